Source: an optimization exercise on an open RTL-to-GDS flow (aim: small area). Production flows keep margins and buffers that such runs may drop.
RTL that was checked went through simulation tests only; none was proved equivalent to the original.
Order is by start time. A run may have started before the one above it ended, and the first run may already hold edits.
Not every run is shown, and edits may drop behaviour that the tests do not exercise.
The RTL of runs 12 and 13 was laid out without a check of its function.
The clock port is modelled as an ideal driver; clocking choices that lean on that would not hold on a real chip.
No activity file was given, so power comes from the tool's default toggle rates.

[flow/run.sh]
#!/bin/bash
# synth_recipe.tcl (not shown) runs the flow's synth.tcl, then flattens the netlist and writes it again
# the make line also repeats each setting of config.mk as NAME=value (left out here)
make -C /OpenROAD-flow-scripts/flow DESIGN_CONFIG=/design/flow/config.mk WORK_HOME=/design/flow/orfs CLKGATE_MAP_FILE= SYNTH_SCRIPT=/design/flow/synth_recipe.tcl finish
[flow/config.mk]
export PLATFORM = sky130hd
export DESIGN_NAME = top
export DESIGN_NICKNAME = top
export VERILOG_FILES = /design/flow/design.v
export SDC_FILE = /design/flow/constraint.sdc
export NUM_CORES = 4
export LEC_CHECK = 0
export CAP_MARGIN = 20
export CORE_MARGIN = 2
export CORE_UTILIZATION = 40
export SLEW_MARGIN = 20
[flow/constraint.sdc]
create_clock -name core_clock -period 5.0 [get_ports {clk}]
set_input_delay 1.0000 -clock core_clock [delete_from_list [all_inputs] [get_ports {clk}]]
set_output_delay 1.0000 -clock core_clock [all_outputs]
set_load 0.01 [all_outputs]
[flow/design.v]
module apb_master (clk,rst,addr_in,wr_in,ready,sel,
        data_in,sel_port,en,wr_out,addr_out,data_out);
  input clk;
  input rst;
  input [11:0] addr_in;
  input wr_in;  
  input ready;
  input sel;
  input [31:0] data_in;
  output reg [2:0] sel_port;
  output reg en;
  output reg wr_out;
  output reg [11:0] addr_out;
  output reg [31:0] data_out;
  reg [1:0] state;
  localparam [1:0]  IDLE    = 2'b00,
                    SETUP   = 2'b01,
                    ACCESS  = 2'b10,
                    WAIT    = 2'b11;
  always @(posedge clk or negedge rst)
    begin
      if (rst == 0) 
        begin 
          state    <= IDLE;
          addr_out <= 12'b0;
          data_out <= 32'b0;
          sel_port <= 3'b0;
          en       <= 0;
          wr_out   <= 0;   
        end
    else
      begin
        case (state)
          IDLE: begin
            addr_out   <= 12'b0;
            data_out   <= 32'b0;
            sel_port   <= 3'b0;
            en         <= 0;
            wr_out     <= 0;
            if (sel == 1) begin
              state  <= SETUP;
              end
              else begin
                state <= IDLE;
              end
            end
            SETUP: begin           
              sel_port   <= {addr_in[10],addr_in[9],addr_in[8]};
              en         <= 1;
              if (sel == 1) begin
                 state  <= ACCESS;
                end
                  else begin
                  state <= SETUP;
                end
              end
            ACCESS: begin
              if (ready == 1)
                begin
                  wr_out <= wr_in;
                  addr_out <= addr_in;
                  data_out <= data_in;
                  state <= WAIT;
                end
                  else begin
                  state <= ACCESS;
                end
              end
            WAIT: begin
                 en <= 0;
                if (sel == 1)
                  begin
                    if (ready == 0)
                      begin
                      state <= SETUP;
                      addr_out   <= 12'b0;
                      data_out   <= 32'b0;
                      sel_port   <= 3'b0;
                      wr_out     <= 0;
                     end
                   else
                     begin
                     state <= WAIT;
                    end
                  end
                else 
                  begin                     
                    state <= IDLE;
                  end
                end
              default: begin
                state <= IDLE;
              end
            endcase
          end
        end
endmodule
module apb_slave (clk,rst,wr_in,en,sel_port,addr_in,data_in,ready,
  wr_out1,addr_out1,data_out1,wr_out2,addr_out2,data_out2,
  wr_out3,addr_out3,data_out3,wr_out4,addr_out4,data_out4,
  wr_out5,addr_out5,data_out5,wr_out6,addr_out6,data_out6,
  psel1,psel2,psel3,psel4,psel5,psel6);
  input clk;
  input rst;
  input wr_in;  
  input en;
  input [2:0] sel_port;
  input [11:0] addr_in;
  input [31:0] data_in;
  output reg ready;
  output reg wr_out1,wr_out2,wr_out3,wr_out4,wr_out5,wr_out6;
  output reg [11:0] addr_out1,addr_out2,addr_out3,addr_out4,addr_out5,addr_out6;
  output reg [31:0] data_out1,data_out2,data_out3,data_out4,data_out5,data_out6;
  output reg psel1,psel2,psel3,psel4,psel5,psel6 ;
  reg [2:0] port,state;
  localparam [2:0] INIT = 3'b000,
                   PORT1 = 3'b010,
                   PORT2 = 3'b011,
                   PORT3 = 3'b100,
                   PORT4 = 3'b101,
                   PORT5 = 3'b110,
                   PORT6 = 3'b111;
  localparam [2:0]  IDLE    = 3'b000,
                    SETUP   = 3'b001,
                    ACCESS  = 3'b010,
                    WAIT    = 3'b101;
  always @(posedge clk or negedge rst)
    begin
      if (rst == 0) 
        begin 
          state    <= IDLE;
          ready    <= 0;
          port     <= INIT;
        end
    else
      begin
        case (state)
          IDLE : begin      
            ready    <= 0;
            port <= INIT;
            if (en == 1)
              begin
                state <= SETUP;
              end
            else
              begin
                state <= IDLE;
              end
            end
            SETUP: begin
              ready <= 1;
              state <= ACCESS;
              end
             ACCESS: begin
               case (sel_port)
                PORT1: begin
                  wr_out1 <=  wr_in;
                  wr_out2 <= 0;
                  wr_out3 <= 0;
                  wr_out4 <= 0;
                  wr_out5 <= 0;
                  wr_out6 <= 0;
                  addr_out1 <= addr_in;
                  addr_out2 <= 12'b0;
                  addr_out3 <= 12'b0;
                  addr_out4 <= 12'b0;
                  addr_out5 <= 12'b0;
                  addr_out6 <= 12'b0;
                  data_out1 <= data_in;
                  data_out2 <= 32'b0;
                  data_out3 <= 32'b0;
                  data_out4 <= 32'b0;
                  data_out5 <= 32'b0;
                  data_out6 <= 32'b0;
                  psel1 <= 1;
                  psel2 <= 0;
                  psel3 <= 0;
                  psel4 <= 0; 
                  psel5 <= 0; 
                  psel6 <= 0;
                 end
                PORT2: begin
                     wr_out1 <= 0;
                     wr_out2 <= wr_in;
                     wr_out3 <= 0;
                     wr_out4 <= 0;
                     wr_out5 <= 0;
                     wr_out6 <= 0;
                    addr_out1 <= 12'b0;
                    addr_out2 <= addr_in;
                    addr_out3 <= 12'b0;
                    addr_out4 <= 12'b0;
                    addr_out5 <= 12'b0;
                    addr_out6 <= 12'b0;
                    data_out1 <= 32'b0;
                    data_out2 <= data_in;
                    data_out3 <= 32'b0;
                    data_out4 <= 32'b0; 
                    data_out5 <= 32'b0;
                    data_out6 <= 32'b0; 
                    psel1 <= 0;
                    psel2 <= 1;
                    psel3 <= 0;
                    psel4 <= 0; 
                    psel5 <= 0; 
                    psel6 <= 0;
                  end   
                PORT3: begin
                    wr_out1 <= 0;
                    wr_out2 <= 0;
                    wr_out3 <= wr_in;
                    wr_out4 <= 0;
                    wr_out5 <= 0;
                    wr_out6 <= 0;
                    addr_out1 <= 12'b0;
                    addr_out2 <= 12'b0;
                    addr_out3 <= addr_in;
                    addr_out4 <= 12'b0;
                    addr_out5 <= 12'b0;
                    addr_out6 <= 12'b0;
                    data_out1 <= 32'b0;
                    data_out2 <= 32'b0;
                    data_out3 <= data_in;
                    data_out4 <= 32'b0;
                    data_out5 <= 32'b0;
                    data_out6 <= 32'b0;
                    psel1 <= 0;
                    psel2 <= 0;
                    psel3 <= 1;
                    psel4 <= 0; 
                    psel5 <= 0; 
                    psel6 <= 0;
                  end
                PORT4: begin
                    wr_out1 <= 0;
                    wr_out2 <= 0;
                    wr_out3 <= 0;
                    wr_out4 <= wr_in;
                    wr_out5 <= 0;
                    wr_out6 <= 0;
                    addr_out1 <= 12'b0;
                    addr_out2 <= 12'b0;
                    addr_out3 <= 12'b0;
                    addr_out4 <= addr_in;
                    addr_out5 <= 12'b0;
                    addr_out6 <= 12'b0;
                    data_out1 <= 32'b0;
                    data_out2 <= 32'b0;
                    data_out3 <= 32'b0;
                    data_out4 <= data_in;
                    data_out5 <= 32'b0;
                    data_out6 <= 32'b0;
                    psel1 <= 0;
                    psel2 <= 0;
                    psel3 <= 0;
                    psel4 <= 1; 
                    psel5 <= 0; 
                    psel6 <= 0;
                  end
                PORT5: begin
                    wr_out1 <= 0;
                    wr_out2 <= 0;
                    wr_out3 <= 0;
                    wr_out4 <= 0;
                    wr_out5 <= wr_in;
                    wr_out6 <= 0;
                    addr_out1 <= 12'b0;
                    addr_out2 <= 12'b0;
                    addr_out3 <= 12'b0;
                    addr_out4 <= 12'b0;
                    addr_out5 <= addr_in;
                    addr_out6 <= 12'b0;
                    data_out1 <= 32'b0;
                    data_out2 <= 32'b0;
                    data_out3 <= 32'b0;
                    data_out4 <= 32'b0;
                    data_out5 <= data_in;
                    data_out6 <= 32'b0;
                    psel1 <= 0;
                    psel2 <= 0;
                    psel3 <= 0;
                    psel4 <= 0; 
                    psel5 <= 1; 
                    psel6 <= 0;
                  end
                PORT6: begin
                    wr_out1 <= 0;
                    wr_out2 <= 0;
                    wr_out3 <= 0;
                    wr_out4 <= 0;
                    wr_out5 <= 0;
                    wr_out6 <= wr_in;
                    addr_out1 <= 12'b0;
                    addr_out2 <= 12'b0;
                    addr_out3 <= 12'b0;
                    addr_out4 <= 12'b0;
                    addr_out5 <= 12'b0;
                    addr_out6 <= addr_in;
                    data_out1 <= 32'b0;
                    data_out2 <= 32'b0;
                    data_out3 <= 32'b0;
                    data_out4 <= 32'b0;
                    data_out5 <= 32'b0;
                    data_out6 <= data_in;
                    psel1 <= 0;
                    psel2 <= 0;
                    psel3 <= 0;
                    psel4 <= 0; 
                    psel5 <= 0; 
                    psel6 <= 1;
                  end
                default:begin
                    wr_out1 <= 0;
                    wr_out2 <= 0;
                    wr_out3 <= 0;
                    wr_out4 <= 0;
                    wr_out5 <= 0;
                    wr_out6 <= 0;
                    addr_out1 <= 12'b0;
                    addr_out2 <= 12'b0;
                    addr_out3 <= 12'b0;
                    addr_out4 <= 12'b0;
                    addr_out5 <= 12'b0;
                    addr_out6 <= 12'b0;
                    data_out1 <= 32'b0;
                    data_out2 <= 32'b0;
                    data_out3 <= 32'b0;
                    data_out4 <= 32'b0;
                    data_out5 <= 32'b0;
                    data_out6 <= 32'b0;
                    psel1 <= 0;
                    psel2 <= 0;
                    psel3 <= 0;
                    psel4 <= 0; 
                    psel5 <= 0; 
                    psel6 <= 0;
                  end 
              endcase
               state <= WAIT;
             end
             WAIT: begin
               ready <= 0;
               if (en == 0)
                 begin
                   state <= IDLE;
                 end
               else
                 begin
                   state <= WAIT;
                 end
               end
             endcase
           end
         end
endmodule   
module top (clk,rst,addr_in,wr_in,sel,data_in,
  wr_out1,addr_out1,data_out1,wr_out2,addr_out2,data_out2,
  wr_out3,addr_out3,data_out3,wr_out4,addr_out4,data_out4,
  wr_out5,addr_out5,data_out5,wr_out6,addr_out6,data_out6,
  psel1,psel2,psel3,psel4,psel5,psel6);
  input clk;
  input rst;
  input [11:0] addr_in;
  input wr_in;  
  input sel;
  input [31:0] data_in;
  output wr_out1,wr_out2,wr_out3,wr_out4,wr_out5,wr_out6;
  output [11:0] addr_out1,addr_out2,addr_out3,addr_out4,addr_out5,addr_out6;
  output [31:0] data_out1,data_out2,data_out3,data_out4,data_out5,data_out6;
  output psel1,psel2,psel3,psel4,psel5,psel6 ;
  wire [2:0] sel_port;
  wire en,wr_out,ready;
  wire [11:0] addr_out;
  wire [31:0] data_out;
 apb_master apb_m (clk,rst,addr_in,wr_in,ready,sel,
        data_in,sel_port,en,wr_out,addr_out,data_out);
 apb_slave apb_s (clk,rst,wr_in,en,sel_port,addr_in,data_in,ready,
        wr_out1,addr_out1,data_out1,wr_out2,addr_out2,data_out2,
        wr_out3,addr_out3,data_out3,wr_out4,addr_out4,data_out4,
        wr_out5,addr_out5,data_out5,wr_out6,addr_out6,data_out6,
        psel1,psel2,psel3,psel4,psel5,psel6);
endmodule
==> results_dict.tcl, run 1 <==
set metrics [dict create \
    status "timing/DRC/antenna clean" \
    antennaDiodeCount 0 \
    arrival_ns 3.02 \
    switching_share_pct 26.2 \
    routabilityCongestion 0.755 \
    reg2reg_slack_ns 2.73 \
    timing.rr.end "apb_s.data_out4[14]" \
    place_worst_setup_slack_ns 1.54 \
    timing.reg2reg.worst_path_depth 4 \
    required_ns 5.17 \
    yosys_warnings 2 \
    p_per_area_nw_per_um2 419 \
    drt_first_iter_violations 481 \
    finalHoldViolations 0 \
    cts_inserted_buffers 30 \
    post-route-drc-count 0 \
    power.share.sequential_pct 48.7 \
    setup_fix_buffers_added_after_clock_tree_synthesis 0 \
    fill_cells 2135 \
    max_clk_rate_mhz 352 \
    fraction_of_the_yosys_area_taken_by_sequential_cells_pct 79.0 \
    min_delay_startpoint "apb_m.en" \
    die_x_um 168 \
    wire_per_inst_um 19.2 \
    grt_start_max_net_pins 103 \
    mappedNetlistArea_um2 10800 \
    post_synthesis_instance_total 625 \
    ys_seq_elements 286 \
    mostFrequentLayoutCell "sky130_fd_sc_hd__clkdlybuf4s50_1" \
    global_route.overflow_total 0 \
    wire_length_of_the_first_global_routing_pass_um 38900 \
    setup_tns_ns 0 \
    dr_total_vias 6133 \
    synth_cell_type_count 28 \
    slew_violations 0 \
    fin_ws_ns 2.16 \
    cp-end-kind "flop" \
    finalSetupViolCount 0 \
    core.rowCount 60 \
    post_route_cells_drive_above_1_share_pct 7.40 \
    fin_crit_ns 2.84 \
    timing_worst_slew_pin_value_ns 1.07 \
    skew_ns 0.0142 \
    reg2reg_from "apb_m.sel_port[0]" \
    die_area_um2 28300 \
    post_cts_resize_count 0 \
    place_hpwl_um 16600 \
    clkTransAtPathRegs_ns 0.06 \
    io_pins 324 \
    most_used_cells_in_the_layout_excluding_fill_and_tap_cells "323 x sky130_fd_sc_hd__clkdlybuf4s50_1, 276 x sky130_fd_sc_hd__edfxtp_1, 252 x sky130_fd_sc_hd__and2_1, 31 x sky130_fd_sc_hd__clkbuf_16, 18 x sky130_fd_sc_hd__and2_2" \
    switching_pwr_mw 1.67 \
    slew_headroom_pct 28.7 \
    setup.worst_path.start_class "input port" \
    clockRootBuffer "sky130_fd_sc_hd__clkbuf_16" \
    clkPwrFrac_pct 30.9 \
    critical_path.max_fanout 102 \
    grt.total_usage_pct 18.0 \
    clkSinkCount 286 \
    comb_power_share_pct 20.4 \
    vias_per_cell 4.62 \
    floorplan.initialDensity_pct 40.4 \
    buffers_added_on_ports 323 \
    core_region_area_um2 26700 \
    final_util_pct 57.1 \
    design.final.nets 1020 \
    vdd_ir_drop_max_mv 0.325 \
    postCtsHoldBufs 0 \
    final.period_utilization_pct 56.9 \
    power.static_leakage_nw 5.45 \
    die_height_um 168 \
    synth_edf_count 276 \
    timing_worst_setup_path_type "input port to flop" \
    h-tree-depth 1 \
    clock_latency_ns 0.54 \
    power_report.internal_total_mw 4.72 \
    drtPass1Iterations 4 \
    antenna_violating_nets_post_route 0 \
    synth.net_count 678 \
    synth.avg_cell_area_um2 17.3 \
    worstHoldPathCells 1 \
    ctsLongestPathBuffers 3 \
    ys_dominant_reg_cell "sky130_fd_sc_hd__edfxtp_1" \
    area_delta_synth_final_pct 41.4 \
    cts_tree "yes" \
    timing.hold.worst_endpoint "apb_s.state[2]" \
    maxCapViolCount 0 \
    grt_pass1_vias 6354 \
    worst_hold_path_type "flop to flop" \
    grt_antenna_before_repair 0 \
    rsz0062_at_grt "false" \
    totalWireLength_um 25500 \
    synth-async-reset-ratio_pct 3.50 \
]
## cell type report
type / count / area [µm²] / share of cell area [%]
inverter: 6 / 25.0 / 0.164
multi-input combinational: 309 / 2050 / 13.4
sequential: 286 / 8540 / 55.9
timing repair buffer: 334 / 3370 / 22.1
tap: 341 / 427 / 2.79
clock inverter: 10 / 43.8 / 0.287
clock buffer: 42 / 817 / 5.35
## routing by layer
metal,part of all wire (%),GRT usage [%],vias to the layer above
met5,0,0,-
met4,3.8,6.37,0
met3,10,7.52,51
met2,46,28.3,248
met1,40,22.4,2956
li1,-,-,2878
## cells in the mapped netlist (2+ instances only)
master	count	share of area (%)
sky130_fd_sc_hd__o21ai_0	3	0.14
sky130_fd_sc_hd__nor2_1	2	0.070
sky130_fd_sc_hd__nor2b_1	2	0.12
sky130_fd_sc_hd__and2_2	18	1.3
sky130_fd_sc_hd__a21oi_1	3	0.14
sky130_fd_sc_hd__and2_1	252	15
sky130_fd_sc_hd__clkbuf_2	6	0.28
sky130_fd_sc_hd__ha_1	5	0.58
sky130_fd_sc_hd__buf_2	3	0.14
sky130_fd_sc_hd__mux2i_1	3	0.28
sky130_fd_sc_hd__buf_6	12	1.3
sky130_fd_sc_hd__clkbuf_1	3	0.10
sky130_fd_sc_hd__nand2_1	5	0.17
sky130_fd_sc_hd__inv_2	2	0.070
sky130_fd_sc_hd__edfxtp_1	276	77
sky130_fd_sc_hd__nand2b_1	2	0.12
sky130_fd_sc_hd__inv_1	3	0.10
sky130_fd_sc_hd__nor3_4	6	0.90
sky130_fd_sc_hd__dfrtp_1	10	2.3
## critical path, stage by stage
cell and delay (ns):
sky130_fd_sc_hd__clkdlybuf4s50_1 0.76, sky130_fd_sc_hd__and3b_4 0.69, sky130_fd_sc_hd__buf_12 0.49
## registers in the layout (all words and copies together), names as in the netlist, 32 cells and up
signal and cells:
apb_s.data_out3 32, apb_s.data_out5 32, apb_s.data_out4 32, apb_s.data_out2 32
apb_s.data_out1 32, apb_s.data_out6 32
## worst max-delay path by stage
stage	from	end	slack, ns	depth (start not counted)
6_report	rst	apb_s.data_out5[30]	2.16	3
5_1_grt	rst	apb_s.data_out3[20]	1.96	3
4_1_cts	rst	apb_s.data_out3[15]	2.11	3
3_5_place_dp	rst	apb_s.data_out3[15]	1.54	3
3_3_place_gp	rst	apb_s.data_out3[15]	1.59	3
2_1_floorplan	rst	apb_s.addr_out1[0]	0.18	1
## through the flow
stage               hold slack (ns)  power, mW  cells  area (µm²)
floorplan                     0.477       3.84    625       10800
global placement              0.522       4.45   1274       14400
detailed placement            0.537       4.49   1275       14400
CTS                           0.550       6.47   1327       15300
global route                  0.597       6.68   1328       15300
finish                        0.548       6.39   1328       15300
## power by group through the flow
stage	clock, mW	sequential [mW]	combinational (mW)
after floorplan	0	3.30	0.542
after global placement	0	3.16	1.30
after detailed placement	0	3.16	1.33
after CTS	2.02	3.12	1.33
after global routing	2.12	3.14	1.42
final	1.98	3.11	1.30
## cell families after synthesis
family                   share of synthesized area (%)
multiplexers                                     0.382
adder cells (fa/ha/maj)                          0.579
AND/OR/NAND/NOR                                   17.4
buffers and inverters                             2.00
AO/OA/AOI/OAI                                    0.579
flip-flops                                        79.0
==> run 2, diff against run 1 <==
==> flow/design.v (replaced) <==
module apb_master (clk, rst, sel, addr_in, latch, acc, sel_port);
  input clk;
  input rst;
  input sel;
  input [11:0] addr_in;
  output latch;
  output acc;
  output reg [2:0] sel_port;
  localparam [3:0] IDLE  = 4'd0,   
                   S0    = 4'd1,   
                   S1    = 4'd2,   
                   S2    = 4'd3,   
                   S3    = 4'd4,   
                   S4    = 4'd5,   
                   A0    = 4'd6,   
                   A1    = 4'd7,   
                   A2    = 4'd8,   
                   W     = 4'd9,   
                   DEAD  = 4'd10;  
  reg [3:0] state;
  always @(posedge clk or negedge rst)
    if (!rst)
      state <= IDLE;
    else
      case (state)
        IDLE:    state <= sel ? S0 : IDLE;
        S0:      state <= sel ? A0 : S1;
        S1:      state <= sel ? A1 : S2;
        S2:      state <= sel ? A2 : S3;
        S3:      state <= sel ? W  : S4;
        S4:      state <= sel ? DEAD : S4;
        A0:      state <= A1;
        A1:      state <= A2;
        A2:      state <= W;
        W:       state <= IDLE;
        default: state <= DEAD;
      endcase
  assign latch = (state == S0) | (state == S1) | (state == S2) |
                 (state == S3) | (state == S4);
  assign acc   = (state == S3) | (state == A2);
  always @(posedge clk)
    if (latch)
      sel_port <= addr_in[10:8];
endmodule
module apb_slave (clk, acc, sel_port, wr_in, addr_in, data_in,
  wr_out1,addr_out1,data_out1,wr_out2,addr_out2,data_out2,
  wr_out3,addr_out3,data_out3,wr_out4,addr_out4,data_out4,
  wr_out5,addr_out5,data_out5,wr_out6,addr_out6,data_out6,
  psel1,psel2,psel3,psel4,psel5,psel6);
  input clk;
  input acc;
  input [2:0] sel_port;
  input wr_in;
  input [11:0] addr_in;
  input [31:0] data_in;
  output wr_out1,wr_out2,wr_out3,wr_out4,wr_out5,wr_out6;
  output [11:0] addr_out1,addr_out2,addr_out3,addr_out4,addr_out5,addr_out6;
  output [31:0] data_out1,data_out2,data_out3,data_out4,data_out5,data_out6;
  output psel1,psel2,psel3,psel4,psel5,psel6;
  reg [2:0]  port;
  reg [44:0] xfer;    
  always @(posedge clk)
    if (acc) begin
      port <= sel_port;
      xfer <= {wr_in, addr_in, data_in};
    end
  assign psel1 = (port == 3'b010);
  assign psel2 = (port == 3'b011);
  assign psel3 = (port == 3'b100);
  assign psel4 = (port == 3'b101);
  assign psel5 = (port == 3'b110);
  assign psel6 = (port == 3'b111);
  assign {wr_out1, addr_out1, data_out1} = xfer & {45{psel1}};
  assign {wr_out2, addr_out2, data_out2} = xfer & {45{psel2}};
  assign {wr_out3, addr_out3, data_out3} = xfer & {45{psel3}};
  assign {wr_out4, addr_out4, data_out4} = xfer & {45{psel4}};
  assign {wr_out5, addr_out5, data_out5} = xfer & {45{psel5}};
  assign {wr_out6, addr_out6, data_out6} = xfer & {45{psel6}};
endmodule
module top (clk,rst,addr_in,wr_in,sel,data_in,
  wr_out1,addr_out1,data_out1,wr_out2,addr_out2,data_out2,
  wr_out3,addr_out3,data_out3,wr_out4,addr_out4,data_out4,
  wr_out5,addr_out5,data_out5,wr_out6,addr_out6,data_out6,
  psel1,psel2,psel3,psel4,psel5,psel6);
  input clk;
  input rst;
  input [11:0] addr_in;
  input wr_in;  
  input sel;
  input [31:0] data_in;
  output wr_out1,wr_out2,wr_out3,wr_out4,wr_out5,wr_out6;
  output [11:0] addr_out1,addr_out2,addr_out3,addr_out4,addr_out5,addr_out6;
  output [31:0] data_out1,data_out2,data_out3,data_out4,data_out5,data_out6;
  output psel1,psel2,psel3,psel4,psel5,psel6 ;
  wire latch, acc;
  wire [2:0] sel_port;
  apb_master apb_m (.clk(clk), .rst(rst), .sel(sel), .addr_in(addr_in),
                    .latch(latch), .acc(acc), .sel_port(sel_port));
  apb_slave apb_s (clk, acc, sel_port, wr_in, addr_in, data_in,
        wr_out1,addr_out1,data_out1,wr_out2,addr_out2,data_out2,
        wr_out3,addr_out3,data_out3,wr_out4,addr_out4,data_out4,
        wr_out5,addr_out5,data_out5,wr_out6,addr_out6,data_out6,
        psel1,psel2,psel3,psel4,psel5,psel6);
endmodule
==> results_dict.tcl, run 2 <==
set metrics [dict create \
    status "timing/DRC/antenna clean" \
    antennaDiodeCount 0 \
    drt_first_iter_violations 199 \
    max_clk_rate_mhz 265 \
    wire_length_of_the_first_global_routing_pass_um 23500 \
    cp-end-kind "output pin" \
    post-synth-top-area-fraction_pct 43.7 \
    grt.total_usage_pct 31.7 \
    reg2reg_from "apb_m.state[1]" \
    die_height_um 97.6 \
    cts_tree "yes" \
    power.share.sequential_pct 29.3 \
    post_route_cells_drive_above_1_share_pct 2.83 \
    wire_per_inst_um 19.0 \
    timing_worst_slew_pin_value_ns 0.733 \
    die_x_um 97.6 \
    h-tree-depth 2 \
    mappedNetlistArea_um2 3500 \
    switching_share_pct 43.4 \
    antenna_violating_nets_post_route 0 \
    grt_start_max_net_pins 35 \
    min_delay_startpoint "apb_m.sel_port[1]" \
    grt_antenna_before_repair 0 \
    fill_cells 628 \
    place_hpwl_um 12500 \
    yosys.area.top_type "sky130_fd_sc_hd__edfxtp_1" \
    largest_reg_flops 45 \
    yosys_warnings 2 \
    clkPwrFrac_pct 8.6 \
    floorplan.initialDensity_pct 40.8 \
    final_util_pct 78.9 \
    multiInputGateArea_um2 1660 \
    core.rowCount 34 \
    design.final.nets 789 \
    mostFrequentLayoutCell "sky130_fd_sc_hd__clkdlybuf4s50_1" \
    setup.worst_path.start_class "flop" \
    post_synthesis_instance_total 442 \
    clockRootBuffer "sky130_fd_sc_hd__clkbuf_8" \
    routing_usage_on_met3_pct 6.91 \
    top_usage_layer "met2" \
    clkTransAtPathRegs_ns 0.11 \
    synth.cells.most_frequent "184 x sky130_fd_sc_hd__nor2_1, 90 x sky130_fd_sc_hd__and2_1, 51 x sky130_fd_sc_hd__edfxtp_1" \
    fin_crit_ns 3.77 \
    met2_usage_pct 57.9 \
    synth-async-reset-ratio_pct 7.27 \
    grt_pass1_vias 3987 \
    vdd_ir_drop_max_mv 0.259 \
    final.period_utilization_pct 75.4 \
    fraction_of_the_yosys_area_taken_by_sequential_cells_pct 46.6 \
    totalWireLength_um 16100 \
    p_per_area_nw_per_um2 418 \
    die_area_um2 9530 \
    synth.most_common_cell "sky130_fd_sc_hd__nor2_1" \
    post_cts_resize_count 0 \
    synth_cell_type_count 30 \
    most_used_cells_in_the_layout_excluding_fill_and_tap_cells "323 x sky130_fd_sc_hd__clkdlybuf4s50_1, 184 x sky130_fd_sc_hd__nor2_1, 90 x sky130_fd_sc_hd__and2_1, 51 x sky130_fd_sc_hd__edfxtp_1, 46 x sky130_fd_sc_hd__nand2_1" \
    timing_worst_setup_path_type "flop to output pin" \
    drtPass1Iterations 5 \
    power.static_leakage_nw 2.44 \
    report.power.total_mw 2.83 \
    slew_headroom_pct 51.0 \
    ctsLongestPathBuffers 2 \
    registers.top_by_ff_count "apb_s.xfer" \
    rsz0062_at_grt "false" \
    core_region_area_um2 8590 \
    dr_total_vias 4208 \
    maxCapViolCount 0 \
    slew_violations 0 \
    post-route-drc-count 0 \
    switching_pwr_mw 1.23 \
    global_route.overflow_total 0 \
    power_report.internal_total_mw 1.60 \
    skew_ns 0.0172 \
    setup_tns_ns 0 \
    area_delta_synth_final_pct 93.4 \
    vias_per_cell 4.95 \
    synth.avg_cell_area_um2 7.93 \
    comb_power_share_pct 62.1 \
    finalHoldViolations 0 \
    clock_latency_ns 0.31 \
    synth_edf_count 51 \
    regArea_um2 1630 \
    crit_path_start "apb_s.port[2]" \
    setup_fix_buffers_added_after_clock_tree_synthesis 0 \
    postCtsHoldBufs 0 \
    worst_hold_path_type "flop to flop" \
    grt_use_met1_pct 37.8 \
    routabilityCongestion 1.01 \
    io_pins 324 \
    clkSinkCount 55 \
    cts_inserted_buffers 5 \
    synthTopCellsByArea "sky130_fd_sc_hd__edfxtp_1 44%, sky130_fd_sc_hd__nor2_1 20%, sky130_fd_sc_hd__and2_1 16%, sky130_fd_sc_hd__nand2_1 5.1%, sky130_fd_sc_hd__dfrtp_1 2.9%" \
    synth.net_count 490 \
    critical_path.max_fanout 34 \
    buffers_added_on_ports 323 \
    ys_dominant_reg_cell "sky130_fd_sc_hd__edfxtp_1" \
    arrival_ns 2.77 \
    reg_top3 "apb_s.xfer (45), apb_m.state (4)" \
    hold-worst-slack_ns 0.414 \
    finalSetupViolCount 0 \
    required_ns 4.00 \
    ys_seq_elements 55 \
]
## run 2: metrics by stage
step	cells	area, µm²	setup slack [ns]
3_5_place_dp	842	6690	1.46
4_1_cts	850	6770	1.11
5_1_grt	850	6780	1.08
6_report	850	6780	1.23
2_1_floorplan	442	3500	0.561
3_3_place_gp	842	6690	1.58
## run 2: routing by layer
| metal | wire length (µm) | part of all wire, % |
|---|---|---|
| met5 | 0 | 0 |
| met4 | 390 | 2.4 |
| met3 | 1240 | 7.7 |
| met2 | 8430 | 52 |
| met1 | 6050 | 38 |
## run 2: path summary, 6_finish.rpt
| kind | to | slack, ns | cells past startpoint |
|---|---|---|---|
| worst max-delay path | data_out4[6] | 1.23 | 4 |
| worst min-delay path | apb_s.port[1] | 0.41 | 0 |
| max in group asynchronous | apb_m.state[0] | 3.90 | 1 |
| worst max register to register | apb_m.sel_port[1] | 3.49 | 2 |
| min in group asynchronous | apb_m.state[3] | 0.90 | 1 |
| worst min register to register | apb_s.port[1] | 0.41 | 0 |
## run 2: final cells by class
cell class / count / area share, %
Clock inverter: 3 / 0.222
Inverter: 2 / 0.111
Sequential cell: 55 / 24.1
Tap cell: 108 / 1.99
Multi-Input combinational cell: 350 / 24.4
Clock buffer: 5 / 1.02
Timing Repair Buffer: 327 / 48.1
## run 2: critical path: stages (launching register included)
cell and delay (ns):
sky130_fd_sc_hd__edfxtp_1 0.78, sky130_fd_sc_hd__inv_2 0.22, sky130_fd_sc_hd__nor2_4 0.64, sky130_fd_sc_hd__and2_1 0.25
sky130_fd_sc_hd__clkdlybuf4s50_1 0.56
## run 2: power by group through the flow
stage	clock (mW)	combinational, mW	sequential, mW
6_report	0.243	1.76	0.830
2_1_floorplan	0	0.889	0.782
3_5_place_dp	0	1.75	0.838
3_3_place_gp	0	1.72	0.824
4_1_cts	0.244	1.76	0.828
5_1_grt	0.262	1.86	0.854
## run 2: cell families after synthesis
family	count (synthesis)	synth area share (%)
simple gates	337	44.4
flops	55	46.6
buf+inv	37	6.46
compound gates	11	2.11
xor+xnor	2	0.500
==> run 3, diff against run 2 <==
==> flow/flow/run.sh (new file) <==
#!/bin/bash
set -o pipefail
export BUFFER_PORTS_ARGS="-buffer_cell sky130_fd_sc_hd__buf_1"
export CTS_ARGS="-sink_clustering_enable -repair_clock_nets -dont_use_dummy_load -buf_list {sky130_fd_sc_hd__clkbuf_4 sky130_fd_sc_hd__clkbuf_8} -sink_clustering_size 30"
bash standard.sh > standard.log 2>&1
==> flow/standard.sh (new file) <==
#!/bin/bash
# synth_recipe.tcl (not shown) runs the flow's synth.tcl, then flattens the netlist and writes it again
# the make line also repeats each setting of config.mk as NAME=value (left out here)
make -C /OpenROAD-flow-scripts/flow DESIGN_CONFIG=/design/flow/config.mk WORK_HOME=/design/flow/orfs CLKGATE_MAP_FILE= SYNTH_SCRIPT=/design/flow/synth_recipe.tcl "${@:-finish}"
--- a/flow/config.mk
+++ b/flow/config.mk
@@ -6,6 +6,7 @@
 export NUM_CORES = 4
 export LEC_CHECK = 0
-export CAP_MARGIN = 20
+export ABC_AREA = 1
+export CAP_MARGIN = 0
 export CORE_MARGIN = 2
 export CORE_UTILIZATION = 40
-export SLEW_MARGIN = 20
+export SLEW_MARGIN = 0
removed: flow/run.sh
==> results_dict.tcl, run 3 <==
set metrics [dict create \
    status "timing/DRC/antenna clean" \
    die_area_um2 9190 \
    worstPathCellList "nand3_2, nor2_1, buf_1" \
    fraction_of_the_yosys_area_taken_by_sequential_cells_pct 48.3 \
    totalWireLength_um 13100 \
    synth.avg_cell_area_um2 7.39 \
    die_x_um 95.9 \
    fill_cells 865 \
    critical-path-top-delay-family "simple AND/OR/NAND/NOR gates" \
    synth.net_count 505 \
    core_region_area_um2 8220 \
    clkSinkCount 55 \
    setup_fix_buffers_added_after_clock_tree_synthesis 0 \
    final_util_pct 55.8 \
    finalHoldViolations 0 \
    place_hpwl_um 9500 \
    synth_cell_type_count 17 \
    core.rowCount 33 \
    cp-end-kind "output pin" \
    design.final.nets 808 \
    cts_inserted_buffers 5 \
    grt_start_max_net_pins 50 \
    critical_path.max_fanout 46 \
    synth.cells.most_frequent "265 x sky130_fd_sc_hd__nor2_1, 59 x sky130_fd_sc_hd__inv_1, 51 x sky130_fd_sc_hd__edfxtp_1" \
    yosys_warnings 2 \
    routabilityCongestion 0.799 \
    synthTopCellsByArea "sky130_fd_sc_hd__edfxtp_1 45%, sky130_fd_sc_hd__nor2_1 29%, sky130_fd_sc_hd__inv_1 6.6%, sky130_fd_sc_hd__buf_6 3.3%, sky130_fd_sc_hd__dfrtp_1 3.0%" \
    arrival_ns 2.40 \
    clkTransAtPathRegs_ns 0.08 \
    dr_total_vias 4049 \
    io_pins 324 \
    final.period_utilization_pct 68.1 \
    worstSetupPathDepth 3 \
    h-tree-depth 2 \
    timing_worst_setup_path_type "flop to output pin" \
    wire_length_of_the_first_global_routing_pass_um 17200 \
    slowest_stage_cell_crit_path "sky130_fd_sc_hd__nand3_2" \
    postCtsHoldBufs 0 \
    cts_tree "yes" \
    grt.total_usage_pct 25.4 \
    ys_seq_elements 55 \
    antennaDiodeCount 0 \
    vias_per_cell 4.69 \
    floorplan.initialDensity_pct 41.1 \
    grt_antenna_before_repair 0 \
    required_ns 4.00 \
    largest_reg_flops 45 \
    mappedNetlistArea_um2 3380 \
    ctsLongestPathBuffers 2 \
    finalSetupViolCount 0 \
    registers.top_by_ff_count "apb_s.xfer" \
    clockRootBuffer "sky130_fd_sc_hd__clkbuf_8" \
    hold-worst-slack_ns 0.424 \
    post_synthesis_instance_total 457 \
    post-route-drc-count 0 \
    mostFrequentLayoutCell "sky130_fd_sc_hd__buf_1" \
    ys_dominant_reg_cell "sky130_fd_sc_hd__edfxtp_1" \
    drt_first_iter_violations 255 \
    timing_worst_slew_pin_value_ns 1.14 \
    cp_num_buf_inv 1 \
    post_route_cells_drive_above_1_share_pct 4.22 \
    max_clk_rate_mhz 294 \
    rsz0062_at_grt "false" \
    area_delta_synth_final_pct 35.8 \
    yosys.area.top_type "sky130_fd_sc_hd__edfxtp_1" \
    antenna_violating_nets_post_route 0 \
    worst_path_largest_cell_delay_ns 0.86 \
    grt_pass1_vias 3098 \
    clock_latency_ns 0.31 \
    post_cts_resize_count 0 \
    slew_violations 0 \
    setup_tns_ns 0 \
    most_used_cells_in_the_layout_excluding_fill_and_tap_cells "323 x sky130_fd_sc_hd__buf_1, 265 x sky130_fd_sc_hd__nor2_1, 59 x sky130_fd_sc_hd__inv_1, 51 x sky130_fd_sc_hd__edfxtp_1, 14 x sky130_fd_sc_hd__nand2_1" \
    setup.worst_path.start_class "flop" \
    synth.most_common_cell "sky130_fd_sc_hd__nor2_1" \
    synth-async-reset-ratio_pct 7.27 \
    synth_edf_count 51 \
    slew_headroom_pct 23.5 \
    wire_per_inst_um 15.2 \
    fin_crit_ns 3.40 \
    worst_hold_path_type "flop to flop" \
    post-synth-top-area-fraction_pct 45.4 \
    die_height_um 95.9 \
    maxCapViolCount 0 \
    reg_top3 "apb_s.xfer (45), apb_m.state (4)" \
    global_route.overflow_total 0 \
    buffers_added_on_ports 323 \
    worstHoldPathCells 0 \
    skew_ns 0.0182 \
    timing.reg2reg.worst_path_depth 3 \
    drtPass1Iterations 4 \
]
-- run 3: kinds of logic after synthesis --
kind of cell           Yosys count  share of synthesized area (%)
AND/OR/NAND/NOR                309                           37.9
AO/OA/AOI/OAI                    3                          0.445
buffers and inverters           90                           13.3
flip-flops                      55                           48.3
-- run 3: area by class of cell --
| cell class | count | area (µm²) | area share (%) |
|---|---|---|---|
| Clock buffer | 5 | 68.8 | 1.50 |
| Timing Repair Buffer | 323 | 1210 | 26.5 |
| Multi-Input combinational cell | 312 | 1300 | 28.3 |
| Tap cell | 105 | 131 | 2.87 |
| Inverter | 63 | 241 | 5.27 |
| Sequential cell | 55 | 1630 | 35.6 |
-- run 3: routing by layer --
| layer | up-vias | track usage [%] | wire, µm |
|---|---|---|---|
| met5 | - | 0 | 0 |
| li1 | 1957 | - | - |
| met4 | 0 | 5.83 | 76 |
| met1 | 1858 | 33.5 | 5310 |
| met2 | 228 | 43.9 | 6620 |
| met3 | 6 | 4.23 | 1090 |
-- run 3: worst reg2reg max path, delay by kind of cell, from the launching register on --
kind / cells / cell delay, ns
DFF: 1 / 0.45
and+or+nand+nor: 3 / 1.25
-- run 3: final timing paths --
path                                       end  slack (ns)         startpoint
worst min register to register   apb_s.port[1]        0.42  apb_m.sel_port[1]
worst min-delay path             apb_s.port[1]        0.42  apb_m.sel_port[1]
min in group asynchronous       apb_m.state[0]        0.53                rst
worst max register to register  apb_s.xfer[28]        2.89     apb_m.state[1]
max in group asynchronous       apb_m.state[2]        4.23                rst
worst max-delay path             data_out6[10]        1.60      apb_s.port[0]
-- run 3: metrics by stage --
step	instance area (µm²)	setup WS, ns	instances
after global routing	4580	1.43	863
after floorplan	3380	2.81	457
after detailed placement	4510	1.94	858
final	4580	1.60	863
after global placement	4510	1.93	858
after CTS	4580	1.60	863
Power of run 3 is not shown: the default activity estimate is doubtful for this run.
==> run 4, diff against run 3 <==
--- a/flow/design.v
+++ b/flow/design.v
@@ -7,36 +7,18 @@
   output acc;
   output reg [2:0] sel_port;
-  localparam [3:0] IDLE  = 4'd0,   
-                   S0    = 4'd1,   
-                   S1    = 4'd2,   
-                   S2    = 4'd3,   
-                   S3    = 4'd4,   
-                   S4    = 4'd5,   
-                   A0    = 4'd6,   
-                   A1    = 4'd7,   
-                   A2    = 4'd8,   
-                   W     = 4'd9,   
-                   DEAD  = 4'd10;  
-  reg [3:0] state;
+  reg [2:0] t;
+  reg m;
+  wire hold = (~t[2] & ~t[0] & ~sel) | (t[2] & ~t[1] & ~m);
   always @(posedge clk or negedge rst)
-    if (!rst)
-      state <= IDLE;
-    else
-      case (state)
-        IDLE:    state <= sel ? S0 : IDLE;
-        S0:      state <= sel ? A0 : S1;
-        S1:      state <= sel ? A1 : S2;
-        S2:      state <= sel ? A2 : S3;
-        S3:      state <= sel ? W  : S4;
-        S4:      state <= sel ? DEAD : S4;
-        A0:      state <= A1;
-        A1:      state <= A2;
-        A2:      state <= W;
-        W:       state <= IDLE;
-        default: state <= DEAD;
-      endcase
-  assign latch = (state == S0) | (state == S1) | (state == S2) |
-                 (state == S3) | (state == S4);
-  assign acc   = (state == S3) | (state == A2);
+    if (!rst) begin
+      t <= 3'b000;
+      m <= 1'b0;
+    end else begin
+      if (!hold)
+        t <= {t[1], t[0], ~t[2]};
+      m <= (t[1] | t[0]) & (m | sel);
+    end
+  assign latch = ~m;
+  assign acc   = t[1] & ~t[0];
   always @(posedge clk)
     if (latch)
==> results_dict.tcl, run 4 <==
set metrics [dict create \
    most_used_cells_in_the_layout_excluding_fill_and_tap_cells "323 x sky130_fd_sc_hd__buf_1, 272 x sky130_fd_sc_hd__nor2_1, 58 x sky130_fd_sc_hd__inv_1, 51 x sky130_fd_sc_hd__edfxtp_1, 7 x sky130_fd_sc_hd__nand2_1" \
    comb_power_share_pct 53.3 \
    slew_violations 0 \
    rsz0062_at_grt "false" \
    top_usage_layer "met2" \
    skew_ns 0.0115 \
    floorplan.initialDensity_pct 41.1 \
    ys_seq_elements 55 \
    die_x_um 92.9 \
    global_route.overflow_total 0 \
    wire_per_inst_um 14.5 \
    timing_worst_slew_pin_value_ns 1.03 \
    finalSetupViolCount 0 \
    maxCapViolCount 0 \
    synth_mux_area_share_pct 0 \
    worst_hold_path_type "flop to flop" \
    synthTopCellsByArea "sky130_fd_sc_hd__edfxtp_1 48%, sky130_fd_sc_hd__nor2_1 32%, sky130_fd_sc_hd__inv_1 6.9%, sky130_fd_sc_hd__dfrtp_1 3.2%, sky130_fd_sc_hd__buf_2 2.5%" \
    h-tree-depth 2 \
    vdd_ir_drop_max_mv 0.237 \
    vias_per_cell 4.63 \
    antenna_violating_nets_post_route 0 \
    synth.avg_cell_area_um2 7.36 \
    met2_usage_pct 44.0 \
    switching_pwr_mw 1.01 \
    synth_top_family_by_area "simple AND/OR/NAND/NOR gates" \
    post_synthesis_instance_total 430 \
    cts_inserted_buffers 5 \
    power.static_leakage_nw 1.92 \
    p_per_area_nw_per_um2 464 \
    synth-async-reset-ratio_pct 7.27 \
    drtPass1Iterations 5 \
    yosys.area.top_type "sky130_fd_sc_hd__edfxtp_1" \
    area_delta_synth_final_pct 39.5 \
    mappedNetlistArea_um2 3160 \
    simple_gate_portion_of_the_synthesized_area_pct 35.6 \
    setup_fix_buffers_added_after_clock_tree_synthesis 0 \
    core_region_area_um2 7690 \
    ctsLongestPathBuffers 2 \
    die_height_um 92.9 \
    clock_latency_ns 0.30 \
    synth.cells.most_frequent "273 x sky130_fd_sc_hd__nor2_1, 58 x sky130_fd_sc_hd__inv_1, 51 x sky130_fd_sc_hd__edfxtp_1" \
    io_pins 324 \
    synth.most_common_cell "sky130_fd_sc_hd__nor2_1" \
    antennaDiodeCount 0 \
    power_report.internal_total_mw 1.04 \
    grt_use_met1_pct 35.2 \
    fraction_of_the_yosys_area_taken_by_sequential_cells_pct 51.6 \
    die_area_um2 8640 \
    status "timing/DRC/antenna clean" \
    setup_tns_ns 0 \
    final_util_pct 57.4 \
    grt.total_usage_pct 26.3 \
    synth_cell_type_count 13 \
    ys_dominant_reg_cell "sky130_fd_sc_hd__edfxtp_1" \
    slew_headroom_pct 31.4 \
    setup.worst_path.start_class "flop" \
    wire_length_of_the_first_global_routing_pass_um 17400 \
    mostFrequentLayoutCell "sky130_fd_sc_hd__buf_1" \
    buffers_added_on_ports 323 \
    critical_path.max_fanout 46 \
    grt_start_max_net_pins 47 \
    post-route-drc-count 0 \
    clkSinkCount 55 \
    clkPwrFrac_pct 10.7 \
    power.share.sequential_pct 36.1 \
    finalHoldViolations 0 \
    cts_tree "yes" \
    required_ns 4.00 \
    postCtsHoldBufs 0 \
    max_clk_rate_mhz 299 \
    switching_share_pct 49.4 \
    synth_edf_count 51 \
    drt_first_iter_violations 215 \
    routing_usage_on_met3_pct 5.78 \
    yosys.area_share.adder_pct 0 \
    yosys_warnings 2 \
    core.rowCount 32 \
    grt_pass1_vias 3228 \
    place_hpwl_um 8850 \
    synth.net_count 478 \
    registers.top_by_ff_count "apb_s.xfer" \
    grt_antenna_before_repair 0 \
    design.final.nets 783 \
    dr_total_vias 3862 \
    timing_worst_setup_path_type "flop to output pin" \
    fin_crit_ns 3.35 \
    cp-end-kind "output pin" \
    largest_reg_flops 45 \
    clkTransAtPathRegs_ns 0.09 \
    routabilityCongestion 0.802 \
    final.period_utilization_pct 67.0 \
    synth_compound_gate_area_share_pct 0.396 \
    clockRootBuffer "sky130_fd_sc_hd__clkbuf_8" \
    post-synth-top-area-fraction_pct 48.4 \
    arrival_ns 2.35 \
    post_cts_resize_count 0 \
    report.power.total_mw 2.05 \
    totalWireLength_um 12100 \
    synthXorXnorAreaFrac_pct 0 \
    post_route_cells_drive_above_1_share_pct 1.77 \
]
-- run 4: cell types whose count changed in the layout (fill, tap and decap cells not counted), moves of 3 or more --
cell,change
sky130_fd_sc_hd__nor2_1,+7
sky130_fd_sc_hd__nor2_4,-3
sky130_fd_sc_hd__nor2_2,-12
sky130_fd_sc_hd__o21ai_0,-3
sky130_fd_sc_hd__nand2_1,-7
sky130_fd_sc_hd__nand3_1,-4
-- run 4: final timing paths --
kind	startpoint	cells past startpoint	slack, ns	to
max reg2reg	apb_m.t[0]	2	3.23	apb_s.xfer[42]
min reg2reg	apb_m.sel_port[2]	0	0.42	apb_s.port[2]
max	apb_s.port[2]	4	1.65	data_out2[3]
max in group asynchronous	rst	1	4.27	apb_m.t[2]
min	apb_m.sel_port[2]	0	0.42	apb_s.port[2]
min in group asynchronous	rst	1	0.52	apb_m.m
-- run 4: worst max-delay path, stage by stage, from the launching register on --
cell                       delay [ns]
sky130_fd_sc_hd__edfxtp_1        0.50
sky130_fd_sc_hd__inv_1           0.15
sky130_fd_sc_hd__nand3_2         0.78
sky130_fd_sc_hd__nor2_1          0.39
sky130_fd_sc_hd__buf_1           0.21
-- run 4: logic make-up after synthesis --
kind of cell	Yosys count
compound gates	2
buf+inv	84
flops	55
simple gates	289
-- run 4: power groups by stage --
stage,sequential (mW),combinational (mW),clock (mW)
detailed placement,0.749,1.09,0
floorplan,0.737,0.722,0
global placement,0.743,1.08,0
global route,0.757,1.21,0.245
CTS,0.740,1.09,0.226
finish,0.739,1.09,0.219
-- run 4: stage by stage --
step                std cells  hold WS, ns  setup slack (ns)  area [µm²]
floorplan                 430        0.400              2.11        3160
global placement          830        0.407              2.11        4340
detailed placement        830        0.405              2.05        4340
CTS                       835        0.428              1.70        4410
global route              835        0.427              1.46        4410
finish                    835        0.420              1.65        4410
-- run 4: area by class of cell --
type                       instances  area [µm²]
clock buffer                       5        68.8
fill                             793        3270
inverter                          58         218
multi-input combinational        291        1150
sequential                        55        1630
tap                              102         128
timing repair buffer             324        1220
-- run 4: layer usage --
metal | vias up | part of all wire (%)
met5 | - | 0
met1 | 1751 | 41
li1 | 1875 | -
met4 | 0 | 1.0
met2 | 221 | 49
met3 | 15 | 9.1
==> run 5, diff against run 4 <==
--- a/flow/design.v
+++ b/flow/design.v
@@ -9,5 +9,6 @@
   reg [2:0] t;
   reg m;
-  wire hold = (~t[2] & ~t[0] & ~sel) | (t[2] & ~t[1] & ~m);
+  wire idle_hold = ~t[2] & ~t[1] & ~t[0] & ~sel;
+  wire stuck     = t[2] & t[1] & ~t[0] & ~m & ~sel;    
   always @(posedge clk or negedge rst)
     if (!rst) begin
@@ -15,10 +16,10 @@
       m <= 1'b0;
     end else begin
-      if (!hold)
-        t <= {t[1], t[0], ~t[2]};
+      if (!idle_hold)
+        t <= {t[1] & ~stuck, t[0] | stuck, ~t[2]};
       m <= (t[1] | t[0]) & (m | sel);
     end
   assign latch = ~m;
-  assign acc   = t[1] & ~t[0];
+  assign acc   = t[2] & t[1] & ~t[0];
   always @(posedge clk)
     if (latch)
==> flow/flow/run.sh (replaced) <==
#!/bin/bash
# The standard layout (standard.sh: unchanged synthesis and ORFS steps),
# with these changes, made through ORFS's own variables and step hooks:
#  - port buffers are the smallest buffer cell (buf_1), not the cell
#    buffer_ports picks by default;
#  - before repair_design, combinational cells are set to their smallest
#    drive strength (downsize.tcl), and repair_design sizes up what it needs;
#  - the clock tree is built by clocktree.tcl (two clock buffers fed by the
#    clock port); TritonCTS is then pointed at the clock port's net, which
#    only feeds those buffers, so it adds nothing. The rest of the CTS step
#    (legalisation, timing repair) runs as usual.
set -o pipefail
here=$(cd "$(dirname "$0")" && pwd)
export BUFFER_PORTS_ARGS="-buffer_cell sky130_fd_sc_hd__buf_1"
export PRE_RESIZE_TCL=$here/downsize.tcl
export PRE_CTS_TCL=$here/clocktree.tcl
export CLK_LEAF_CELL=sky130_fd_sc_hd__clkbuf_16
export CLK_NLEAF=2
export CTS_ARGS="-dont_use_dummy_load -clk_nets clk"
bash standard.sh > standard.log 2>&1
==> flow/flow/clocktree.tcl (new file) <==
set block [ord::get_db_block]
set db [ord::get_db]
set clknet [$block findNet clk]
set leafcell $::env(CLK_LEAF_CELL)
set nleaf $::env(CLK_NLEAF)
set sinks {}
foreach it [$clknet getITerms] {
  set bb [[$it getInst] getBBox]
  lappend sinks [list $it [expr {([$bb xMin]+[$bb xMax])/2.0}] [expr {([$bb yMin]+[$bb yMax])/2.0}]]
}
set n [llength $sinks]
set sorted [lsort -real -index 1 $sinks]
set cx {}; set cy {}
for {set k 0} {$k < $nleaf} {incr k} {
  set s [lindex $sorted [expr {int(($k + 0.5) * $n / $nleaf)}]]
  lappend cx [lindex $s 1]; lappend cy [lindex $s 2]
}
for {set iter 0} {$iter < 50} {incr iter} {
  set assign {}
  foreach s $sinks {
    set best 0; set bd 1e30
    for {set k 0} {$k < $nleaf} {incr k} {
      set d [expr {abs([lindex $s 1]-[lindex $cx $k]) + abs([lindex $s 2]-[lindex $cy $k])}]
      if {$d < $bd} {set bd $d; set best $k}
    }
    lappend assign $best
  }
  set nx {}; set ny {}
  for {set k 0} {$k < $nleaf} {incr k} {
    set sx 0; set sy 0; set c 0
    foreach s $sinks a $assign {
      if {$a == $k} { set sx [expr {$sx+[lindex $s 1]}]; set sy [expr {$sy+[lindex $s 2]}]; incr c }
    }
    if {$c > 0} { lappend nx [expr {$sx/$c}]; lappend ny [expr {$sy/$c}] } else { lappend nx [lindex $cx $k]; lappend ny [lindex $cy $k] }
  }
  set cx $nx; set cy $ny
}
for {set k 0} {$k < $nleaf} {incr k} {
  set leaf [odb::dbInst_create $block [$db findMaster $leafcell] clkbuf_leaf_$k]
  set net [odb::dbNet_create $block clknet_leaf_$k]
  $net setSigType CLOCK
  [$leaf findITerm A] connect $clknet
  [$leaf findITerm X] connect $net
  set c 0
  foreach s $sinks a $assign {
    if {$a == $k} { set it [lindex $s 0]; $it disconnect; $it connect $net; incr c }
  }
  $leaf setLocation [expr {int([lindex $cx $k])}] [expr {int([lindex $cy $k])}]
  $leaf setPlacementStatus PLACED
  puts "clock tree: leaf $k, $leafcell, $c registers"
}
set_propagated_clock [all_clocks]
==> flow/flow/downsize.tcl (new file) <==
# Before repair_design: give every combinational cell its smallest drive
# strength (same function and pins), so that only the nets that need it
# are sized up or buffered again by repair_design.
set n 0
set saved 0.0
foreach inst [get_cells *] {
  set lc [get_lib_cells -of_objects $inst]
  set name [get_name $lc]
  if {![regexp {^(sky130_fd_sc_hd__[a-z0-9]+)_([0-9]+)$} $name -> base drive]} { continue }
  if {[regexp {df|edf|sdf|dl|tap|fill|decap|conb|clkbuf|clkinv} $base]} { continue }
  set best $name
  set barea [get_property $lc area]
  foreach d {0 1 2} {
    set cand [get_lib_cells -quiet */${base}_$d]
    if {$cand eq "" || [get_property $cand dont_use]} { continue }
    set a [get_property $cand area]
    if {$a < $barea} { set best [get_name $cand]; set barea $a }
  }
  if {$best ne $name} {
    set saved [expr {$saved + [get_property $lc area] - $barea}]
    replace_cell $inst [get_lib_cells */$best]
    incr n
  }
}
puts "downsize: $n cells to a smaller drive, [format %.1f $saved] um2"
==> results_dict.tcl, run 5 <==
set metrics [dict create \
    synth.most_common_cell "sky130_fd_sc_hd__nor2_1" \
    mappedNetlistArea_um2 3140 \
    ys_dominant_reg_cell "sky130_fd_sc_hd__edfxtp_1" \
    yosys.area.top_type "sky130_fd_sc_hd__edfxtp_1" \
    status "stopped before the end" \
    synth.net_count 473 \
    synth_top_family_by_area "simple AND/OR/NAND/NOR gates" \
    yosys.area_share.adder_pct 0 \
    routabilityCongestion 0.825 \
    synth_cell_type_count 11 \
    ys_seq_elements 55 \
    io_pins 324 \
    post_synthesis_instance_total 425 \
    synth_edf_count 51 \
    synthTopCellsByArea "sky130_fd_sc_hd__edfxtp_1 49%, sky130_fd_sc_hd__nor2_1 33%, sky130_fd_sc_hd__inv_1 6.9%, sky130_fd_sc_hd__dfrtp_1 3.2%, sky130_fd_sc_hd__buf_2 2.5%" \
    post-synth-top-area-fraction_pct 48.8 \
    yosys_warnings 2 \
    synthXorXnorAreaFrac_pct 0 \
    synth.avg_cell_area_um2 7.39 \
    synth.cells.most_frequent "275 x sky130_fd_sc_hd__nor2_1, 58 x sky130_fd_sc_hd__inv_1, 51 x sky130_fd_sc_hd__edfxtp_1" \
    synth-async-reset-ratio_pct 7.27 \
    die_height_um 92.6 \
    failed_stage "placement repair" \
    fraction_of_the_yosys_area_taken_by_sequential_cells_pct 52.0 \
    simple_gate_portion_of_the_synthesized_area_pct 35.0 \
    floorplan.initialDensity_pct 41.1 \
    synth_mux_area_share_pct 0 \
    core.rowCount 32 \
    tool.error "[ERROR STA-2204] get_property NULL is not an object." \
    synth_compound_gate_area_share_pct 0.558 \
    die_x_um 92.6 \
    buffers_added_on_ports 323 \
]
-- run 5: cell families after synthesis --
logic type / after synthesis
compound gates: 3
buf+inv: 84
flops: 55
simple gates: 283
-- run 5: power by group through the flow --
stage	combinational [mW]	clock, mW	sequential, mW
floorplan	0.000237	0	0.512
global placement	0.0139	0	0.512
-- run 5: worst max path at each step --
stage	endpoint	slack, ns
floorplan	apb_s.port[0]	2.11
global placement	data_out1[4]	2.18
==> run 6, diff against run 5 <==
--- a/flow/flow/downsize.tcl
+++ b/flow/flow/downsize.tcl
@@ -4,9 +4,9 @@
 set n 0
 set saved 0.0
-foreach inst [get_cells *] {
-  set lc [get_lib_cells -of_objects $inst]
-  set name [get_name $lc]
+foreach dbinst [[ord::get_db_block] getInsts] {
+  set name [[$dbinst getMaster] getName]
   if {![regexp {^(sky130_fd_sc_hd__[a-z0-9]+)_([0-9]+)$} $name -> base drive]} { continue }
   if {[regexp {df|edf|sdf|dl|tap|fill|decap|conb|clkbuf|clkinv} $base]} { continue }
+  set lc [get_lib_cells */$name]
   set best $name
   set barea [get_property $lc area]
@@ -18,6 +18,7 @@
   }
   if {$best ne $name} {
+    puts "downsize: [$dbinst getName] $name -> $best"
     set saved [expr {$saved + [get_property $lc area] - $barea}]
-    replace_cell $inst [get_lib_cells */$best]
+    replace_cell [get_cells [$dbinst getName]] [get_lib_cells */$best]
     incr n
   }
==> results_dict.tcl, run 6 <==
set metrics [dict create \
    die_area_um2 8580 \
    synth.avg_cell_area_um2 7.39 \
    max_clk_rate_mhz 297 \
    dr_total_vias 3824 \
    yosys_warnings 2 \
    post_cts_resize_count 0 \
    wire_length_of_the_first_global_routing_pass_um 17800 \
    synth_edf_count 51 \
    global_route.overflow_total 0 \
    mostFrequentLayoutCell "sky130_fd_sc_hd__buf_1" \
    area_delta_synth_final_pct 43.9 \
    die_x_um 92.6 \
    finalHoldViolations 0 \
    registers.top_by_ff_count "apb_s.xfer" \
    slew_headroom_pct 13.9 \
    postCtsHoldBufs 0 \
    largest_reg_flops 45 \
    drt_first_iter_violations 196 \
    cts_inserted_buffers 3 \
    skew_ns 0.0126 \
    die_height_um 92.6 \
    timing_worst_setup_path_type "flop to output pin" \
    ys_dominant_reg_cell "sky130_fd_sc_hd__edfxtp_1" \
    most_used_cells_in_the_layout_excluding_fill_and_tap_cells "323 x sky130_fd_sc_hd__buf_1, 275 x sky130_fd_sc_hd__nor2_1, 58 x sky130_fd_sc_hd__inv_1, 51 x sky130_fd_sc_hd__edfxtp_1, 6 x sky130_fd_sc_hd__nand3_2" \
    synthTopCellsByArea "sky130_fd_sc_hd__edfxtp_1 49%, sky130_fd_sc_hd__nor2_1 33%, sky130_fd_sc_hd__inv_1 6.9%, sky130_fd_sc_hd__dfrtp_1 3.2%, sky130_fd_sc_hd__buf_2 2.5%" \
    reg2reg_from "apb_m.t[1]" \
    cts_tree "yes" \
    place_worst_setup_slack_ns 2.10 \
    critical_path.max_fanout 46 \
    ys_seq_elements 55 \
    fill_cells 752 \
    finalSetupViolCount 0 \
    clock_latency_ns 0.40 \
    worstPathCellList "inv_1, nand3_2, nor2_1, buf_1" \
    arrival_ns 2.37 \
    post_synthesis_instance_total 425 \
    worst_hold_path_type "input port to async pin" \
    mappedNetlistArea_um2 3140 \
    totalWireLength_um 12400 \
    slew_violations 0 \
    synth_cell_type_count 11 \
    synth.cells.most_frequent "275 x sky130_fd_sc_hd__nor2_1, 58 x sky130_fd_sc_hd__inv_1, 51 x sky130_fd_sc_hd__edfxtp_1" \
    routabilityCongestion 0.825 \
    grt.total_usage_pct 26.9 \
    setup.worst_path.start_class "flop" \
    setup_fix_buffers_added_after_clock_tree_synthesis 0 \
    vias_per_cell 4.58 \
    place_hpwl_um 9570 \
    crit_path_start "apb_s.port[1]" \
    fin_crit_ns 3.37 \
    post-route-drc-count 0 \
    grt_pass1_vias 3245 \
    synth.most_common_cell "sky130_fd_sc_hd__nor2_1" \
    grt_antenna_before_repair 0 \
    fin_ws_ns 1.63 \
    maxCapViolCount 0 \
    final.period_utilization_pct 67.4 \
    timing.rr.end "apb_s.xfer[42]" \
    core.rowCount 32 \
    reg2reg_slack_ns 2.43 \
    post_route_cells_drive_above_1_share_pct 2.32 \
    core_region_area_um2 7650 \
    timing_worst_slew_pin_value_ns 1.29 \
    antennaDiodeCount 0 \
    synth-async-reset-ratio_pct 7.27 \
    wire_per_inst_um 14.8 \
    io_pins 324 \
    fraction_of_the_yosys_area_taken_by_sequential_cells_pct 52.0 \
    buffers_added_on_ports 323 \
    clkTransAtPathRegs_ns 0.11 \
    timing.critical_path.to "data_out3[22]" \
    status "timing/DRC/antenna clean" \
    post-synth-top-area-fraction_pct 48.8 \
    worst_path_largest_cell_delay_ns 0.75 \
    grt_start_max_net_pins 47 \
    floorplan.initialDensity_pct 41.1 \
    slowest_stage_cell_crit_path "sky130_fd_sc_hd__nand3_2" \
    timing.reg2reg.worst_path_depth 3 \
    setup_tns_ns 0 \
    drtPass1Iterations 5 \
    required_ns 4.00 \
    synth.net_count 473 \
    yosys.area.top_type "sky130_fd_sc_hd__edfxtp_1" \
    antenna_violating_nets_post_route 0 \
    rsz0062_at_grt "false" \
    design.final.nets 783 \
    cp-end-kind "output pin" \
]
==> run 6: cell counts after synthesis <==
Identical to the previous run, type by type.
==> run 6: final cells by class, clock buffers not listed <==
class	instances	area (µm²)	share of cell area (%)
buffer	2	50.0	1.11
inverter	58	218	4.82
multi-input combinational	286	1120	24.7
sequential	55	1630	36.1
tap	102	128	2.82
timing repair buffer	329	1330	29.5
==> run 6: worst min path at each step <==
| stage | slack (ns) | startpoint | endpoint | cells past startpoint |
|---|---|---|---|---|
| floorplan | 0.40 | apb_m.sel_port[0] | apb_s.port[0] | 0 |
| global placement | 0.40 | apb_m.sel_port[1] | apb_s.port[1] | 0 |
| detailed placement | 0.41 | apb_m.sel_port[0] | apb_s.port[0] | 0 |
| CTS | 0.41 | rst | apb_m.m | 1 |
| global route | 0.42 | rst | apb_m.m | 1 |
| finish | 0.41 | rst | apb_m.m | 1 |
==> run 6: metal layers <==
layer | vias up | wire length (µm) | part of all wire, % | GRT usage [%]
met1 | 1735 | 4730 | 38 | 32.6
met5 | - | 0 | 0 | 0
met4 | 0 | 199 | 1.6 | 7.21
met3 | 10 | 887 | 7.2 | 3.25
met2 | 208 | 6580 | 53 | 50.0
li1 | 1871 | - | - | -
==> run 6: through the flow <==
step / instance area [µm²] / instances / utilization [%] / hold WS [ns]
floorplan: 3140 / 425 / - / 0.400
global placement: 4320 / 825 / 56.5 / 0.403
detailed placement: 4430 / 830 / 57.9 / 0.407
CTS: 4520 / 835 / 59.1 / 0.415
global route: 4520 / 835 / 59.1 / 0.420
finish: 4520 / 835 / 59.1 / 0.415
==> run 6: cell families after synthesis <==
logic type      count (synthesis)  share of synthesized area [%]
simple gates                  283                           35.0
buf+inv                        84                           12.5
flops                          55                           52.0
compound gates                  3                          0.558
==> run 6: critical path: cells and delay by family, from the launching register on <==
family        cells  cell delay, ns
flops             1            0.51
buf+inv           2            0.33
simple gates      2            1.10
Power of run 6 is not shown: the default activity estimate is doubtful for this run.
==> run 7, diff against run 6 <==
==> flow/flow/run.sh (replaced) <==
#!/bin/bash
# The standard layout (standard.sh: unchanged synthesis and ORFS steps),
# with these changes, made through ORFS's own variables and step hooks:
#  - port buffers are the smallest buffer cell (buf_1), not the cell
#    buffer_ports picks by default;
#  - the clock tree is built by clocktree.tcl (a small root buffer on the
#    clock port feeding two leaf clock buffers); TritonCTS is then pointed at the clock port's net, which
#    only feeds those buffers, so it adds nothing. The rest of the CTS step
#    (legalisation, timing repair) runs as usual.
set -o pipefail
here=$(cd "$(dirname "$0")" && pwd)
export BUFFER_PORTS_ARGS="-buffer_cell sky130_fd_sc_hd__buf_1"
export PRE_CTS_TCL=$here/clocktree.tcl
export CLK_LEAF_CELL=sky130_fd_sc_hd__clkbuf_16
export CLK_NLEAF=2
export CLK_ROOT_CELL=sky130_fd_sc_hd__clkbuf_1
export CTS_ARGS="-dont_use_dummy_load -clk_nets clk"
bash standard.sh > standard.log 2>&1
--- a/flow/flow/clocktree.tcl
+++ b/flow/flow/clocktree.tcl
@@ -1,2 +1,6 @@
+# Clock tree by hand, in place of TritonCTS's: the clock port drives one
+# small root buffer, which drives NLEAF leaf clock buffers; the registers
+# are split among the leaves by position (k-means on their locations), each
+# leaf placed at its cluster's centre and the root at the leaves' centre.
 set block [ord::get_db_block]
 set db [ord::get_db]
@@ -36,9 +40,15 @@
   set cx $nx; set cy $ny
 }
+set root [odb::dbInst_create $block [$db findMaster $::env(CLK_ROOT_CELL)] clkbuf_root]
+set rootnet [odb::dbNet_create $block clknet_root]
+$rootnet setSigType CLOCK
+[$root findITerm A] connect $clknet
+[$root findITerm X] connect $rootnet
+set rx 0; set ry 0
 for {set k 0} {$k < $nleaf} {incr k} {
   set leaf [odb::dbInst_create $block [$db findMaster $leafcell] clkbuf_leaf_$k]
   set net [odb::dbNet_create $block clknet_leaf_$k]
   $net setSigType CLOCK
-  [$leaf findITerm A] connect $clknet
+  [$leaf findITerm A] connect $rootnet
   [$leaf findITerm X] connect $net
   set c 0
@@ -48,5 +58,8 @@
   $leaf setLocation [expr {int([lindex $cx $k])}] [expr {int([lindex $cy $k])}]
   $leaf setPlacementStatus PLACED
+  set rx [expr {$rx + [lindex $cx $k]}]; set ry [expr {$ry + [lindex $cy $k]}]
   puts "clock tree: leaf $k, $leafcell, $c registers"
 }
+$root setLocation [expr {int($rx/$nleaf)}] [expr {int($ry/$nleaf)}]
+$root setPlacementStatus PLACED
 set_propagated_clock [all_clocks]
removed: flow/flow/downsize.tcl
==> results_dict.tcl, run 7 <==
set metrics [dict create \
    status "timing/DRC/antenna clean" \
    skew_ns 0.0115 \
    finalHoldViolations 0 \
    antenna_violating_nets_post_route 0 \
    floorplan.initialDensity_pct 41.1 \
    post-synth-top-area-fraction_pct 48.8 \
    finalSetupViolCount 0 \
    vias_per_cell 4.58 \
    die_x_um 92.6 \
    worstPathCellList "inv_1, nand3_2, nor2_1, buf_1" \
    setup_tns_ns 0 \
    cp-end-kind "output pin" \
    mostFrequentLayoutCell "sky130_fd_sc_hd__buf_1" \
    largest_reg_flops 45 \
    setup_fix_buffers_added_after_clock_tree_synthesis 0 \
    critical-path-top-delay-family "simple AND/OR/NAND/NOR gates" \
    grt_pass1_vias 3130 \
    clkTransAtPathRegs_ns 0.11 \
    die_area_um2 8580 \
    synth_edf_count 51 \
    post_cts_resize_count 0 \
    rsz0062_at_grt "false" \
    hold-worst-slack_ns 0.367 \
    wire_length_of_the_first_global_routing_pass_um 17400 \
    fin_crit_ns 3.46 \
    post_synthesis_instance_total 425 \
    critical_path.max_fanout 46 \
    wire_per_inst_um 14.8 \
    post-route-drc-count 0 \
    postCtsHoldBufs 0 \
    totalWireLength_um 12300 \
    max_clk_rate_mhz 289 \
    io_pins 324 \
    drtPass1Iterations 6 \
    synth_cell_type_count 11 \
    ys_seq_elements 55 \
    fraction_of_the_yosys_area_taken_by_sequential_cells_pct 52.0 \
    arrival_ns 2.46 \
    clock_latency_ns 0.46 \
    synth-async-reset-ratio_pct 7.27 \
    worst_hold_path_type "input port to async pin" \
    core_region_area_um2 7650 \
    final.period_utilization_pct 69.2 \
    timing_worst_setup_path_type "flop to output pin" \
    grt_start_max_net_pins 47 \
    registers.top_by_ff_count "apb_s.xfer" \
    most_used_cells_in_the_layout_excluding_fill_and_tap_cells "323 x sky130_fd_sc_hd__buf_1, 274 x sky130_fd_sc_hd__nor2_1, 58 x sky130_fd_sc_hd__inv_1, 51 x sky130_fd_sc_hd__edfxtp_1, 6 x sky130_fd_sc_hd__nand3_2" \
    slew_headroom_pct 31.1 \
    routabilityCongestion 0.825 \
    timing_worst_slew_pin_value_ns 1.03 \
    place_hpwl_um 9040 \
    grt_antenna_before_repair 0 \
    global_route.overflow_total 0 \
    worst_path_largest_cell_delay_ns 0.80 \
    yosys_warnings 2 \
    core.rowCount 32 \
    ys_dominant_reg_cell "sky130_fd_sc_hd__edfxtp_1" \
    grt.total_usage_pct 25.8 \
    drt_first_iter_violations 271 \
    buffers_added_on_ports 323 \
    dr_total_vias 3791 \
    die_height_um 92.6 \
    slowest_stage_cell_crit_path "sky130_fd_sc_hd__nand3_2" \
    cp_num_buf_inv 2 \
    required_ns 4.00 \
    slew_violations 0 \
    synthTopCellsByArea "sky130_fd_sc_hd__edfxtp_1 49%, sky130_fd_sc_hd__nor2_1 33%, sky130_fd_sc_hd__inv_1 6.9%, sky130_fd_sc_hd__dfrtp_1 3.2%, sky130_fd_sc_hd__buf_2 2.5%" \
    synth.most_common_cell "sky130_fd_sc_hd__nor2_1" \
    yosys.area.top_type "sky130_fd_sc_hd__edfxtp_1" \
    post_route_cells_drive_above_1_share_pct 1.38 \
    synth.net_count 473 \
    maxCapViolCount 0 \
    antennaDiodeCount 0 \
    setup.worst_path.start_class "flop" \
    synth.cells.most_frequent "275 x sky130_fd_sc_hd__nor2_1, 58 x sky130_fd_sc_hd__inv_1, 51 x sky130_fd_sc_hd__edfxtp_1" \
    area_delta_synth_final_pct 39.3 \
    mappedNetlistArea_um2 3140 \
    design.final.nets 776 \
    synth.avg_cell_area_um2 7.39 \
]
## run 7: cell counts after synthesis
No cell type changed its count.
## run 7: area by class of cell
cell class	count	area (µm²)
fill	758	3270
inverter	58	218
buffer	3	53.8
tap	102	128
timing repair buffer	324	1220
multi-input combinational	286	1120
sequential	55	1630
## run 7: routing by layer
metal | share of wire, % | track usage [%] | up-vias
met1 | 39 | 32.1 | 1702
met3 | 6.7 | 2.36 | 12
met2 | 52 | 49.0 | 220
li1 | - | - | 1857
met5 | 0 | 0 | -
met4 | 1.9 | 4.48 | 0
## run 7: per-stage QoR
step,setup WS [ns],area (µm²),cells,utilization [%]
after global routing,1.27,4380,828,57.2
after global placement,2.18,4320,825,56.5
after detailed placement,2.07,4320,825,56.5
after CTS,1.55,4380,828,57.2
after floorplan,2.11,3140,425,-
final,1.54,4380,828,57.2
## run 7: worst paths after layout
kind,from,end,slack (ns),depth (start not counted)
setup / recovery,apb_s.port[0],data_out5[29],1.54,4
hold / removal,rst,apb_m.m,0.37,1
setup reg to reg,apb_m.t[1],apb_s.xfer[41],3.29,3
hold reg to reg,apb_m.sel_port[1],apb_s.port[1],0.43,0
max in group asynchronous,rst,apb_m.t[0],4.42,1
min in group core_clock,apb_m.sel_port[1],apb_s.port[1],0.43,0
## run 7: logic make-up after synthesis
family	share of synthesized area, %
and+or+nand+nor	35.0
AOI/OAI and AO/OA	0.558
DFF	52.0
buffers and inverters	12.5
Power of run 7 is not shown: the default activity estimate is doubtful for this run.
==> run 8, diff against run 7 <==
--- a/flow/flow/run.sh
+++ b/flow/flow/run.sh
@@ -5,5 +5,5 @@
 #    buffer_ports picks by default;
 #  - the clock tree is built by clocktree.tcl (a small root buffer on the
-#    clock port feeding two leaf clock buffers); TritonCTS is then pointed at the clock port's net, which
+#    clock port feeding three leaf buffers); TritonCTS is then pointed at the clock port's net, which
 #    only feeds those buffers, so it adds nothing. The rest of the CTS step
 #    (legalisation, timing repair) runs as usual.
@@ -12,6 +12,6 @@
 export BUFFER_PORTS_ARGS="-buffer_cell sky130_fd_sc_hd__buf_1"
 export PRE_CTS_TCL=$here/clocktree.tcl
-export CLK_LEAF_CELL=sky130_fd_sc_hd__clkbuf_16
-export CLK_NLEAF=2
+export CLK_LEAF_CELL=sky130_fd_sc_hd__buf_8
+export CLK_NLEAF=3
 export CLK_ROOT_CELL=sky130_fd_sc_hd__clkbuf_1
 export CTS_ARGS="-dont_use_dummy_load -clk_nets clk"
==> results_dict.tcl, run 8 <==
set metrics [dict create \
    status "timing/DRC/antenna clean" \
    required_ns 4.00 \
    floorplan.initialDensity_pct 41.1 \
    post-synth-top-area-fraction_pct 48.8 \
    fin_crit_ns 3.54 \
    reg2reg_slack_ns 3.30 \
    area_delta_synth_final_pct 39.2 \
    synth.avg_cell_area_um2 7.39 \
    rsz0062_at_grt "false" \
    skew_ns 0.00916 \
    grt_pass1_vias 3137 \
    buffers_added_on_ports 323 \
    maxCapViolCount 0 \
    clkTransAtPathRegs_ns 0.10 \
    grt_antenna_before_repair 0 \
    antenna_violating_nets_post_route 0 \
    timing_worst_slew_pin_value_ns 1.03 \
    wire_per_inst_um 14.8 \
    totalWireLength_um 12300 \
    synth_edf_count 51 \
    ys_dominant_reg_cell "sky130_fd_sc_hd__edfxtp_1" \
    largest_reg_flops 45 \
    yosys.area.top_type "sky130_fd_sc_hd__edfxtp_1" \
    timing.rr.end "apb_s.xfer[16]" \
    setup_fix_buffers_added_after_clock_tree_synthesis 0 \
    antennaDiodeCount 0 \
    die_area_um2 8580 \
    post-route-drc-count 0 \
    fraction_of_the_yosys_area_taken_by_sequential_cells_pct 52.0 \
    post_synthesis_instance_total 425 \
    synth.net_count 473 \
    grt_start_max_net_pins 47 \
    timing_worst_setup_path_type "flop to output pin" \
    global_route.overflow_total 0 \
    arrival_ns 2.54 \
    slew_violations 0 \
    post_cts_resize_count 0 \
    cp-end-kind "output pin" \
    postCtsHoldBufs 0 \
    synth.most_common_cell "sky130_fd_sc_hd__nor2_1" \
    finalSetupViolCount 0 \
    mostFrequentLayoutCell "sky130_fd_sc_hd__buf_1" \
    synth.cells.most_frequent "275 x sky130_fd_sc_hd__nor2_1, 58 x sky130_fd_sc_hd__inv_1, 51 x sky130_fd_sc_hd__edfxtp_1" \
    synthTopCellsByArea "sky130_fd_sc_hd__edfxtp_1 49%, sky130_fd_sc_hd__nor2_1 33%, sky130_fd_sc_hd__inv_1 6.9%, sky130_fd_sc_hd__dfrtp_1 3.2%, sky130_fd_sc_hd__buf_2 2.5%" \
    setup.worst_path.start_class "flop" \
    drt_first_iter_violations 298 \
    registers.top_by_ff_count "apb_s.xfer" \
    reg2reg_from "apb_m.t[1]" \
    place_hpwl_um 9040 \
    worst_hold_path_type "input port to async pin" \
    regArea_um2 1630 \
    clock_latency_ns 0.53 \
    synth_cell_type_count 11 \
    most_used_cells_in_the_layout_excluding_fill_and_tap_cells "323 x sky130_fd_sc_hd__buf_1, 274 x sky130_fd_sc_hd__nor2_1, 58 x sky130_fd_sc_hd__inv_1, 51 x sky130_fd_sc_hd__edfxtp_1, 6 x sky130_fd_sc_hd__nand3_2" \
    design.final.nets 777 \
    post_route_cells_drive_above_1_share_pct 1.51 \
    synth-async-reset-ratio_pct 7.27 \
    core_region_area_um2 7650 \
    dr_total_vias 3785 \
    setup_tns_ns 0 \
    hold-worst-slack_ns 0.293 \
    io_pins 324 \
    mappedNetlistArea_um2 3140 \
    core.rowCount 32 \
    vias_per_cell 4.57 \
    drtPass1Iterations 6 \
    ys_seq_elements 55 \
    wire_length_of_the_first_global_routing_pass_um 17500 \
    fill_cells 761 \
    finalHoldViolations 0 \
    die_height_um 92.6 \
    critical_path.max_fanout 46 \
    multiInputGateArea_um2 1120 \
    timing.reg2reg.worst_path_depth 3 \
    die_x_um 92.6 \
    timing.critical_path.to "data_out1[4]" \
    slew_headroom_pct 31.5 \
    grt.total_usage_pct 26.0 \
    crit_path_start "apb_s.port[2]" \
    yosys_warnings 2 \
    final.period_utilization_pct 70.8 \
    max_clk_rate_mhz 282 \
    routabilityCongestion 0.825 \
]
-- run 8: routing by layer --
layer  routed length [µm]  GRT usage (%)  share of wire, %
met2                 6420           49.3                52
met1                 4690           32.1                38
met3                  850           2.60               6.9
met5                    0              0                 0
met4                  303           4.85               2.5
-- run 8: worst min path at each step --
stage / start / end / depth (start not counted)
final: rst / apb_m.m / 1
after detailed placement: apb_m.sel_port[1] / apb_s.port[1] / 0
after CTS: rst / apb_m.m / 1
after global routing: rst / apb_m.m / 1
after global placement: apb_m.sel_port[1] / apb_s.port[1] / 0
after floorplan: apb_m.sel_port[0] / apb_s.port[0] / 0
-- run 8: cell type report --
type,count,area share [%]
plain buffers,4,1.12
multi-input cells,286,25.7
well taps,102,2.92
repair buffers,324,27.9
inverters,58,4.98
flip-flops and latches,55,37.3
-- run 8: kinds of logic (layout without fill, tap and decap cells) --
group	Yosys count	after routing	synth area share, %
buffers and inverters	84	386	12.5
AO/OA/AOI/OAI	3	3	0.558
flip-flops	55	55	52.0
AND/OR/NAND/NOR	283	283	35.0
-- run 8: through the flow --
stage                     cells  setup WS [ns]  area (µm²)  util [%]
after global routing        829           1.20        4370      57.1
after global placement      825           2.18        4320      56.5
after CTS                   829           1.47        4370      57.1
after detailed placement    825           2.07        4320      56.5
after floorplan             425           2.11        3140         -
final                       829           1.46        4370      57.1
-- run 8: worst max-delay path, cell delays in order (launching register included) --
cell and delay, ns:
sky130_fd_sc_hd__edfxtp_1 0.50, sky130_fd_sc_hd__inv_1 0.14, sky130_fd_sc_hd__nand3_2 0.75, sky130_fd_sc_hd__nor2_1 0.37, sky130_fd_sc_hd__buf_1 0.21
Power of run 8 is not shown: the default activity estimate is doubtful for this run.
==> run 9, diff against run 8 <==
==> flow/flow/run.sh (replaced) <==
#!/bin/bash
# The standard layout (standard.sh: unchanged synthesis and ORFS steps),
# with these changes, made through ORFS's own variables and step hooks:
#  - port buffers are the smallest buffer cell (buf_1), not the cell
#    buffer_ports picks by default;
#  - the clock tree is built by clocktree.tcl (the clock port feeds one clock
#    buffer, which feeds every register); TritonCTS is then pointed at the
#    clock port's net, which only feeds that buffer, so it adds nothing. The rest of the CTS step
#    (legalisation, timing repair) runs as usual.
set -o pipefail
here=$(cd "$(dirname "$0")" && pwd)
export BUFFER_PORTS_ARGS="-buffer_cell sky130_fd_sc_hd__buf_1"
export PRE_CTS_TCL=$here/clocktree.tcl
export CLK_LEAF_CELL=sky130_fd_sc_hd__clkbuf_16
export CLK_NLEAF=1
export CLK_ROOT_CELL=
export CTS_ARGS="-dont_use_dummy_load -clk_nets clk"
bash standard.sh > standard.log 2>&1
--- a/flow/flow/clocktree.tcl
+++ b/flow/flow/clocktree.tcl
@@ -1,6 +1,7 @@
 # Clock tree by hand, in place of TritonCTS's: the clock port drives one
-# small root buffer, which drives NLEAF leaf clock buffers; the registers
-# are split among the leaves by position (k-means on their locations), each
-# leaf placed at its cluster's centre and the root at the leaves' centre.
+# small root buffer (or, when CLK_ROOT_CELL is empty, the leaves directly),
+# which drives NLEAF leaf clock buffers; the registers are split among the
+# leaves by position (k-means on their locations), each leaf placed at its
+# cluster's centre and the root at the leaves' centre.
 set block [ord::get_db_block]
 set db [ord::get_db]
@@ -40,9 +41,13 @@
   set cx $nx; set cy $ny
 }
-set root [odb::dbInst_create $block [$db findMaster $::env(CLK_ROOT_CELL)] clkbuf_root]
-set rootnet [odb::dbNet_create $block clknet_root]
-$rootnet setSigType CLOCK
-[$root findITerm A] connect $clknet
-[$root findITerm X] connect $rootnet
+if {$::env(CLK_ROOT_CELL) ne ""} {
+  set root [odb::dbInst_create $block [$db findMaster $::env(CLK_ROOT_CELL)] clkbuf_root]
+  set rootnet [odb::dbNet_create $block clknet_root]
+  $rootnet setSigType CLOCK
+  [$root findITerm A] connect $clknet
+  [$root findITerm X] connect $rootnet
+} else {
+  set rootnet $clknet
+}
 set rx 0; set ry 0
 for {set k 0} {$k < $nleaf} {incr k} {
@@ -61,5 +66,7 @@
   puts "clock tree: leaf $k, $leafcell, $c registers"
 }
-$root setLocation [expr {int($rx/$nleaf)}] [expr {int($ry/$nleaf)}]
-$root setPlacementStatus PLACED
+if {$::env(CLK_ROOT_CELL) ne ""} {
+  $root setLocation [expr {int($rx/$nleaf)}] [expr {int($ry/$nleaf)}]
+  $root setPlacementStatus PLACED
+}
 set_propagated_clock [all_clocks]
--- a/flow/config.mk
+++ b/flow/config.mk
@@ -9,4 +9,4 @@
 export CAP_MARGIN = 0
 export CORE_MARGIN = 2
-export CORE_UTILIZATION = 40
+export CORE_UTILIZATION = 70
 export SLEW_MARGIN = 0
==> results_dict.tcl, run 9 <==
set metrics [dict create \
    status "stopped before the end" \
    failed_stage "I/O pin placement" \
    tool.error "[ERROR PPL-0024] Number of IO pins (324) exceeds maximum number of available positions (246). Increase the die perimeter from 283.92um to 440.64um." \
    synth_mux_area_share_pct 0 \
    synthXorXnorAreaFrac_pct 0 \
    core.rowCount 24 \
    synth.cells.most_frequent "275 x sky130_fd_sc_hd__nor2_1, 58 x sky130_fd_sc_hd__inv_1, 51 x sky130_fd_sc_hd__edfxtp_1" \
    synth_edf_count 51 \
    die_x_um 71.0 \
    synth.avg_cell_area_um2 7.39 \
    ys_seq_elements 55 \
    post_synthesis_instance_total 425 \
    synth-async-reset-ratio_pct 7.27 \
    simple_gate_portion_of_the_synthesized_area_pct 35.0 \
    yosys_warnings 2 \
    synth.net_count 473 \
    synth_compound_gate_area_share_pct 0.558 \
    mappedNetlistArea_um2 3140 \
    yosys.area.top_type "sky130_fd_sc_hd__edfxtp_1" \
    synth.most_common_cell "sky130_fd_sc_hd__nor2_1" \
    fraction_of_the_yosys_area_taken_by_sequential_cells_pct 52.0 \
    synth_top_family_by_area "simple AND/OR/NAND/NOR gates" \
    synthTopCellsByArea "sky130_fd_sc_hd__edfxtp_1 49%, sky130_fd_sc_hd__nor2_1 33%, sky130_fd_sc_hd__inv_1 6.9%, sky130_fd_sc_hd__dfrtp_1 3.2%, sky130_fd_sc_hd__buf_2 2.5%" \
    ys_dominant_reg_cell "sky130_fd_sc_hd__edfxtp_1" \
    synth_cell_type_count 11 \
    die_height_um 71.0 \
    yosys.area_share.adder_pct 0 \
    floorplan.initialDensity_pct 72.6 \
    post-synth-top-area-fraction_pct 48.8 \
]
-- run 9: cell counts after synthesis --
No cell type changed its count.
-- run 9: kinds of logic after synthesis --
family / Yosys count
simple gates: 283
buf+inv: 84
compound gates: 3
flops: 55
==> run 10, diff against run 9 <==
==> flow/flow/run.sh (replaced) <==
#!/bin/bash
# The standard layout (standard.sh: unchanged synthesis and ORFS steps),
# with these changes, made through ORFS's own variables and step hooks:
#  - port buffers are the smallest buffer cell (buf_1), not the cell
#    buffer_ports picks by default;
#  - the clock tree is built by clocktree.tcl (a small root buffer on the
#    clock port feeding two leaf buffers); TritonCTS is then pointed at the clock port's net, which
#    only feeds those buffers, so it adds nothing. The rest of the CTS step
#    (legalisation, timing repair) runs as usual.
set -o pipefail
here=$(cd "$(dirname "$0")" && pwd)
export BUFFER_PORTS_ARGS="-buffer_cell sky130_fd_sc_hd__buf_1"
export PRE_CTS_TCL=$here/clocktree.tcl
export CLK_LEAF_CELL=sky130_fd_sc_hd__buf_12
export CLK_NLEAF=2
export CLK_ROOT_CELL=sky130_fd_sc_hd__clkbuf_1
export CTS_ARGS="-dont_use_dummy_load -clk_nets clk"
bash standard.sh > standard.log 2>&1
--- a/flow/flow/clocktree.tcl
+++ b/flow/flow/clocktree.tcl
@@ -1,7 +1,6 @@
 # Clock tree by hand, in place of TritonCTS's: the clock port drives one
-# small root buffer (or, when CLK_ROOT_CELL is empty, the leaves directly),
-# which drives NLEAF leaf clock buffers; the registers are split among the
-# leaves by position (k-means on their locations), each leaf placed at its
-# cluster's centre and the root at the leaves' centre.
+# small root buffer, which drives NLEAF leaf clock buffers; the registers
+# are split among the leaves by position (k-means on their locations), each
+# leaf placed at its cluster's centre and the root at the leaves' centre.
 set block [ord::get_db_block]
 set db [ord::get_db]
@@ -41,13 +40,9 @@
   set cx $nx; set cy $ny
 }
-if {$::env(CLK_ROOT_CELL) ne ""} {
-  set root [odb::dbInst_create $block [$db findMaster $::env(CLK_ROOT_CELL)] clkbuf_root]
-  set rootnet [odb::dbNet_create $block clknet_root]
-  $rootnet setSigType CLOCK
-  [$root findITerm A] connect $clknet
-  [$root findITerm X] connect $rootnet
-} else {
-  set rootnet $clknet
-}
+set root [odb::dbInst_create $block [$db findMaster $::env(CLK_ROOT_CELL)] clkbuf_root]
+set rootnet [odb::dbNet_create $block clknet_root]
+$rootnet setSigType CLOCK
+[$root findITerm A] connect $clknet
+[$root findITerm X] connect $rootnet
 set rx 0; set ry 0
 for {set k 0} {$k < $nleaf} {incr k} {
@@ -66,7 +61,5 @@
   puts "clock tree: leaf $k, $leafcell, $c registers"
 }
-if {$::env(CLK_ROOT_CELL) ne ""} {
-  $root setLocation [expr {int($rx/$nleaf)}] [expr {int($ry/$nleaf)}]
-  $root setPlacementStatus PLACED
-}
+$root setLocation [expr {int($rx/$nleaf)}] [expr {int($ry/$nleaf)}]
+$root setPlacementStatus PLACED
 set_propagated_clock [all_clocks]
--- a/flow/config.mk
+++ b/flow/config.mk
@@ -9,4 +9,4 @@
 export CAP_MARGIN = 0
 export CORE_MARGIN = 2
-export CORE_UTILIZATION = 70
+export CORE_UTILIZATION = 40
 export SLEW_MARGIN = 0
==> results_dict.tcl, run 10 <==
set metrics [dict create \
    final_util_pct 57.1 \
    die_x_um 92.6 \
    die_height_um 92.6 \
    critical_path.max_fanout 46 \
    die_area_um2 8580 \
    vias_per_cell 4.58 \
    post_synthesis_instance_total 425 \
    cp_num_buf_inv 2 \
    cp-end-kind "output pin" \
    slew_headroom_pct 32.3 \
    timing_worst_setup_path_type "flop to output pin" \
    post_route_cells_drive_above_1_share_pct 1.38 \
    fin_crit_ns 3.44 \
    synthTopCellsByArea "sky130_fd_sc_hd__edfxtp_1 49%, sky130_fd_sc_hd__nor2_1 33%, sky130_fd_sc_hd__inv_1 6.9%, sky130_fd_sc_hd__dfrtp_1 3.2%, sky130_fd_sc_hd__buf_2 2.5%" \
    floorplan.initialDensity_pct 41.1 \
    skew_ns 0.00943 \
    largest_reg_flops 45 \
    synth_edf_count 51 \
    grt_start_max_net_pins 47 \
    mappedNetlistArea_um2 3140 \
    post-route-drc-count 0 \
    required_ns 4.00 \
    post-synth-top-area-fraction_pct 48.8 \
    design.final.nets 776 \
    antenna_violating_nets_post_route 0 \
    grt_antenna_before_repair 0 \
    wire_length_of_the_first_global_routing_pass_um 17400 \
    most_used_cells_in_the_layout_excluding_fill_and_tap_cells "323 x sky130_fd_sc_hd__buf_1, 274 x sky130_fd_sc_hd__nor2_1, 58 x sky130_fd_sc_hd__inv_1, 51 x sky130_fd_sc_hd__edfxtp_1, 6 x sky130_fd_sc_hd__nand3_2" \
    synth-async-reset-ratio_pct 7.27 \
    timing_worst_slew_pin_value_ns 1.02 \
    synth.net_count 473 \
    drtPass1Iterations 5 \
    status "timing/DRC/antenna clean" \
    io_pins 324 \
    arrival_ns 2.44 \
    drt_first_iter_violations 296 \
    routabilityCongestion 0.825 \
    synth.most_common_cell "sky130_fd_sc_hd__nor2_1" \
    synth.avg_cell_area_um2 7.39 \
    clock_latency_ns 0.44 \
    worst_hold_path_type "input port to async pin" \
    mostFrequentLayoutCell "sky130_fd_sc_hd__buf_1" \
    fraction_of_the_yosys_area_taken_by_sequential_cells_pct 52.0 \
    antennaDiodeCount 0 \
    postCtsHoldBufs 0 \
    setup_fix_buffers_added_after_clock_tree_synthesis 0 \
    ys_dominant_reg_cell "sky130_fd_sc_hd__edfxtp_1" \
    setup.worst_path.start_class "flop" \
    synth.cells.most_frequent "275 x sky130_fd_sc_hd__nor2_1, 58 x sky130_fd_sc_hd__inv_1, 51 x sky130_fd_sc_hd__edfxtp_1" \
    slowest_stage_cell_crit_path "sky130_fd_sc_hd__nand3_2" \
    post_cts_resize_count 0 \
    place_hpwl_um 9040 \
    rsz0062_at_grt "false" \
    grt_pass1_vias 3129 \
    slew_violations 0 \
    stdcell_area_um2 4370 \
    final.period_utilization_pct 68.8 \
    buffers_added_on_ports 323 \
    wire_per_inst_um 14.8 \
    synth_cell_type_count 11 \
    dr_total_vias 3790 \
    yosys_warnings 2 \
    critical-path-top-delay-family "simple AND/OR/NAND/NOR gates" \
    finalHoldViolations 0 \
    totalWireLength_um 12300 \
    ys_seq_elements 55 \
    grt.total_usage_pct 25.8 \
    registers.top_by_ff_count "apb_s.xfer" \
    worstPathCellList "inv_1, nand3_2, nor2_1, buf_1" \
    setup_tns_ns 0 \
    maxCapViolCount 0 \
    clkTransAtPathRegs_ns 0.11 \
    worst_path_largest_cell_delay_ns 0.75 \
    yosys.area.top_type "sky130_fd_sc_hd__edfxtp_1" \
    place_area_um2 4320 \
    global_route.overflow_total 0 \
    finalSetupViolCount 0 \
    area_delta_synth_final_pct 39.0 \
    max_clk_rate_mhz 291 \
    core_region_area_um2 7650 \
    core.rowCount 32 \
]
## run 10: per-stage QoR
stage          instances  worst slack (ns)  hold slack, ns
2_1_floorplan        425              2.11           0.400
3_3_place_gp         825              2.18           0.403
3_5_place_dp         825              2.07           0.405
4_1_cts              828              1.58           0.361
5_1_grt              828              1.28           0.350
6_report             828              1.56           0.382
## run 10: cells by family after synthesis
family	synth area share, %
buffers and inverters	12.5
AO/OA/AOI/OAI	0.558
AND/OR/NAND/NOR	35.0
flip-flops	52.0
## run 10: final timing paths
check	startpoint	to	slack [ns]	cells past startpoint
hold / removal	rst	apb_m.m	0.38	1
max in group asynchronous	rst	apb_m.t[0]	4.40	1
min in group core_clock	apb_m.sel_port[1]	apb_s.port[1]	0.43	0
hold reg to reg	apb_m.sel_port[1]	apb_s.port[1]	0.43	0
setup reg to reg	apb_m.t[1]	apb_s.xfer[37]	3.31	3
setup / recovery	apb_s.port[2]	data_out1[4]	1.56	4
## run 10: final cells by class
class	instances	area, µm²
Inverter	58	218
Fill cell	759	3280
Multi-Input combinational cell	286	1120
Tap cell	102	128
Sequential cell	55	1630
Timing Repair Buffer	324	1220
Buffer	3	43.8
## run 10: layer usage
layer  wire, µm  up-vias  track usage [%]
met5          0        -                0
met4        231        0             4.35
met3        766       12             2.44
met2       6420      210             49.2
met1       4850     1711             32.0
li1           -     1857                -
Power of run 10 is not shown: the default activity estimate is doubtful for this run.
==> run 11, diff against run 10 <==
--- a/flow/design.v
+++ b/flow/design.v
@@ -54,10 +54,18 @@
   assign psel5 = (port == 3'b110);
   assign psel6 = (port == 3'b111);
-  assign {wr_out1, addr_out1, data_out1} = xfer & {45{psel1}};
-  assign {wr_out2, addr_out2, data_out2} = xfer & {45{psel2}};
-  assign {wr_out3, addr_out3, data_out3} = xfer & {45{psel3}};
-  assign {wr_out4, addr_out4, data_out4} = xfer & {45{psel4}};
-  assign {wr_out5, addr_out5, data_out5} = xfer & {45{psel5}};
-  assign {wr_out6, addr_out6, data_out6} = xfer & {45{psel6}};
+  wire [44:0] xfer_n = ~xfer;
+  apb_gate g1 (xfer_n, psel1, {wr_out1, addr_out1, data_out1});
+  apb_gate g2 (xfer_n, psel2, {wr_out2, addr_out2, data_out2});
+  apb_gate g3 (xfer_n, psel3, {wr_out3, addr_out3, data_out3});
+  apb_gate g4 (xfer_n, psel4, {wr_out4, addr_out4, data_out4});
+  apb_gate g5 (xfer_n, psel5, {wr_out5, addr_out5, data_out5});
+  apb_gate g6 (xfer_n, psel6, {wr_out6, addr_out6, data_out6});
+endmodule
+module apb_gate (xfer_n, psel, out);
+  input [44:0] xfer_n;
+  input psel;
+  output [44:0] out;
+  wire psel_n = ~psel;
+  assign out = ~(xfer_n | {45{psel_n}});
 endmodule
 module top (clk,rst,addr_in,wr_in,sel,data_in,
--- a/flow/config.mk
+++ b/flow/config.mk
@@ -11,2 +11,3 @@
 export CORE_UTILIZATION = 40
 export SLEW_MARGIN = 0
+export SYNTH_HIERARCHICAL = 1
==> results_dict.tcl, run 11 <==
set metrics [dict create \
    antennaDiodeCount 0 \
    drtPass1Iterations 5 \
    die_area_um2 8770 \
    finalHoldViolations 0 \
    cp_num_buf_inv 3 \
    synthTopCellsByArea "sky130_fd_sc_hd__edfxtp_1 48%, sky130_fd_sc_hd__nor2_1 33%, sky130_fd_sc_hd__buf_6 8.4%, sky130_fd_sc_hd__inv_1 6.1%, sky130_fd_sc_hd__dfrtp_1 3.1%" \
    slew_headroom_pct 42.5 \
    ys_dominant_reg_cell "sky130_fd_sc_hd__edfxtp_1" \
    synth_compound_gate_area_share_pct 0.662 \
    finalSetupViolCount 0 \
    synth_cell_type_count 9 \
    arrival_ns 2.13 \
    vias_per_cell 4.64 \
    max_clk_rate_mhz 319 \
    die_height_um 93.6 \
    maxCapViolCount 0 \
    topRoutingLayerUsed "met4" \
    post-route-drc-count 0 \
    timing_worst_slew_pin_value_ns 0.862 \
    simple_gate_portion_of_the_synthesized_area_pct 33.4 \
    yosys.area.top_type "sky130_fd_sc_hd__edfxtp_1" \
    timing_worst_setup_path_type "flop to output pin" \
    critical_path.max_fanout 45 \
    final.period_utilization_pct 62.6 \
    grt_start_max_net_pins 46 \
    totalWireLength_um 11900 \
    setup_fix_buffers_added_after_clock_tree_synthesis 0 \
    post_route_cells_drive_above_1_share_pct 1.51 \
    critical-path-top-cell-by-count "sky130_fd_sc_hd__nor2_1" \
    mappedNetlistArea_um2 3210 \
    antenna_violating_nets_post_route 0 \
    fraction_of_the_yosys_area_taken_by_sequential_cells_pct 50.8 \
    slowest_stage_cell_crit_path "sky130_fd_sc_hd__inv_2" \
    registers.top_by_ff_count "apb_s.xfer" \
    post-synth-top-area-fraction_pct 47.6 \
    post_synthesis_instance_total 426 \
    drt_first_iter_violations 283 \
    slew_violations 0 \
    floorplan.initialDensity_pct 41.4 \
    required_ns 4.00 \
    setup.worst_path.start_class "flop" \
    post_cts_resize_count 0 \
    met3_wirelength_um 1130 \
    worstPathCellList "inv_1, nor2_1, inv_2, nor2_1, buf_1" \
    rsz0062_at_grt "false" \
    die_x_um 93.6 \
    core.rowCount 32 \
    worst_hold_path_type "input port to async pin" \
    yosys.area_share.adder_pct 0 \
    global_route.overflow_total 0 \
    dr_total_vias 3857 \
    grt.total_usage_pct 24.2 \
    most_used_cells_in_the_layout_excluding_fill_and_tap_cells "323 x sky130_fd_sc_hd__buf_1, 280 x sky130_fd_sc_hd__nor2_1, 52 x sky130_fd_sc_hd__inv_1, 51 x sky130_fd_sc_hd__edfxtp_1, 6 x sky130_fd_sc_hd__inv_2" \
    yosys_warnings 8 \
    skew_ns 0.00593 \
    grt_pass1_vias 3190 \
    synth-async-reset-ratio_pct 7.27 \
    fin_crit_ns 3.13 \
    io_pins 324 \
    synth.most_common_cell "sky130_fd_sc_hd__nor2_1" \
    buffers_added_on_ports 323 \
    synth_edf_count 51 \
    route.layer.met1.wl_um 4560 \
    status "timing/DRC/antenna clean" \
    setup_tns_ns 0 \
    synth_mux_area_share_pct 0 \
    routabilityCongestion 0.846 \
    synth_top_family_by_area "simple AND/OR/NAND/NOR gates" \
    worstSetupPathDepth 5 \
    synthXorXnorAreaFrac_pct 0 \
    synth.cells.most_frequent "281 x sky130_fd_sc_hd__nor2_1, 52 x sky130_fd_sc_hd__inv_1, 51 x sky130_fd_sc_hd__edfxtp_1" \
    clock_latency_ns 0.46 \
    synth.avg_cell_area_um2 7.55 \
    synth.net_count 474 \
    wire_length_of_the_first_global_routing_pass_um 16900 \
    postCtsHoldBufs 0 \
    cp-end-kind "output pin" \
    ys_seq_elements 55 \
    design.final.nets 779 \
    timing.reg2reg.worst_path_depth 3 \
    core_region_area_um2 7770 \
    grt_antenna_before_repair 0 \
    largest_reg_flops 45 \
    place_hpwl_um 8660 \
    mostFrequentLayoutCell "sky130_fd_sc_hd__buf_1" \
    wire_per_inst_um 14.4 \
    critical-path-top-delay-family "buffers and inverters" \
    worst_path_largest_cell_delay_ns 0.63 \
    area_delta_synth_final_pct 35.1 \
    wl_met2_um 6040 \
    clkTransAtPathRegs_ns 0.11 \
]
run 11: metrics by stage:
stage | instances | setup slack (ns) | util, % | hold WS, ns | cell area (µm²)
floorplan | 426 | 2.10 | - | 0.400 | 3210
global placement | 828 | 2.44 | 55.3 | 0.402 | 4300
detailed placement | 828 | 2.40 | 55.3 | 0.405 | 4300
CTS | 831 | 1.87 | 55.9 | 0.325 | 4340
global route | 831 | 1.72 | 55.9 | 0.312 | 4340
finish | 831 | 1.87 | 55.9 | 0.349 | 4340
run 11: worst register-to-register path, stage by stage, from the launching register on:
cell and delay (ns):
sky130_fd_sc_hd__dfrtp_1 0.40, sky130_fd_sc_hd__nand2_1 0.12, sky130_fd_sc_hd__nor2_4 0.31, sky130_fd_sc_hd__buf_4 0.50
run 11: final cells by class:
cell class	count	area, µm²
flip-flops and latches	55	1630
well taps	102	128
inverters	58	218
fillers	807	3420
repair buffers	324	1220
plain buffers	3	43.8
multi-input cells	289	1100
run 11: Yosys stat by module, one instance, submodules excluded, excerpt:
module,cells,times used,area [µm²]
apb_gate,50,6,218
apb_master,21,1,253
apb_slave,105,1,1660
run 11: path summary, 6_finish.rpt:
path | start | endpoint | slack, ns
worst max-delay path | apb_s.port[2] | data_out6[9] | 1.87
worst min-delay path | rst | apb_m.m | 0.35
worst max register to register | apb_m.t[2] | apb_s.xfer[26] | 3.31
worst min register to register | apb_m.sel_port[2] | apb_s.port[2] | 0.43
max in group asynchronous | rst | apb_m.t[0] | 4.46
min in group core_clock | apb_m.sel_port[2] | apb_s.port[2] | 0.43
run 11: logic make-up after synthesis:
group | after synthesis
and+or+nand+nor | 286
DFF | 55
buffers and inverters | 82
AOI/OAI and AO/OA | 3
run 11: layer usage:
metal | GRT usage [%] | up-vias
met1 | 31.0 | 1769
li1 | - | 1857
met3 | 4.03 | 20
met2 | 43.6 | 211
met5 | 0 | -
met4 | 4.35 | 0
Power of run 11 is not shown: the default activity estimate is doubtful for this run.
==> run 12, diff against run 11 <==
--- a/flow/design.v
+++ b/flow/design.v
@@ -1,3 +1,3 @@
-module apb_master (clk, rst, sel, addr_in, latch, acc, sel_port);
+module apb_master (clk, rst, sel, addr_in, latch, acc_n, sel_port);
   input clk;
   input rst;
@@ -5,5 +5,5 @@
   input [11:0] addr_in;
   output latch;
-  output acc;
+  output acc_n;
   output reg [2:0] sel_port;
   reg [2:0] t;
@@ -21,10 +21,10 @@
     end
   assign latch = ~m;
-  assign acc   = t[2] & t[1] & ~t[0];
+  assign acc_n = ~(t[2] & t[1] & ~t[0]);
   always @(posedge clk)
     if (latch)
       sel_port <= addr_in[10:8];
 endmodule
-module apb_slave (clk, acc, sel_port, wr_in, addr_in, data_in,
+module apb_slave (clk, acc_n, sel_port, wr_in, addr_in, data_in,
   wr_out1,addr_out1,data_out1,wr_out2,addr_out2,data_out2,
   wr_out3,addr_out3,data_out3,wr_out4,addr_out4,data_out4,
@@ -32,5 +32,5 @@
   psel1,psel2,psel3,psel4,psel5,psel6);
   input clk;
-  input acc;
+  input acc_n;    
   input [2:0] sel_port;
   input wr_in;
@@ -43,4 +43,5 @@
   reg [2:0]  port;
   reg [44:0] xfer;    
+  wire acc = ~acc_n;
   always @(posedge clk)
     if (acc) begin
@@ -84,9 +85,9 @@
   output [31:0] data_out1,data_out2,data_out3,data_out4,data_out5,data_out6;
   output psel1,psel2,psel3,psel4,psel5,psel6 ;
-  wire latch, acc;
+  wire latch, acc_n;
   wire [2:0] sel_port;
   apb_master apb_m (.clk(clk), .rst(rst), .sel(sel), .addr_in(addr_in),
-                    .latch(latch), .acc(acc), .sel_port(sel_port));
-  apb_slave apb_s (clk, acc, sel_port, wr_in, addr_in, data_in,
+                    .latch(latch), .acc_n(acc_n), .sel_port(sel_port));
+  apb_slave apb_s (clk, acc_n, sel_port, wr_in, addr_in, data_in,
         wr_out1,addr_out1,data_out1,wr_out2,addr_out2,data_out2,
         wr_out3,addr_out3,data_out3,wr_out4,addr_out4,data_out4,
==> results_dict.tcl, run 12 <==
set metrics [dict create \
    status "timing/DRC/antenna clean" \
    grt_antenna_before_repair 0 \
    die_height_um 93.7 \
    yosys.area.top_type "sky130_fd_sc_hd__edfxtp_1" \
    post_synthesis_instance_total 427 \
    antenna_violating_nets_post_route 0 \
    dr_total_vias 3853 \
    synthTopCellsByArea "sky130_fd_sc_hd__edfxtp_1 48%, sky130_fd_sc_hd__nor2_1 33%, sky130_fd_sc_hd__buf_6 8.4%, sky130_fd_sc_hd__inv_1 6.2%, sky130_fd_sc_hd__dfrtp_1 3.1%" \
    setup_fix_buffers_added_after_clock_tree_synthesis 0 \
    synth.net_count 475 \
    grt_pass1_vias 3191 \
    most_used_cells_in_the_layout_excluding_fill_and_tap_cells "323 x sky130_fd_sc_hd__buf_1, 280 x sky130_fd_sc_hd__nor2_1, 52 x sky130_fd_sc_hd__inv_1, 51 x sky130_fd_sc_hd__edfxtp_1, 7 x sky130_fd_sc_hd__inv_2" \
    place_hpwl_um 8310 \
    final_util_pct 55.8 \
    fill_cells 797 \
    timing_worst_setup_path_type "flop to output pin" \
    grt.total_usage_pct 22.7 \
    max_clk_rate_mhz 324 \
    clkTransAtPathRegs_ns 0.11 \
    postCtsHoldBufs 0 \
    skew_ns 0.00963 \
    antennaDiodeCount 0 \
    die_area_um2 8780 \
    finalHoldViolations 0 \
    io_pins 324 \
    synth_edf_count 51 \
    core.rowCount 32 \
    largest_reg_flops 45 \
    floorplan.initialDensity_pct 41.4 \
    finalSetupViolCount 0 \
    area_delta_synth_final_pct 34.6 \
    buffers_added_on_ports 323 \
    synth.most_common_cell "sky130_fd_sc_hd__nor2_1" \
    arrival_ns 2.09 \
    maxCapViolCount 0 \
    wire_per_inst_um 13.8 \
    synth.avg_cell_area_um2 7.54 \
    worst_hold_path_type "input port to async pin" \
    mappedNetlistArea_um2 3220 \
    design.final.nets 779 \
    setup.worst_path.start_class "flop" \
    routabilityCongestion 0.896 \
    yosys_warnings 8 \
    post_cts_resize_count 0 \
    rsz0062_at_grt "false" \
    drtPass1Iterations 5 \
    mostFrequentLayoutCell "sky130_fd_sc_hd__buf_1" \
    wire_length_of_the_first_global_routing_pass_um 16100 \
    clock_latency_ns 0.47 \
    place_inst 828 \
    ys_seq_elements 55 \
    slew_violations 0 \
    synth-async-reset-ratio_pct 7.27 \
    critical_path.max_fanout 45 \
    post_route_cells_drive_above_1_share_pct 1.37 \
    post-synth-top-area-fraction_pct 47.6 \
    registers.top_by_ff_count "apb_s.xfer" \
    post-route-drc-count 0 \
    die_x_um 93.7 \
    final.period_utilization_pct 61.8 \
    fin_crit_ns 3.09 \
    final_cell_count_no_fill 831 \
    drt_first_iter_violations 285 \
    synth.cells.most_frequent "280 x sky130_fd_sc_hd__nor2_1, 53 x sky130_fd_sc_hd__inv_1, 51 x sky130_fd_sc_hd__edfxtp_1" \
    required_ns 4.00 \
    hold-worst-slack_ns 0.328 \
    global_route.overflow_total 0 \
    slew_headroom_pct 33.4 \
    cp-end-kind "output pin" \
    fraction_of_the_yosys_area_taken_by_sequential_cells_pct 50.7 \
    ys_dominant_reg_cell "sky130_fd_sc_hd__edfxtp_1" \
    totalWireLength_um 11500 \
    setup_tns_ns 0 \
    synth_cell_type_count 9 \
    core_region_area_um2 7770 \
    timing_worst_slew_pin_value_ns 0.999 \
    grt_start_max_net_pins 49 \
    vias_per_cell 4.64 \
]
[run 12: changes by cell type after synthesis, sizes merged]
| cell | before | now |
|---|---|---|
| inv | 58 | 59 |
| nand2 | 5 | 6 |
| nor2 | 281 | 280 |
[run 12: area by class of cell]
class                           count  area (µm²)  area share [%]
Sequential cell                    55        1630            37.7
Timing Repair Buffer              323        1210            28.0
Multi-Input combinational cell    289        1090            25.3
Inverter                           59         221            5.11
Tap cell                          102         128            2.95
Buffer                              3        43.8            1.01
[run 12: path summary, 6_finish.rpt]
check                      slack (ns)              start  cells after the start              to
min in group core_clock          0.44  apb_m.sel_port[2]                      0   apb_s.port[2]
max reg2reg                      3.25         apb_m.t[2]                      4  apb_s.xfer[35]
min                              0.33                rst                      1      apb_m.t[0]
max in group asynchronous        4.48                rst                      1         apb_m.m
max                              1.91      apb_s.port[2]                      5   data_out3[20]
min reg2reg                      0.44  apb_m.sel_port[2]                      0   apb_s.port[2]
[run 12: critical path, cell delays in order (launching register included)]
cell and delay, ns:
sky130_fd_sc_hd__edfxtp_1 0.46, sky130_fd_sc_hd__nand2_1 0.14, sky130_fd_sc_hd__nor2_1 0.08, sky130_fd_sc_hd__inv_2 0.62
sky130_fd_sc_hd__nor2_1 0.14, sky130_fd_sc_hd__buf_1 0.17
[run 12: kinds of logic after synthesis]
group	Yosys count	share of synthesized area (%)
simple gates	286	33.4
buf+inv	83	15.3
flops	55	50.7
compound gates	3	0.661
[run 12: Yosys stat by module (local to each module, per instance), excerpt]
module	flip-flops and latches	cells inside	cell area, µm²
apb_gate	0	50	218
apb_master	7	21	253
apb_slave	48	106	1660
[run 12: routing by layer]
layer	wire length, µm	share of wire [%]	global-route usage, %
met1	4310	38	26.8
met2	5990	52	42.7
met3	1120	9.8	4.98
met4	77	0.67	3.86
met5	0	0	0
[run 12: metrics by stage]
stage / setup slack [ns] / instance area, µm²
after floorplan: 2.80 / 3220
after global placement: 2.54 / 4290
after detailed placement: 2.52 / 4290
after CTS: 1.94 / 4330
after global routing: 1.76 / 4330
final: 1.91 / 4330
Power of run 12 is not shown: the default activity estimate is doubtful for this run.
==> run 13, diff against run 12 <==
--- a/flow/flow/run.sh
+++ b/flow/flow/run.sh
@@ -5,5 +5,5 @@
 #    buffer_ports picks by default;
 #  - the clock tree is built by clocktree.tcl (a small root buffer on the
-#    clock port feeding two leaf buffers); TritonCTS is then pointed at the clock port's net, which
+#    clock port feeding three leaf buffers); TritonCTS is then pointed at the clock port's net, which
 #    only feeds those buffers, so it adds nothing. The rest of the CTS step
 #    (legalisation, timing repair) runs as usual.
@@ -12,6 +12,6 @@
 export BUFFER_PORTS_ARGS="-buffer_cell sky130_fd_sc_hd__buf_1"
 export PRE_CTS_TCL=$here/clocktree.tcl
-export CLK_LEAF_CELL=sky130_fd_sc_hd__buf_12
-export CLK_NLEAF=2
+export CLK_LEAF_CELL=sky130_fd_sc_hd__buf_8
+export CLK_NLEAF=3
 export CLK_ROOT_CELL=sky130_fd_sc_hd__clkbuf_1
 export CTS_ARGS="-dont_use_dummy_load -clk_nets clk"
==> results_dict.tcl, run 13 <==
set metrics [dict create \
    status "timing/DRC/antenna clean" \
    drt_first_iter_violations 261 \
    skew_ns 0.0310 \
    rsz0062_at_grt "false" \
    die_height_um 93.7 \
    post_cts_resize_count 0 \
    vias_per_cell 4.64 \
    slew_violations 0 \
    timing_worst_setup_path_type "flop to output pin" \
    drtPass1Iterations 5 \
    area_delta_synth_final_pct 34.8 \
    place_worst_setup_slack_ns 2.52 \
    hold-worst-slack_ns 0.291 \
    postCtsHoldBufs 0 \
    synth.net_count 475 \
    grt.total_usage_pct 22.7 \
    yosys_warnings 8 \
    registers.top_by_ff_count "apb_s.xfer" \
    arrival_ns 2.11 \
    fill_cells 796 \
    totalWireLength_um 11500 \
    die_area_um2 8780 \
    antennaDiodeCount 0 \
    finalSetupViolCount 0 \
    grt_start_max_net_pins 49 \
    slowest_stage_cell_crit_path "sky130_fd_sc_hd__inv_2" \
    worst_hold_path_type "input port to async pin" \
    slew_headroom_pct 33.7 \
    synth_cell_type_count 9 \
    setup_fix_buffers_added_after_clock_tree_synthesis 0 \
    global_route.overflow_total 0 \
    routing_usage_on_met3_pct 5.14 \
    fin_ws_ns 1.89 \
    final.period_utilization_pct 62.2 \
    floorplan.initialDensity_pct 41.4 \
    ys_seq_elements 55 \
    ys_dominant_reg_cell "sky130_fd_sc_hd__edfxtp_1" \
    yosys.area.top_type "sky130_fd_sc_hd__edfxtp_1" \
    critical-path-top-delay-family "buffers and inverters" \
    setup_tns_ns 0 \
    place_inst 828 \
    final_cell_count_no_fill 832 \
    mappedNetlistArea_um2 3220 \
    dr_total_vias 3864 \
    grt_use_met1_pct 26.7 \
    critical_path.max_fanout 45 \
    buffers_added_on_ports 323 \
    grt_pass1_vias 3190 \
    die_x_um 93.7 \
    top_usage_layer "met2" \
    synth.avg_cell_area_um2 7.54 \
    cp-end-kind "output pin" \
    post_synthesis_instance_total 427 \
    worstPathCellList "nand2_1, nor2_1, inv_2, nor2_1, buf_1" \
    post-route-drc-count 0 \
    place_hpwl_um 8310 \
    antenna_violating_nets_post_route 0 \
    finalHoldViolations 0 \
    max_clk_rate_mhz 322 \
    wire_per_inst_um 13.8 \
    maxCapViolCount 0 \
    core.rowCount 32 \
    wire_length_of_the_first_global_routing_pass_um 16100 \
    synth.most_common_cell "sky130_fd_sc_hd__nor2_1" \
    largest_reg_flops 45 \
    io_pins 324 \
    synthTopCellsByArea "sky130_fd_sc_hd__edfxtp_1 48%, sky130_fd_sc_hd__nor2_1 33%, sky130_fd_sc_hd__buf_6 8.4%, sky130_fd_sc_hd__inv_1 6.2%, sky130_fd_sc_hd__dfrtp_1 3.1%" \
    most_used_cells_in_the_layout_excluding_fill_and_tap_cells "323 x sky130_fd_sc_hd__buf_1, 280 x sky130_fd_sc_hd__nor2_1, 52 x sky130_fd_sc_hd__inv_1, 51 x sky130_fd_sc_hd__edfxtp_1, 7 x sky130_fd_sc_hd__inv_2" \
    critical-path-top-cell-by-count "sky130_fd_sc_hd__nor2_1" \
    post_route_cells_drive_above_1_share_pct 1.51 \
    required_ns 4.00 \
    fin_crit_ns 3.11 \
    synth.cells.most_frequent "280 x sky130_fd_sc_hd__nor2_1, 53 x sky130_fd_sc_hd__inv_1, 51 x sky130_fd_sc_hd__edfxtp_1" \
    clock_latency_ns 0.51 \
    setup.worst_path.start_class "flop" \
    cp_num_buf_inv 2 \
    synth_edf_count 51 \
    core_region_area_um2 7770 \
    timing_worst_slew_pin_value_ns 0.993 \
    clkTransAtPathRegs_ns 0.12 \
    fraction_of_the_yosys_area_taken_by_sequential_cells_pct 50.7 \
    mostFrequentLayoutCell "sky130_fd_sc_hd__buf_1" \
    worst_path_largest_cell_delay_ns 0.61 \
    design.final.nets 780 \
    routabilityCongestion 0.896 \
    synth-async-reset-ratio_pct 7.27 \
    post-synth-top-area-fraction_pct 47.6 \
    met2_usage_pct 42.6 \
    grt_antenna_before_repair 0 \
]
==> run 13: cell counts after synthesis <==
Identical to the previous run, type by type.
==> run 13: cells by family (layout without fill, tap and decap cells) <==
| logic type | after synthesis | after routing | synth area share [%] |
|---|---|---|---|
| buffers and inverters | 83 | 386 | 15.3 |
| and+or+nand+nor | 286 | 286 | 33.4 |
| DFF | 55 | 55 | 50.7 |
| AOI/OAI and AO/OA | 3 | 3 | 0.661 |
==> run 13: layer usage <==
metal | part of all wire (%) | vias to the layer above
met3 | 9.4 | 11
met4 | 0.83 | 0
met5 | 0 | -
li1 | - | 1862
met2 | 52 | 201
met1 | 38 | 1790
==> run 13: path summary, 6_finish.rpt <==
path                          startpoint             end  slack [ns]  depth (start not counted)
setup / recovery           apb_s.port[2]   data_out3[20]        1.89                          5
hold / removal                       rst      apb_m.t[0]        0.29                          1
setup reg to reg              apb_m.t[0]  apb_s.xfer[13]        3.22                          3
hold reg to reg               apb_m.t[2]      apb_m.t[0]        0.43                          1
max in group asynchronous            rst      apb_m.t[2]        4.49                          1
min in group core_clock       apb_m.t[2]      apb_m.t[0]        0.43                          1
==> run 13: per-module statistics from Yosys, one instance, submodules excluded, a selection <==
module,cells,flip-flops and latches,copies in the design
apb_master,21,7,1
apb_gate,50,0,6
apb_slave,106,48,1
==> run 13: final cells by class <==
class	count	area, µm²	share of cell area, %
Buffer	4	48.8	1.13
Inverter	59	221	5.11
Multi-Input combinational cell	289	1090	25.2
Sequential cell	55	1630	37.6
Tap cell	102	128	2.94
Timing Repair Buffer	323	1210	28.0
==> run 13: through the flow <==
stage          instance area [µm²]  util [%]
4_1_cts                       4340      55.8
3_3_place_gp                  4290      55.2
3_5_place_dp                  4290      55.2
6_report                      4340      55.8
2_1_floorplan                 3220         -
5_1_grt                       4340      55.8
Power of run 13 is not shown: the default activity estimate is doubtful for this run.
==> run 14, diff against run 13 <==
--- a/flow/design.v
+++ b/flow/design.v
@@ -9,6 +9,5 @@
   reg [2:0] t;
   reg m;
-  wire idle_hold = ~t[2] & ~t[1] & ~t[0] & ~sel;
-  wire stuck     = t[2] & t[1] & ~t[0] & ~m & ~sel;    
+  wire stuck = t[2] & t[1] & ~t[0] & ~m & ~sel;    
   always @(posedge clk or negedge rst)
     if (!rst) begin
@@ -16,6 +15,5 @@
       m <= 1'b0;
     end else begin
-      if (!idle_hold)
-        t <= {t[1] & ~stuck, t[0] | stuck, ~t[2]};
+      t <= {t[1], t[0], (~t[2] & (t[1] | t[0] | sel)) | stuck};
       m <= (t[1] | t[0]) & (m | sel);
     end
==> results_dict.tcl, run 14 <==
set metrics [dict create \
    largest_reg_flops 45 \
    reg2reg_from "apb_m.t[0]" \
    worst_hold_path_type "input port to async pin" \
    switching_pwr_uw 739 \
    postCtsHoldBufs 0 \
    most_used_cells_in_the_layout_excluding_fill_and_tap_cells "323 x sky130_fd_sc_hd__buf_1, 278 x sky130_fd_sc_hd__nor2_1, 52 x sky130_fd_sc_hd__inv_1, 51 x sky130_fd_sc_hd__edfxtp_1, 8 x sky130_fd_sc_hd__nand2_1" \
    floorplan.initialDensity_pct 41.3 \
    setup.worst_path.start_class "flop" \
    slowest_stage_cell_crit_path "sky130_fd_sc_hd__inv_2" \
    setup_fix_buffers_added_after_clock_tree_synthesis 0 \
    rsz0062_at_grt "false" \
    skew_ns 0.0152 \
    post-synth-top-area-fraction_pct 47.7 \
    reg2reg_slack_ns 3.26 \
    finalHoldViolations 0 \
    grt_antenna_before_repair 0 \
    cp_num_buf_inv 3 \
    clkTransAtPathRegs_ns 0.11 \
    status "timing/DRC/antenna clean" \
    antennaDiodeCount 0 \
    final.period_utilization_pct 62.3 \
    post_route_cells_drive_above_1_share_pct 1.65 \
    p_per_area_nw_per_um2 373 \
    drtPass1Iterations 5 \
    critical-path-top-delay-family "buffers and inverters" \
    timing.rr.end "apb_s.xfer[28]" \
    timing_worst_setup_path_type "flop to output pin" \
    max_clk_rate_mhz 321 \
    place_hpwl_um 8780 \
    slew_violations 0 \
    timing.reg2reg.worst_path_depth 3 \
    vdd_ir_drop_max_mv 0.330 \
    vias_per_cell 4.59 \
    synth.cells.most_frequent "278 x sky130_fd_sc_hd__nor2_1, 53 x sky130_fd_sc_hd__inv_1, 51 x sky130_fd_sc_hd__edfxtp_1" \
    switching_share_pct 45.7 \
    die_height_um 93.6 \
    timing_worst_slew_pin_value_ns 1.01 \
    maxCapViolCount 0 \
    comb_power_share_pct 45.8 \
    synth.avg_cell_area_um2 7.53 \
    worst_path_largest_cell_delay_ns 0.62 \
    buffers_added_on_ports 323 \
    required_ns 4.00 \
    drt_first_iter_violations 219 \
    synth_edf_count 51 \
    die_area_um2 8760 \
    wire_length_of_the_first_global_routing_pass_um 17000 \
    global_route.overflow_total 0 \
    registers.top_by_ff_count "apb_s.xfer" \
    wire_per_inst_um 14.8 \
    antenna_violating_nets_post_route 0 \
    cp-end-kind "output pin" \
    synth.net_count 474 \
    core_region_area_um2 7770 \
    dr_total_vias 3814 \
    synthTopCellsByArea "sky130_fd_sc_hd__edfxtp_1 48%, sky130_fd_sc_hd__nor2_1 33%, sky130_fd_sc_hd__buf_6 8.4%, sky130_fd_sc_hd__inv_1 6.2%, sky130_fd_sc_hd__dfrtp_1 3.1%" \
    worstPathCellList "inv_1, nor2_1, inv_2, nor2_1, buf_1" \
    post_cts_resize_count 0 \
    io_pins 324 \
    grt.total_usage_pct 24.7 \
    mostFrequentLayoutCell "sky130_fd_sc_hd__buf_1" \
    setup_tns_ns 0 \
    design.final.nets 779 \
    power.share.sequential_pct 41.9 \
    post_synthesis_instance_total 426 \
    clkPwrFrac_pct 12.3 \
    clock_latency_ns 0.49 \
    fraction_of_the_yosys_area_taken_by_sequential_cells_pct 50.8 \
    ys_dominant_reg_cell "sky130_fd_sc_hd__edfxtp_1" \
    arrival_ns 2.12 \
    power.static_leakage_nw 1.84 \
    yosys.area.top_type "sky130_fd_sc_hd__edfxtp_1" \
    ys_seq_elements 55 \
    grt_start_max_net_pins 49 \
    post-route-drc-count 0 \
    place_inst 827 \
    routabilityCongestion 0.760 \
    totalWireLength_um 12300 \
    final_cell_count_no_fill 831 \
    crit_path_start "apb_s.port[2]" \
    critical_path.max_fanout 45 \
    hold-worst-slack_ns 0.321 \
    core.rowCount 32 \
    finalSetupViolCount 0 \
    grt_pass1_vias 3081 \
    area_delta_synth_final_pct 34.9 \
    die_x_um 93.6 \
    synth.most_common_cell "sky130_fd_sc_hd__nor2_1" \
    slew_headroom_pct 32.4 \
    yosys_warnings 8 \
    fin_crit_ns 3.12 \
    mappedNetlistArea_um2 3210 \
    power_report.internal_total_uw 878 \
    synth_cell_type_count 8 \
    synth-async-reset-ratio_pct 7.27 \
    critical-path-top-cell-by-count "sky130_fd_sc_hd__nor2_1" \
]
[run 14: cell types whose count changed after synthesis, sizes merged]
cell    before  now
nand2        6    8
a21oi        2    0
o21bai       1    0
[run 14: how the worst max path moves through the flow]
stage | end | slack (ns) | cells after the start
after floorplan | addr_out5[0] | 2.80 | 6
after global placement | data_out6[7] | 2.47 | 5
after detailed placement | data_out6[6] | 2.41 | 5
after CTS | data_out6[6] | 1.85 | 5
after global routing | data_out6[7] | 1.65 | 5
final | data_out6[6] | 1.88 | 5
[run 14: metrics by stage]
step	instance area (µm²)	setup slack (ns)	utilization (%)	total power, mW
after floorplan	3210	2.80	-	1.19
after global placement	4280	2.47	55.1	1.42
after detailed placement	4280	2.41	55.1	1.43
after CTS	4330	1.85	55.7	1.62
after global routing	4330	1.65	55.7	1.73
final	4330	1.88	55.7	1.62
[run 14: modules after synthesis (local to each module, per instance), excerpt]
module / copies in the design / cells inside / flip-flops and latches / cell area [µm²]
apb_slave: 1 / 106 / 48 / 1660
apb_gate: 6 / 50 / 0 / 218
apb_master: 1 / 20 / 7 / 244
[run 14: area by class of cell]
type / instances / area, µm²
tap: 102 / 128
fill: 848 / 3440
multi-input combinational: 288 / 1090
sequential: 55 / 1630
buffer: 4 / 48.8
inverter: 59 / 221
timing repair buffer: 323 / 1210
[run 14: cells by family (layout without fill, tap and decap cells)]
family | after synthesis | count (layout) | share of synthesized area [%]
flip-flops | 55 | 55 | 50.8
buffers and inverters | 83 | 386 | 15.3
AND/OR/NAND/NOR | 288 | 288 | 33.8
[run 14: power groups by stage]
stage          logic (mW)  registers (mW)  clock network [mW]
2_1_floorplan       0.514           0.681                   0
3_3_place_gp        0.731           0.685                   0
3_5_place_dp        0.738           0.689                   0
4_1_cts             0.741           0.679               0.203
5_1_grt             0.818           0.689               0.220
6_report            0.740           0.678               0.199
[run 14: layer usage]
metal / wire, µm / up-vias / track usage [%]
li1: - / 1854 / -
met1: 4990 / 1753 / 33.1
met2: 6160 / 201 / 43.9
met3: 1070 / 6 / 4.35
met4: 55 / 0 / 1.45
met5: 0 / - / 0
==> run 15, diff against run 14 <==
==> flow/flow/run.sh (replaced) <==
#!/bin/bash
# The standard layout (standard.sh: unchanged synthesis and ORFS steps),
# with these changes, made through ORFS's own variables and step hooks:
#  - port buffers are the smallest buffer cell (buf_1), not the cell
#    buffer_ports picks by default;
#  - the clock tree is built by clocktree.tcl: a small root buffer on the
#    clock port feeding two leaf buffers, the smallest of CLK_LEAF_CELL that
#    keeps the registers' estimated clock slew within CLK_MAX_SLEW_NS.
#    TritonCTS is then pointed at the clock port's net, which only feeds the
#    root buffer, so it adds nothing. The rest of the CTS step (legalisation,
#    timing repair) runs as usual.
set -o pipefail
here=$(cd "$(dirname "$0")" && pwd)
export BUFFER_PORTS_ARGS="-buffer_cell sky130_fd_sc_hd__buf_1"
export PRE_CTS_TCL=$here/clocktree.tcl
export CLK_LEAF_CELL="sky130_fd_sc_hd__buf_12 sky130_fd_sc_hd__clkbuf_16 sky130_fd_sc_hd__buf_16"
export CLK_MAX_SLEW_NS=0.118
export CLK_NLEAF=2
export CLK_ROOT_CELL=sky130_fd_sc_hd__clkbuf_1
export CTS_ARGS="-dont_use_dummy_load -clk_nets clk"
bash standard.sh > standard.log 2>&1
--- a/flow/flow/clocktree.tcl
+++ b/flow/flow/clocktree.tcl
@@ -1,10 +1,14 @@
 # Clock tree by hand, in place of TritonCTS's: the clock port drives one
-# small root buffer, which drives NLEAF leaf clock buffers; the registers
-# are split among the leaves by position (k-means on their locations), each
-# leaf placed at its cluster's centre and the root at the leaves' centre.
+# small root buffer, which drives NLEAF leaf buffers; the registers are
+# split among the leaves by position (k-means on their locations), each leaf
+# placed at its cluster's centre and the root at the leaves' centre.
+# CLK_LEAF_CELL lists leaf cells from smallest to largest: the leaves take
+# the first one whose estimated slew at the registers' clock pins is at most
+# CLK_MAX_SLEW_NS, or the last.
 set block [ord::get_db_block]
 set db [ord::get_db]
 set clknet [$block findNet clk]
-set leafcell $::env(CLK_LEAF_CELL)
+set leafcells $::env(CLK_LEAF_CELL)
+set leafcell [lindex $leafcells 0]
 set nleaf $::env(CLK_NLEAF)
 set sinks {}
@@ -64,2 +68,20 @@
 $root setPlacementStatus PLACED
 set_propagated_clock [all_clocks]
+
+proc clk_pin_slew_max {} {
+  estimate_parasitics -placement
+  set ms 0.0
+  foreach p [get_pins -hierarchical */CLK] {
+    set s [get_property $p slew_max]
+    if {$s > $ms} { set ms $s }
+  }
+  return $ms
+}
+set leaves {}
+for {set k 0} {$k < $nleaf} {incr k} { lappend leaves [$block findInst clkbuf_leaf_$k] }
+foreach cell $leafcells {
+  foreach leaf $leaves { $leaf swapMaster [$db findMaster $cell] }
+  set slew [clk_pin_slew_max]
+  puts "clock tree: leaves $cell, estimated clock-pin slew [format %.1f [expr {$slew * 1000}]] ps"
+  if {$slew <= $::env(CLK_MAX_SLEW_NS)} { break }
+}
==> results_dict.tcl, run 15 <==
set metrics [dict create \
    status "timing/DRC/antenna clean" \
    final.period_utilization_pct 62.1 \
    grt_start_max_net_pins 49 \
    fraction_of_the_yosys_area_taken_by_sequential_cells_pct 50.8 \
    slew_headroom_pct 32.4 \
    drt_first_iter_violations 228 \
    antenna_violating_nets_post_route 0 \
    postCtsHoldBufs 0 \
    regArea_um2 1630 \
    synth.avg_cell_area_um2 7.53 \
    wire_length_of_the_first_global_routing_pass_um 16900 \
    arrival_ns 2.10 \
    setup_fix_buffers_added_after_clock_tree_synthesis 0 \
    stdcell_area_um2 4320 \
    die_area_um2 8760 \
    synth.most_common_cell "sky130_fd_sc_hd__nor2_1" \
    synth-async-reset-ratio_pct 7.27 \
    finalSetupViolCount 0 \
    synth_cell_type_count 8 \
    clkTransAtPathRegs_ns 0.11 \
    largest_reg_flops 45 \
    synth_edf_count 51 \
    synth.cells.most_frequent "278 x sky130_fd_sc_hd__nor2_1, 53 x sky130_fd_sc_hd__inv_1, 51 x sky130_fd_sc_hd__edfxtp_1" \
    fill_cells 842 \
    grt_pass1_vias 3070 \
    final_util_pct 55.7 \
    most_used_cells_in_the_layout_excluding_fill_and_tap_cells "323 x sky130_fd_sc_hd__buf_1, 278 x sky130_fd_sc_hd__nor2_1, 52 x sky130_fd_sc_hd__inv_1, 51 x sky130_fd_sc_hd__edfxtp_1, 8 x sky130_fd_sc_hd__nand2_1" \
    mappedNetlistArea_um2 3210 \
    buffers_added_on_ports 323 \
    antennaDiodeCount 0 \
    timing_worst_setup_path_type "flop to output pin" \
    yosys_warnings 8 \
    multiInputGateArea_um2 1090 \
    hold-worst-slack_ns 0.351 \
    fin_crit_ns 3.10 \
    critical_path.max_fanout 45 \
    yosys.area.top_type "sky130_fd_sc_hd__edfxtp_1" \
    post-route-drc-count 0 \
    core_region_area_um2 7770 \
    report.power.total_mw 1.61 \
    core.rowCount 32 \
    skew_ns 0.00542 \
    met2_usage_pct 43.5 \
    totalWireLength_um 12200 \
    floorplan.initialDensity_pct 41.3 \
    global_route.overflow_total 0 \
    finalHoldViolations 0 \
    maxCapViolCount 0 \
    cp-end-kind "output pin" \
    synthTopCellsByArea "sky130_fd_sc_hd__edfxtp_1 48%, sky130_fd_sc_hd__nor2_1 33%, sky130_fd_sc_hd__buf_6 8.4%, sky130_fd_sc_hd__inv_1 6.2%, sky130_fd_sc_hd__dfrtp_1 3.1%" \
    design.final.nets 778 \
    setup.worst_path.start_class "flop" \
    ys_seq_elements 55 \
    area_delta_synth_final_pct 34.7 \
    setup_tns_ns 0 \
    post_synthesis_instance_total 426 \
    synth.net_count 474 \
    p_per_area_nw_per_um2 372 \
    vias_per_cell 4.56 \
    vdd_ir_drop_max_mv 0.240 \
    post_route_cells_drive_above_1_share_pct 1.51 \
    max_clk_rate_mhz 322 \
    registers.top_by_ff_count "apb_s.xfer" \
    required_ns 4.00 \
    timing_worst_slew_pin_value_ns 1.01 \
    die_height_um 93.6 \
    power.static_leakage_nw 1.84 \
    ys_dominant_reg_cell "sky130_fd_sc_hd__edfxtp_1" \
    rsz0062_at_grt "false" \
    mostFrequentLayoutCell "sky130_fd_sc_hd__buf_1" \
    grt_use_met1_pct 33.3 \
    post-synth-top-area-fraction_pct 47.7 \
    grt_antenna_before_repair 0 \
    io_pins 324 \
    grt.total_usage_pct 24.6 \
    place_hpwl_um 8780 \
    routing_usage_on_met3_pct 4.03 \
    top_usage_layer "met2" \
    slew_violations 0 \
    wire_per_inst_um 14.7 \
    drtPass1Iterations 5 \
    die_x_um 93.6 \
    place_area_um2 4280 \
    clock_latency_ns 0.46 \
    post_cts_resize_count 0 \
    routabilityCongestion 0.760 \
    dr_total_vias 3787 \
    worst_hold_path_type "input port to async pin" \
]
run 15: changes by cell type in the layout (fill, tap and decap cells not counted):
| cell | delta |
|---|---|
| sky130_fd_sc_hd__buf_12 | +2 |
| sky130_fd_sc_hd__buf_8 | -3 |
run 15: path summary, 6_finish.rpt:
| path | from | end | slack, ns | cells past startpoint |
|---|---|---|---|---|
| setup / recovery | apb_s.port[2] | data_out6[6] | 1.90 | 5 |
| hold / removal | rst | apb_m.t[2] | 0.35 | 1 |
| setup reg to reg | apb_m.t[1] | apb_s.xfer[30] | 3.28 | 4 |
| hold reg to reg | apb_m.t[1] | apb_m.t[2] | 0.42 | 0 |
| max in group asynchronous | rst | apb_m.m | 4.45 | 1 |
| min in group core_clock | apb_m.t[1] | apb_m.t[2] | 0.42 | 0 |
run 15: cell families after synthesis:
family	after synthesis	synth area share, %
and+or+nand+nor	288	33.8
buffers and inverters	83	15.3
DFF	55	50.8
run 15: worst max-delay path, stage by stage, from the launching register on:
cell	delay (ns)
sky130_fd_sc_hd__edfxtp_1	0.44
sky130_fd_sc_hd__inv_1	0.11
sky130_fd_sc_hd__nor2_1	0.08
sky130_fd_sc_hd__inv_2	0.63
sky130_fd_sc_hd__nor2_1	0.19
sky130_fd_sc_hd__buf_1	0.19
run 15: final cells by class:
class / count / share of cell area (%)
multi-input combinational: 288 / 25.1
sequential: 55 / 37.7
buffer: 3 / 1.01
inverter: 59 / 5.12
tap: 102 / 2.95
timing repair buffer: 323 / 28.0
run 15: metal layers:
metal | up-vias | share of wire, %
li1 | 1855 | -
met1 | 1718 | 41
met2 | 208 | 50
met3 | 6 | 8.3
met4 | 0 | 0.61
met5 | - | 0
run 15: metrics by stage:
stage | worst slack (ns) | cells
final | 1.90 | 830
after CTS | 1.88 | 830
after global placement | 2.47 | 827
after global routing | 1.71 | 830
after detailed placement | 2.41 | 827
after floorplan | 2.80 | 426
run 15: Yosys stat by module, one instance, submodules excluded, a selection:
module	cells inside	copies in the design	area [µm²]
apb_slave	106	1	1660
apb_master	20	1	244
apb_gate	50	6	218
run 15: power by group:
part / switching (mW) / internal [mW]
sequential: 0.0344 / 0.643
clock: 0.127 / 0.0652
combinational: 0.573 / 0.167
==> run 16, diff against run 15 <==
--- a/flow/flow/run.sh
+++ b/flow/flow/run.sh
@@ -4,4 +4,7 @@
 #  - port buffers are the smallest buffer cell (buf_1), not the cell
 #    buffer_ports picks by default;
+#  - before repair_design, combinational cells with a fanout of at most
+#    DOWNSIZE_MAX_FANOUT are set to their smallest drive strength
+#    (downsize.tcl); repair_design sizes up what needs it;
 #  - the clock tree is built by clocktree.tcl: a small root buffer on the
 #    clock port feeding two leaf buffers, the smallest of CLK_LEAF_CELL that
@@ -13,4 +16,6 @@
 here=$(cd "$(dirname "$0")" && pwd)
 export BUFFER_PORTS_ARGS="-buffer_cell sky130_fd_sc_hd__buf_1"
+export PRE_RESIZE_TCL=$here/downsize.tcl
+export DOWNSIZE_MAX_FANOUT=4
 export PRE_CTS_TCL=$here/clocktree.tcl
 export CLK_LEAF_CELL="sky130_fd_sc_hd__buf_12 sky130_fd_sc_hd__clkbuf_16 sky130_fd_sc_hd__buf_16"
==> flow/flow/downsize.tcl (new file) <==
# Before repair_design: a combinational cell that drives only a few pins
# gets its smallest drive strength (same function and pins); repair_design
# then sizes up again whatever needs it.
set n 0
set saved 0.0
foreach dbinst [[ord::get_db_block] getInsts] {
  set name [[$dbinst getMaster] getName]
  if {![regexp {^(sky130_fd_sc_hd__[a-z0-9]+)_([0-9]+)$} $name -> base drive]} { continue }
  if {[regexp {df|edf|sdf|dl|tap|fill|decap|conb|clkbuf|clkinv|^sky130_fd_sc_hd__buf$} $base]} { continue }
  set fanout 0
  foreach it [$dbinst getITerms] {
    if {[$it isOutputSignal] && [$it getNet] ne "NULL"} {
      set fanout [expr {[llength [[$it getNet] getITerms]] - 1 + [llength [[$it getNet] getBTerms]]}]
    }
  }
  if {$fanout > $::env(DOWNSIZE_MAX_FANOUT)} { continue }
  set lc [get_lib_cells */$name]
  set best $name
  set barea [get_property $lc area]
  foreach d {0 1 2} {
    set cand [get_lib_cells -quiet */${base}_$d]
    if {$cand eq "" || [get_property $cand dont_use]} { continue }
    set a [get_property $cand area]
    if {$a < $barea} { set best [get_name $cand]; set barea $a }
  }
  if {$best ne $name} {
    puts "downsize: [$dbinst getName] $name -> $best (fanout $fanout)"
    set saved [expr {$saved + [get_property $lc area] - $barea}]
    replace_cell [get_cells [$dbinst getName]] [get_lib_cells */$best]
    incr n
  }
}
puts "downsize: $n cells to a smaller drive, [format %.1f $saved] um2"
==> results_dict.tcl, run 16 <==
set metrics [dict create \
    global_route.overflow_total 0 \
    routabilityCongestion 0.760 \
    die_height_um 93.6 \
    registers.top_by_ff_count "apb_s.xfer" \
    design.final.nets 778 \
    finalHoldViolations 0 \
    rsz0062_at_grt "false" \
    slew_headroom_pct 32.7 \
    p_per_area_nw_per_um2 373 \
    wire_per_inst_um 14.7 \
    critical_path.max_fanout 45 \
    grt_antenna_before_repair 0 \
    antennaDiodeCount 0 \
    slowest_stage_cell_crit_path "sky130_fd_sc_hd__inv_2" \
    io_pins 324 \
    place_inst 827 \
    yosys.area.top_type "sky130_fd_sc_hd__edfxtp_1" \
    power_report.internal_total_uw 883 \
    post_route_cells_drive_above_1_share_pct 1.24 \
    arrival_ns 2.12 \
    cp_num_buf_inv 3 \
    wire_length_of_the_first_global_routing_pass_um 17000 \
    core_region_area_um2 7770 \
    skew_ns 0.0149 \
    largest_reg_flops 45 \
    die_x_um 93.6 \
    worst_path_largest_cell_delay_ns 0.62 \
    floorplan.initialDensity_pct 41.3 \
    worst_hold_path_type "input port to async pin" \
    critical-path-top-delay-family "buffers and inverters" \
    grt.total_usage_pct 24.6 \
    hold-worst-slack_ns 0.328 \
    synthTopCellsByArea "sky130_fd_sc_hd__edfxtp_1 48%, sky130_fd_sc_hd__nor2_1 33%, sky130_fd_sc_hd__buf_6 8.4%, sky130_fd_sc_hd__inv_1 6.2%, sky130_fd_sc_hd__dfrtp_1 3.1%" \
    maxCapViolCount 0 \
    yosys_warnings 8 \
    vias_per_cell 4.64 \
    required_ns 4.00 \
    post-synth-top-area-fraction_pct 47.7 \
    postCtsHoldBufs 0 \
    max_clk_rate_mhz 321 \
    cp-end-kind "output pin" \
    grt_pass1_vias 3194 \
    power.static_leakage_nw 1.84 \
    dr_total_vias 3850 \
    area_delta_synth_final_pct 34.9 \
    setup.worst_path.start_class "flop" \
    ys_dominant_reg_cell "sky130_fd_sc_hd__edfxtp_1" \
    grt_start_max_net_pins 49 \
    status "timing/DRC/antenna clean" \
    synth_edf_count 51 \
    place_hpwl_um 8800 \
    timing_worst_slew_pin_value_ns 1.01 \
    clkPwrFrac_pct 12.4 \
    fin_ws_ns 1.88 \
    die_area_um2 8760 \
    synth_cell_type_count 8 \
    synth.most_common_cell "sky130_fd_sc_hd__nor2_1" \
    mostFrequentLayoutCell "sky130_fd_sc_hd__buf_1" \
    switching_pwr_uw 729 \
    fraction_of_the_yosys_area_taken_by_sequential_cells_pct 50.8 \
    most_used_cells_in_the_layout_excluding_fill_and_tap_cells "323 x sky130_fd_sc_hd__buf_1, 280 x sky130_fd_sc_hd__nor2_1, 52 x sky130_fd_sc_hd__inv_1, 51 x sky130_fd_sc_hd__edfxtp_1, 8 x sky130_fd_sc_hd__nand2_1" \
    timing_worst_setup_path_type "flop to output pin" \
    ys_seq_elements 55 \
    buffers_added_on_ports 323 \
    drtPass1Iterations 5 \
    synth.net_count 474 \
    mappedNetlistArea_um2 3210 \
    finalSetupViolCount 0 \
    comb_power_share_pct 45.7 \
    core.rowCount 32 \
    setup_fix_buffers_added_after_clock_tree_synthesis 0 \
    post-route-drc-count 0 \
    critical-path-top-cell-by-count "sky130_fd_sc_hd__nor2_1" \
    post_cts_resize_count 0 \
    synth.avg_cell_area_um2 7.53 \
    synth-async-reset-ratio_pct 7.27 \
    final_cell_count_no_fill 830 \
    fin_crit_ns 3.12 \
    clock_latency_ns 0.48 \
    final.period_utilization_pct 62.3 \
    drt_first_iter_violations 265 \
    post_synthesis_instance_total 426 \
    vdd_ir_drop_max_mv 0.339 \
    switching_share_pct 45.2 \
    setup_tns_ns 0 \
    antenna_violating_nets_post_route 0 \
    worstPathCellList "inv_1, nor2_1, inv_2, nor2_1, buf_1" \
    clkTransAtPathRegs_ns 0.11 \
    power.share.sequential_pct 41.9 \
    place_worst_setup_slack_ns 2.39 \
    slew_violations 0 \
    synth.cells.most_frequent "278 x sky130_fd_sc_hd__nor2_1, 53 x sky130_fd_sc_hd__inv_1, 51 x sky130_fd_sc_hd__edfxtp_1" \
    totalWireLength_um 12200 \
]
[run 16: cell types whose count changed in the layout (fill, tap and decap cells not counted)]
cell	previous run	this run
sky130_fd_sc_hd__buf_12	2	0
sky130_fd_sc_hd__clkbuf_16	0	2
sky130_fd_sc_hd__nor2_1	278	280
sky130_fd_sc_hd__nor2_2	2	0
[run 16: final cells by class]
type / count / area, µm²
repair buffers: 323 / 1210
flip-flops and latches: 55 / 1630
plain buffers: 3 / 53.8
well taps: 102 / 128
inverters: 59 / 221
multi-input cells: 288 / 1080
fillers: 841 / 3440
[run 16: stage by stage]
| step | cell area (µm²) | power [mW] | utilization [%] |
|---|---|---|---|
| after CTS | 4330 | 1.62 | 55.7 |
| after global routing | 4330 | 1.72 | 55.7 |
| after floorplan | 3210 | 1.19 | - |
| after global placement | 4280 | 1.42 | 55.1 |
| after detailed placement | 4270 | 1.42 | 55.0 |
| final | 4330 | 1.61 | 55.7 |
[run 16: path summary, 6_finish.rpt]
kind,startpoint,to,slack [ns],cells after the start
worst max-delay path,apb_s.port[2],data_out6[6],1.88,5
worst min-delay path,rst,apb_m.t[0],0.33,1
worst max register to register,apb_m.t[0],apb_s.port[2],3.26,3
worst min register to register,apb_m.t[1],apb_m.t[2],0.42,0
max in group asynchronous,rst,apb_m.m,4.47,1
min in group core_clock,apb_m.t[1],apb_m.t[2],0.42,0
[run 16: metal layers]
layer  wire [µm]  part of all wire [%]  global-route usage, %  up-vias
met5           0                     0                      0        -
met4          59                  0.48                   3.26        0
met3        1170                   9.5                   4.83        6
met2        6130                    50                   43.7      200
met1        4860                    40                   32.0     1786
li1            -                     -                      -     1858
[run 16: cells by family after synthesis]
group	count (synthesis)	share of synthesized area (%)
simple gates	288	33.8
buf+inv	83	15.3
flops	55	50.8
[run 16: power by group through the flow]
stage,combinational [mW],clock [mW],sequential (mW)
CTS,0.739,0.205,0.677
floorplan,0.514,0,0.681
detailed placement,0.737,0,0.687
global placement,0.731,0,0.685
finish,0.736,0.200,0.676
global route,0.818,0.219,0.688
[run 16: per-module statistics from Yosys, one instance, submodules excluded, excerpt]
| module | cells | area, µm² | times used |
|---|---|---|---|
| apb_slave | 106 | 1660 | 1 |
| apb_master | 20 | 244 | 1 |
| apb_gate | 50 | 218 | 6 |
==> run 17, diff against run 16 <==
--- a/flow/flow/run.sh
+++ b/flow/flow/run.sh
@@ -8,6 +8,7 @@
 #    (downsize.tcl); repair_design sizes up what needs it;
 #  - the clock tree is built by clocktree.tcl: a small root buffer on the
-#    clock port feeding two leaf buffers, the smallest of CLK_LEAF_CELL that
-#    keeps the registers' estimated clock slew within CLK_MAX_SLEW_NS.
+#    clock port feeding a few leaf buffers, the smallest choice in
+#    CLK_OPTIONS that keeps the registers' estimated clock slew within
+#    CLK_MAX_SLEW_NS.
 #    TritonCTS is then pointed at the clock port's net, which only feeds the
 #    root buffer, so it adds nothing. The rest of the CTS step (legalisation,
@@ -19,7 +20,6 @@
 export DOWNSIZE_MAX_FANOUT=4
 export PRE_CTS_TCL=$here/clocktree.tcl
-export CLK_LEAF_CELL="sky130_fd_sc_hd__buf_12 sky130_fd_sc_hd__clkbuf_16 sky130_fd_sc_hd__buf_16"
+export CLK_OPTIONS="2:sky130_fd_sc_hd__buf_12 3:sky130_fd_sc_hd__buf_8 2:sky130_fd_sc_hd__clkbuf_16 3:sky130_fd_sc_hd__buf_12"
 export CLK_MAX_SLEW_NS=0.118
-export CLK_NLEAF=2
 export CLK_ROOT_CELL=sky130_fd_sc_hd__clkbuf_1
 export CTS_ARGS="-dont_use_dummy_load -clk_nets clk"
==> flow/flow/clocktree.tcl (replaced) <==
# Clock tree by hand, in place of TritonCTS's: the clock port drives one
# small root buffer (CLK_ROOT_CELL), which drives a few leaf buffers; the
# registers are split among the leaves by position (k-means on their
# locations), each leaf placed at its cluster's centre and the root at the
# leaves' centre.
# CLK_OPTIONS lists "count:cell" choices for the leaves, smallest total area
# first: the tree takes the first whose estimated slew at the registers'
# clock pins is at most CLK_MAX_SLEW_NS, or the last.
set block [ord::get_db_block]
set db [ord::get_db]
set clknet [$block findNet clk]

set sinks {}
foreach it [$clknet getITerms] {
  set bb [[$it getInst] getBBox]
  lappend sinks [list $it [expr {([$bb xMin]+[$bb xMax])/2.0}] [expr {([$bb yMin]+[$bb yMax])/2.0}]]
}
set n [llength $sinks]

set root [odb::dbInst_create $block [$db findMaster $::env(CLK_ROOT_CELL)] clkbuf_root]
set rootnet [odb::dbNet_create $block clknet_root]
$rootnet setSigType CLOCK
[$root findITerm A] connect $clknet
[$root findITerm X] connect $rootnet

# k-means of the registers into nleaf clusters; returns {assignment cx cy}
proc clusters {sinks nleaf} {
  set n [llength $sinks]
  set sorted [lsort -real -index 1 $sinks]
  set cx {}; set cy {}
  for {set k 0} {$k < $nleaf} {incr k} {
    set s [lindex $sorted [expr {int(($k + 0.5) * $n / $nleaf)}]]
    lappend cx [lindex $s 1]; lappend cy [lindex $s 2]
  }
  for {set iter 0} {$iter < 50} {incr iter} {
    set assign {}
    foreach s $sinks {
      set best 0; set bd 1e30
      for {set k 0} {$k < $nleaf} {incr k} {
        set d [expr {abs([lindex $s 1]-[lindex $cx $k]) + abs([lindex $s 2]-[lindex $cy $k])}]
        if {$d < $bd} {set bd $d; set best $k}
      }
      lappend assign $best
    }
    set nx {}; set ny {}
    for {set k 0} {$k < $nleaf} {incr k} {
      set sx 0; set sy 0; set c 0
      foreach s $sinks a $assign {
        if {$a == $k} { set sx [expr {$sx+[lindex $s 1]}]; set sy [expr {$sy+[lindex $s 2]}]; incr c }
      }
      if {$c > 0} { lappend nx [expr {$sx/$c}]; lappend ny [expr {$sy/$c}] } else { lappend nx [lindex $cx $k]; lappend ny [lindex $cy $k] }
    }
    set cx $nx; set cy $ny
  }
  return [list $assign $cx $cy]
}

proc build {nleaf cell} {
  global block db sinks root rootnet
  lassign [clusters $sinks $nleaf] assign cx cy
  set rx 0; set ry 0
  for {set k 0} {$k < $nleaf} {incr k} {
    set leaf [odb::dbInst_create $block [$db findMaster $cell] clkbuf_leaf_$k]
    set net [odb::dbNet_create $block clknet_leaf_$k]
    $net setSigType CLOCK
    [$leaf findITerm A] connect $rootnet
    [$leaf findITerm X] connect $net
    set c 0
    foreach s $sinks a $assign {
      if {$a == $k} { set it [lindex $s 0]; $it disconnect; $it connect $net; incr c }
    }
    $leaf setLocation [expr {int([lindex $cx $k])}] [expr {int([lindex $cy $k])}]
    $leaf setPlacementStatus PLACED
    set rx [expr {$rx + [lindex $cx $k]}]; set ry [expr {$ry + [lindex $cy $k]}]
    puts "clock tree: leaf $k, $cell, $c registers"
  }
  $root setLocation [expr {int($rx/$nleaf)}] [expr {int($ry/$nleaf)}]
  $root setPlacementStatus PLACED
}

# undo build: every register back on the clock port's net
proc teardown {nleaf} {
  global block sinks clknet
  foreach s $sinks { set it [lindex $s 0]; $it disconnect; $it connect $clknet }
  for {set k 0} {$k < $nleaf} {incr k} {
    odb::dbInst_destroy [$block findInst clkbuf_leaf_$k]
    odb::dbNet_destroy [$block findNet clknet_leaf_$k]
  }
}

proc clk_pin_slew_max {} {
  estimate_parasitics -placement
  set ms 0.0
  foreach p [get_pins -hierarchical */CLK] {
    set s [get_property $p slew_max]
    if {$s > $ms} { set ms $s }
  }
  return $ms
}

set_propagated_clock [all_clocks]
set options $::env(CLK_OPTIONS)
foreach opt $options {
  lassign [split $opt :] nleaf cell
  build $nleaf $cell
  set slew [clk_pin_slew_max]
  puts "clock tree: $nleaf x $cell, estimated clock-pin slew [format %.1f [expr {$slew * 1000}]] ps"
  if {$slew <= $::env(CLK_MAX_SLEW_NS) || $opt eq [lindex $options end]} { break }
  teardown $nleaf
}
==> results_dict.tcl, run 17 <==
set metrics [dict create \
    status "stopped before the end" \
    failed_stage "clock tree synthesis" \
    tool.error "Error: cts.tcl, 6 can't read \"sinks\": no such variable" \
    post-synth-top-area-fraction_pct 47.7 \
    synth_edf_count 51 \
    synth.cells.most_frequent "278 x sky130_fd_sc_hd__nor2_1, 53 x sky130_fd_sc_hd__inv_1, 51 x sky130_fd_sc_hd__edfxtp_1" \
    yosys.area_share.adder_pct 0 \
    place_hpwl_um 8800 \
    die_x_um 93.6 \
    synth.avg_cell_area_um2 7.53 \
    synth-async-reset-ratio_pct 7.27 \
    place_area_um2 4270 \
    synth_mux_area_share_pct 0 \
    floorplan.initialDensity_pct 41.3 \
    simple_gate_portion_of_the_synthesized_area_pct 33.8 \
    yosys.area.top_type "sky130_fd_sc_hd__edfxtp_1" \
    routabilityCongestion 0.760 \
    die_height_um 93.6 \
    yosys_warnings 8 \
    post_synthesis_instance_total 426 \
    ys_seq_elements 55 \
    synthXorXnorAreaFrac_pct 0 \
    synthTopCellsByArea "sky130_fd_sc_hd__edfxtp_1 48%, sky130_fd_sc_hd__nor2_1 33%, sky130_fd_sc_hd__buf_6 8.4%, sky130_fd_sc_hd__inv_1 6.2%, sky130_fd_sc_hd__dfrtp_1 3.1%" \
    buffers_added_on_ports 323 \
    ys_dominant_reg_cell "sky130_fd_sc_hd__edfxtp_1" \
    io_pins 324 \
    synth.most_common_cell "sky130_fd_sc_hd__nor2_1" \
    mappedNetlistArea_um2 3210 \
    synth_top_family_by_area "simple AND/OR/NAND/NOR gates" \
    synth.net_count 474 \
    core.rowCount 32 \
    synth_cell_type_count 8 \
    place_worst_setup_slack_ns 2.39 \
    fraction_of_the_yosys_area_taken_by_sequential_cells_pct 50.8 \
    synth_compound_gate_area_share_pct 0 \
]
## run 17: cell counts after synthesis
Identical to the previous run, type by type.
## run 17: per-module statistics from Yosys (local to each module, per instance), excerpt
module | times used | area (µm²) | cells
apb_gate | 6 | 218 | 50
apb_master | 1 | 244 | 20
apb_slave | 1 | 1660 | 106
## run 17: how the worst max path moves through the flow
stage | startpoint | to | depth (start not counted)
detailed placement | apb_s.port[2] | data_out6[6] | 5
global placement | apb_s.port[2] | data_out6[7] | 5
floorplan | apb_s.port[0] | addr_out5[0] | 6
## run 17: power by group through the flow
| stage | sequential (mW) | combinational, mW | clock [mW] |
|---|---|---|---|
| 3_3_place_gp | 0.685 | 0.731 | 0 |
| 2_1_floorplan | 0.681 | 0.514 | 0 |
| 3_5_place_dp | 0.687 | 0.737 | 0 |
## run 17: metrics by stage
step                      total power [mW]  std cells  hold slack (ns)  utilization, %
after global placement                1.42        827            0.386            55.1
after floorplan                       1.19        426            0.374               -
after detailed placement              1.42        827            0.394            55.0
## run 17: cell families after synthesis
family        Yosys count
simple gates          288
flops                  55
buf+inv                83
==> run 18, diff against run 17 <==
--- a/flow/flow/clocktree.tcl
+++ b/flow/flow/clocktree.tcl
@@ -7,25 +7,25 @@
 # first: the tree takes the first whose estimated slew at the registers'
 # clock pins is at most CLK_MAX_SLEW_NS, or the last.
-set block [ord::get_db_block]
-set db [ord::get_db]
-set clknet [$block findNet clk]
+set ::block [ord::get_db_block]
+set ::db [ord::get_db]
+set ::clknet [$::block findNet clk]
 
-set sinks {}
-foreach it [$clknet getITerms] {
+set ::sinks {}
+foreach it [$::clknet getITerms] {
   set bb [[$it getInst] getBBox]
-  lappend sinks [list $it [expr {([$bb xMin]+[$bb xMax])/2.0}] [expr {([$bb yMin]+[$bb yMax])/2.0}]]
+  lappend ::sinks [list $it [expr {([$bb xMin]+[$bb xMax])/2.0}] [expr {([$bb yMin]+[$bb yMax])/2.0}]]
 }
-set n [llength $sinks]
+set n [llength $::sinks]
 
-set root [odb::dbInst_create $block [$db findMaster $::env(CLK_ROOT_CELL)] clkbuf_root]
-set rootnet [odb::dbNet_create $block clknet_root]
-$rootnet setSigType CLOCK
-[$root findITerm A] connect $clknet
-[$root findITerm X] connect $rootnet
+set ::root [odb::dbInst_create $::block [$::db findMaster $::env(CLK_ROOT_CELL)] clkbuf_root]
+set ::rootnet [odb::dbNet_create $::block clknet_root]
+$::rootnet setSigType CLOCK
+[$::root findITerm A] connect $::clknet
+[$::root findITerm X] connect $::rootnet
 
 # k-means of the registers into nleaf clusters; returns {assignment cx cy}
-proc clusters {sinks nleaf} {
-  set n [llength $sinks]
-  set sorted [lsort -real -index 1 $sinks]
+proc clusters {nleaf} {
+  set n [llength $::sinks]
+  set sorted [lsort -real -index 1 $::sinks]
   set cx {}; set cy {}
   for {set k 0} {$k < $nleaf} {incr k} {
@@ -35,5 +35,5 @@
   for {set iter 0} {$iter < 50} {incr iter} {
     set assign {}
-    foreach s $sinks {
+    foreach s $::sinks {
       set best 0; set bd 1e30
       for {set k 0} {$k < $nleaf} {incr k} {
@@ -46,5 +46,5 @@
     for {set k 0} {$k < $nleaf} {incr k} {
       set sx 0; set sy 0; set c 0
-      foreach s $sinks a $assign {
+      foreach s $::sinks a $assign {
         if {$a == $k} { set sx [expr {$sx+[lindex $s 1]}]; set sy [expr {$sy+[lindex $s 2]}]; incr c }
       }
@@ -57,15 +57,14 @@
 
 proc build {nleaf cell} {
-  global block db sinks root rootnet
-  lassign [clusters $sinks $nleaf] assign cx cy
+  lassign [clusters $nleaf] assign cx cy
   set rx 0; set ry 0
   for {set k 0} {$k < $nleaf} {incr k} {
-    set leaf [odb::dbInst_create $block [$db findMaster $cell] clkbuf_leaf_$k]
-    set net [odb::dbNet_create $block clknet_leaf_$k]
+    set leaf [odb::dbInst_create $::block [$::db findMaster $cell] clkbuf_leaf_$k]
+    set net [odb::dbNet_create $::block clknet_leaf_$k]
     $net setSigType CLOCK
-    [$leaf findITerm A] connect $rootnet
+    [$leaf findITerm A] connect $::rootnet
     [$leaf findITerm X] connect $net
     set c 0
-    foreach s $sinks a $assign {
+    foreach s $::sinks a $assign {
       if {$a == $k} { set it [lindex $s 0]; $it disconnect; $it connect $net; incr c }
     }
@@ -75,15 +74,14 @@
     puts "clock tree: leaf $k, $cell, $c registers"
   }
-  $root setLocation [expr {int($rx/$nleaf)}] [expr {int($ry/$nleaf)}]
-  $root setPlacementStatus PLACED
+  $::root setLocation [expr {int($rx/$nleaf)}] [expr {int($ry/$nleaf)}]
+  $::root setPlacementStatus PLACED
 }
 
 # undo build: every register back on the clock port's net
 proc teardown {nleaf} {
-  global block sinks clknet
-  foreach s $sinks { set it [lindex $s 0]; $it disconnect; $it connect $clknet }
+  foreach s $::sinks { set it [lindex $s 0]; $it disconnect; $it connect $::clknet }
   for {set k 0} {$k < $nleaf} {incr k} {
-    odb::dbInst_destroy [$block findInst clkbuf_leaf_$k]
-    odb::dbNet_destroy [$block findNet clknet_leaf_$k]
+    odb::dbInst_destroy [$::block findInst clkbuf_leaf_$k]
+    odb::dbNet_destroy [$::block findNet clknet_leaf_$k]
   }
 }
==> results_dict.tcl, run 18 <==
set metrics [dict create \
    power_report.internal_total_uw 876 \
    grt_antenna_before_repair 0 \
    stdcell_area_um2 4320 \
    fin_ws_ns 1.83 \
    timing_worst_setup_path_type "flop to output pin" \
    mostFrequentLayoutCell "sky130_fd_sc_hd__buf_1" \
    totalWireLength_um 12200 \
    critical_path.max_fanout 45 \
    slew_headroom_pct 31.9 \
    synth_edf_count 51 \
    core_region_area_um2 7770 \
    place_area_um2 4270 \
    power.static_leakage_nw 1.84 \
    synth-async-reset-ratio_pct 7.27 \
    cp-end-kind "output pin" \
    largest_reg_flops 45 \
    drtPass1Iterations 5 \
    finalSetupViolCount 0 \
    io_pins 324 \
    fraction_of_the_yosys_area_taken_by_sequential_cells_pct 50.8 \
    registers.top_by_ff_count "apb_s.xfer" \
    fill_cells 846 \
    grt.total_usage_pct 24.6 \
    timing.rr.end "apb_s.port[2]" \
    synth.net_count 474 \
    ys_dominant_reg_cell "sky130_fd_sc_hd__edfxtp_1" \
    max_clk_rate_mhz 315 \
    synthTopCellsByArea "sky130_fd_sc_hd__edfxtp_1 48%, sky130_fd_sc_hd__nor2_1 33%, sky130_fd_sc_hd__buf_6 8.4%, sky130_fd_sc_hd__inv_1 6.2%, sky130_fd_sc_hd__dfrtp_1 3.1%" \
    ys_seq_elements 55 \
    floorplan.initialDensity_pct 41.3 \
    setup_fix_buffers_added_after_clock_tree_synthesis 0 \
    wire_length_of_the_first_global_routing_pass_um 17000 \
    required_ns 4.00 \
    switching_share_pct 45.8 \
    mappedNetlistArea_um2 3210 \
    place_hpwl_um 8800 \
    post_route_cells_drive_above_1_share_pct 1.37 \
    drt_first_iter_violations 283 \
    grt_start_max_net_pins 49 \
    synth.avg_cell_area_um2 7.53 \
    buffers_added_on_ports 323 \
    switching_pwr_uw 740 \
    die_height_um 93.6 \
    clkTransAtPathRegs_ns 0.11 \
    post_synthesis_instance_total 426 \
    status "timing/DRC/antenna clean" \
    setup.worst_path.start_class "flop" \
    synth.most_common_cell "sky130_fd_sc_hd__nor2_1" \
    clock_latency_ns 0.52 \
    timing.reg2reg.worst_path_depth 4 \
    die_x_um 93.6 \
    worst_hold_path_type "input port to async pin" \
    skew_ns 0.0101 \
    grt_pass1_vias 3191 \
    maxCapViolCount 0 \
    reg2reg_from "apb_m.t[1]" \
    yosys_warnings 8 \
    die_area_um2 8760 \
    vias_per_cell 4.66 \
    setup_tns_ns 0 \
    arrival_ns 2.17 \
    finalHoldViolations 0 \
    place_worst_setup_slack_ns 2.39 \
    post-route-drc-count 0 \
    final.period_utilization_pct 63.5 \
    dr_total_vias 3872 \
    antennaDiodeCount 0 \
    global_route.overflow_total 0 \
    reg2reg_slack_ns 3.24 \
    wire_per_inst_um 14.7 \
    synth_cell_type_count 8 \
    most_used_cells_in_the_layout_excluding_fill_and_tap_cells "323 x sky130_fd_sc_hd__buf_1, 280 x sky130_fd_sc_hd__nor2_1, 52 x sky130_fd_sc_hd__inv_1, 51 x sky130_fd_sc_hd__edfxtp_1, 8 x sky130_fd_sc_hd__nand2_1" \
    fin_crit_ns 3.17 \
    antenna_violating_nets_post_route 0 \
    post-synth-top-area-fraction_pct 47.7 \
    power.share.sequential_pct 41.9 \
    postCtsHoldBufs 0 \
    yosys.area.top_type "sky130_fd_sc_hd__edfxtp_1" \
    p_per_area_nw_per_um2 374 \
    area_delta_synth_final_pct 34.7 \
    hold-worst-slack_ns 0.284 \
    final_util_pct 55.7 \
    routabilityCongestion 0.760 \
    core.rowCount 32 \
    post_cts_resize_count 0 \
    design.final.nets 779 \
    timing_worst_slew_pin_value_ns 1.02 \
    clkPwrFrac_pct 12.5 \
    vdd_ir_drop_max_mv 0.311 \
    rsz0062_at_grt "false" \
    comb_power_share_pct 45.6 \
    synth.cells.most_frequent "278 x sky130_fd_sc_hd__nor2_1, 53 x sky130_fd_sc_hd__inv_1, 51 x sky130_fd_sc_hd__edfxtp_1" \
    slew_violations 0 \
]
-- run 18: cell counts after synthesis --
Identical to the previous run, type by type.
-- run 18: per-module statistics from Yosys, one instance, submodules excluded, a selection --
| module | cells | flip-flops and latches | copies in the design |
|---|---|---|---|
| apb_slave | 106 | 48 | 1 |
| apb_master | 20 | 7 | 1 |
| apb_gate | 50 | 0 | 6 |
-- run 18: metrics by stage --
| step | power [mW] | instances |
|---|---|---|
| after floorplan | 1.19 | 426 |
| after global placement | 1.42 | 827 |
| after detailed placement | 1.42 | 827 |
| after CTS | 1.62 | 831 |
| after global routing | 1.73 | 831 |
| final | 1.62 | 831 |
-- run 18: how the worst max path moves through the flow --
| stage | startpoint | end | cells after the start |
|---|---|---|---|
| floorplan | apb_s.port[0] | addr_out5[0] | 6 |
| global placement | apb_s.port[2] | data_out6[7] | 5 |
| detailed placement | apb_s.port[2] | data_out6[6] | 5 |
| CTS | apb_s.port[2] | data_out6[6] | 5 |
| global route | apb_s.port[1] | data_out4[6] | 6 |
| finish | apb_s.port[2] | data_out6[6] | 5 |
-- run 18: layer usage --
layer / GRT usage [%] / share of wire (%) / wire (µm) / vias to the layer above
met4: 4.11 / 0.90 / 110 / 0
met2: 43.0 / 50 / 6090 / 202
li1: - / - / - / 1857
met3: 5.08 / 8.9 / 1090 / 14
met5: 0 / 0 / 0 / -
met1: 32.2 / 40 / 4910 / 1799
-- run 18: cell type report --
class / instances / area (µm²) / area share [%]
Sequential cell: 55 / 1630 / 37.7
Multi-Input combinational cell: 288 / 1080 / 25.0
Inverter: 59 / 221 / 5.12
Tap cell: 102 / 128 / 2.95
Buffer: 4 / 48.8 / 1.13
Timing Repair Buffer: 323 / 1210 / 28.0
-- run 18: cell families (layout without fill, tap and decap cells) --
family	after synthesis	in the layout	share of synthesized area (%)
AND/OR/NAND/NOR	288	288	33.8
flip-flops	55	55	50.8
buffers and inverters	83	386	15.3
-- run 18: critical path: stages, from the launching register on --
cell and delay, ns:
sky130_fd_sc_hd__edfxtp_1 0.44, sky130_fd_sc_hd__inv_1 0.11, sky130_fd_sc_hd__nor2_1 0.09, sky130_fd_sc_hd__inv_2 0.63, sky130_fd_sc_hd__nor2_1 0.19, sky130_fd_sc_hd__buf_1 0.19
-- run 18: power by group through the flow --
stage	Clock [mW]	Sequential, mW	Combinational (mW)
3_5_place_dp	0	0.687	0.737
6_report	0.202	0.677	0.737
3_3_place_gp	0	0.685	0.731
2_1_floorplan	0	0.681	0.514
5_1_grt	0.223	0.688	0.818
4_1_cts	0.207	0.677	0.739
==> run 19, diff against run 18 <==
--- a/flow/design.v
+++ b/flow/design.v
@@ -8,15 +8,15 @@
   output reg [2:0] sel_port;
   reg [2:0] t;
-  reg m;
-  wire stuck = t[2] & t[1] & ~t[0] & ~m & ~sel;    
+  reg m_n;    
+  wire stuck = t[2] & t[1] & ~t[0] & m_n & ~sel;    
   always @(posedge clk or negedge rst)
     if (!rst) begin
       t <= 3'b000;
-      m <= 1'b0;
+      m_n <= 1'b1;
     end else begin
       t <= {t[1], t[0], (~t[2] & (t[1] | t[0] | sel)) | stuck};
-      m <= (t[1] | t[0]) & (m | sel);
+      m_n <= ~((t[1] | t[0]) & (~m_n | sel));
     end
-  assign latch = ~m;
+  assign latch = m_n;
   assign acc_n = ~(t[2] & t[1] & ~t[0]);
   always @(posedge clk)
==> results_dict.tcl, run 19 <==
set metrics [dict create \
    status "timing/DRC/antenna clean" \
    finalSetupViolCount 0 \
    clock_latency_ns 0.45 \
    synth_edf_count 51 \
    mappedNetlistArea_um2 3210 \
    routabilityCongestion 0.791 \
    critical-path-top-cell-by-count "sky130_fd_sc_hd__nor2_1" \
    registers.top_by_ff_count "apb_s.xfer" \
    synth.cells.most_frequent "278 x sky130_fd_sc_hd__nor2_1, 53 x sky130_fd_sc_hd__inv_1, 51 x sky130_fd_sc_hd__edfxtp_1" \
    grt_start_max_net_pins 49 \
    fin_crit_ns 3.04 \
    p_per_area_nw_per_um2 371 \
    worstPathCellList "inv_1, nand2_1, nor2_1, inv_2, nor2_1, buf_1" \
    clkTransAtPathRegs_ns 0.11 \
    setup_tns_ns 0 \
    post_cts_resize_count 0 \
    critical_path.max_fanout 45 \
    post_route_cells_drive_above_1_share_pct 1.37 \
    place_hpwl_um 8820 \
    design.final.nets 778 \
    antennaDiodeCount 0 \
    fraction_of_the_yosys_area_taken_by_sequential_cells_pct 50.9 \
    wire_per_inst_um 14.5 \
    final.period_utilization_pct 60.9 \
    timing_worst_slew_pin_value_ns 0.992 \
    die_height_um 93.6 \
    synth.avg_cell_area_um2 7.54 \
    synth.net_count 474 \
    global_route.overflow_total 0 \
    die_x_um 93.6 \
    wire_length_of_the_first_global_routing_pass_um 17100 \
    post_synthesis_instance_total 426 \
    slew_headroom_pct 33.9 \
    slew_violations 0 \
    timing_worst_setup_path_type "flop to output pin" \
    synth_cell_type_count 10 \
    hold-worst-slack_ns 0.357 \
    die_area_um2 8760 \
    post-route-drc-count 0 \
    vdd_ir_drop_max_mv 0.250 \
    worst_hold_path_type "input port to async pin" \
    skew_ns 0.0177 \
    largest_reg_flops 45 \
    buffers_added_on_ports 323 \
    grt_antenna_before_repair 0 \
    grt.total_usage_pct 24.8 \
    drtPass1Iterations 5 \
    yosys_warnings 8 \
    cp_num_buf_inv 3 \
    finalHoldViolations 0 \
    core.rowCount 32 \
    synth-async-reset-ratio_pct 7.27 \
    most_used_cells_in_the_layout_excluding_fill_and_tap_cells "323 x sky130_fd_sc_hd__buf_1, 279 x sky130_fd_sc_hd__nor2_1, 52 x sky130_fd_sc_hd__inv_1, 51 x sky130_fd_sc_hd__edfxtp_1, 8 x sky130_fd_sc_hd__nand2_1" \
    critical-path-top-delay-family "buffers and inverters" \
    max_clk_rate_mhz 329 \
    post-synth-top-area-fraction_pct 47.7 \
    power.static_leakage_nw 1.84 \
    grt_pass1_vias 3163 \
    floorplan.initialDensity_pct 41.3 \
    fill_cells 800 \
    ys_dominant_reg_cell "sky130_fd_sc_hd__edfxtp_1" \
    totalWireLength_um 12100 \
    postCtsHoldBufs 0 \
    core_region_area_um2 7770 \
    synth.most_common_cell "sky130_fd_sc_hd__nor2_1" \
    ys_seq_elements 55 \
    arrival_ns 2.04 \
    required_ns 4.00 \
    rsz0062_at_grt "false" \
    yosys.area.top_type "sky130_fd_sc_hd__edfxtp_1" \
    regArea_um2 1630 \
    worst_path_largest_cell_delay_ns 0.42 \
    slowest_stage_cell_crit_path "sky130_fd_sc_hd__edfxtp_1" \
    vias_per_cell 4.57 \
    maxCapViolCount 0 \
    drt_first_iter_violations 238 \
    setup_fix_buffers_added_after_clock_tree_synthesis 0 \
    area_delta_synth_final_pct 34.6 \
    cp-end-kind "output pin" \
    multiInputGateArea_um2 1080 \
    synthTopCellsByArea "sky130_fd_sc_hd__edfxtp_1 48%, sky130_fd_sc_hd__nor2_1 33%, sky130_fd_sc_hd__buf_6 8.4%, sky130_fd_sc_hd__inv_1 6.2%, sky130_fd_sc_hd__dfrtp_1 2.3%" \
    mostFrequentLayoutCell "sky130_fd_sc_hd__buf_1" \
    antenna_violating_nets_post_route 0 \
    setup.worst_path.start_class "flop" \
    io_pins 324 \
    dr_total_vias 3793 \
]
## run 19: cell types whose count changed in the layout (fill, tap and decap cells not counted)
cell / change
sky130_fd_sc_hd__dfrtp_1: -1
sky130_fd_sc_hd__o22ai_1: +1
sky130_fd_sc_hd__buf_12: +2
sky130_fd_sc_hd__dfstp_2: +1
sky130_fd_sc_hd__nor2_1: -1
sky130_fd_sc_hd__buf_8: -3
## run 19: per-stage QoR
stage	cells	power (mW)	instance area, µm²	util [%]	setup slack [ns]
finish	830	1.60	4320	55.6	1.96
global route	830	1.72	4320	55.6	1.82
CTS	830	1.61	4320	55.6	1.98
detailed placement	827	1.43	4280	55.1	2.47
global placement	827	1.42	4280	55.1	2.50
floorplan	426	1.20	3210	-	2.80
## run 19: kinds of logic (layout without fill, tap and decap cells)
family | count (synthesis) | after routing | share of synthesized area (%)
DFF | 55 | 55 | 50.9
AOI/OAI and AO/OA | 1 | 1 | 0.195
buffers and inverters | 83 | 385 | 15.3
and+or+nand+nor | 287 | 287 | 33.6
## run 19: final cells by class
type / count / area share, %
Timing Repair Buffer: 323 / 28.1
Buffer: 3 / 1.01
Sequential cell: 55 / 37.8
Multi-Input combinational cell: 288 / 25.1
Inverter: 59 / 5.12
Tap cell: 102 / 2.95
## run 19: path summary, 6_finish.rpt
| path | slack, ns | start | to | cells after the start |
|---|---|---|---|---|
| max reg2reg | 3.24 | apb_m.t[1] | apb_s.xfer[37] | 4 |
| max in group asynchronous | 4.36 | rst | apb_m.m_n | 1 |
| min reg2reg | 0.43 | apb_m.sel_port[2] | apb_s.port[2] | 0 |
| min in group core_clock | 0.43 | apb_m.sel_port[2] | apb_s.port[2] | 0 |
| max | 1.96 | apb_s.port[1] | addr_out4[8] | 6 |
| min | 0.36 | rst | apb_m.t[2] | 1 |
## run 19: worst reg2reg max path, cell delays in order, from the launching register on
cell,delay (ns)
sky130_fd_sc_hd__dfrtp_1,0.41
sky130_fd_sc_hd__nand2_1,0.06
sky130_fd_sc_hd__nor2_1,0.13
sky130_fd_sc_hd__inv_1,0.06
sky130_fd_sc_hd__inv_2,0.70
## run 19: per-module statistics from Yosys, one instance, submodules excluded, excerpt
module	cells inside	area [µm²]	copies in the design	flops+latches
apb_gate	50	218	6	0
apb_master	20	245	1	7
apb_slave	106	1660	1	48
## run 19: power by group
group / switching [mW] / internal (mW) / total [mW]
clock network: 0.121 / 0.0651 / 0.186
logic: 0.565 / 0.166 / 0.731
registers: 0.0399 / 0.646 / 0.686
total: 0.726 / 0.878 / 1.60
## run 19: layer usage
| metal | global-route usage (%) | part of all wire, % |
|---|---|---|
| met1 | 32.9 | 41 |
| met2 | 43.5 | 50 |
| met3 | 4.67 | 8.2 |
| met4 | 3.26 | 1.1 |
| met5 | 0 | 0 |
==> run 20, diff against run 19 <==
--- a/flow/flow/run.sh
+++ b/flow/flow/run.sh
@@ -20,5 +20,5 @@
 export DOWNSIZE_MAX_FANOUT=4
 export PRE_CTS_TCL=$here/clocktree.tcl
-export CLK_OPTIONS="2:sky130_fd_sc_hd__buf_12 3:sky130_fd_sc_hd__buf_8 2:sky130_fd_sc_hd__clkbuf_16 3:sky130_fd_sc_hd__buf_12"
+export CLK_OPTIONS="2:sky130_fd_sc_hd__buf_6 2:sky130_fd_sc_hd__buf_8 3:sky130_fd_sc_hd__buf_6 2:sky130_fd_sc_hd__buf_12 3:sky130_fd_sc_hd__buf_8 2:sky130_fd_sc_hd__clkbuf_16 3:sky130_fd_sc_hd__buf_12"
 export CLK_MAX_SLEW_NS=0.118
 export CLK_ROOT_CELL=sky130_fd_sc_hd__clkbuf_1
--- a/flow/config.mk
+++ b/flow/config.mk
@@ -9,5 +9,5 @@
 export CAP_MARGIN = 0
 export CORE_MARGIN = 2
-export CORE_UTILIZATION = 40
+export CORE_UTILIZATION = 50
 export SLEW_MARGIN = 0
 export SYNTH_HIERARCHICAL = 1
==> results_dict.tcl, run 20 <==
set metrics [dict create \
    synth_cell_type_count 10 \
    synth.net_count 474 \
    die_height_um 84.1 \
    floorplan.initialDensity_pct 51.1 \
    fraction_of_the_yosys_area_taken_by_sequential_cells_pct 50.9 \
    synth.most_common_cell "sky130_fd_sc_hd__nor2_1" \
    synth.cells.most_frequent "278 x sky130_fd_sc_hd__nor2_1, 53 x sky130_fd_sc_hd__inv_1, 51 x sky130_fd_sc_hd__edfxtp_1" \
    core.rowCount 29 \
    status "stopped before the end" \
    post-synth-top-area-fraction_pct 47.7 \
    die_x_um 84.1 \
    synth.avg_cell_area_um2 7.54 \
    ys_seq_elements 55 \
    ys_dominant_reg_cell "sky130_fd_sc_hd__edfxtp_1" \
    synth_edf_count 51 \
    post_synthesis_instance_total 426 \
    mappedNetlistArea_um2 3210 \
    yosys_warnings 8 \
    yosys.area.top_type "sky130_fd_sc_hd__edfxtp_1" \
    failed_stage "I/O pin placement" \
    tool.error "[ERROR PPL-0024] Number of IO pins (324) exceeds maximum number of available positions (296). Increase the die perimeter from 336.52um to 440.64um." \
    synthTopCellsByArea "sky130_fd_sc_hd__edfxtp_1 48%, sky130_fd_sc_hd__nor2_1 33%, sky130_fd_sc_hd__buf_6 8.4%, sky130_fd_sc_hd__inv_1 6.2%, sky130_fd_sc_hd__dfrtp_1 2.3%" \
    synth-async-reset-ratio_pct 7.27 \
]
run 20: logic make-up after synthesis:
family	Yosys count	synth area share, %
AND/OR/NAND/NOR	287	33.6
buffers and inverters	83	15.3
AO/OA/AOI/OAI	1	0.195
flip-flops	55	50.9
run 20: modules after synthesis (local to each module, per instance), a selection:
module / copies in the design / cells
apb_slave: 1 / 106
apb_gate: 6 / 50
apb_master: 1 / 20

[static timing again, ports no longer ideal]
Ports are ideal in the flow. The routed layouts listed here were re-timed in OpenROAD. Step 1: set_driving_cell puts a clkbuf_16 on clk and a buf_2 on each other input, an assumption about the parent block. Step 2 moves the port delays by t, midway between the first and last clock arrival at a register: inputs arrive t later, outputs are due t later. That takes back most of the time a late clock gives input paths. a / b / c = no drivers / after step 1 / after step 2; a / b = the first two.
| run | t, ns | setup WS [ns] | worst setup path at the end | worst data-port slew with drivers (ns) | pins driven straight from the clock port |
|---|---|---|---|---|---|
| run 1 | 0.580 | 2.155 / 2.161 / 1.581 | input to register | 0.07 | 1 |
| run 2 | 0.331 | 1.229 / 1.200 / 1.530 | register to output | 0.07 | 1 |
| run 3 | 0.331 | 1.596 / 1.564 / 1.894 | register to output | 0.06 | 1 |
| run 4 | 0.325 | 1.651 / 1.619 / 1.944 | register to output | 0.06 | 1 |
| run 6 | 0.429 | 1.630 / 1.595 / 2.024 | register to output | 0.07 | 1 |
| run 7 | 0.480 | 1.539 / 1.507 / 1.987 | register to output | 0.08 | 1 |
| run 8 | 0.558 | 1.460 / 1.429 / 1.987 | register to output | 0.08 | 1 |
| run 10 | 0.465 | 1.559 / 1.528 / 1.993 | register to output | 0.08 | 1 |
| run 11 | 0.486 | 1.870 / 1.841 / 2.327 | register to output | 0.05 | 1 |
| run 12 | 0.498 | 1.909 / 1.880 / 2.378 | register to output | 0.05 | 1 |
| run 13 | 0.524 | 1.890 / 1.863 / 2.387 | register to output | 0.05 | 1 |
| run 14 | 0.515 | 1.883 / 1.852 / 2.367 | register to output | 0.06 | 1 |
| run 15 | 0.492 | 1.896 / 1.864 / 2.356 | register to output | 0.07 | 1 |
| run 16 | 0.505 | 1.883 / 1.851 / 2.356 | register to output | 0.06 | 1 |
| run 18 | 0.547 | 1.826 / 1.794 / 2.341 | register to output | 0.06 | 1 |
| run 19 | 0.478 | 1.956 / 1.924 / 2.402 | register to output | 0.06 | 1 |
After both steps setup and hold are still met in every run listed. The setup slack of run 1, which loses most, moves by +0.006 ns with the drivers and by -0.574 ns with both steps.
